What follows belongs to an exercise in optimizing a design on an open flow for small area; a production flow would make more cautious choices. Where RTL was checked, it was by simulation tests only, not by an equivalence proof against the original. Order is by start time. A run may have started before the one above it ended, and the first run may already hold edits. Not every run is shown, and edits may drop behaviour that the tests do not exercise. Only the layout flow was run in runs 5 to 8, 16 and 17; the RTL was not checked for function there. Power is estimated from default activity; no workload was simulated.

`flow/config.mk`:
```
export PLATFORM = sky130hd
export DESIGN_NAME = UNIT_FINAL
export DESIGN_NICKNAME = UNIT_FINAL
export VERILOG_FILES = /design/flow/design.v
export SDC_FILE = /design/flow/constraint.sdc
export NUM_CORES = 4
export LEC_CHECK = 0
export CAP_MARGIN = 20
export CORE_MARGIN = 2
export CORE_UTILIZATION = 40
export SLEW_MARGIN = 20
```
`flow/constraint.sdc`:
```
create_clock -name core_clock -period 25.0 [get_ports {clk}]
set_input_delay 5.0000 -clock core_clock [delete_from_list [all_inputs] [get_ports {clk}]]
set_output_delay 5.0000 -clock core_clock [all_outputs]
set_load 0.01 [all_outputs]
```
`flow/design.v`:
```
module ad(clk, rst_n, t_data, ad_in, adclk, cs_n, volt);
    input	clk;
    input	rst_n;
    input	[15:0]t_data;  
    input	ad_in;
    output	adclk;
    output	cs_n;
    output	[15:0]volt;
    reg		cs_n;
    reg		adclk;
    reg		[15:0]volt;
    reg		[15:0]rsr;
    reg		[5:0]clk_div;
    reg		[4:0]ad_count;
    always@(posedge clk or negedge rst_n)
    begin
    if(!rst_n)
        cs_n <= 1'b1;
    else if(t_data >= 16'd1 && t_data <= 16'd700)
        cs_n <= 1'b0;
    else
        cs_n <= 1'b1;
    end
    always@(posedge clk or negedge rst_n)
    begin
    if(!rst_n)
        clk_div <= 6'b0;
    else if(cs_n)
        clk_div <= 6'b0;
    else
        begin
        if(clk_div < 6'd39) 
            clk_div <= clk_div + 1'b1;
        else
            clk_div <= 6'b0;
        end
    end
    always@(posedge clk or negedge rst_n) 
    begin
    if(!rst_n)
        adclk <= 1'b1;
    else if(cs_n)
		adclk <= 1'b1;
    else if(clk_div == 6'd19)
        adclk <= 1'b1;
    else if(clk_div == 6'd39)
        begin
        if(ad_count >= 6'd16)
            adclk <= 1'b1;
        else
            adclk <= 1'b0;
        end
    end
    always@(posedge clk or negedge rst_n)
    begin
    if(!rst_n)
        begin
        volt <= 16'b0;
        ad_count <= 5'b0;
        end
    else if(cs_n)
        begin
        volt <= rsr;
        ad_count <= 5'b0;
        end
    else if(clk_div == 6'd39)
        begin
        if(ad_count < 5'd16)
            ad_count <= ad_count + 1'b1;
        else
            ad_count <= 5'd16;
        end
    end
    always@(posedge clk or negedge rst_n)
    begin
    if(!rst_n)
        rsr <= 16'b0;
    else if(clk_div == 6'd19)
        begin
        if(ad_count < 5'd16)
            begin
            rsr[0] <= ad_in;
            rsr[15:1] <= rsr[14:0];
            end
        end
    end
endmodule
module DoublePulse (
  input enable,
  input clk,
  input rst_n,
  input TEM,
  output reg K1,
  output reg K2
);
parameter SHAKE_TIMES=2; 
parameter WORK_DELAY_TIMES=249; 
reg [1:0]sigin_syn;
reg [7:0]cnt_work_delay; 
reg [7:0]cnt_1us;
reg [7:0]cnt_shake; 
reg [7:0]cnt_lowshake; 
always@(posedge clk or negedge rst_n)
begin 
	if(!rst_n)
	sigin_syn<=2'b0;
	else
	sigin_syn<={sigin_syn[0],TEM};
end 
always@(posedge clk or negedge rst_n)
begin
	if(!rst_n)
	cnt_1us<=8'd0;
	else if(sigin_syn[0]!=sigin_syn[1])
	cnt_1us<=8'd0;
	else if(cnt_1us==8'd99)
	cnt_1us<=8'd0;
	else 
	cnt_1us<=cnt_1us+1'b1;
end 
always@(posedge clk or negedge rst_n)   
begin 
	if(!rst_n)
	cnt_shake<=8'd0;
	else if(~sigin_syn[1])
	cnt_shake<=8'd0;
	else if(cnt_shake<8'd250&&cnt_1us==8'd99)
	cnt_shake<=cnt_shake +1'b1;
end
always@(posedge clk or negedge rst_n)   
begin 
	if(!rst_n)
	cnt_lowshake<=8'd0;
	else if(sigin_syn[1])
	cnt_lowshake<=8'd0;
	else if(cnt_lowshake<8'd250&&cnt_1us==8'd99)
	cnt_lowshake<=cnt_lowshake +1'b1;
end
always@(posedge clk or negedge rst_n)
begin 
	if(!rst_n) begin
		K1<=1'b0;
		K2<=1'b0;
	end
	else if((cnt_shake>(SHAKE_TIMES))) begin
		K1<=1'b0;
		K2<=1'b0;	
	end
	else if((cnt_lowshake>(SHAKE_TIMES)))begin
		K1 <= 1'b1;
		K2 <= 1'b1;	
	end
end 
endmodule
 module err_high_detect (
						clk			,
						rst_n		,
						time_1us    ,
						reset_unit	,
						signal_in	,
						signal_out  ,
						delay_tims	
						);
input clk			;
input rst_n			;
input time_1us    	;
input reset_unit	;
input signal_in	;
output reg signal_out	;
input [13:0]delay_tims;
    parameter DEBOUNCE_TIME = 4; 
    reg [8:0] count;  
    reg signal_in_dly;  
    always @(posedge clk or negedge rst_n) begin
        if (!rst_n)
            signal_in_dly <= 0;
        else
            signal_in_dly <= signal_in;
    end
    always @(posedge clk or negedge rst_n) begin
            if (!rst_n) begin
                count <= 0;
                signal_out <= 0;
            end else if (signal_in == signal_in_dly) begin
                if (count < DEBOUNCE_TIME) begin
                    count <= count + 1;
                end else begin
                    signal_out <= signal_in_dly;  
                end
            end else begin
                count <= 0;  
                signal_out <= 0;  
            end
    end
endmodule 
`timescale  1ns/1ns
module  uart_rx
#(
    parameter   UART_BPS    =   'd9600,          
    parameter   CLK_FREQ    =   'd40_000_000     
)
(
    input   wire            sys_clk     ,    
    input   wire            sys_rst_n   ,    
    input   wire            rx          ,    
    output  reg     [7:0]   po_data     ,    
    output  reg             po_flag          
);
localparam  BAUD_CNT_MAX    =   CLK_FREQ/UART_BPS   ;
reg         rx_reg1     ;
reg         rx_reg2     ;
reg         rx_reg3     ;
reg         start_nedge ;
reg         work_en     ;
reg [12:0]  baud_cnt    ;
reg         bit_flag    ;
reg [3:0]   bit_cnt     ;
reg [7:0]   rx_data     ;
reg         rx_flag     ;
always@(posedge sys_clk or negedge sys_rst_n)
    if(sys_rst_n == 1'b0)
        rx_reg1 <= 1'b1;
    else
        rx_reg1 <= rx;
always@(posedge sys_clk or negedge sys_rst_n)
    if(sys_rst_n == 1'b0)
        rx_reg2 <= 1'b1;
    else
        rx_reg2 <= rx_reg1;
always@(posedge sys_clk or negedge sys_rst_n)
    if(sys_rst_n == 1'b0)
        rx_reg3 <= 1'b1;
    else
        rx_reg3 <= rx_reg2;
always@(posedge sys_clk or negedge sys_rst_n)
    if(sys_rst_n == 1'b0)
        start_nedge <= 1'b0;
    else    if((~rx_reg2) && (rx_reg3))
        start_nedge <= 1'b1;
    else
        start_nedge <= 1'b0;
always@(posedge sys_clk or negedge sys_rst_n)
    if(sys_rst_n == 1'b0)
        work_en <= 1'b0;
    else    if(start_nedge == 1'b1)
        work_en <= 1'b1;
    else    if((bit_cnt == 4'd8) && (bit_flag == 1'b1))
        work_en <= 1'b0;
always@(posedge sys_clk or negedge sys_rst_n)
    if(sys_rst_n == 1'b0)
        baud_cnt <= 13'b0;
    else    if((baud_cnt == BAUD_CNT_MAX - 1) || (work_en == 1'b0))
        baud_cnt <= 13'b0;
    else    if(work_en == 1'b1)
        baud_cnt <= baud_cnt + 1'b1;
always@(posedge sys_clk or negedge sys_rst_n)
    if(sys_rst_n == 1'b0)
        bit_flag <= 1'b0;
    else    if(baud_cnt == BAUD_CNT_MAX/2 - 1)
        bit_flag <= 1'b1;
    else
        bit_flag <= 1'b0;
always@(posedge sys_clk or negedge sys_rst_n)
    if(sys_rst_n == 1'b0)
        bit_cnt <= 4'b0;
    else    if((bit_cnt == 4'd8) && (bit_flag == 1'b1))
        bit_cnt <= 4'b0;
     else    if(bit_flag ==1'b1)
         bit_cnt <= bit_cnt + 1'b1;
always@(posedge sys_clk or negedge sys_rst_n)
    if(sys_rst_n == 1'b0)
        rx_data <= 8'b0;
    else    if((bit_cnt >= 4'd1)&&(bit_cnt <= 4'd8)&&(bit_flag == 1'b1))
        rx_data <= {rx_reg3, rx_data[7:1]};
always@(posedge sys_clk or negedge sys_rst_n)
    if(sys_rst_n == 1'b0)
        rx_flag <= 1'b0;
    else    if((bit_cnt == 4'd8) && (bit_flag == 1'b1))
        rx_flag <= 1'b1;
    else
        rx_flag <= 1'b0;
always@(posedge sys_clk or negedge sys_rst_n)
    if(sys_rst_n == 1'b0)
        po_data <= 8'b0;
    else    if(rx_flag == 1'b1)
        po_data <= rx_data;
always@(posedge sys_clk or negedge sys_rst_n)
    if(sys_rst_n == 1'b0)
        po_flag <= 1'b0;
    else
        po_flag <= rx_flag;
endmodule
`timescale  1ns/1ns
module  uart_tx
#(
    parameter   UART_BPS    =   'd9600,          
    parameter   CLK_FREQ    =   'd40_000_000     
)
(
     input   wire            sys_clk     ,    
     input   wire            sys_rst_n   ,    
     input   wire    [7:0]   pi_data     ,    
     input   wire            pi_flag     ,    
     output  reg             tx               
);
localparam  BAUD_CNT_MAX    =   CLK_FREQ/UART_BPS   ;
reg [12:0]  baud_cnt;
reg         bit_flag;
reg [3:0]   bit_cnt ;
reg         work_en ;
always@(posedge sys_clk or negedge sys_rst_n)
        if(sys_rst_n == 1'b0)
            work_en <= 1'b0;
        else    if(pi_flag == 1'b1)
            work_en <= 1'b1;
        else    if((bit_flag == 1'b1) && (bit_cnt == 4'd9))
            work_en <= 1'b0;
always@(posedge sys_clk or negedge sys_rst_n)
        if(sys_rst_n == 1'b0)
            baud_cnt <= 13'b0;
        else    if((baud_cnt == BAUD_CNT_MAX - 1) || (work_en == 1'b0))
            baud_cnt <= 13'b0;
        else    if(work_en == 1'b1)
            baud_cnt <= baud_cnt + 1'b1;
always@(posedge sys_clk or negedge sys_rst_n)
        if(sys_rst_n == 1'b0)
            bit_flag <= 1'b0;
        else    if(baud_cnt == 13'd1)
            bit_flag <= 1'b1;
        else
            bit_flag <= 1'b0;
always@(posedge sys_clk or negedge sys_rst_n)
    if(sys_rst_n == 1'b0)
        bit_cnt <= 4'b0;
    else    if((bit_flag == 1'b1) && (bit_cnt == 4'd9))
        bit_cnt <= 4'b0;
    else    if((bit_flag == 1'b1) && (work_en == 1'b1))
        bit_cnt <= bit_cnt + 1'b1;
always@(posedge sys_clk or negedge sys_rst_n)
        if(sys_rst_n == 1'b0)
            tx <= 1'b1;  
        else    if(bit_flag == 1'b1)
            case(bit_cnt)
                0       : tx <= 1'b0;
                1       : tx <= pi_data[0];
                2       : tx <= pi_data[1];
                3       : tx <= pi_data[2];
                4       : tx <= pi_data[3];
                5       : tx <= pi_data[4];
                6       : tx <= pi_data[5];
                7       : tx <= pi_data[6];
                8       : tx <= pi_data[7];
                9       : tx <= 1'b1;
                default : tx <= 1'b1;
            endcase
endmodule
`timescale  1ns/1ns
module  rs232
(
    input   wire    sys_clk     ,    
    input   wire    sys_rst_n   ,    
    input   wire    rx          ,    
    output  wire    tx               
);
parameter   UART_BPS    =   14'd9600        ,    
            CLK_FREQ    =   26'd40_000_000  ;    
wire    [7:0]   po_data;
wire            po_flag;
uart_rx
#(
    .UART_BPS    (UART_BPS  ),   
    .CLK_FREQ    (CLK_FREQ  )    
)
uart_rx_inst
(
    .sys_clk    (sys_clk    ),   
    .sys_rst_n  (sys_rst_n  ),   
    .rx         (rx         ),   
    .po_data    (po_data    ),   
    .po_flag    (po_flag    )    
);
uart_tx
#(
    .UART_BPS    (UART_BPS  ),   
    .CLK_FREQ    (CLK_FREQ  )    
)
uart_tx_inst
(
    .sys_clk    (sys_clk    ),   
    .sys_rst_n  (sys_rst_n  ),   
    .pi_data    (po_data    ),   
    .pi_flag    (po_flag    ),   
    .tx         (tx         )    
);
endmodule
module UNIT_FINAL(
               input	clk,
					input sys_rst_n,
					input	ad_in,
					output	adclk,
					input   TEM,
					input    rx,
					input [3:0]ERR, 
					output   tx,
					output   cs_n,
					output	K_1 ,
					output	K_2 ,
					output	K_3 ,
					output	K_4 ,
					output	LED1,
					output	LED2,
					output	LED3,
					output	LED4,
					output	LED5, 
					output	LED7, 
					output	LED8, 
					output	LED9, 
					output	LED10 
				);
	reg		LED1_reg,LED2_reg,LED3_reg,LED4_reg,LED5_reg;
	reg		[19:0]t;
	reg		[15:0]tri_200us;
    reg		[15:0]tri_20us;
	reg	 EnableOut;
	wire	[15:0]volt;
    assign LED1 = LED1_reg;
	assign LED2 = LED2_reg;
	assign LED3 = LED3_reg;
	assign LED4 = LED4_reg;
	assign LED5 = LED5_reg;
wire [3:0] igbt_err;
assign LED7=~igbt_err[3]; 
assign LED8=~igbt_err[2];
assign LED9=~igbt_err[1];	
assign LED10=~igbt_err[0];
always@(posedge clk or negedge sys_rst_n)
	begin
	if(!sys_rst_n)
		t <= 20'h0;
	else if(t < 20'hFFFFF)
		t <= t + 1'b1;
	else
		t <= 20'hFFFFF;
	end
always@(posedge clk or negedge sys_rst_n)
	begin
	  if(!sys_rst_n)
		tri_200us <= 16'b0;
	  else if(t < 20'h0FFF)
		tri_200us <= 16'b0;
	  else 
	   begin
	     if(tri_200us < 16'd7999) 
		 tri_200us <= tri_200us + 1'b1;   
	     else
		 begin
		 tri_200us <= 16'b0;
		 end
	   end
	end
	ad ad
	(   .clk      (clk     ),   
		.rst_n    (sys_rst_n),
		.t_data(tri_200us),
		.ad_in    (ad_in   ),
		.adclk    (adclk   ),
		.cs_n     (cs_n    ),
 		.volt     (volt    )
	);
		always@(posedge clk or negedge sys_rst_n)
	 begin
		 if(!sys_rst_n)
		   begin
			  LED1_reg <=1; 
			  LED2_reg <=1; 
			  LED3_reg <=1; 
			  LED4_reg <=1; 
			  LED5_reg <=1; 
			  EnableOut<=0;
		   end
		 else if(t>=20'hFFFF)
		    begin
		       if((volt > 16'h0000)&&(volt <=16'h0860))
			   begin
				  LED4_reg <=0; 
				  EnableOut<=0;
				 end		
			   else if((volt > 16'h800)&&(volt <=16'h8b0)) 
			   begin
			      LED1_reg <=1; 
				  LED2_reg <=1; 
				  LED4_reg <=1; 
				  LED5_reg <=1;
				  LED3_reg <=0; 
				  EnableOut<=0;
				 end
			   else if((volt > 16'h8b0)&&(volt <=16'hc0c)) 
			   begin
			      LED1_reg <=1; 
				  LED3_reg <=1; 
				  LED4_reg <=1; 
				  LED5_reg <=1;
				  LED2_reg <=0; 
				  EnableOut<=1;
				 end				 
			  else if(volt > 16'hc0c) 
			   begin
				  LED2_reg <=1; 
				  LED3_reg <=1; 
				  LED4_reg <=1; 
				  LED5_reg <=1;
				  LED1_reg <=0; 
				  EnableOut<=0;
				 end
			  else 
			   begin
			      LED1_reg <=1; 
				  LED2_reg <=1; 
				  LED3_reg <=1; 
				  LED4_reg <=1; 
				  LED5_reg <=1;  
				  EnableOut<=0;
			end   end
		 else 
		   begin
			  LED1_reg <=1; 
			  LED2_reg <=1; 
			  LED3_reg <=1; 
			  LED4_reg <=1; 
			  LED5_reg <=1; 
			  EnableOut<=0;
		  end
	end
DoublePulse DoublePulse1(
	    .enable ( 1'b1 ),
		.clk ( clk   ),
		.rst_n ( sys_rst_n ),
		.TEM ( TEM   ),
		.K1 ( K_1   ),
		.K2 ( K_2    )
	);
	DoublePulse DoublePulse4(
		.enable ( 1'b1 ),
		.clk ( clk   ),
		.rst_n ( sys_rst_n ),
		.TEM ( TEM   ),
		.K1 ( K_3   ),
		.K2 ( K_4   )
		);
   rs232  rs232
(
   . sys_clk   (clk  ) ,    
   . sys_rst_n (sys_rst_n) ,    
   . rx        (rx       ) ,    
   . tx        (tx       )      
);
wire time_1us;
wire time_1ms;	
wire time_100ns;
parameter COUNT_1US=39;
parameter COUNT_1MS=999;
parameter COUNT_100NS = 3;
reg [5:0]cnt_time;
reg	[10:0]cnt_time1ms;
reg [3:0] cnt_time100ns;
always@(posedge clk or negedge sys_rst_n)
begin 
	if(!sys_rst_n)
	cnt_time<=0;
	else if(cnt_time==COUNT_1US)
	cnt_time<=0;
	else 
	cnt_time<=cnt_time+1'b1;
end 
always@(posedge clk or negedge sys_rst_n)
begin 
	if(!sys_rst_n)
	cnt_time1ms<=0;
	else if(cnt_time1ms==COUNT_1MS)
	cnt_time1ms<=0;
	else if(cnt_time==COUNT_1US) 
	cnt_time1ms<=cnt_time1ms+1'b1;
end 
always @(posedge clk or negedge sys_rst_n)
begin
    if (!sys_rst_n)
        cnt_time100ns <= 0;
    else if (cnt_time100ns == COUNT_100NS)
        cnt_time100ns <= 0;
    else
        cnt_time100ns <= cnt_time100ns + 1'b1;
end
assign time_1us = (cnt_time>6'd19)?1'b1:1'b0;
assign time_1ms = (cnt_time1ms>11'd499)?1'b1:1'b0; 
assign time_100ns = (cnt_time100ns > 4'd3) ? 1'b1 : 1'b0;
err_high_detect err1(
						.clk(clk),
						.rst_n(sys_rst_n),
						.time_1us(time_100ns), 
						.reset_unit(1'b0),
						.signal_in(~ERR[0]),
						.signal_out(igbt_err[0]),
						.delay_tims(14'd1) 
						);
err_high_detect err2(
						.clk(clk),
						.rst_n(sys_rst_n),
						.time_1us(time_100ns), 
						.reset_unit(1'b0),
						.signal_in(~ERR[1]),
						.signal_out(igbt_err[1]),
						.delay_tims(14'd1) 
						);
err_high_detect err3(
						.clk(clk),
						.rst_n(sys_rst_n),
						.time_1us(time_100ns), 
						.reset_unit(1'b0),
						.signal_in(~ERR[2]),
						.signal_out(igbt_err[2]),
						.delay_tims(14'd1) 
						);
err_high_detect err4(
						.clk(clk),
						.rst_n(sys_rst_n),
						.time_1us(time_100ns), 
						.reset_unit(1'b0),
						.signal_in(~ERR[3]),
						.signal_out(igbt_err[3]),
						.delay_tims(14'd1) 
						);	
endmodule	
```
`flow/run.sh`:
```
#!/bin/bash
# synth_recipe.tcl (not shown) runs the flow's synth.tcl, then flattens the netlist and writes it again
# the make line also repeats each setting of config.mk as NAME=value (left out here)
make -C /OpenROAD-flow-scripts/flow DESIGN_CONFIG=/design/flow/config.mk WORK_HOME=/design/flow/orfs CLKGATE_MAP_FILE= SYNTH_SCRIPT=/design/flow/synth_recipe.tcl finish
```
==> results.sh, run 1 <==
export IMPL_synth_fa_ha_area_share_pct=4.20
export IMPL_holdPathStages=0
export IMPL_critPathKind="register to output pin"
export IMPL_post_dp_hpwl_microns=11800
export IMPL_rr_startpoint="DoublePulse1.cnt_1us[0]"
export IMPL_crit_family="flip-flops"
export IMPL_synth_compound_area_share_pct=7.70
export IMPL_final_setup_tns_ns=0
export IMPL_ys_warn_count=6
export IMPL_hp_class="register to register"
export IMPL_postSynthCellCount=1010
export IMPL_synthSimpleGateAreaFrac_pct=18.7
export IMPL_slew_limit_headroom_pct=45.2
export IMPL_cts_resized=0
export IMPL_crit_slowest_cell="dfstp_2"
export IMPL_endpoint_kind="output pin"
export IMPL_maxCapViolCount=0
export IMPL_slew_violations=0
export IMPL_diodes=0
export IMPL_ir_worst_vdd_v=0.0000586
export IMPL_drive_above_1_share_pct=12.0
export IMPL_wl_per_cell_microns=13.3
export IMPL_clkSlewWorstSetupHoldPaths_ns=0.06
export IMPL_fin_crit_sh_pct=28.2
export IMPL_synth_top_family_by_area="simple AND/OR/NAND/NOR gates"
export IMPL_crit_chain="clkdlybuf4s50_1"
export IMPL_design_core_area_sq_mm=0.0270
export IMPL_clockBufferDepth=3
export IMPL_status="complete, no violations"
export IMPL_initial_core_util_pct=40.8
export IMPL_min_to="rs232.uart_rx_inst.rx_reg2"
export IMPL_clock_sinks=242
export IMPL_vias_per_cell=5.22
export IMPL_synthArstFlopShare_pct=100
export IMPL_num_rows=60
export IMPL_boundaryPins=25
export IMPL_grt_usage_pct=13.7
export IMPL_fp_dieW_microns=170
export IMPL_syn_area_sq_mm=0.0110
export IMPL_post_cts_buffers=0
export IMPL_die_h_microns=170
export IMPL_largest_reg_flops=20
export IMPL_gp_congestion=0.765
export IMPL_dieArea_sq_mm=0.0289
export IMPL_hold_slack_ns=0.364
export IMPL_cts_root_buffer="clkbuf_16"
export IMPL_tightest_slew_ns=0.823
export IMPL_fmax_mhz=142
export IMPL_synth_xor_area_share_pct=5.56
export IMPL_power_density_mw_per_mm2=72.5
export IMPL_grt_pass1_vias=7212
export IMPL_grt_overflow=0
export IMPL_largest_register="t"
export IMPL_report_final_setup_viol=0
export IMPL_cp_data_arrival_time_ns=2.05
export IMPL_antenna_found_initial=0
export IMPL_synthFlopType="dfrtp_1"
export IMPL_critPathLaunchType="register"
export IMPL_postSynthAreaPerCell_sq_um=10.9
export IMPL_grt_max_degree=113
export IMPL_yosysSeqAreaShare_pct=55.0
export IMPL_detail_route_antenna_nets=0
export IMPL_drtIter0Drc=480
export IMPL_synth_mux_area_fraction_pct=6.04
export IMPL_h_tree_depth=1
export IMPL_wl_microns=18600
export IMPL_nets=1080
export IMPL_path_buf_inv=1
export IMPL_fin_skew_ns=0.0100
export IMPL_finalCriticalPeriod_ns=7.05
export IMPL_synth_ff_latch_count=242
export IMPL_port_buffer_count=23
export IMPL_synthDistinctLibCells=63
export IMPL_reg2reg_to="DoublePulse1.cnt_lowshake[5]"
export IMPL_grt_pass1_wl_microns=33800
export IMPL_max_stage_delay_ns=0.87
export IMPL_firstDrtPassIters=5
export IMPL_worstHoldStart="rs232.uart_rx_inst.rx_reg1"
export IMPL_leakagePower_nw=5.65
export IMPL_hold_buffers=0
export IMPL_rsz0062_at_grt="false"
export IMPL_vias=7289
export IMPL_hold_violations=0
export IMPL_reg2reg_depth=5
export IMPL_synth_enable_flop_cells=0
export IMPL_path_max_fanout=26
export IMPL_route_detailed_drc=0
export IMPL_cp_required_ns=20.00
export IMPL_syn2layout_area_growth_pct=14.2
export IMPL_numCtsBuffers=27
export IMPL_reg2reg_slack_ns=22.75
export IMPL_worst_skew_pair_late_latency_ns=0.54
export IMPL_tritoncts="built"
-- synth_stat cells (30+ instances only) --
| master | number | area (sq um) |
|---|---|---|
| ha_1 | 37 | 463 |
| a21oi_1 | 34 | 170 |
| inv_1 | 37 | 139 |
| nand3_1 | 44 | 220 |
| clkbuf_1 | 30 | 113 |
| nand2_1 | 70 | 263 |
| xnor2_1 | 37 | 324 |
| nor2_1 | 105 | 394 |
| dfrtp_1 | 232 | 5810 |
| xor2_1 | 33 | 289 |
| mux2_2 | 52 | 586 |
-- how the worst max path moves through the flow --
stage	slack (ns)	depth (start not counted)	end	start
detailed placement	18.43	2	DoublePulse4.K1	sys_rst_n
global route	17.85	1	cs_n	ad.cs_n
CTS	17.90	1	cs_n	ad.cs_n
global placement	18.45	2	DoublePulse4.K1	sys_rst_n
finish	17.95	1	cs_n	ad.cs_n
floorplan	19.12	5	err1.signal_out	ERR[0]
-- per-layer routing --
| layer | share of wire, % | GRT usage, % |
|---|---|---|
| met5 | 0 | 0 |
| met4 | 2.6 | 4.12 |
| met3 | 2.3 | 2.07 |
| met2 | 45 | 21.9 |
| met1 | 50 | 19.2 |
-- per-stage QoR --
step	instance area, sq um	setup WS [ns]	power, mW	instances	util (%)
floorplan	11000	19.12	0.464	1012	-
global placement	11600	18.45	0.485	1346	42.9
detailed placement	11600	18.43	0.486	1346	42.9
CTS	12600	17.90	0.928	1396	46.6
global route	12600	17.85	0.954	1396	46.6
finish	12600	17.95	0.913	1396	46.6
-- power by group --
part / total (mW) / internal [mW] / switching (mW)
Sequential: 0.422 / 0.408 / 0.0144
Combinational: 0.0554 / 0.0231 / 0.0323
Clock: 0.435 / 0.269 / 0.166
-- layout make-up --
cell class | count | area (sq um)
clock buffers | 30 | 707
clock inverters | 20 | 297
fillers | 2489 | 14400
inverters | 37 | 139
multi-input cells | 697 | 4680
flip-flops and latches | 242 | 6070
well taps | 341 | 427
repair buffers | 29 | 280
-- placed cells by master, fill, tap and decap left out, types with 26 or more instances in the layout --
| master | instances |
|---|---|
| nand2_1 | 70 |
| mux2_2 | 52 |
| inv_1 | 37 |
| xnor2_1 | 37 |
| ha_1 | 37 |
| dfrtp_1 | 232 |
| a21oi_1 | 34 |
| nor2_1 | 105 |
| xor2_1 | 33 |
| nor4_1 | 26 |
| o21ai_0 | 28 |
| nor2b_1 | 28 |
| clkbuf_16 | 27 |
| nand3_1 | 44 |
-- cells by family (layout without fill, tap and decap cells) --
kind of cell / after synthesis / after routing
buffers and inverters: 73 / 116
adders and majority gates: 37 / 37
xor gates and xnor gates: 70 / 70
muxes: 60 / 60
AOI/OAI and AO/OA: 129 / 129
other: 2 / 4
DFF: 242 / 242
and+or+nand+nor: 397 / 397
==> run 2: changes to the inputs <==
==> flow/design.v (replaced) <==
module ad (
    input  clk,
    input  rst_n,
    input  ad_in,
    output adclk,
    output cs_n,
    output LED1,
    output LED2,
    output LED3,
    output LED4
);
    reg [5:0] l;    
    reg [7:0] h;    
    reg [3:0] w;    
    wire l_end = (l == 6'd39);
    wire t_ok  = w[3] & w[0];
    always @(posedge clk or negedge rst_n)
        if (!rst_n) begin
            l <= 6'd23;
            h <= 8'd97;
            w <= 4'd0;
        end else begin
            l <= l_end ? 6'd0 : l + 6'd1;
            if (l_end)
                h <= (h == 8'd199) ? 8'd0 : h + 8'd1;
            if (!t_ok && h == 8'd135 && l == 6'd37)
                w <= w + 4'd1;
        end
    wire l_lo = (l < 6'd20);
    assign cs_n  = ~((h < 8'd17) || (h == 8'd17 && l_lo));
    assign adclk = ~((h != 8'd0) && (h <= 8'd16) && l_lo);
    localparam Z = 3'b000, E86 = 3'b001, E8B = 3'b010, EC0 = 3'b011;
    localparam C4 = 3'b100, C1 = 3'b101, C2 = 3'b110, C3 = 3'b111;
    reg  [2:0] s;
    wire       samp = (l == 6'd19) && (h < 8'd16);
    wire [3:0] p    = h[3:0];
    wire [2:0] sp   = (p == 4'd0) ? Z : s;
    wire       b    = ad_in;
    wire [15:0] K860 = 16'h0860, K8B0 = 16'h08B0, KC0C = 16'h0C0C;
    wire c860 = K860[4'd15 - p];
    wire c8B0 = K8B0[4'd15 - p];
    wire cC0C = KC0C[4'd15 - p];
    reg [2:0] sn;
    always @(*) begin
        sn = sp;
        case (sp)
            Z:   if (b) sn = (p < 4'd4) ? C4 : (p == 4'd4) ? E86 : C1;
            E86: if (p <= 4'd8) begin
                     if (p == 4'd5)      sn = b ? EC0 : E86;
                     else if (p == 4'd8) sn = b ? E8B : E86;
                     else if (b)         sn = C3;
                 end else begin
                     if (b & ~c860)      sn = C2;
                     else if (~b & c860) sn = C1;
                 end
            E8B: if (b & ~c8B0)      sn = C3;
                 else if (~b & c8B0) sn = C2;
            EC0: if (b & ~cC0C)      sn = C4;
                 else if (~b & cC0C) sn = C3;
            default: sn = sp;
        endcase
    end
    always @(posedge clk)
        if (samp)
            s <= sn;
    wire win = (h > 8'd17) || (h == 8'd17 && l >= 6'd21);
    reg [4:1] led;
    always @(posedge clk or negedge rst_n)
        if (!rst_n)
            led <= 4'b1111;
        else if (!t_ok)
            led <= 4'b1111;
        else if (win)
            case (s[1:0])
                2'b01: led[4] <= 1'b0;
                2'b10: led <= 4'b1011;
                2'b11: led <= 4'b1101;
                2'b00: led <= s[2] ? 4'b1110 : 4'b1111;
            endcase
    assign LED1 = led[1];
    assign LED2 = led[2];
    assign LED3 = led[3];
    assign LED4 = led[4];
endmodule
module DoublePulse (
    input      clk,
    input      rst_n,
    input      TEM,
    output reg K
);
    reg       s0, s1;
    reg [6:0] cnt;
    reg [1:0] c;
    always @(posedge clk or negedge rst_n)
        if (!rst_n) begin
            s0  <= 1'b0;
            s1  <= 1'b0;
            cnt <= 7'd0;
            c   <= 2'd0;
            K   <= 1'b0;
        end else begin
            s0 <= TEM;
            s1 <= s0;
            if (s0 != s1 || cnt == 7'd99)
                cnt <= 7'd0;
            else
                cnt <= cnt + 7'd1;
            if (c == 2'd3) begin
                c <= 2'd0;
                K <= ~K;
            end else if (s1 != K)
                c <= 2'd0;
            else if (cnt == 7'd99)
                c <= c + 2'd1;
        end
endmodule
module err_high_detect (
    input  clk,
    input  rst_n,
    input  err,
    output led
);
    reg       e;     
    reg [2:0] st;
    always @(posedge clk or negedge rst_n)
        if (!rst_n) begin
            e  <= 1'b1;
            st <= 3'd0;
        end else begin
            e <= err;
            if (err != e)
                st <= 3'd0;
            else if (st != 3'd5)
                st <= st + 3'd1;
        end
    assign led = (st != 3'd5) | e;
endmodule
module uart_rx (
    input            sys_clk,
    input            sys_rst_n,
    input            rx,
    output reg [7:0] rx_data,
    output reg [3:0] bit_cnt,
    output reg       po_flag
);
    localparam IDLE = 4'd15;
    reg        rx_reg1, rx_reg2, rx_reg3;
    reg        start_nedge;
    reg [12:0] baud_cnt;
    wire work_en  = (bit_cnt != IDLE);
    wire bit_flag = (baud_cnt == 13'd2083);
    wire rx_flag  = (baud_cnt == 13'd2084) && (bit_cnt == 4'd0 || bit_cnt == IDLE);
    always @(posedge sys_clk or negedge sys_rst_n)
        if (!sys_rst_n) begin
            rx_reg1     <= 1'b1;
            rx_reg2     <= 1'b1;
            rx_reg3     <= 1'b1;
            start_nedge <= 1'b0;
            baud_cnt    <= 13'd0;
            bit_cnt     <= IDLE;
            po_flag     <= 1'b0;
        end else begin
            rx_reg1     <= rx;
            rx_reg2     <= rx_reg1;
            rx_reg3     <= rx_reg2;
            start_nedge <= ~rx_reg2 & rx_reg3;
            if (baud_cnt == 13'd4165 || !work_en)
                baud_cnt <= 13'd0;
            else
                baud_cnt <= baud_cnt + 13'd1;
            if (bit_flag && bit_cnt == 4'd8)
                bit_cnt <= start_nedge ? 4'd0 : IDLE;
            else if (bit_flag)
                bit_cnt <= bit_cnt + 4'd1;
            else if (start_nedge && !work_en)
                bit_cnt <= 4'd0;
            po_flag <= rx_flag;
        end
    always @(posedge sys_clk)
        if (bit_flag && bit_cnt != 4'd0)
            rx_data <= {rx_reg3, rx_data[7:1]};
endmodule
module uart_tx (
    input        sys_clk,
    input        sys_rst_n,
    input  [7:0] rx_data,
    input  [3:0] rx_cnt,
    input        pi_flag,
    output reg   tx
);
    localparam IDLE = 4'd15;
    reg [12:0] baud_cnt;
    reg [3:0]  bit_cnt;
    wire work_en  = (bit_cnt != IDLE);
    wire bit_flag = (baud_cnt == 13'd2);
    wire [2:0] shifted = (rx_cnt >= 4'd2 && rx_cnt <= 4'd8) ? rx_cnt[2:0] - 3'd1 : 3'd0;
    wire [2:0] idx     = bit_cnt[2:0] - 3'd1 - shifted;
    always @(posedge sys_clk or negedge sys_rst_n)
        if (!sys_rst_n) begin
            baud_cnt <= 13'd0;
            bit_cnt  <= IDLE;
            tx       <= 1'b1;
        end else begin
            if (baud_cnt == 13'd4165 || !work_en)
                baud_cnt <= 13'd0;
            else
                baud_cnt <= baud_cnt + 13'd1;
            if (bit_flag && bit_cnt == 4'd9)
                bit_cnt <= pi_flag ? 4'd0 : IDLE;
            else if (pi_flag && !work_en)
                bit_cnt <= 4'd0;
            else if (bit_flag)
                bit_cnt <= bit_cnt + 4'd1;
            if (bit_flag)
                case (bit_cnt)
                    4'd0:    tx <= 1'b0;
                    4'd9:    tx <= 1'b1;
                    default: tx <= rx_data[idx];
                endcase
        end
endmodule
module rs232 (
    input  sys_clk,
    input  sys_rst_n,
    input  rx,
    output tx
);
    wire [7:0] rx_data;
    wire [3:0] rx_cnt;
    wire       po_flag;
    uart_rx uart_rx_inst (
        .sys_clk   (sys_clk),
        .sys_rst_n (sys_rst_n),
        .rx        (rx),
        .rx_data   (rx_data),
        .bit_cnt   (rx_cnt),
        .po_flag   (po_flag)
    );
    uart_tx uart_tx_inst (
        .sys_clk   (sys_clk),
        .sys_rst_n (sys_rst_n),
        .rx_data   (rx_data),
        .rx_cnt    (rx_cnt),
        .pi_flag   (po_flag),
        .tx        (tx)
    );
endmodule
module UNIT_FINAL(
    input        clk,
    input        sys_rst_n,
    input        ad_in,
    output       adclk,
    input        TEM,
    input        rx,
    input  [3:0] ERR,
    output       tx,
    output       cs_n,
    output       K_1,
    output       K_2,
    output       K_3,
    output       K_4,
    output       LED1,
    output       LED2,
    output       LED3,
    output       LED4,
    output       LED5,
    output       LED7,
    output       LED8,
    output       LED9,
    output       LED10
);
    ad ad (
        .clk   (clk),
        .rst_n (sys_rst_n),
        .ad_in (ad_in),
        .adclk (adclk),
        .cs_n  (cs_n),
        .LED1  (LED1),
        .LED2  (LED2),
        .LED3  (LED3),
        .LED4  (LED4)
    );
    assign LED5 = 1'b1;
    wire k;
    DoublePulse DoublePulse1 (
        .clk   (clk),
        .rst_n (sys_rst_n),
        .TEM   (TEM),
        .K     (k)
    );
    assign K_1 = k;
    assign K_2 = k;
    assign K_3 = k;
    assign K_4 = k;
    err_high_detect err1 (.clk(clk), .rst_n(sys_rst_n), .err(ERR[0]), .led(LED10));
    err_high_detect err2 (.clk(clk), .rst_n(sys_rst_n), .err(ERR[1]), .led(LED9));
    err_high_detect err3 (.clk(clk), .rst_n(sys_rst_n), .err(ERR[2]), .led(LED8));
    err_high_detect err4 (.clk(clk), .rst_n(sys_rst_n), .err(ERR[3]), .led(LED7));
    rs232 rs232 (
        .sys_clk   (clk),
        .sys_rst_n (sys_rst_n),
        .rx        (rx),
        .tx        (tx)
    );
endmodule
==> run 2 against run 1 <==
  * Non-clock buffer count fell by 4
  * Clock power fell by 69%
  * Register-to-register slack got worse by 0.86 ns
  * Highest routed layer unchanged
  * Critical endpoint unchanged
  * Cell count fell by 46%
  * Flip-flop and latch count fell by 141
  * Cell area fell by 50%
==> results.sh, run 2 <==
export IMPL_status="complete, no violations"
export IMPL_grt_max_degree=76
export IMPL_synth_common_cells="70 x nor2_1, 63 x dfrtp_1, 44 x nand2_1"
export IMPL_h_tree_depth=3
export IMPL_worst_skew_pair_late_latency_ns=0.34
export IMPL_hp_class="register to register"
export IMPL_finalPower_mw=0.332
export IMPL_leakagePower_nw=2.55
export IMPL_synthDistinctLibCells=76
export IMPL_rsz0062_at_grt="false"
export IMPL_clkSlewWorstSetupHoldPaths_ns=0.07
export IMPL_postSynthCellCount=555
export IMPL_reg2reg_slack_ns=21.89
export IMPL_syn_area_sq_mm=0.00567
export IMPL_cts_root_buffer="clkbuf_16"
export IMPL_wl_per_cell_microns=13.6
export IMPL_critPathLaunchType="register"
export IMPL_drtIter0Drc=294
export IMPL_hold_buffers=0
export IMPL_synth_top_area_share_pct=27.8
export IMPL_finalCriticalPeriod_ns=7.19
export IMPL_firstDrtPassIters=4
export IMPL_slew_violations=0
export IMPL_clockBufferDepth=2
export IMPL_dieArea_sq_mm=0.0151
export IMPL_grt_overflow=0
export IMPL_port_buffer_count=23
export IMPL_yosysMostFrequentCell="nor2_1"
export IMPL_worstHoldStart="rs232.uart_rx_inst.rx_reg1"
export IMPL_hold_violations=0
export IMPL_maxCapViolCount=0
export IMPL_fin_crit_sh_pct=28.7
export IMPL_grt_pass1_vias=4008
export IMPL_postSynthAreaPerCell_sq_um=10.2
export IMPL_post_dp_hpwl_microns=7210
export IMPL_die_h_microns=123
export IMPL_final_cell_mix="70 x nor2_1, 63 x dfrtp_1, 44 x nand2_1"
export IMPL_drive_above_1_share_pct=12.0
export IMPL_cp_required_ns=20.00
export IMPL_synth_ff_latch_count=101
export IMPL_final_setup_tns_ns=0
export IMPL_numCtsBuffers=9
export IMPL_vias=3997
export IMPL_antenna_found_initial=0
export IMPL_reg2reg_to="rs232.uart_tx_inst.tx"
export IMPL_path_max_fanout=7
export IMPL_num_rows=43
export IMPL_synth_enable_flop_cells=11
export IMPL_post_cts_buffers=0
export IMPL_reg2reg_depth=11
export IMPL_power_density_mw_per_mm2=52.8
export IMPL_vias_per_cell=5.28
export IMPL_slew_limit_headroom_pct=36.0
export IMPL_diodes=0
export IMPL_clock_sinks=101
export IMPL_fmax_mhz=139
export IMPL_endpoint_kind="output pin"
export IMPL_gp_congestion=0.896
export IMPL_synthFlopType="dfrtp_1"
export IMPL_detail_route_antenna_nets=0
export IMPL_n_fill_cell=1315
export IMPL_fp_dieW_microns=123
export IMPL_synth_area_top_cells="dfrtp_1 28%, dfstp_2 13%, ha_1 8.4%"
export IMPL_grt_usage_pct=15.1
export IMPL_ir_worst_vdd_v=0.0000391
export IMPL_cts_resized=0
export IMPL_report_final_setup_viol=0
export IMPL_critPathKind="register to output pin"
export IMPL_min_to="rs232.uart_rx_inst.rx_reg2"
export IMPL_rr_startpoint="rs232.uart_rx_inst.bit_cnt[1]"
export IMPL_tightest_slew_ns=0.959
export IMPL_route_detailed_drc=0
export IMPL_mostFrequentLayoutCell="nor2_1"
export IMPL_wl_microns=10300
export IMPL_boundaryPins=25
export IMPL_initial_core_util_pct=40.8
export IMPL_synthArstFlopShare_pct=89.1
export IMPL_ys_warn_count=5
export IMPL_holdPathStages=0
export IMPL_fin_skew_ns=0.00571
export IMPL_syn2layout_area_growth_pct=11.0
export IMPL_grt_pass1_wl_microns=18500
export IMPL_cp_data_arrival_time_ns=2.19
export IMPL_design_core_area_sq_mm=0.0139
export IMPL_tritoncts="built"
export IMPL_yosysSeqAreaShare_pct=46.1
export IMPL_nets=620
export IMPL_yosysTopAreaCell="dfrtp_1"
==> run 2: cell count changes after synthesis, moves of 23 or more <==
cell / delta
mux2_2: -51
nor4_1: -23
nor2_1: -35
dfrtp_1: -169
clkbuf_1: -27
nor2b_1: -25
nand2_1: -26
==> run 2: kinds of logic (layout without fill, tap and decap cells) <==
kind of cell,count (synthesis),after routing,share of synthesized area [%]
xor gates and xnor gates,47,47,7.26
other,1,1,0.0661
and+or+nand+nor,218,218,20.5
muxes,7,7,1.90
AOI/OAI and AO/OA,90,90,10.8
DFF,101,101,46.1
adders and majority gates,39,39,8.74
buffers and inverters,52,74,4.61
==> run 2: metrics by stage <==
| step | std cells | setup WS (ns) | instance area, sq um | hold slack [ns] | util, % |
|---|---|---|---|---|---|
| after detailed placement | 741 | 18.23 | 6000 | 0.349 | 43.2 |
| after global placement | 741 | 18.26 | 6000 | 0.347 | 43.2 |
| final | 757 | 17.81 | 6290 | 0.357 | 45.3 |
| after floorplan | 555 | 18.74 | 5670 | 0.345 | - |
| after global routing | 757 | 17.66 | 6290 | 0.363 | 45.3 |
| after CTS | 757 | 17.81 | 6290 | 0.359 | 45.3 |
==> run 2: area by class of cell <==
type / instances / area [sq um] / share of cell area [%]
multi-input cells: 402 / 2790 / 44.4
flip-flops and latches: 101 / 2620 / 41.6
repair buffers: 25 / 243 / 3.86
clock buffers: 10 / 229 / 3.64
well taps: 180 / 225 / 3.58
inverters: 33 / 124 / 1.97
clock inverters: 6 / 63.8 / 1.01
==> run 2: where the power goes <==
| part | total (mW) | internal (mW) | switching (mW) |
|---|---|---|---|
| combinational | 0.0186 | 0.00817 | 0.0105 |
| sequential | 0.177 | 0.172 | 0.00469 |
| clock | 0.137 | 0.0774 | 0.0594 |
==> run 2: worst max path at each step <==
stage                 start  endpoint  cells past startpoint
floorplan           ad.h[0]      cs_n                      5
global placement    ad.h[0]      cs_n                      6
detailed placement  ad.h[0]      cs_n                      6
CTS                 ad.h[0]      cs_n                      6
global route        ad.h[1]      cs_n                      6
finish              ad.h[0]      cs_n                      6
==> run 2: layer usage <==
layer  track usage (%)  vias to the layer above  part of all wire (%)
met4              3.91                        0                  0.74
li1                  -                     1974                     -
met3              3.87                        5                   3.0
met5                 0                        -                     0
met2              25.0                       58                    49
met1              19.9                     1960                    47
==> run 2: worst max-delay path, stage by stage (launching register included) <==
cell and delay, ns:
dfstp_2 0.60, inv_1 0.10, ha_1 0.22, inv_1 0.08
o31ai_1 0.08, o21ai_0 0.20, clkdlybuf4s50_1 0.56
==> run 3: changes to the inputs <==
--- a/flow/config.mk
+++ b/flow/config.mk
@@ -6,4 +6,5 @@
 export NUM_CORES = 4
 export LEC_CHECK = 0
+export ABC_AREA = 1
 export CAP_MARGIN = 20
 export CORE_MARGIN = 2
==> run 3 against run 2 <==
  * Still clean on timing, DRC and antenna
  * Die area increased by 1.5%
  * Hold slack gained 0.00067 ns
  * Sequential power hardly changed
  * Non-clock buffer count is the same
  * Critical path type unchanged
  * Critical endpoint is now adclk
==> results.sh, run 3 <==
export IMPL_tightest_slew_ns=0.952
export IMPL_reg2reg_to="rs232.uart_tx_inst.tx"
export IMPL_synth_top_area_share_pct=27.4
export IMPL_syn2layout_area_growth_pct=11.8
export IMPL_post_dp_hpwl_microns=7780
export IMPL_endpoint_kind="output pin"
export IMPL_h_tree_depth=3
export IMPL_worst_skew_pair_late_latency_ns=0.35
export IMPL_vias_per_cell=4.88
export IMPL_postLayoutCoreUtil_pct=46.0
export IMPL_fin_crit_sh_pct=28.7
export IMPL_tritoncts="built"
export IMPL_slew_violations=0
export IMPL_critPathKind="register to output pin"
export IMPL_reg2reg_depth=14
export IMPL_wl_microns=10600
export IMPL_maxCapViolCount=0
export IMPL_post_cts_buffers=0
export IMPL_final_cell_mix="132 x nand2_1, 94 x inv_1, 71 x nor2_1"
export IMPL_wl_per_cell_microns=11.8
export IMPL_path_max_fanout=6
export IMPL_design_core_area_sq_mm=0.0140
export IMPL_startpoint="ad.h[0]"
export IMPL_drtIter0Drc=256
export IMPL_status="complete, no violations"
export IMPL_route_detailed_drc=0
export IMPL_boundaryPins=25
export IMPL_synthArstFlopShare_pct=89.1
export IMPL_grt_pass1_vias=4138
export IMPL_gp_congestion=0.916
export IMPL_worst_slack_ns=17.83
export IMPL_die_h_microns=124
export IMPL_ff_latch_area_sq_mm=0.00262
export IMPL_clkSlewWorstSetupHoldPaths_ns=0.07
export IMPL_antenna_found_initial=0
export IMPL_clock_sinks=101
export IMPL_ys_warn_count=5
export IMPL_postSynthAreaPerCell_sq_um=8.35
export IMPL_synth_enable_flop_cells=11
export IMPL_hold_slack_ns=0.358
export IMPL_post_dp_cell_area_sq_mm=0.00615
export IMPL_cp_required_ns=20.00
export IMPL_syn_area_sq_mm=0.00575
export IMPL_synth_ff_latch_count=101
export IMPL_yosysSeqAreaShare_pct=45.5
export IMPL_slew_limit_headroom_pct=36.2
export IMPL_fp_dieW_microns=124
export IMPL_nets=762
export IMPL_finalCriticalPeriod_ns=7.17
export IMPL_clockBufferDepth=2
export IMPL_hold_violations=0
export IMPL_fin_skew_ns=0.00805
export IMPL_rsz0062_at_grt="false"
export IMPL_port_buffer_count=23
export IMPL_synth_common_cells="132 x nand2_1, 94 x inv_1, 71 x nor2_1"
export IMPL_ir_worst_vdd_v=0.0000392
export IMPL_report_final_setup_viol=0
export IMPL_synthFlopType="dfrtp_1"
export IMPL_hp_class="register to register"
export IMPL_vias=4389
export IMPL_grt_overflow=0
export IMPL_fmax_mhz=139
export IMPL_yosysMostFrequentCell="nand2_1"
export IMPL_dieArea_sq_mm=0.0154
export IMPL_post_place_ws_ns=18.23
export IMPL_finish_instance_area_sq_mm=0.00643
export IMPL_grt_usage_pct=15.0
export IMPL_rr_startpoint="rs232.uart_rx_inst.bit_cnt[1]"
export IMPL_power_density_mw_per_mm2=52.2
export IMPL_grt_pass1_wl_microns=18300
export IMPL_final_setup_tns_ns=0
export IMPL_n_fill_cell=1390
export IMPL_grt_max_degree=76
export IMPL_numCtsBuffers=9
export IMPL_synth_area_top_cells="dfrtp_1 27%, dfstp_2 12%, nand2_1 8.6%"
export IMPL_mostFrequentLayoutCell="nand2_1"
export IMPL_crit_end="adclk"
export IMPL_yosysTopAreaCell="dfrtp_1"
export IMPL_hold_buffers=0
export IMPL_synthDistinctLibCells=39
export IMPL_critPathLaunchType="register"
export IMPL_firstDrtPassIters=4
export IMPL_leakagePower_nw=2.88
export IMPL_num_rows=43
export IMPL_drive_above_1_share_pct=9.60
export IMPL_diodes=0
export IMPL_postSynthCellCount=689
export IMPL_cts_resized=0
export IMPL_cts_root_buffer="clkbuf_16"
export IMPL_initial_core_util_pct=41.1
export IMPL_reg2reg_slack_ns=22.53
export IMPL_detail_route_antenna_nets=0
export IMPL_multi_input_comb_area_sq_mm=0.00270
export IMPL_cp_data_arrival_time_ns=2.17
run 3: cell count changes in the layout (fill, tap and decap cells not counted), sizes merged, moves of 8 or more:
cell,change
nand2,+88
a21oi,+11
nor3,+17
nand3,+35
nand4,+8
inv,+67
xnor2,-14
run 3: logic make-up after synthesis:
family | after synthesis | synth area share (%)
and+or+nand+nor | 344 | 27.1
buffers and inverters | 108 | 7.59
DFF | 101 | 45.5
AOI/OAI and AO/OA | 66 | 6.59
adders and majority gates | 39 | 8.61
xor gates and xnor gates | 30 | 4.57
other | 1 | 0.0652
run 3: area by class of cell:
cell class	count	area share [%]
clock buffer	9	3.50
clock inverter	7	0.895
inverter	97	5.66
multi-input combinational	480	42.0
sequential	101	40.7
tap	180	3.50
timing repair buffer	25	3.77
run 3: metal layers:
layer | vias to the layer above | GRT usage [%] | routed length (microns)
li1 | 2288 | - | -
met2 | 37 | 25.0 | 5120
met3 | 7 | 4.21 | 266
met4 | 0 | 4.21 | 96
met1 | 2057 | 19.0 | 5140
met5 | - | 0 | 0
run 3: how the worst min path moves through the flow:
stage	from	end	slack [ns]	cells past startpoint
2_1_floorplan	rs232.uart_rx_inst.rx_reg1	rs232.uart_rx_inst.rx_reg2	0.35	0
3_3_place_gp	rs232.uart_rx_inst.rx_reg1	rs232.uart_rx_inst.rx_reg2	0.35	0
3_5_place_dp	rs232.uart_rx_inst.rx_reg1	rs232.uart_rx_inst.rx_reg2	0.35	0
4_1_cts	rs232.uart_rx_inst.rx_reg1	rs232.uart_rx_inst.rx_reg2	0.36	0
5_1_grt	rs232.uart_rx_inst.rx_reg1	rs232.uart_rx_inst.rx_reg2	0.37	0
6_report	rs232.uart_rx_inst.rx_reg1	rs232.uart_rx_inst.rx_reg2	0.36	0
run 3: worst max-delay path: stages (launching register included):
cell and delay, ns:
dfstp_2 0.56, inv_1 0.11, ha_1 0.25, nand2_1 0.17
nand2_1 0.08, nand2_1 0.09, nand3b_1 0.08, clkdlybuf4s50_1 0.49
run 3: where the power goes:
group,switching [mW],internal [mW],leakage (nW)
Combinational,0.0127,0.0105,1.54
Clock,0.0658,0.0691,0.135
Sequential,0.00507,0.173,1.21
run 3: metrics by stage:
stage | instances | total power [mW]
final | 899 | 0.336
after CTS | 899 | 0.342
after global placement | 883 | 0.203
after floorplan | 689 | 0.196
after global routing | 899 | 0.354
after detailed placement | 883 | 0.205
==> run 4: changes to the inputs <==
--- a/flow/design.v
+++ b/flow/design.v
@@ -140,6 +140,5 @@
     input            sys_rst_n,
     input            rx,
-    output reg [7:0] rx_data,
-    output reg [3:0] bit_cnt,
+    output reg [7:0] po_data,
     output reg       po_flag
 );
@@ -148,4 +147,6 @@
     reg        start_nedge;
     reg [12:0] baud_cnt;
+    reg [3:0]  bit_cnt;
+    reg [7:0]  rx_data;
     wire work_en  = (bit_cnt != IDLE);
     wire bit_flag = (baud_cnt == 13'd2083);
@@ -180,10 +181,12 @@
         if (bit_flag && bit_cnt != 4'd0)
             rx_data <= {rx_reg3, rx_data[7:1]};
+    always @(posedge sys_clk)
+        if (rx_flag)
+            po_data <= rx_data;
 endmodule
 module uart_tx (
     input        sys_clk,
     input        sys_rst_n,
-    input  [7:0] rx_data,
-    input  [3:0] rx_cnt,
+    input  [7:0] pi_data,
     input        pi_flag,
     output reg   tx
@@ -194,6 +197,4 @@
     wire work_en  = (bit_cnt != IDLE);
     wire bit_flag = (baud_cnt == 13'd2);
-    wire [2:0] shifted = (rx_cnt >= 4'd2 && rx_cnt <= 4'd8) ? rx_cnt[2:0] - 3'd1 : 3'd0;
-    wire [2:0] idx     = bit_cnt[2:0] - 3'd1 - shifted;
     always @(posedge sys_clk or negedge sys_rst_n)
         if (!sys_rst_n) begin
@@ -216,5 +217,5 @@
                     4'd0:    tx <= 1'b0;
                     4'd9:    tx <= 1'b1;
-                    default: tx <= rx_data[idx];
+                    default: tx <= pi_data[bit_cnt[2:0] - 3'd1];
                 endcase
         end
@@ -226,6 +227,5 @@
     output tx
 );
-    wire [7:0] rx_data;
-    wire [3:0] rx_cnt;
+    wire [7:0] po_data;
     wire       po_flag;
     uart_rx uart_rx_inst (
@@ -233,6 +233,5 @@
         .sys_rst_n (sys_rst_n),
         .rx        (rx),
-        .rx_data   (rx_data),
-        .bit_cnt   (rx_cnt),
+        .po_data   (po_data),
         .po_flag   (po_flag)
     );
@@ -240,6 +239,5 @@
         .sys_clk   (sys_clk),
         .sys_rst_n (sys_rst_n),
-        .rx_data   (rx_data),
-        .rx_cnt    (rx_cnt),
+        .pi_data   (po_data),
         .pi_flag   (po_flag),
         .tx        (tx)
--- a/flow/config.mk
+++ b/flow/config.mk
@@ -6,5 +6,4 @@
 export NUM_CORES = 4
 export LEC_CHECK = 0
-export ABC_AREA = 1
 export CAP_MARGIN = 20
 export CORE_MARGIN = 2
==> run 4 against run 3 <==
  * Still clean
  * Clock skew shrank 0.0016 ns
  * Highest routed layer unchanged
  * Global-route usage decreased by 0.63 points
  * Critical path depth fell by 2
==> results.sh, run 4 <==
export IMPL_cts_resized=0
export IMPL_reg2reg_depth=7
export IMPL_critPathKind="register to output pin"
export IMPL_synth_enable_flop_cells=19
export IMPL_ys_warn_count=5
export IMPL_h_tree_depth=3
export IMPL_yosysSeqAreaShare_pct=50.5
export IMPL_antenna_found_initial=0
export IMPL_cts_root_buffer="clkbuf_16"
export IMPL_hp_class="register to register"
export IMPL_die_h_microns=123
export IMPL_n_fill_cell=1269
export IMPL_grt_usage_pct=14.3
export IMPL_hold_violations=0
export IMPL_grt_pass1_vias=3825
export IMPL_gp_congestion=0.829
export IMPL_synth_area_top_cells="dfrtp_1 28%, dfstp_2 13%, edfxtp_1 10%"
export IMPL_hold_buffers=0
export IMPL_synthDistinctLibCells=65
export IMPL_initial_core_util_pct=40.9
export IMPL_critPathLaunchType="register"
export IMPL_synthArstFlopShare_pct=82.6
export IMPL_power_density_mw_per_mm2=55.1
export IMPL_min_to="rs232.uart_rx_inst.rx_reg2"
export IMPL_endpoint_kind="output pin"
export IMPL_top_layer="met4"
export IMPL_dieArea_sq_mm=0.0151
export IMPL_final_cell_mix="67 x nor2_1, 63 x dfrtp_1, 42 x nand2_1"
export IMPL_final_setup_tns_ns=0
export IMPL_crit_slowest_cell="clkdlybuf4s50_1"
export IMPL_fmax_mhz=136
export IMPL_crit_chain="or3_4, or2_2, a21oi_1, a41oi_1, clkdlybuf4s50_1"
export IMPL_worst_skew_pair_late_latency_ns=0.34
export IMPL_report_final_setup_viol=0
export IMPL_vias=3886
export IMPL_post_cts_buffers=0
export IMPL_cp_required_ns=20.00
export IMPL_post_dp_hpwl_microns=6930
export IMPL_boundaryPins=25
export IMPL_tritoncts="built"
export IMPL_route_detailed_drc=0
export IMPL_synthFlopType="dfrtp_1"
export IMPL_wl_microns=9970
export IMPL_vias_per_cell=5.24
export IMPL_clkSlewWorstSetupHoldPaths_ns=0.07
export IMPL_synth_ff_latch_count=109
export IMPL_yosysTopAreaCell="dfrtp_1"
export IMPL_detail_route_antenna_nets=0
export IMPL_dr_wl_met2_microns=4650
export IMPL_reg2reg_to="rs232.uart_tx_inst.tx"
export IMPL_slew_limit_headroom_pct=43.0
export IMPL_reg2reg_slack_ns=22.71
export IMPL_postSynthCellCount=538
export IMPL_wl_per_cell_microns=13.4
export IMPL_cp_data_arrival_time_ns=2.34
export IMPL_leakagePower_nw=2.63
export IMPL_wl_met1_microns=4840
export IMPL_grt_max_degree=52
export IMPL_worstHoldStart="rs232.uart_rx_inst.rx_reg1"
export IMPL_finalPower_mw=0.349
export IMPL_drive_above_1_share_pct=11.0
export IMPL_num_rows=43
export IMPL_ir_worst_vdd_v=0.0000421
export IMPL_numCtsBuffers=9
export IMPL_design_core_area_sq_mm=0.0138
export IMPL_firstDrtPassIters=4
export IMPL_nets=602
export IMPL_fin_skew_ns=0.00643
export IMPL_hold_slack_ns=0.364
export IMPL_syn2layout_area_growth_pct=11.8
export IMPL_dr_wl_met3_microns=291
export IMPL_rr_startpoint="rs232.uart_tx_inst.bit_cnt[0]"
export IMPL_maxCapViolCount=0
export IMPL_synth_common_cells="67 x nor2_1, 63 x dfrtp_1, 42 x nand2_1"
export IMPL_path_max_fanout=5
export IMPL_syn_area_sq_mm=0.00566
export IMPL_port_buffer_count=23
export IMPL_clockBufferDepth=2
export IMPL_fp_dieW_microns=123
export IMPL_holdPathStages=0
export IMPL_diodes=0
export IMPL_yosysMostFrequentCell="nor2_1"
export IMPL_grt_overflow=0
export IMPL_fin_crit_sh_pct=29.4
export IMPL_max_stage_delay_ns=0.52
export IMPL_postSynthAreaPerCell_sq_um=10.5
export IMPL_mostFrequentLayoutCell="nor2_1"
export IMPL_tightest_slew_ns=0.855
export IMPL_drtIter0Drc=205
export IMPL_slew_violations=0
export IMPL_status="complete, no violations"
export IMPL_grt_pass1_wl_microns=17500
export IMPL_synth_top_area_share_pct=27.8
export IMPL_finalCriticalPeriod_ns=7.34
export IMPL_clock_sinks=109
export IMPL_rsz0062_at_grt="false"
run 4: cell count changes in the layout (fill, tap and decap cells not counted), sizes merged, moves of 13 or more:
cell / previous run / this run
xnor2: 11 / 24
inv: 100 / 26
a21oi: 29 / 14
and3: 1 / 20
nand3: 65 / 23
nor3: 34 / 10
nand2: 132 / 42
run 4: metal layers:
layer / GRT usage (%) / vias to the layer above
met2: 23.2 / 63
met1: 19.0 / 1882
li1: - / 1927
met4: 5.97 / 0
met3: 2.44 / 14
met5: 0 / -
run 4: worst max path at each step:
stage / start / to / slack [ns] / cells after the start
after global placement: ad.h[5] / cs_n / 18.06 / 5
after global routing: ad.h[1] / cs_n / 17.57 / 6
final: ad.h[5] / cs_n / 17.66 / 5
after floorplan: ad.h[5] / cs_n / 18.60 / 4
after detailed placement: ad.h[5] / cs_n / 18.05 / 5
after CTS: ad.h[5] / cs_n / 17.66 / 5
run 4: stage by stage:
step	std cells	worst slack (ns)	util, %	instance area, sq um
after global placement	726	18.06	43.7	6040
after CTS	742	17.66	45.8	6330
final	742	17.66	45.8	6330
after global routing	742	17.57	45.8	6330
after floorplan	538	18.60	-	5660
after detailed placement	726	18.05	43.7	6040
run 4: cell families (layout without fill, tap and decap cells):
| kind of cell | count (synthesis) | after routing | synth area share [%] |
|---|---|---|---|
| XOR/XNOR | 48 | 48 | 7.43 |
| multiplexers | 8 | 8 | 1.48 |
| AO/OA/AOI/OAI | 79 | 79 | 9.92 |
| adder cells (fa/ha/maj) | 36 | 36 | 7.96 |
| AND/OR/NAND/NOR | 215 | 215 | 19.4 |
| flip-flops | 109 | 109 | 50.5 |
| other | 1 | 1 | 0.0662 |
| buffers and inverters | 42 | 66 | 3.29 |
run 4: final cells by class:
type,instances,area [sq um],share of cell area (%)
clock buffer,12,236,3.74
clock inverter,4,50.0,0.791
inverter,26,97.6,1.54
multi-input combinational,387,2630,41.5
sequential,109,2860,45.1
tap,180,225,3.56
timing repair buffer,24,235,3.72
run 4: worst max-delay path, delay by kind of cell (launching register included):
family	cells	cell delay, ns
and+or+nand+nor	2	0.72
buffers and inverters	1	0.52
DFF	1	0.40
AOI/OAI and AO/OA	2	0.35
run 4: power breakdown:
part           leakage (nW)  switching, mW  internal, mW  total [mW]
Combinational          1.21         0.0103       0.00808      0.0183
Sequential             1.28        0.00457         0.186       0.191
Clock                 0.134         0.0616        0.0777       0.139
Total                  2.63         0.0764         0.272       0.349
==> run 5: changes to the inputs <==
--- a/flow/design.v
+++ b/flow/design.v
@@ -30,38 +30,20 @@
     assign cs_n  = ~((h < 8'd17) || (h == 8'd17 && l_lo));
     assign adclk = ~((h != 8'd0) && (h <= 8'd16) && l_lo);
-    localparam Z = 3'b000, E86 = 3'b001, E8B = 3'b010, EC0 = 3'b011;
-    localparam C4 = 3'b100, C1 = 3'b101, C2 = 3'b110, C3 = 3'b111;
-    reg  [2:0] s;
     wire       samp = (l == 6'd19) && (h < 8'd16);
     wire [3:0] p    = h[3:0];
-    wire [2:0] sp   = (p == 4'd0) ? Z : s;
     wire       b    = ad_in;
-    wire [15:0] K860 = 16'h0860, K8B0 = 16'h08B0, KC0C = 16'h0C0C;
-    wire c860 = K860[4'd15 - p];
-    wire c8B0 = K8B0[4'd15 - p];
-    wire cC0C = KC0C[4'd15 - p];
-    reg [2:0] sn;
-    always @(*) begin
-        sn = sp;
-        case (sp)
-            Z:   if (b) sn = (p < 4'd4) ? C4 : (p == 4'd4) ? E86 : C1;
-            E86: if (p <= 4'd8) begin
-                     if (p == 4'd5)      sn = b ? EC0 : E86;
-                     else if (p == 4'd8) sn = b ? E8B : E86;
-                     else if (b)         sn = C3;
-                 end else begin
-                     if (b & ~c860)      sn = C2;
-                     else if (~b & c860) sn = C1;
-                 end
-            E8B: if (b & ~c8B0)      sn = C3;
-                 else if (~b & c8B0) sn = C2;
-            EC0: if (b & ~cC0C)      sn = C4;
-                 else if (~b & cC0C) sn = C3;
-            default: sn = sp;
-        endcase
-    end
+    wire       first = (p == 4'd0);
+    wire [15:0] K1 = 16'h0860, K2 = 16'h08B0, K3 = 16'h0C0C;
+    wire [2:0] c = {K3[4'd15 - p], K2[4'd15 - p], K1[4'd15 - p]};
+    reg  [2:0] gt, eq;
+    reg        nz;
+    wire [2:0] eq_i = eq | {3{first}};
+    wire [2:0] gt_i = gt & ~{3{first}};
     always @(posedge clk)
-        if (samp)
-            s <= sn;
+        if (samp) begin
+            eq <= eq_i & ~({3{b}} ^ c);
+            gt <= gt_i | (eq_i & {3{b}} & ~c);
+            nz <= (nz & ~first) | b;
+        end
     wire win = (h > 8'd17) || (h == 8'd17 && l >= 6'd21);
     reg [4:1] led;
@@ -71,11 +53,16 @@
         else if (!t_ok)
             led <= 4'b1111;
-        else if (win)
-            case (s[1:0])
-                2'b01: led[4] <= 1'b0;
-                2'b10: led <= 4'b1011;
-                2'b11: led <= 4'b1101;
-                2'b00: led <= s[2] ? 4'b1110 : 4'b1111;
-            endcase
+        else if (win) begin
+            if (!nz)
+                led <= 4'b1111;            
+            else if (!gt[0])
+                led[4] <= 1'b0;            
+            else if (!gt[1])
+                led <= 4'b1011;            
+            else if (!gt[2])
+                led <= 4'b1101;            
+            else
+                led <= 4'b1110;            
+        end
     assign LED1 = led[1];
     assign LED2 = led[2];
@@ -92,4 +79,6 @@
     reg [6:0] cnt;
     reg [1:0] c;
+    localparam [6:0] C_99 = 7'd75;
+    wire tick = (cnt == C_99);
     always @(posedge clk or negedge rst_n)
         if (!rst_n) begin
@@ -102,8 +91,8 @@
             s0 <= TEM;
             s1 <= s0;
-            if (s0 != s1 || cnt == 7'd99)
+            if (s0 != s1 || tick)
                 cnt <= 7'd0;
             else
-                cnt <= cnt + 7'd1;
+                cnt <= {cnt[5:0], ~(cnt[6] ^ cnt[5])};
             if (c == 2'd3) begin
                 c <= 2'd0;
@@ -111,5 +100,5 @@
             end else if (s1 != K)
                 c <= 2'd0;
-            else if (cnt == 7'd99)
+            else if (tick)
                 c <= c + 2'd1;
         end
@@ -144,12 +133,19 @@
 );
     localparam IDLE = 4'd15;
+    localparam [12:0] MASK = 13'b1010101010101;
+    localparam [12:0] Q_2083 = 13'd1989, Q_4165 = 13'd6425;
     reg        rx_reg1, rx_reg2, rx_reg3;
     reg        start_nedge;
-    reg [12:0] baud_cnt;
+    reg [12:0] baud_reg;
     reg [3:0]  bit_cnt;
     reg [7:0]  rx_data;
-    wire work_en  = (bit_cnt != IDLE);
-    wire bit_flag = (baud_cnt == 13'd2083);
-    wire rx_flag  = (baud_cnt == 13'd2084) && (bit_cnt == 4'd0 || bit_cnt == IDLE);
+    reg        rx_flag;
+    wire [12:0] q        = baud_reg ^ MASK;
+    wire        work_en  = (bit_cnt != IDLE);
+    wire        bit_flag = work_en && (q == Q_2083);
+    wire        load     = !work_en || (q == Q_4165);
+    wire [12:0] q_next   = load ? 13'd0 : {q[11:0], ~(q[12] ^ q[11])};
+    always @(posedge sys_clk)
+        baud_reg <= q_next ^ MASK;
     always @(posedge sys_clk or negedge sys_rst_n)
         if (!sys_rst_n) begin
@@ -158,6 +154,6 @@
             rx_reg3     <= 1'b1;
             start_nedge <= 1'b0;
-            baud_cnt    <= 13'd0;
             bit_cnt     <= IDLE;
+            rx_flag     <= 1'b0;
             po_flag     <= 1'b0;
         end else begin
@@ -166,8 +162,4 @@
             rx_reg3     <= rx_reg2;
             start_nedge <= ~rx_reg2 & rx_reg3;
-            if (baud_cnt == 13'd4165 || !work_en)
-                baud_cnt <= 13'd0;
-            else
-                baud_cnt <= baud_cnt + 13'd1;
             if (bit_flag && bit_cnt == 4'd8)
                 bit_cnt <= start_nedge ? 4'd0 : IDLE;
@@ -176,4 +168,5 @@
             else if (start_nedge && !work_en)
                 bit_cnt <= 4'd0;
+            rx_flag <= bit_flag && bit_cnt == 4'd8;
             po_flag <= rx_flag;
         end
@@ -193,18 +186,20 @@
 );
     localparam IDLE = 4'd15;
-    reg [12:0] baud_cnt;
+    localparam [12:0] MASK = 13'b1010101010101;
+    localparam [12:0] Q_2 = 13'd3, Q_4165 = 13'd6425;
+    reg [12:0] baud_reg;
     reg [3:0]  bit_cnt;
-    wire work_en  = (bit_cnt != IDLE);
-    wire bit_flag = (baud_cnt == 13'd2);
+    wire [12:0] q        = baud_reg ^ MASK;
+    wire        work_en  = (bit_cnt != IDLE);
+    wire        bit_flag = work_en && (q == Q_2);
+    wire        load     = !work_en || (q == Q_4165);
+    wire [12:0] q_next   = load ? 13'd0 : {q[11:0], ~(q[12] ^ q[11])};
+    always @(posedge sys_clk)
+        baud_reg <= q_next ^ MASK;
     always @(posedge sys_clk or negedge sys_rst_n)
         if (!sys_rst_n) begin
-            baud_cnt <= 13'd0;
-            bit_cnt  <= IDLE;
-            tx       <= 1'b1;
+            bit_cnt <= IDLE;
+            tx      <= 1'b1;
         end else begin
-            if (baud_cnt == 13'd4165 || !work_en)
-                baud_cnt <= 13'd0;
-            else
-                baud_cnt <= baud_cnt + 13'd1;
             if (bit_flag && bit_cnt == 4'd9)
                 bit_cnt <= pi_flag ? 4'd0 : IDLE;
==> run 5 against run 4 <==
  * Routed wire length is 11% lower
  * Non-clock buffer count stayed put
  * Flip-flop and latch count up 5
  * Register-to-register slack worse by 0.21 ns
  * Sequential share of layout area is 1.9 points higher
  * Cell count shrank 7.1%
  * Combinational power fell by 6%
  * Global-route usage grew 0.072 points
==> results.sh, run 5 <==
export IMPL_grt_usage_pct=14.4
export IMPL_fin_skew_ns=0.00677
export IMPL_holdPathStages=0
export IMPL_hp_class="register to register"
export IMPL_synth_common_cells="57 x nor2_1, 56 x nand2_1, 38 x dfrtp_1"
export IMPL_diodes=0
export IMPL_pwr_share_seq_pct=41.5
export IMPL_clkPwrFrac_pct=54.9
export IMPL_comb_power_share_pct=3.6
export IMPL_slew_violations=0
export IMPL_crit_slowest_cell="dfstp_2"
export IMPL_power_density_mw_per_mm2=78.7
export IMPL_clock_sinks=114
export IMPL_numCtsBuffers=17
export IMPL_tightest_slew_ns=1.01
export IMPL_firstDrtPassIters=5
export IMPL_initial_core_util_pct=40.6
export IMPL_gp_congestion=0.813
export IMPL_reg2reg_to="ad.eq[2]"
export IMPL_swShare_pct=19.9
export IMPL_reg2reg_slack_ns=22.50
export IMPL_synth_enable_flop_cells=23
export IMPL_vias_per_cell=4.96
export IMPL_worst_slack_ns=17.70
export IMPL_grt_max_degree=66
export IMPL_layout_cells_non_filler=689
export IMPL_max_stage_delay_ns=0.55
export IMPL_yosysTopAreaCell="dfrtp_1"
export IMPL_synthDistinctLibCells=56
export IMPL_vias=3419
export IMPL_synth_ff_latch_count=114
export IMPL_cp_data_arrival_time_ns=2.30
export IMPL_finalPower_mw=0.481
export IMPL_status="complete, no violations"
export IMPL_slew_limit_headroom_pct=31.9
export IMPL_boundaryPins=25
export IMPL_critPathLaunchType="register"
export IMPL_reg2reg_depth=4
export IMPL_dieArea_sq_mm=0.0136
export IMPL_wl_per_cell_microns=12.8
export IMPL_detail_route_antenna_nets=0
export IMPL_fin_crit_sh_pct=29.2
export IMPL_fmax_mhz=137
export IMPL_route_detailed_drc=0
export IMPL_syn_area_sq_mm=0.00509
export IMPL_critPathKind="register to output pin"
export IMPL_dp_cells=657
export IMPL_grt_pass1_vias=3335
export IMPL_hold_violations=0
export IMPL_synthArstFlopShare_pct=57.0
export IMPL_post_place_ws_ns=18.11
export IMPL_yosysSeqAreaShare_pct=56.5
export IMPL_nets=536
export IMPL_final_setup_tns_ns=0
export IMPL_p_int_mw=0.385
export IMPL_startpoint="ad.h[0]"
export IMPL_yosysMostFrequentCell="nor2_1"
export IMPL_power_switching_mw=0.0956
export IMPL_port_buffer_count=23
export IMPL_drtIter0Drc=175
export IMPL_synth_top_area_share_pct=18.7
export IMPL_hold_buffers=0
export IMPL_ys_warn_count=5
export IMPL_worstHoldStart="rs232.uart_rx_inst.rx_reg1"
export IMPL_min_to="rs232.uart_rx_inst.rx_reg2"
export IMPL_h_tree_depth=4
export IMPL_ir_worst_vdd_v=0.0000473
export IMPL_cp_required_ns=20.00
export IMPL_synth_area_top_cells="dfrtp_1 19%, dfstp_2 14%, edfxtp_1 14%"
export IMPL_leakagePower_nw=2.56
export IMPL_num_rows=41
export IMPL_postLayoutCoreUtil_pct=48.8
export IMPL_endpoint_kind="output pin"
export IMPL_hold_slack_ns=0.354
export IMPL_post_dp_hpwl_microns=5860
export IMPL_crit_family="buffers and inverters"
export IMPL_clockBufferDepth=2
export IMPL_worst_skew_pair_late_latency_ns=0.41
export IMPL_grt_overflow=0
export IMPL_clkSlewWorstSetupHoldPaths_ns=0.05
export IMPL_finish_instance_area_sq_mm=0.00611
export IMPL_postSynthCellCount=478
export IMPL_final_cell_mix="57 x nor2_1, 56 x nand2_1, 38 x dfrtp_1"
export IMPL_cts_root_buffer="clkbuf_16"
export IMPL_grt_pass1_wl_microns=15200
export IMPL_cpMostUsedCell="nand2_1"
export IMPL_maxCapViolCount=0
export IMPL_mostFrequentLayoutCell="nor2_1"
export IMPL_crit_chain="inv_1, ha_1, nand2_1, xnor2_1, nor3_1, nand2_1, clkdlybuf4s50_1"
export IMPL_drive_above_1_share_pct=14.1
export IMPL_die_h_microns=117
export IMPL_path_max_fanout=7
export IMPL_fp_dieW_microns=117
export IMPL_post_dp_cell_area_sq_mm=0.00545
export IMPL_antenna_found_initial=0
export IMPL_synthFlopType="dfrtp_1"
export IMPL_rr_startpoint="ad.l[0]"
export IMPL_wl_microns=8840
export IMPL_postSynthAreaPerCell_sq_um=10.6
export IMPL_syn2layout_area_growth_pct=20.1
export IMPL_rsz0062_at_grt="false"
export IMPL_post_cts_buffers=0
export IMPL_tritoncts="built"
export IMPL_finalCriticalPeriod_ns=7.30
export IMPL_report_final_setup_viol=0
export IMPL_design_core_area_sq_mm=0.0125
export IMPL_cts_resized=0
export IMPL_path_buf_inv=2
-- run 5: cell count changes after synthesis, sizes merged, moves of 9 or more --
cell   before  now
nand3      23   14
xor2       24   12
dfxtp       0   26
inv        26   17
dfrtp      63   38
ha         36   23
and3       20    5
nor2       67   57
nand2      42   56
-- run 5: how the worst max path moves through the flow --
stage | to | slack [ns] | cells after the start
2_1_floorplan | adclk | 18.69 | 6
3_3_place_gp | adclk | 18.13 | 7
3_5_place_dp | adclk | 18.11 | 7
4_1_cts | adclk | 17.67 | 7
5_1_grt | adclk | 17.54 | 7
6_report | adclk | 17.70 | 7
-- run 5: cells by family (layout without fill, tap and decap cells) --
group	Yosys count	count (layout)	share of synthesized area, %
AOI/OAI and AO/OA	71	71	8.78
xor gates and xnor gates	28	28	4.82
adders and majority gates	23	23	5.66
buffers and inverters	34	73	2.85
DFF	114	114	56.5
muxes	11	11	2.26
other	1	1	0.0737
and+or+nand+nor	196	196	19.1
-- run 5: power by group through the flow --
stage               Sequential, mW  Clock (mW)  Combinational, mW
global placement             0.202           0             0.0162
global route                 0.200       0.277             0.0199
detailed placement           0.203           0             0.0172
CTS                          0.200       0.269             0.0177
floorplan                    0.202           0             0.0112
finish                       0.200       0.264             0.0172
-- run 5: final cells by class --
cell class	instances	area, sq um
fill	1152	6410
inverter	17	63.8
timing repair buffer	24	233
tap	172	215
sequential	114	2870
multi-input combinational	330	2070
clock inverter	9	148
clock buffer	23	509
-- run 5: metal layers --
| layer | vias to the layer above | GRT usage, % | routed length, microns |
|---|---|---|---|
| met4 | 0 | 7.61 | 192 |
| met3 | 15 | 3.74 | 249 |
| li1 | 1715 | - | - |
| met1 | 1642 | 18.0 | 4190 |
| met5 | - | 0 | 0 |
| met2 | 47 | 22.9 | 4210 |
==> run 6: changes to the inputs <==
--- a/flow/config.mk
+++ b/flow/config.mk
@@ -9,3 +9,6 @@
 export CORE_MARGIN = 2
 export CORE_UTILIZATION = 40
+export CTS_BUF_LIST = sky130_fd_sc_hd__clkbuf_4
+export CTS_CLUSTER_DIAMETER = 100
+export CTS_CLUSTER_SIZE = 50
 export SLEW_MARGIN = 20
==> run 6 against run 5 <==
  * Still clean
  * Routed wire length fell by 2.7%
  * Cell count did not move
  * Critical path type unchanged
  * Flip-flop and latch count unchanged
  * Global-route usage fell by 0.34 points
  * First-iteration DRC count rose by 19%
  * Clock-buffer cell count shrank 5
  * Non-clock buffer count is the same
  * Worst setup slack worse by 0.099 ns
  * Cell area is 5.4% lower
  * Maximum frequency down 1.3%
==> results.sh, run 6 <==
export IMPL_synthFlopType="dfrtp_1"
export IMPL_finish_instance_area_sq_mm=0.00578
export IMPL_syn_area_sq_mm=0.00509
export IMPL_yosysTopAreaCell="dfrtp_1"
export IMPL_rr_startpoint="ad.l[0]"
export IMPL_clkPwrFrac_pct=41.9
export IMPL_multi_input_comb_area_sq_mm=0.00207
export IMPL_vias_per_cell=4.92
export IMPL_vias=3392
export IMPL_hold_violations=0
export IMPL_boundaryPins=25
export IMPL_synth_ff_latch_count=114
export IMPL_tritoncts="built"
export IMPL_firstDrtPassIters=4
export IMPL_grt_overflow=0
export IMPL_layout_cells_non_filler=689
export IMPL_power_density_mw_per_mm2=64.2
export IMPL_grt_max_degree=66
export IMPL_post_cts_buffers=0
export IMPL_hold_buffers=0
export IMPL_startpoint="ad.h[0]"
export IMPL_path_max_fanout=7
export IMPL_synth_top_area_share_pct=18.7
export IMPL_fmax_mhz=135
export IMPL_postSynthCellCount=478
export IMPL_status="complete, no violations"
export IMPL_num_rows=41
export IMPL_leakagePower_nw=2.41
export IMPL_synth_common_cells="57 x nor2_1, 56 x nand2_1, 38 x dfrtp_1"
export IMPL_slew_violations=0
export IMPL_pwr_share_seq_pct=53.6
export IMPL_crit_chain="inv_1, ha_1, nand2_1, xnor2_1, nor3_1, nand2_1, clkdlybuf4s50_1"
export IMPL_h_tree_depth=4
export IMPL_postSynthAreaPerCell_sq_um=10.6
export IMPL_max_stage_delay_ns=0.57
export IMPL_yosysMostFrequentCell="nor2_1"
export IMPL_finalCriticalPeriod_ns=7.40
export IMPL_cp_required_ns=20.00
export IMPL_design_core_area_sq_mm=0.0125
export IMPL_critPathLaunchType="register"
export IMPL_fin_skew_ns=0.0162
export IMPL_worstHoldStart="rs232.uart_rx_inst.rx_reg1"
export IMPL_synthDistinctLibCells=56
export IMPL_drtIter0Drc=209
export IMPL_post_dp_cell_area_sq_mm=0.00545
export IMPL_endpoint_kind="output pin"
export IMPL_gp_congestion=0.813
export IMPL_final_setup_tns_ns=0
export IMPL_final_cell_mix="57 x nor2_1, 56 x nand2_1, 38 x dfrtp_1"
export IMPL_n_fill_cell=1195
export IMPL_dp_cells=657
export IMPL_ff_latch_area_sq_mm=0.00287
export IMPL_cp_data_arrival_time_ns=2.40
export IMPL_slew_limit_headroom_pct=32.5
export IMPL_drive_above_1_share_pct=13.5
export IMPL_rsz0062_at_grt="false"
export IMPL_nets=536
export IMPL_post_dp_hpwl_microns=5860
export IMPL_fin_crit_sh_pct=29.6
export IMPL_mostFrequentLayoutCell="nor2_1"
export IMPL_comb_power_share_pct=4.5
export IMPL_postLayoutCoreUtil_pct=46.2
export IMPL_cts_resized=0
export IMPL_diodes=0
export IMPL_initial_core_util_pct=40.6
export IMPL_grt_pass1_vias=3318
export IMPL_ys_warn_count=5
export IMPL_hp_class="register to register"
export IMPL_die_h_microns=117
export IMPL_dieArea_sq_mm=0.0136
export IMPL_grt_usage_pct=14.1
export IMPL_route_detailed_drc=0
export IMPL_worst_skew_pair_late_latency_ns=0.50
export IMPL_clock_sinks=114
export IMPL_power_switching_mw=0.0806
export IMPL_swShare_pct=21.7
export IMPL_cpMostUsedCell="nand2_1"
export IMPL_fp_dieW_microns=117
export IMPL_critPathKind="register to output pin"
export IMPL_p_int_mw=0.291
export IMPL_synth_area_top_cells="dfrtp_1 19%, dfstp_2 14%, edfxtp_1 14%"
export IMPL_antenna_found_initial=0
export IMPL_maxCapViolCount=0
export IMPL_detail_route_antenna_nets=0
export IMPL_clockBufferDepth=2
export IMPL_wl_per_cell_microns=12.5
export IMPL_numCtsBuffers=17
export IMPL_crit_slowest_cell="dfstp_2"
export IMPL_clkSlewWorstSetupHoldPaths_ns=0.09
export IMPL_yosysSeqAreaShare_pct=56.5
export IMPL_grt_pass1_wl_microns=15000
export IMPL_port_buffer_count=23
export IMPL_synthArstFlopShare_pct=57.0
export IMPL_report_final_setup_viol=0
export IMPL_synth_enable_flop_cells=23
export IMPL_cts_root_buffer="clkbuf_4"
export IMPL_tightest_slew_ns=1.00
export IMPL_syn2layout_area_growth_pct=13.7
export IMPL_wl_microns=8600
export IMPL_ir_worst_vdd_v=0.0000292
[run 6: per-stage QoR]
stage,hold WS (ns),setup WS (ns),total power [mW]
2_1_floorplan,0.345,18.69,0.213
3_3_place_gp,0.347,18.13,0.218
3_5_place_dp,0.348,18.11,0.220
4_1_cts,0.361,17.54,0.377
5_1_grt,0.365,17.39,0.389
6_report,0.359,17.60,0.371
[run 6: worst paths after layout]
kind                       slack (ns)  cells after the start                              to
hold reg to reg                  0.36                      0      rs232.uart_rx_inst.rx_reg2
min in group asynchronous        4.67                      2                      err2.st[2]
setup reg to reg                22.49                      4                        ad.eq[2]
setup / recovery                17.60                      7                           adclk
hold / removal                   0.36                      0      rs232.uart_rx_inst.rx_reg2
max in group asynchronous       19.77                      2  rs232.uart_rx_inst.start_nedge
[run 6: per-layer routing]
metal | wire [microns] | share of wire, % | vias to the layer above | global-route usage [%]
met2 | 4050 | 47 | 39 | 22.5
li1 | - | - | 1713 | -
met5 | 0 | 0 | - | 0
met1 | 4150 | 48 | 1629 | 17.8
met3 | 281 | 3.3 | 11 | 4.83
met4 | 114 | 1.3 | 0 | 4.78
[run 6: final cells by class]
cell class,instances,area share [%]
tap,172,3.72
clock buffer,18,2.34
inverter,17,1.10
clock inverter,14,3.33
sequential,114,49.7
timing repair buffer,24,4.03
multi-input combinational,330,35.8
[run 6: kinds of logic after synthesis]
| group | count (synthesis) | share of synthesized area, % |
|---|---|---|
| AND/OR/NAND/NOR | 196 | 19.1 |
| flip-flops | 114 | 56.5 |
| AO/OA/AOI/OAI | 71 | 8.78 |
| buffers and inverters | 34 | 2.85 |
| XOR/XNOR | 28 | 4.82 |
| adder cells (fa/ha/maj) | 23 | 5.66 |
| multiplexers | 11 | 2.26 |
| other | 1 | 0.0737 |
[run 6: power groups by stage]
| stage | sequential (mW) | combinational [mW] | clock, mW |
|---|---|---|---|
| 2_1_floorplan | 0.202 | 0.0112 | 0 |
| 3_3_place_gp | 0.202 | 0.0162 | 0 |
| 3_5_place_dp | 0.203 | 0.0172 | 0 |
| 4_1_cts | 0.199 | 0.0174 | 0.160 |
| 5_1_grt | 0.200 | 0.0200 | 0.169 |
| 6_report | 0.199 | 0.0168 | 0.156 |
[run 6: worst max-delay path: cells and delay by family, from the launching register on]
kind | cells | cell delay, ns
flip-flops | 1 | 0.57
XOR/XNOR | 1 | 0.14
adder cells (fa/ha/maj) | 1 | 0.26
buffers and inverters | 2 | 0.61
AND/OR/NAND/NOR | 3 | 0.33
==> run 7: changes to the inputs <==
--- a/flow/config.mk
+++ b/flow/config.mk
@@ -10,5 +10,5 @@
 export CORE_UTILIZATION = 40
 export CTS_BUF_LIST = sky130_fd_sc_hd__clkbuf_4
-export CTS_CLUSTER_DIAMETER = 100
-export CTS_CLUSTER_SIZE = 50
+export CTS_CLUSTER_DIAMETER = 500
+export CTS_CLUSTER_SIZE = 100
 export SLEW_MARGIN = 20
==> run 7 against run 6 <==
  * Total power is the same
  * Core utilization is the same
  * Hold slack is the same
  * Routed wire length is the same
  * Synthesized area is the same
  * Clock power is essentially flat
  * Global-route usage is the same
  * Sequential share of layout area is the same
  * First-iteration DRC count is the same
  * Highest routed layer unchanged
==> results.sh, run 7 <==
export IMPL_slew_limit_headroom_pct=32.5
export IMPL_clockBufferDepth=2
export IMPL_grt_pass1_vias=3318
export IMPL_vias_per_cell=4.92
export IMPL_design_core_area_sq_mm=0.0125
export IMPL_mostFrequentLayoutCell="nor2_1"
export IMPL_ys_warn_count=5
export IMPL_fin_skew_ns=0.0162
export IMPL_postSynthAreaPerCell_sq_um=10.6
export IMPL_numCtsBuffers=17
export IMPL_boundaryPins=25
export IMPL_synth_top_area_share_pct=18.7
export IMPL_hold_buffers=0
export IMPL_cp_required_ns=20.00
export IMPL_grt_max_degree=66
export IMPL_hold_violations=0
export IMPL_ir_worst_vdd_v=0.0000292
export IMPL_clock_sinks=114
export IMPL_firstDrtPassIters=4
export IMPL_cts_root_buffer="clkbuf_4"
export IMPL_synth_enable_flop_cells=23
export IMPL_path_max_fanout=7
export IMPL_synth_ff_latch_count=114
export IMPL_final_setup_tns_ns=0
export IMPL_tritoncts="built"
export IMPL_grt_pass1_wl_microns=15000
export IMPL_dieArea_sq_mm=0.0136
export IMPL_port_buffer_count=23
export IMPL_status="complete, no violations"
export IMPL_route_detailed_drc=0
export IMPL_wl_microns=8600
export IMPL_slew_violations=0
export IMPL_yosysMostFrequentCell="nor2_1"
export IMPL_synth_area_top_cells="dfrtp_1 19%, dfstp_2 14%, edfxtp_1 14%"
export IMPL_postSynthCellCount=478
export IMPL_cts_resized=0
export IMPL_critPathKind="register to output pin"
export IMPL_syn_area_sq_mm=0.00509
export IMPL_yosysTopAreaCell="dfrtp_1"
export IMPL_grt_overflow=0
export IMPL_synthArstFlopShare_pct=57.0
export IMPL_clkSlewWorstSetupHoldPaths_ns=0.09
export IMPL_synth_common_cells="57 x nor2_1, 56 x nand2_1, 38 x dfrtp_1"
export IMPL_h_tree_depth=4
export IMPL_hp_class="register to register"
export IMPL_final_cell_mix="57 x nor2_1, 56 x nand2_1, 38 x dfrtp_1"
export IMPL_leakagePower_nw=2.41
export IMPL_grt_usage_pct=14.1
export IMPL_worst_skew_pair_late_latency_ns=0.50
export IMPL_power_density_mw_per_mm2=64.2
export IMPL_synthFlopType="dfrtp_1"
export IMPL_die_h_microns=117
export IMPL_report_final_setup_viol=0
export IMPL_diodes=0
export IMPL_gp_congestion=0.813
export IMPL_wl_per_cell_microns=12.5
export IMPL_drtIter0Drc=209
export IMPL_finalCriticalPeriod_ns=7.40
export IMPL_post_place_ws_ns=18.11
export IMPL_fmax_mhz=135
export IMPL_detail_route_antenna_nets=0
export IMPL_vias=3392
export IMPL_num_rows=41
export IMPL_syn2layout_area_growth_pct=13.7
export IMPL_worst_slack_ns=17.60
export IMPL_maxCapViolCount=0
export IMPL_fin_crit_sh_pct=29.6
export IMPL_nets=536
export IMPL_post_cts_buffers=0
export IMPL_endpoint_kind="output pin"
export IMPL_cp_data_arrival_time_ns=2.40
export IMPL_rsz0062_at_grt="false"
export IMPL_yosysSeqAreaShare_pct=56.5
export IMPL_antenna_found_initial=0
export IMPL_tightest_slew_ns=1.00
export IMPL_drive_above_1_share_pct=13.5
export IMPL_fp_dieW_microns=117
export IMPL_critPathLaunchType="register"
export IMPL_post_dp_hpwl_microns=5860
export IMPL_initial_core_util_pct=40.6
export IMPL_synthDistinctLibCells=56
export IMPL_n_fill_cell=1195
[run 7: cell counts after synthesis]
Identical to the previous run, type by type.
[run 7: final timing paths]
path	endpoint	start	cells past startpoint	slack (ns)
max reg2reg	ad.eq[2]	ad.l[0]	4	22.49
max in group asynchronous	rs232.uart_rx_inst.start_nedge	sys_rst_n	2	19.77
min reg2reg	rs232.uart_rx_inst.rx_reg2	rs232.uart_rx_inst.rx_reg1	0	0.36
min	rs232.uart_rx_inst.rx_reg2	rs232.uart_rx_inst.rx_reg1	0	0.36
max	adclk	ad.h[0]	7	17.60
min in group asynchronous	err2.st[2]	sys_rst_n	2	4.67
[run 7: final cells by class]
cell class | count | area (sq um) | area share [%]
timing repair buffer | 24 | 233 | 4.03
inverter | 17 | 63.8 | 1.10
clock buffer | 18 | 135 | 2.34
clock inverter | 14 | 193 | 3.33
tap | 172 | 215 | 3.72
multi-input combinational | 330 | 2070 | 35.8
sequential | 114 | 2870 | 49.7
[run 7: routing by layer]
metal	vias to the layer above	track usage, %	wire (microns)
li1	1713	-	-
met1	1629	17.8	4150
met2	39	22.5	4050
met3	11	4.83	281
met4	0	4.78	114
met5	-	0	0
[run 7: kinds of logic (layout without fill, tap and decap cells)]
group	Yosys count	count (layout)	synth area share, %
simple gates	196	196	19.1
flops	114	114	56.5
compound gates	71	71	8.78
buf+inv	34	73	2.85
xor+xnor	28	28	4.82
fa+ha+maj	23	23	5.66
mux	11	11	2.26
other cells	1	1	0.0737
[run 7: through the flow]
| step | hold WS, ns | util (%) | area, sq um | cells | power (mW) |
|---|---|---|---|---|---|
| 2_1_floorplan | 0.345 | - | 5090 | 478 | 0.213 |
| 3_3_place_gp | 0.347 | 43.6 | 5450 | 657 | 0.218 |
| 3_5_place_dp | 0.348 | 43.6 | 5450 | 657 | 0.220 |
| 4_1_cts | 0.361 | 46.2 | 5780 | 689 | 0.377 |
| 5_1_grt | 0.365 | 46.2 | 5780 | 689 | 0.389 |
| 6_report | 0.359 | 46.2 | 5780 | 689 | 0.371 |
[run 7: power by group]
| part | total, mW | leakage [nW] | switching, mW | internal (mW) |
|---|---|---|---|---|
| Combinational | 0.0168 | 1.02 | 0.00902 | 0.00782 |
| Clock | 0.156 | 0.176 | 0.0669 | 0.0886 |
| Sequential | 0.199 | 1.21 | 0.00465 | 0.194 |
[run 7: critical path: stages (launching register included)]
cell and delay (ns):
dfstp_2 0.57, inv_1 0.08, ha_1 0.26, nand2_1 0.20, xnor2_1 0.14, nor3_1 0.06, nand2_1 0.07, clkdlybuf4s50_1 0.53
==> run 8: changes to the inputs <==
--- a/flow/config.mk
+++ b/flow/config.mk
@@ -9,5 +9,5 @@
 export CORE_MARGIN = 2
 export CORE_UTILIZATION = 40
-export CTS_BUF_LIST = sky130_fd_sc_hd__clkbuf_4
+export CTS_BUF_LIST = sky130_fd_sc_hd__clkbuf_8
 export CTS_CLUSTER_DIAMETER = 500
 export CTS_CLUSTER_SIZE = 100
==> run 8 against run 7 <==
  * Highest routed layer unchanged
  * Critical path depth is the same
  * Synthesized cell count is the same
  * Still clean on timing, DRC and antenna
  * Cell count is the same
==> results.sh, run 8 <==
export IMPL_ir_worst_vdd_v=0.0000359
export IMPL_cp_data_arrival_time_ns=2.32
export IMPL_antenna_found_initial=0
export IMPL_path_max_fanout=7
export IMPL_leakagePower_nw=2.47
export IMPL_finish_instance_area_sq_mm=0.00592
export IMPL_gp_congestion=0.813
export IMPL_yosysSeqAreaShare_pct=56.5
export IMPL_diodes=0
export IMPL_tritoncts="built"
export IMPL_grt_usage_pct=14.1
export IMPL_drtIter0Drc=166
export IMPL_final_setup_tns_ns=0
export IMPL_synth_common_cells="57 x nor2_1, 56 x nand2_1, 38 x dfrtp_1"
export IMPL_synth_enable_flop_cells=23
export IMPL_postSynthAreaPerCell_sq_um=10.6
export IMPL_post_dp_cell_area_sq_mm=0.00545
export IMPL_cts_root_buffer="clkbuf_8"
export IMPL_cts_resized=0
export IMPL_h_tree_depth=4
export IMPL_wl_per_cell_microns=12.5
export IMPL_n_fill_cell=1171
export IMPL_yosysMostFrequentCell="nor2_1"
export IMPL_critPathLaunchType="register"
export IMPL_nets=536
export IMPL_ys_warn_count=5
export IMPL_slew_violations=0
export IMPL_num_rows=41
export IMPL_wl_microns=8600
export IMPL_synth_area_top_cells="dfrtp_1 19%, dfstp_2 14%, edfxtp_1 14%"
export IMPL_fin_skew_ns=0.00933
export IMPL_synthArstFlopShare_pct=57.0
export IMPL_syn2layout_area_growth_pct=16.5
export IMPL_post_dp_hpwl_microns=5860
export IMPL_drive_above_1_share_pct=14.1
export IMPL_grt_overflow=0
export IMPL_hp_class="register to register"
export IMPL_synthDistinctLibCells=56
export IMPL_firstDrtPassIters=5
export IMPL_initial_core_util_pct=40.6
export IMPL_layout_cells_non_filler=689
export IMPL_synth_top_area_share_pct=18.7
export IMPL_fin_crit_sh_pct=29.3
export IMPL_grt_max_degree=66
export IMPL_port_buffer_count=23
export IMPL_yosysTopAreaCell="dfrtp_1"
export IMPL_final_cell_mix="57 x nor2_1, 56 x nand2_1, 38 x dfrtp_1"
export IMPL_tightest_slew_ns=1.01
export IMPL_slew_limit_headroom_pct=31.8
export IMPL_report_final_setup_viol=0
export IMPL_route_detailed_drc=0
export IMPL_dieArea_sq_mm=0.0136
export IMPL_worst_skew_pair_late_latency_ns=0.42
export IMPL_hold_slack_ns=0.356
export IMPL_synth_ff_latch_count=114
export IMPL_maxCapViolCount=0
export IMPL_die_h_microns=117
export IMPL_status="complete, no violations"
export IMPL_clkSlewWorstSetupHoldPaths_ns=0.06
export IMPL_vias_per_cell=4.91
export IMPL_postSynthCellCount=478
export IMPL_vias=3384
export IMPL_fmax_mhz=137
export IMPL_cp_required_ns=20.00
export IMPL_syn_area_sq_mm=0.00509
export IMPL_clock_sinks=114
export IMPL_detail_route_antenna_nets=0
export IMPL_boundaryPins=25
export IMPL_synthFlopType="dfrtp_1"
export IMPL_fp_dieW_microns=117
export IMPL_numCtsBuffers=17
export IMPL_grt_pass1_wl_microns=15000
export IMPL_design_core_area_sq_mm=0.0125
export IMPL_mostFrequentLayoutCell="nor2_1"
export IMPL_grt_pass1_vias=3311
export IMPL_power_density_mw_per_mm2=70.4
export IMPL_clockBufferDepth=2
export IMPL_rsz0062_at_grt="false"
export IMPL_finalCriticalPeriod_ns=7.32
export IMPL_critPathKind="register to output pin"
export IMPL_post_cts_buffers=0
export IMPL_dp_cells=657
export IMPL_endpoint_kind="output pin"
export IMPL_hold_buffers=0
export IMPL_hold_violations=0
-- run 8: cell types whose count changed in the layout (fill, tap and decap cells not counted) --
cell | previous run | this run
clkbuf_8 | 0 | 21
clkbuf_4 | 18 | 0
clkinv_1 | 4 | 0
inv_1 | 17 | 18
-- run 8: metal layers --
layer / share of wire [%] / global-route usage (%)
met1: 48 / 17.9
met2: 48 / 22.6
met3: 2.8 / 4.20
met4: 1.6 / 5.88
met5: 0 / 0
-- run 8: cells by family after synthesis --
family	after synthesis	share of synthesized area (%)
AND/OR/NAND/NOR	196	19.1
flip-flops	114	56.5
AO/OA/AOI/OAI	71	8.78
buffers and inverters	34	2.85
XOR/XNOR	28	4.82
adder cells (fa/ha/maj)	23	5.66
multiplexers	11	2.26
other	1	0.0737
-- run 8: worst max-delay path, stage by stage, from the launching register on --
cell             delay, ns
dfstp_2               0.56
inv_1                 0.08
ha_1                  0.26
nand2_1               0.20
xnor2_1               0.14
nor3_1                0.06
nand2_1               0.07
clkdlybuf4s50_1       0.53
-- run 8: path summary, 6_finish.rpt --
kind | startpoint | to | slack, ns | depth (start not counted)
worst max-delay path | ad.h[0] | adclk | 17.68 | 7
worst min-delay path | rs232.uart_rx_inst.rx_reg1 | rs232.uart_rx_inst.rx_reg2 | 0.36 | 0
worst max register to register | ad.l[0] | ad.eq[2] | 22.50 | 4
worst min register to register | rs232.uart_rx_inst.rx_reg1 | rs232.uart_rx_inst.rx_reg2 | 0.36 | 0
max in group asynchronous | sys_rst_n | DoublePulse1.c[0] | 19.70 | 2
min in group asynchronous | sys_rst_n | err2.st[2] | 4.75 | 2
-- run 8: where the power goes --
| part | leakage (nW) | internal [mW] | switching (mW) |
|---|---|---|---|
| Clock | 0.243 | 0.128 | 0.0722 |
| Combinational | 1.02 | 0.00782 | 0.00902 |
| Sequential | 1.21 | 0.195 | 0.00467 |
| Total | 2.47 | 0.331 | 0.0859 |
-- run 8: metrics by stage --
step	util (%)	power [mW]	setup WS (ns)
floorplan	-	0.213	18.69
global placement	43.6	0.218	18.13
detailed placement	43.6	0.220	18.11
CTS	47.3	0.422	17.64
global route	47.3	0.434	17.50
finish	47.3	0.417	17.68
-- run 8: area by class of cell --
type	instances	area (sq um)	area share, %
clock buffers	21	289	4.88
clock inverters	11	181	3.06
inverters	17	63.8	1.08
multi-input cells	330	2070	34.9
flip-flops and latches	114	2870	48.5
well taps	172	215	3.63
repair buffers	24	233	3.93
==> run 9: changes to the inputs <==
--- a/flow/design.v
+++ b/flow/design.v
@@ -112,16 +112,17 @@
     reg       e;     
     reg [2:0] st;
+    wire chg  = err ^ e;
+    wire full = st[2] & ~st[1];
     always @(posedge clk or negedge rst_n)
         if (!rst_n) begin
             e  <= 1'b1;
-            st <= 3'd0;
-        end else begin
-            e <= err;
-            if (err != e)
-                st <= 3'd0;
-            else if (st != 3'd5)
-                st <= st + 3'd1;
-        end
-    assign led = (st != 3'd5) | e;
+            st <= 3'b000;
+        end else begin
+            e     <= err;
+            st[2] <= ~chg & (st[2] | st[1]);
+            st[1] <= ~chg & st[0];
+            st[0] <= ~chg & ~st[2];
+        end
+    assign led = ~full | e;
 endmodule
 module uart_rx (
==> flow/flow/run.sh (new file) <==
#!/bin/bash
# The standard layout, with the clock tree built without dummy loads and
# with larger sink clusters. Each tool's output goes to a log in this folder.
set -euo pipefail
export CTS_ARGS="-sink_clustering_enable -repair_clock_nets -dont_use_dummy_load -buf_list sky130_fd_sc_hd__clkbuf_8 -sink_clustering_size 50 -sink_clustering_max_diameter 150"
bash standard.sh > make_flow.log 2>&1
==> flow/standard.sh (new file) <==
#!/bin/bash
# synth_recipe.tcl (not shown) runs the flow's synth.tcl, then flattens the netlist and writes it again
# the make line also repeats each setting of config.mk as NAME=value (left out here)
make -C /OpenROAD-flow-scripts/flow DESIGN_CONFIG=/design/flow/config.mk WORK_HOME=/design/flow/orfs CLKGATE_MAP_FILE= SYNTH_SCRIPT=/design/flow/synth_recipe.tcl "${@:-finish}"
--- a/flow/config.mk
+++ b/flow/config.mk
@@ -9,6 +9,3 @@
 export CORE_MARGIN = 2
 export CORE_UTILIZATION = 40
-export CTS_BUF_LIST = sky130_fd_sc_hd__clkbuf_8
-export CTS_CLUSTER_DIAMETER = 500
-export CTS_CLUSTER_SIZE = 100
 export SLEW_MARGIN = 20
removed: flow/run.sh
==> run 9 against run 8 <==
  * Highest routed layer unchanged
  * Global-route usage is 0.55 points lower
  * Register-to-register slack improved by 0.27 ns
  * Cell area down 6.7%
  * Worst setup slack better by 0.0091 ns
  * Critical endpoint unchanged
  * Sequential share of layout area grew 3.5 points
  * Non-clock buffer count stayed put
  * Largest cell class unchanged
==> results.sh, run 9 <==
export IMPL_status="complete, no violations"
export IMPL_crit_chain="inv_1, ha_1, nand2_1, xor2_1, nand3_1, clkdlybuf4s50_1"
export IMPL_cp_data_arrival_time_ns=2.31
export IMPL_cts_root_buffer="clkbuf_8"
export IMPL_pwr_share_seq_pct=60.6
export IMPL_grt_pass1_wl_microns=14000
export IMPL_final_cell_mix="56 x nor2_1, 44 x nand2_1, 38 x dfrtp_1"
export IMPL_post_cts_buffers=0
export IMPL_dr_wl_met2_microns=3590
export IMPL_fmax_mhz=137
export IMPL_synth_enable_flop_cells=23
export IMPL_grt_pass1_vias=3129
export IMPL_rsz0062_at_grt="false"
export IMPL_swShare_pct=20.4
export IMPL_wl_microns=8000
export IMPL_postSynthAreaPerCell_sq_um=11.0
export IMPL_cp_required_ns=20.00
export IMPL_wl_met1_microns=4020
export IMPL_path_max_fanout=7
export IMPL_critPathLaunchType="register"
export IMPL_worst_skew_pair_late_latency_ns=0.42
export IMPL_synthFlopType="dfrtp_1"
export IMPL_finalCriticalPeriod_ns=7.31
export IMPL_drtIter0Drc=254
export IMPL_synthArstFlopShare_pct=57.0
export IMPL_numCtsBuffers=17
export IMPL_yosysTopAreaCell="dfrtp_1"
export IMPL_port_buffer_count=23
export IMPL_post_dp_hpwl_microns=5520
export IMPL_ys_warn_count=5
export IMPL_vias=3182
export IMPL_nets=495
export IMPL_synth_top_area_share_pct=19.2
export IMPL_crit_family="buffers and inverters"
export IMPL_postLayoutCoreUtil_pct=45.8
export IMPL_critPathKind="register to output pin"
export IMPL_hold_buffers=0
export IMPL_report_final_setup_viol=0
export IMPL_clock_sinks=114
export IMPL_yosysSeqAreaShare_pct=58.1
export IMPL_synthDistinctLibCells=62
export IMPL_max_stage_delay_ns=0.57
export IMPL_h_tree_depth=4
export IMPL_tritoncts="built"
export IMPL_p_int_mw=0.257
export IMPL_design_core_area_sq_mm=0.0121
export IMPL_endpoint_kind="output pin"
export IMPL_syn_area_sq_mm=0.00495
export IMPL_synth_common_cells="56 x nor2_1, 44 x nand2_1, 38 x dfrtp_1"
export IMPL_grt_overflow=0
export IMPL_antenna_found_initial=0
export IMPL_slew_limit_headroom_pct=43.8
export IMPL_fin_crit_sh_pct=29.2
export IMPL_vias_per_cell=4.99
export IMPL_power_switching_mw=0.0659
export IMPL_grt_usage_pct=13.6
export IMPL_final_setup_tns_ns=0
export IMPL_fin_skew_ns=0.0231
export IMPL_cts_resized=0
export IMPL_hp_class="register to register"
export IMPL_leakagePower_nw=2.29
export IMPL_clockBufferDepth=2
export IMPL_power_density_mw_per_mm2=58.4
export IMPL_route_detailed_drc=0
export IMPL_wl_per_cell_microns=12.5
export IMPL_ir_worst_vdd_v=0.0000283
export IMPL_hold_violations=0
export IMPL_drive_above_1_share_pct=13.0
export IMPL_clkPwrFrac_pct=36.3
export IMPL_boundaryPins=25
export IMPL_tightest_slew_ns=0.843
export IMPL_diodes=0
export IMPL_dieArea_sq_mm=0.0133
export IMPL_num_rows=40
export IMPL_mostFrequentLayoutCell="nor2_1"
export IMPL_finalPower_mw=0.323
export IMPL_detail_route_antenna_nets=0
export IMPL_dr_wl_met3_microns=271
export IMPL_post_place_ws_ns=18.12
export IMPL_reg2reg_slack_ns=22.77
export IMPL_firstDrtPassIters=4
export IMPL_path_buf_inv=2
export IMPL_synth_area_top_cells="dfrtp_1 19%, dfstp_2 14%, edfxtp_1 14%"
export IMPL_postSynthCellCount=448
export IMPL_comb_power_share_pct=3.1
export IMPL_synth_ff_latch_count=114
export IMPL_worst_slack_ns=17.69
export IMPL_crit_slowest_cell="dfstp_2"
export IMPL_yosysMostFrequentCell="nor2_1"
export IMPL_clkSlewWorstSetupHoldPaths_ns=0.06
export IMPL_top_layer="met4"
export IMPL_slew_violations=0
export IMPL_die_h_microns=115
export IMPL_maxCapViolCount=0
export IMPL_grt_max_degree=66
export IMPL_gp_congestion=0.765
export IMPL_fp_dieW_microns=115
export IMPL_syn2layout_area_growth_pct=11.8
export IMPL_initial_core_util_pct=41.0
## run 9: final timing paths
kind,from,depth (start not counted),end
max,ad.h[0],6,adclk
min,rs232.uart_rx_inst.rx_reg1,0,rs232.uart_rx_inst.rx_reg2
max reg2reg,rs232.uart_tx_inst.bit_cnt[0],7,rs232.uart_tx_inst.tx
min reg2reg,rs232.uart_rx_inst.rx_reg1,0,rs232.uart_rx_inst.rx_reg2
max in group asynchronous,sys_rst_n,2,err2.st[0]
min in group asynchronous,sys_rst_n,2,DoublePulse1.K
## run 9: routing by layer
layer | track usage, % | vias to the layer above
li1 | - | 1589
met1 | 17.6 | 1543
met5 | 0 | -
met3 | 4.90 | 9
met4 | 6.27 | 0
met2 | 20.4 | 41
## run 9: logic make-up (layout without fill, tap and decap cells)
kind of cell / after synthesis / in the layout / share of synthesized area, %
flops: 114 / 114 / 58.1
buf+inv: 38 / 60 / 3.44
mux: 9 / 9 / 2.61
fa+ha+maj: 14 / 14 / 3.54
xor+xnor: 23 / 23 / 4.07
other cells: 1 / 1 / 0.0758
simple gates: 183 / 183 / 19.4
compound gates: 66 / 66 / 8.85
## run 9: area by class of cell
cell class	instances	area [sq um]
flip-flops and latches	114	2870
clock buffers	17	234
fillers	1144	6530
inverters	19	71.3
multi-input cells	296	1910
well taps	168	210
repair buffers	24	233
## run 9: power groups by stage
stage	registers (mW)	logic (mW)	clock network [mW]
floorplan	0.198	0.00522	0
global placement	0.199	0.0101	0
detailed placement	0.199	0.0104	0
CTS	0.196	0.0104	0.124
global route	0.196	0.0117	0.131
finish	0.196	0.0101	0.117
## run 9: stage by stage
stage | std cells | cell area, sq um | hold slack [ns]
after global routing | 638 | 5530 | 0.361
after global placement | 621 | 5290 | 0.346
final | 638 | 5530 | 0.354
after CTS | 638 | 5520 | 0.355
after detailed placement | 621 | 5290 | 0.347
after floorplan | 448 | 4950 | 0.345
==> run 10: changes to the inputs <==
==> flow/flow/run.sh (replaced) <==
#!/bin/bash
# The standard layout, with the clock tree built without dummy loads and
# with larger sink clusters. Each tool's output goes to a log in this folder.
set -euo pipefail
export CTS_ARGS="-sink_clustering_enable -repair_clock_nets -dont_use_dummy_load -buf_list sky130_fd_sc_hd__clkbuf_4 -sink_clustering_size 30 -sink_clustering_max_diameter 100"
bash standard.sh > make_flow.log 2>&1
==> run 10 against run 9 <==
  * Core utilization fell by 0.86 points
  * Maximum frequency fell by 1.1%
  * Combinational power is essentially flat
  * Cell area down 1.9%
  * Routed wire length fell by 0.20%
  * Critical path depth is the same
  * Critical path type unchanged
  * Largest power group unchanged
==> results.sh, run 10 <==
export IMPL_status="complete, no violations"
export IMPL_fin_crit_sh_pct=29.6
export IMPL_cp_data_arrival_time_ns=2.39
export IMPL_firstDrtPassIters=4
export IMPL_path_max_fanout=7
export IMPL_worst_skew_pair_late_latency_ns=0.50
export IMPL_numCtsBuffers=17
export IMPL_slew_limit_headroom_pct=44.2
export IMPL_num_rows=40
export IMPL_post_cts_buffers=0
export IMPL_boundaryPins=25
export IMPL_ff_latch_area_sq_mm=0.00287
export IMPL_synth_common_cells="56 x nor2_1, 44 x nand2_1, 38 x dfrtp_1"
export IMPL_tightest_slew_ns=0.837
export IMPL_reg2reg_slack_ns=22.76
export IMPL_route_detailed_drc=0
export IMPL_final_setup_tns_ns=0
export IMPL_hold_violations=0
export IMPL_cts_root_buffer="clkbuf_4"
export IMPL_ys_warn_count=5
export IMPL_post_dp_cell_area_sq_mm=0.00529
export IMPL_synthDistinctLibCells=62
export IMPL_clkSlewWorstSetupHoldPaths_ns=0.08
export IMPL_cts_resized=0
export IMPL_critPathKind="register to output pin"
export IMPL_detail_route_antenna_nets=0
export IMPL_h_tree_depth=4
export IMPL_die_h_microns=115
export IMPL_hold_buffers=0
export IMPL_synth_area_top_cells="dfrtp_1 19%, dfstp_2 14%, edfxtp_1 14%"
export IMPL_power_density_mw_per_mm2=53.5
export IMPL_ir_worst_vdd_v=0.0000268
export IMPL_clock_sinks=114
export IMPL_grt_pass1_wl_microns=14000
export IMPL_mostFrequentLayoutCell="nor2_1"
export IMPL_post_dp_hpwl_microns=5520
export IMPL_max_stage_delay_ns=0.58
export IMPL_syn2layout_area_growth_pct=9.69
export IMPL_design_core_area_sq_mm=0.0121
export IMPL_critPathLaunchType="register"
export IMPL_slew_violations=0
export IMPL_postSynthAreaPerCell_sq_um=11.0
export IMPL_yosysMostFrequentCell="nor2_1"
export IMPL_synthArstFlopShare_pct=57.0
export IMPL_yosysSeqAreaShare_pct=58.1
export IMPL_wl_per_cell_microns=12.5
export IMPL_dieArea_sq_mm=0.0133
export IMPL_fin_skew_ns=0.0346
export IMPL_vias=3181
export IMPL_finalCriticalPeriod_ns=7.39
export IMPL_synth_top_area_share_pct=19.2
export IMPL_synth_ff_latch_count=114
export IMPL_wl_microns=7980
export IMPL_leakagePower_nw=2.24
export IMPL_tritoncts="built"
export IMPL_report_final_setup_viol=0
export IMPL_synth_enable_flop_cells=23
export IMPL_cp_required_ns=20.00
export IMPL_grt_max_degree=66
export IMPL_rsz0062_at_grt="false"
export IMPL_endpoint_kind="output pin"
export IMPL_n_fill_cell=1160
export IMPL_fmax_mhz=135
export IMPL_finish_instance_area_sq_mm=0.00543
export IMPL_initial_core_util_pct=41.0
export IMPL_port_buffer_count=23
export IMPL_postSynthCellCount=448
export IMPL_drtIter0Drc=221
export IMPL_multi_input_comb_area_sq_mm=0.00191
export IMPL_vias_per_cell=4.98
export IMPL_crit_chain="inv_1, ha_1, nand2_1, xor2_1, nand3_1, clkdlybuf4s50_1"
export IMPL_grt_usage_pct=13.6
export IMPL_fp_dieW_microns=115
export IMPL_hold_slack_ns=0.357
export IMPL_synthFlopType="dfrtp_1"
export IMPL_syn_area_sq_mm=0.00495
export IMPL_maxCapViolCount=0
export IMPL_hp_class="register to register"
export IMPL_clockBufferDepth=2
export IMPL_nets=495
export IMPL_crit_slowest_cell="dfstp_2"
export IMPL_yosysTopAreaCell="dfrtp_1"
export IMPL_antenna_found_initial=1
export IMPL_drive_above_1_share_pct=13.0
export IMPL_gp_congestion=0.765
export IMPL_grt_overflow=0
export IMPL_grt_pass1_vias=3108
export IMPL_final_cell_mix="56 x nor2_1, 44 x nand2_1, 38 x dfrtp_1"
==> run 10: path summary, 6_finish.rpt <==
| path | start | cells after the start | endpoint |
|---|---|---|---|
| max | ad.h[0] | 6 | adclk |
| min | rs232.uart_rx_inst.rx_reg1 | 0 | rs232.uart_rx_inst.rx_reg2 |
| max reg2reg | rs232.uart_tx_inst.bit_cnt[0] | 7 | rs232.uart_tx_inst.tx |
| min reg2reg | rs232.uart_rx_inst.rx_reg1 | 0 | rs232.uart_rx_inst.rx_reg2 |
| max in group asynchronous | sys_rst_n | 2 | ad.l[5] |
| min in group asynchronous | sys_rst_n | 2 | DoublePulse1.cnt[2] |
==> run 10: metrics by stage <==
stage / total power [mW] / std cells / setup slack (ns) / utilization [%]
floorplan: 0.204 / 448 / 18.71 / -
global route: 0.306 / 639 / 17.43 / 45.0
global placement: 0.209 / 621 / 18.14 / 43.9
finish: 0.290 / 639 / 17.61 / 45.0
CTS: 0.297 / 638 / 17.54 / 44.9
detailed placement: 0.209 / 621 / 18.12 / 43.9
==> run 10: cells by family (layout without fill, tap and decap cells) <==
group           count (synthesis)  after routing  share of synthesized area, %
simple gates                  183            183                          19.4
flops                         114            114                          58.1
compound gates                 66             66                          8.85
buf+inv                        38             60                          3.44
xor+xnor                       23             23                          4.07
fa+ha+maj                      14             14                          3.54
mux                             9              9                          2.61
other cells                     1              2                        0.0758
==> run 10: cell type report <==
cell class	count	share of cell area (%)
repair buffers	24	4.29
flip-flops and latches	114	52.9
well taps	168	3.87
clock buffers	17	2.35
multi-input cells	296	35.2
diodes	1	0.0461
inverters	19	1.31
==> run 10: critical path: cells and delay by family, from the launching register on <==
family	cells	cell delay, ns
simple gates	2	0.33
buf+inv	2	0.57
flops	1	0.58
xor+xnor	1	0.17
fa+ha+maj	1	0.26
==> run 10: per-layer routing <==
metal	track usage, %	vias to the layer above	wire length (microns)
met4	6.02	0	79
li1	-	1595	-
met1	17.7	1533	4030
met3	5.38	4	288
met5	0	-	0
met2	20.2	49	3580
==> run 10: power breakdown <==
group          internal [mW]  switching [mW]
sequential             0.193         0.00231
combinational        0.00434         0.00570
clock                 0.0310          0.0538
total                  0.228          0.0618
==> run 11: changes to the inputs <==
==> flow/run.sh (new file) <==
#!/bin/bash
# synth_recipe.tcl (not shown) runs the flow's synth.tcl, then flattens the netlist and writes it again
# the make line also repeats each setting of config.mk as NAME=value (left out here)
make -C /OpenROAD-flow-scripts/flow DESIGN_CONFIG=/design/flow/config.mk WORK_HOME=/design/flow/orfs CLKGATE_MAP_FILE= SYNTH_SCRIPT=/design/flow/synth_recipe.tcl finish
--- a/flow/config.mk
+++ b/flow/config.mk
@@ -9,3 +9,6 @@
 export CORE_MARGIN = 2
 export CORE_UTILIZATION = 40
+export CTS_BUF_LIST = sky130_fd_sc_hd__clkbuf_4
+export CTS_CLUSTER_DIAMETER = 100
+export CTS_CLUSTER_SIZE = 50
 export SLEW_MARGIN = 20
removed: flow/flow/run.sh
removed: flow/standard.sh
==> run 11 against run 10 <==
  * Hold slack better by 0.0022 ns
  * Total power is 7.2% higher
  * Cell count is 2.3% higher
  * Synthesized cell count stayed put
  * Clock-buffer cell count is 2 higher
  * Combinational power hardly changed
  * Synthesized area stayed put
==> results.sh, run 11 <==
export IMPL_status="complete, no violations"
export IMPL_dieArea_sq_mm=0.0133
export IMPL_endpoint_kind="output pin"
export IMPL_syn2layout_area_growth_pct=11.4
export IMPL_detail_route_antenna_nets=0
export IMPL_crit_family="flip-flops"
export IMPL_final_setup_tns_ns=0
export IMPL_p_int_mw=0.237
export IMPL_grt_pass1_vias=3137
export IMPL_hold_buffers=0
export IMPL_reg2reg_slack_ns=22.78
export IMPL_design_core_area_sq_mm=0.0121
export IMPL_synth_common_cells="56 x nor2_1, 44 x nand2_1, 38 x dfrtp_1"
export IMPL_wl_microns=8010
export IMPL_synth_compound_area_share_pct=8.85
export IMPL_worstHoldStart="rs232.uart_rx_inst.rx_reg1"
export IMPL_comb_power_share_pct=3.2
export IMPL_pwr_share_seq_pct=62.8
export IMPL_grt_max_degree=66
export IMPL_reg2reg_depth=7
export IMPL_crit_end="adclk"
export IMPL_fin_crit_sh_pct=29.6
export IMPL_fin_skew_ns=0.0198
export IMPL_tritoncts="built"
export IMPL_startpoint="ad.h[0]"
export IMPL_grt_overflow=0
export IMPL_numCtsBuffers=17
export IMPL_synthDistinctLibCells=62
export IMPL_post_place_ws_ns=18.12
export IMPL_fmax_mhz=135
export IMPL_postSynthCellCount=448
export IMPL_synth_top_area_share_pct=19.2
export IMPL_vias=3205
export IMPL_final_cell_mix="56 x nor2_1, 44 x nand2_1, 38 x dfrtp_1"
export IMPL_nets=495
export IMPL_yosysTopAreaCell="dfrtp_1"
export IMPL_route_detailed_drc=0
export IMPL_clkPwrFrac_pct=34.0
export IMPL_finalCriticalPeriod_ns=7.41
export IMPL_synth_mux_area_fraction_pct=2.61
export IMPL_slew_violations=0
export IMPL_worst_slack_ns=17.59
export IMPL_synth_fa_ha_area_share_pct=3.54
export IMPL_clockBufferDepth=2
export IMPL_post_dp_cell_area_sq_mm=0.00529
export IMPL_cp_data_arrival_time_ns=2.41
export IMPL_rr_startpoint="rs232.uart_tx_inst.bit_cnt[0]"
export IMPL_postSynthAreaPerCell_sq_um=11.0
export IMPL_tightest_slew_ns=0.837
export IMPL_drive_above_1_share_pct=15.3
export IMPL_rsz0062_at_grt="false"
export IMPL_cp_required_ns=20.00
export IMPL_post_dp_hpwl_microns=5520
export IMPL_report_final_setup_viol=0
export IMPL_num_rows=40
export IMPL_mostFrequentLayoutCell="nor2_1"
export IMPL_syn_area_sq_mm=0.00495
export IMPL_antenna_found_initial=1
export IMPL_wl_per_cell_microns=12.2
export IMPL_clock_sinks=114
export IMPL_cts_root_buffer="clkbuf_4"
export IMPL_cp_num_cells=6
export IMPL_port_buffer_count=23
export IMPL_synth_area_top_cells="dfrtp_1 19%, dfstp_2 14%, edfxtp_1 14%"
export IMPL_hp_class="register to register"
export IMPL_grt_usage_pct=13.6
export IMPL_slew_limit_headroom_pct=44.2
export IMPL_maxCapViolCount=0
export IMPL_leakagePower_nw=2.29
export IMPL_power_switching_mw=0.0743
export IMPL_crit_chain="inv_1, ha_1, nand2_1, xor2_1, nand3_1, clkdlybuf4s50_1"
export IMPL_n_fill_cell=1159
export IMPL_post_cts_buffers=0
export IMPL_hold_violations=0
export IMPL_synth_top_family_by_area="simple AND/OR/NAND/NOR gates"
export IMPL_ir_worst_vdd_v=0.0000327
export IMPL_worst_skew_pair_late_latency_ns=0.52
export IMPL_critPathLaunchType="register"
export IMPL_synth_ff_latch_count=114
export IMPL_synthArstFlopShare_pct=57.0
export IMPL_yosysSeqAreaShare_pct=58.1
export IMPL_critPathKind="register to output pin"
export IMPL_die_h_microns=115
export IMPL_h_tree_depth=4
export IMPL_swShare_pct=23.9
export IMPL_grt_pass1_wl_microns=14100
export IMPL_synth_xor_area_share_pct=4.07
export IMPL_cts_resized=0
export IMPL_synthFlopType="dfrtp_1"
export IMPL_synth_enable_flop_cells=23
export IMPL_boundaryPins=25
export IMPL_max_stage_delay_ns=0.58
export IMPL_power_density_mw_per_mm2=56.4
export IMPL_fp_dieW_microns=115
export IMPL_drtIter0Drc=241
export IMPL_firstDrtPassIters=4
export IMPL_vias_per_cell=4.90
export IMPL_path_max_fanout=7
export IMPL_initial_core_util_pct=41.0
export IMPL_gp_congestion=0.765
export IMPL_clkSlewWorstSetupHoldPaths_ns=0.09
export IMPL_ys_warn_count=5
export IMPL_finish_instance_area_sq_mm=0.00551
export IMPL_crit_slowest_cell="dfstp_2"
export IMPL_yosysMostFrequentCell="nor2_1"
export IMPL_synthSimpleGateAreaFrac_pct=19.4
export IMPL_path_buf_inv=2
export IMPL_reg2reg_to="rs232.uart_tx_inst.tx"
[run 11: metrics by stage]
step	power, mW	utilization (%)	cells	hold slack, ns
final	0.311	45.7	654	0.359
after global placement	0.209	43.9	621	0.346
after floorplan	0.204	-	448	0.345
after detailed placement	0.209	43.9	621	0.347
after CTS	0.317	45.6	653	0.361
after global routing	0.327	45.7	654	0.367
[run 11: worst min-delay path by stage]
stage | endpoint | slack [ns] | depth (start not counted)
after global placement | rs232.uart_rx_inst.rx_reg2 | 0.35 | 0
after CTS | rs232.uart_rx_inst.rx_reg2 | 0.36 | 0
final | rs232.uart_rx_inst.rx_reg2 | 0.36 | 0
after global routing | rs232.uart_rx_inst.rx_reg2 | 0.37 | 0
after floorplan | rs232.uart_rx_inst.rx_reg2 | 0.35 | 0
after detailed placement | rs232.uart_rx_inst.rx_reg2 | 0.35 | 0
[run 11: routing by layer]
layer,vias up,GRT usage [%],routed length [microns]
li1,1609,-,-
met1,1541,17.7,4030
met2,46,20.4,3580
met3,9,4.90,287
met4,0,6.51,107
met5,-,0,0
[run 11: kinds of logic after synthesis]
kind of cell,Yosys count
flops,114
mux,9
compound gates,66
xor+xnor,23
simple gates,183
other cells,1
buf+inv,38
fa+ha+maj,14
[run 11: area by class of cell]
type	instances	area, sq um	area share, %
Sequential cell	114	2870	52.1
Inverter	19	71.3	1.29
Timing Repair Buffer	24	233	4.22
Clock inverter	13	71.3	1.29
Multi-Input combinational cell	296	1910	34.6
Tap cell	168	210	3.81
Antenna cell	1	2.50	0.0454
Clock buffer	19	143	2.59
[run 11: power by group through the flow]
stage               Clock [mW]  Combinational, mW  Sequential, mW
finish                   0.106             0.0101           0.195
floorplan                    0            0.00522           0.198
CTS                      0.111             0.0104           0.195
global route             0.119             0.0117           0.196
detailed placement           0             0.0104           0.199
global placement             0             0.0101           0.199
==> run 12: changes to the inputs <==
--- a/flow/design.v
+++ b/flow/design.v
@@ -47,26 +47,28 @@
         end
     wire win = (h > 8'd17) || (h == 8'd17 && l >= 6'd21);
-    reg [4:1] led;
+    reg       led4;
+    reg [1:0] k;
     always @(posedge clk or negedge rst_n)
-        if (!rst_n)
-            led <= 4'b1111;
-        else if (!t_ok)
-            led <= 4'b1111;
-        else if (win) begin
-            if (!nz)
-                led <= 4'b1111;            
-            else if (!gt[0])
-                led[4] <= 1'b0;            
-            else if (!gt[1])
-                led <= 4'b1011;            
-            else if (!gt[2])
-                led <= 4'b1101;            
-            else
-                led <= 4'b1110;            
-        end
-    assign LED1 = led[1];
-    assign LED2 = led[2];
-    assign LED3 = led[3];
-    assign LED4 = led[4];
+        if (!rst_n) begin
+            led4 <= 1'b1;
+            k    <= 2'b00;
+        end else if (!t_ok) begin
+            led4 <= 1'b1;
+            k    <= 2'b00;
+        end else if (win) begin
+            if (!nz) begin                    
+                led4 <= 1'b1;
+                k    <= 2'b00;
+            end else if (!gt[0])              
+                led4 <= 1'b0;
+            else begin
+                led4 <= 1'b1;
+                k    <= {~gt[2], ~gt[1] | gt[2]};
+            end
+        end
+    assign LED1 = (k != 2'b01);
+    assign LED2 = (k != 2'b10);
+    assign LED3 = (k != 2'b11);
+    assign LED4 = led4;
 endmodule
 module DoublePulse (
@@ -131,5 +133,5 @@
     input            rx,
     output reg [7:0] po_data,
-    output reg       po_flag
+    output reg       rx_flag
 );
     localparam IDLE = 4'd15;
@@ -141,5 +143,4 @@
     reg [3:0]  bit_cnt;
     reg [7:0]  rx_data;
-    reg        rx_flag;
     wire [12:0] q        = baud_reg ^ MASK;
     wire        work_en  = (bit_cnt != IDLE);
@@ -157,5 +158,4 @@
             bit_cnt     <= IDLE;
             rx_flag     <= 1'b0;
-            po_flag     <= 1'b0;
         end else begin
             rx_reg1     <= rx;
@@ -170,5 +170,4 @@
                 bit_cnt <= 4'd0;
             rx_flag <= bit_flag && bit_cnt == 4'd8;
-            po_flag <= rx_flag;
         end
     always @(posedge sys_clk)
@@ -183,17 +182,22 @@
     input        sys_rst_n,
     input  [7:0] pi_data,
-    input        pi_flag,
+    input        rx_flag,
     output reg   tx
 );
-    localparam IDLE = 4'd15;
+    localparam IDLE = 4'd15, CHAIN = 4'd10;
     localparam [12:0] MASK = 13'b1010101010101;
-    localparam [12:0] Q_2 = 13'd3, Q_4165 = 13'd6425;
+    localparam [12:0] Q_M1 = 13'h1000, Q_4165 = 13'd6425;
     reg [12:0] baud_reg;
     reg [3:0]  bit_cnt;
     wire [12:0] q        = baud_reg ^ MASK;
     wire        work_en  = (bit_cnt != IDLE);
-    wire        bit_flag = work_en && (q == Q_2);
+    wire        q_lo     = (q[12:2] == 11'd0);
+    wire        q_1      = q_lo & ~q[1] & q[0];           
+    wire        bit_flag = work_en & q_lo & q[1] & q[0];  
+    wire        stop     = bit_flag && bit_cnt == 4'd9;
+    wire        start    = rx_flag && (!work_en || stop);
     wire        load     = !work_en || (q == Q_4165);
-    wire [12:0] q_next   = load ? 13'd0 : {q[11:0], ~(q[12] ^ q[11])};
+    wire [12:0] q_next   = start ? Q_M1 :
+                           load  ? 13'd0 : {q[11:0], ~(q[12] ^ q[11])};
     always @(posedge sys_clk)
         baud_reg <= q_next ^ MASK;
@@ -203,7 +207,11 @@
             tx      <= 1'b1;
         end else begin
-            if (bit_flag && bit_cnt == 4'd9)
-                bit_cnt <= pi_flag ? 4'd0 : IDLE;
-            else if (pi_flag && !work_en)
+            if (start)
+                bit_cnt <= 4'd0;
+            else if (rx_flag && bit_cnt == 4'd9 && q_1)
+                bit_cnt <= CHAIN;
+            else if (stop)
+                bit_cnt <= IDLE;
+            else if (bit_flag && bit_cnt == CHAIN)
                 bit_cnt <= 4'd0;
             else if (bit_flag)
@@ -211,7 +219,7 @@
             if (bit_flag)
                 case (bit_cnt)
-                    4'd0:    tx <= 1'b0;
-                    4'd9:    tx <= 1'b1;
-                    default: tx <= pi_data[bit_cnt[2:0] - 3'd1];
+                    4'd0:            tx <= 1'b0;
+                    4'd9, CHAIN:     tx <= 1'b1;
+                    default:         tx <= pi_data[bit_cnt[2:0] - 3'd1];
                 endcase
         end
@@ -224,5 +232,5 @@
 );
     wire [7:0] po_data;
-    wire       po_flag;
+    wire       rx_flag;
     uart_rx uart_rx_inst (
         .sys_clk   (sys_clk),
@@ -230,5 +238,5 @@
         .rx        (rx),
         .po_data   (po_data),
-        .po_flag   (po_flag)
+        .rx_flag   (rx_flag)
     );
     uart_tx uart_tx_inst (
@@ -236,5 +244,5 @@
         .sys_rst_n (sys_rst_n),
         .pi_data   (po_data),
-        .pi_flag   (po_flag),
+        .rx_flag   (rx_flag),
         .tx        (tx)
     );
==> flow/flow/run.sh (new file) <==
#!/bin/bash
# Layout flow: the standard synthesis; then ABC maps the combinational
# logic again for area, keeping every register cell as the synthesis made it;
# then the standard layout, with a clock tree built without dummy loads.
# Each tool writes its full output to a log file in this folder.
set -euo pipefail
W=$(pwd)
RES=$W/orfs/results/$FLOW_PLATFORM/UNIT_FINAL/base
LIB=$FLOW_HOME/platforms/$FLOW_PLATFORM/lib/sky130_fd_sc_hd__tt_025C_1v80.lib
YOSYS=$FLOW_HOME/../tools/install/yosys/bin/yosys
[[ -x $YOSYS ]] || YOSYS=yosys

# 1. standard synthesis
bash standard.sh "$RES/1_2_yosys.v" > synth.log 2>&1
cp "$RES/1_2_yosys.v" "$W/synth_standard.v"

# 2. area re-mapping of the logic between the registers
cat > "$W/remap.ys" <<EOS
read_liberty -ignore_miss_func $LIB
read_verilog $W/synth_standard.v
hierarchy -top $FLOW_TOP
setattr -mod -set keep_hierarchy 1 sky130_fd_sc_hd__df* sky130_fd_sc_hd__edf* sky130_fd_sc_hd__sdf* sky130_fd_sc_hd__sedf* sky130_fd_sc_hd__dl* sky130_fd_sc_hd__conb*
flatten
opt_clean -purge
abc -liberty $LIB -dont_use sky130_fd_sc_hd__probe_p_8 -dont_use sky130_fd_sc_hd__probec_p_8 -dont_use sky130_fd_sc_hd__lpflow_bleeder_1 -dont_use sky130_fd_sc_hd__lpflow_clkbufkapwr_1 -dont_use sky130_fd_sc_hd__lpflow_clkbufkapwr_16 -dont_use sky130_fd_sc_hd__lpflow_clkbufkapwr_2 -dont_use sky130_fd_sc_hd__lpflow_clkbufkapwr_4 -dont_use sky130_fd_sc_hd__lpflow_clkbufkapwr_8 -dont_use sky130_fd_sc_hd__lpflow_clkinvkapwr_1 -dont_use sky130_fd_sc_hd__lpflow_clkinvkapwr_16 -dont_use sky130_fd_sc_hd__lpflow_clkinvkapwr_2 -dont_use sky130_fd_sc_hd__lpflow_clkinvkapwr_4 -dont_use sky130_fd_sc_hd__lpflow_clkinvkapwr_8 -dont_use sky130_fd_sc_hd__lpflow_decapkapwr_12 -dont_use sky130_fd_sc_hd__lpflow_decapkapwr_3 -dont_use sky130_fd_sc_hd__lpflow_decapkapwr_4 -dont_use sky130_fd_sc_hd__lpflow_decapkapwr_6 -dont_use sky130_fd_sc_hd__lpflow_decapkapwr_8 -dont_use sky130_fd_sc_hd__lpflow_inputiso0n_1 -dont_use sky130_fd_sc_hd__lpflow_inputiso0p_1 -dont_use sky130_fd_sc_hd__lpflow_inputiso1n_1 -dont_use sky130_fd_sc_hd__lpflow_inputiso1p_1 -dont_use sky130_fd_sc_hd__lpflow_inputisolatch_1 -dont_use sky130_fd_sc_hd__lpflow_isobufsrc_1 -dont_use sky130_fd_sc_hd__lpflow_isobufsrc_16 -dont_use sky130_fd_sc_hd__lpflow_isobufsrc_2 -dont_use sky130_fd_sc_hd__lpflow_isobufsrc_4 -dont_use sky130_fd_sc_hd__lpflow_isobufsrc_8 -dont_use sky130_fd_sc_hd__lpflow_isobufsrckapwr_16 -dont_use sky130_fd_sc_hd__lpflow_lsbuf_lh_hl_isowell_tap_1 -dont_use sky130_fd_sc_hd__lpflow_lsbuf_lh_hl_isowell_tap_2 -dont_use sky130_fd_sc_hd__lpflow_lsbuf_lh_hl_isowell_tap_4 -dont_use sky130_fd_sc_hd__lpflow_lsbuf_lh_isowell_4 -dont_use sky130_fd_sc_hd__lpflow_lsbuf_lh_isowell_tap_1 -dont_use sky130_fd_sc_hd__lpflow_lsbuf_lh_isowell_tap_2 -dont_use sky130_fd_sc_hd__lpflow_lsbuf_lh_isowell_tap_4 -dont_use sky130_fd_sc_hd__fill_1 -dont_use sky130_fd_sc_hd__fill_2 -dont_use sky130_fd_sc_hd__fill_4 -dont_use sky130_fd_sc_hd__fill_8  -script +strash;ifraig;dc2;dch,-f;amap;topo;dnsize;strash;dch,-f;amap;topo;dnsize
opt_clean -purge
stat -liberty $LIB
select $FLOW_TOP
write_verilog -selected -noattr -nohex -nodec $W/synth_remapped.v
EOS
$YOSYS -s "$W/remap.ys" > remap.log 2>&1
cp "$W/synth_remapped.v" "$RES/1_2_yosys.v"
touch "$RES/1_2_yosys.v"

# 3. standard layout, clock tree without dummy loads
export CTS_ARGS="-sink_clustering_enable -repair_clock_nets -dont_use_dummy_load -buf_list sky130_fd_sc_hd__clkbuf_8"
bash standard.sh > layout.log 2>&1
==> flow/standard.sh (new file) <==
#!/bin/bash
# synth_recipe.tcl (not shown) runs the flow's synth.tcl, then flattens the netlist and writes it again
# the make line also repeats each setting of config.mk as NAME=value (left out here)
make -C /OpenROAD-flow-scripts/flow DESIGN_CONFIG=/design/flow/config.mk WORK_HOME=/design/flow/orfs CLKGATE_MAP_FILE= SYNTH_SCRIPT=/design/flow/synth_recipe.tcl "${@:-finish}"
--- a/flow/config.mk
+++ b/flow/config.mk
@@ -9,6 +9,3 @@
 export CORE_MARGIN = 2
 export CORE_UTILIZATION = 40
-export CTS_BUF_LIST = sky130_fd_sc_hd__clkbuf_4
-export CTS_CLUSTER_DIAMETER = 100
-export CTS_CLUSTER_SIZE = 50
 export SLEW_MARGIN = 20
removed: flow/run.sh
==> run 12 against run 11 <==
  * Global-route usage decreased by 0.31 points
  * Sequential share of layout area increased by 5.3 points
  * Clock skew decreased by 0.0036 ns
  * Via count decreased by 5.9%
  * Clock power decreased by 22%
  * Hold slack improved by 0.00056 ns
  * Non-clock buffer count unchanged
  * Register-to-register slack got worse by 0.64 ns
  * Critical path depth increased by 2
  * Critical path type unchanged
  * Largest cell class unchanged
  * Highest routed layer unchanged
==> results.sh, run 12 <==
export IMPL_finalCriticalPeriod_ns=7.48
export IMPL_fin_crit_sh_pct=29.9
export IMPL_dieArea_sq_mm=0.0118
export IMPL_slew_limit_headroom_pct=28.6
export IMPL_rr_startpoint="ad.l[1]"
export IMPL_report_final_setup_viol=0
export IMPL_clockBufferDepth=2
export IMPL_cpMostUsedCell="clkinv_1"
export IMPL_reg2reg_depth=15
export IMPL_route_detailed_drc=0
export IMPL_power_switching_mw=0.0567
export IMPL_cp_data_arrival_time_ns=2.48
export IMPL_crit_chain="clkinv_1, nand2_1, nor2_1, clkinv_1, nor2_1, clkinv_1, o211ai_1, clkdlybuf4s50_1"
export IMPL_clkPwrFrac_pct=29.5
export IMPL_maxCapViolCount=0
export IMPL_finalPower_mw=0.281
export IMPL_postSynthCellCount=439
export IMPL_finish_instance_area_sq_mm=0.00491
export IMPL_path_buf_inv=4
export IMPL_grt_pass1_wl_microns=12500
export IMPL_critPathLaunchType="register"
export IMPL_ys_warn_count=5
export IMPL_post_place_ws_ns=17.89
export IMPL_clkSlewWorstSetupHoldPaths_ns=0.08
export IMPL_dp_cells=603
export IMPL_grt_pass1_vias=2916
export IMPL_gp_congestion=0.846
export IMPL_ir_worst_vdd_v=0.0000226
export IMPL_syn_area_sq_mm=0.00438
export IMPL_clock_sinks=112
export IMPL_postSynthAreaPerCell_sq_um=9.97
export IMPL_grt_max_degree=64
export IMPL_tightest_slew_ns=1.07
export IMPL_wl_microns=7110
export IMPL_die_h_microns=109
export IMPL_rsz0062_at_grt="false"
export IMPL_boundaryPins=25
export IMPL_wl_per_cell_microns=11.6
export IMPL_p_int_mw=0.224
export IMPL_cts_root_buffer="clkbuf_8"
export IMPL_post_dp_hpwl_microns=5140
export IMPL_status="complete, no violations"
export IMPL_drive_above_1_share_pct=7.42
export IMPL_hold_violations=0
export IMPL_n_fill_cell=1047
export IMPL_path_max_fanout=6
export IMPL_initial_core_util_pct=40.7
export IMPL_fin_skew_ns=0.0163
export IMPL_syn2layout_area_growth_pct=12.2
export IMPL_vias_per_cell=4.93
export IMPL_worst_slack_ns=17.52
export IMPL_port_buffer_count=23
export IMPL_postLayoutCoreUtil_pct=45.7
export IMPL_grt_overflow=0
export IMPL_tritoncts="built"
export IMPL_swShare_pct=20.2
export IMPL_vias=3016
export IMPL_cts_resized=0
export IMPL_critPathKind="register to output pin"
export IMPL_final_cell_mix="95 x nor2_1, 60 x clkinv_1, 40 x nand2_1"
export IMPL_numCtsBuffers=9
export IMPL_mostFrequentLayoutCell="nor2_1"
export IMPL_comb_power_share_pct=2.9
export IMPL_holdPathStages=0
export IMPL_fmax_mhz=134
export IMPL_pwr_share_seq_pct=67.6
export IMPL_detail_route_antenna_nets=0
export IMPL_reg2reg_to="ad.h[7]"
export IMPL_firstDrtPassIters=4
export IMPL_leakagePower_nw=1.90
export IMPL_grt_usage_pct=13.3
export IMPL_nets=483
export IMPL_h_tree_depth=3
export IMPL_layout_cells_non_filler=612
export IMPL_design_core_area_sq_mm=0.0107
export IMPL_final_setup_tns_ns=0
export IMPL_cp_required_ns=20.00
export IMPL_max_stage_delay_ns=0.57
export IMPL_endpoint_kind="output pin"
export IMPL_min_to="rs232.uart_rx_inst.rx_reg2"
export IMPL_diodes=0
export IMPL_slew_violations=0
export IMPL_power_density_mw_per_mm2=57.2
export IMPL_drtIter0Drc=183
export IMPL_hold_buffers=0
export IMPL_hp_class="register to register"
export IMPL_post_cts_buffers=0
export IMPL_fp_dieW_microns=109
export IMPL_post_dp_cell_area_sq_mm=0.00478
export IMPL_crit_family="buffers and inverters"
export IMPL_worst_skew_pair_late_latency_ns=0.36
export IMPL_antenna_found_initial=0
export IMPL_num_rows=38
export IMPL_hold_slack_ns=0.360
export IMPL_worstHoldStart="rs232.uart_rx_inst.rx_reg1"
export IMPL_crit_slowest_cell="clkdlybuf4s50_1"
export IMPL_reg2reg_slack_ns=22.14
run 12: final cells by class:
| class | instances | area, sq um | share of cell area, % |
|---|---|---|---|
| clock buffer | 9 | 124 | 2.52 |
| inverter | 60 | 225 | 4.59 |
| multi-input combinational | 267 | 1330 | 27.2 |
| sequential | 112 | 2820 | 57.4 |
| tap | 140 | 175 | 3.57 |
| timing repair buffer | 24 | 233 | 4.74 |
run 12: worst max path at each step:
stage / start / endpoint / slack, ns / depth (start not counted)
after floorplan: ad.h[1] / adclk / 18.58 / 7
after global placement: ad.h[1] / adclk / 17.99 / 8
after detailed placement: ad.h[1] / adclk / 17.89 / 8
after CTS: ad.h[1] / adclk / 17.50 / 8
after global routing: ad.h[1] / adclk / 17.32 / 8
final: ad.h[1] / adclk / 17.52 / 8
run 12: power by group through the flow:
stage          Sequential [mW]  Clock (mW)  Combinational, mW
2_1_floorplan            0.193           0            0.00352
3_3_place_gp             0.194           0            0.00814
3_5_place_dp             0.194           0            0.00838
4_1_cts                  0.190      0.0884            0.00838
5_1_grt                  0.190      0.0937            0.00935
6_report                 0.190      0.0829            0.00805
run 12: per-layer routing:
metal  routed length (microns)  vias to the layer above  GRT usage [%]  share of wire, %
met1                      3440                     1426           16.8                48
met3                       172                       11           3.07               2.4
li1                          -                     1545              -                 -
met2                      3390                       34           21.6                48
met5                         0                        -              0                 0
met4                       115                        0           6.32               1.6
run 12: worst reg2reg max path: cells and delay by family (launching register included):
family	cells	cell delay, ns
flip-flops	1	0.54
AO/OA/AOI/OAI	2	0.27
AND/OR/NAND/NOR	7	1.24
buffers and inverters	6	0.70
==> run 13: changes to the inputs <==
--- a/flow/flow/run.sh
+++ b/flow/flow/run.sh
@@ -34,4 +34,4 @@
 
 # 3. standard layout, clock tree without dummy loads
-export CTS_ARGS="-sink_clustering_enable -repair_clock_nets -dont_use_dummy_load -buf_list sky130_fd_sc_hd__clkbuf_8"
+export CTS_ARGS="-sink_clustering_enable -repair_clock_nets -dont_use_dummy_load -root_buf sky130_fd_sc_hd__clkbuf_16 -buf_list sky130_fd_sc_hd__clkbuf_8"
 bash standard.sh > layout.log 2>&1
==> run 13 against run 12 <==
  * Combinational power is essentially flat
  * Clock skew shrank 0.0069 ns
  * Core utilization grew 0.94 points
  * Largest power group unchanged
  * Still clean
  * Maximum frequency increased by 0.32%
==> results.sh, run 13 <==
export IMPL_grt_usage_pct=13.5
export IMPL_clkSlewWorstSetupHoldPaths_ns=0.06
export IMPL_dp_cells=603
export IMPL_finish_instance_area_sq_mm=0.00501
export IMPL_rsz0062_at_grt="false"
export IMPL_syn2layout_area_growth_pct=14.5
export IMPL_leakagePower_nw=1.94
export IMPL_drtIter0Drc=206
export IMPL_grt_overflow=0
export IMPL_finalCriticalPeriod_ns=7.46
export IMPL_layout_cells_non_filler=612
export IMPL_post_dp_cell_area_sq_mm=0.00478
export IMPL_finalPower_mw=0.316
export IMPL_drive_above_1_share_pct=7.42
export IMPL_post_dp_hpwl_microns=5140
export IMPL_status="complete, no violations"
export IMPL_slew_violations=0
export IMPL_num_rows=38
export IMPL_worst_skew_pair_late_latency_ns=0.34
export IMPL_vias_per_cell=4.92
export IMPL_fin_skew_ns=0.00941
export IMPL_firstDrtPassIters=5
export IMPL_cpMostUsedCell="clkinv_1"
export IMPL_crit_family="buffers and inverters"
export IMPL_fmax_mhz=134
export IMPL_critPathKind="register to output pin"
export IMPL_gp_congestion=0.846
export IMPL_cts_resized=0
export IMPL_hold_slack_ns=0.357
export IMPL_clock_sinks=112
export IMPL_mostFrequentLayoutCell="nor2_1"
export IMPL_postSynthCellCount=439
export IMPL_diodes=0
export IMPL_crit_slowest_cell="clkdlybuf4s50_1"
export IMPL_vias=3014
export IMPL_cp_data_arrival_time_ns=2.46
export IMPL_design_core_area_sq_mm=0.0107
export IMPL_slew_limit_headroom_pct=28.5
export IMPL_cp_required_ns=20.00
export IMPL_numCtsBuffers=9
export IMPL_final_setup_tns_ns=0
export IMPL_nets=483
export IMPL_endpoint_kind="output pin"
export IMPL_max_stage_delay_ns=0.57
export IMPL_wl_microns=7150
export IMPL_hold_violations=0
export IMPL_ys_warn_count=5
export IMPL_fp_dieW_microns=109
export IMPL_dieArea_sq_mm=0.0118
export IMPL_power_density_mw_per_mm2=63.1
export IMPL_initial_core_util_pct=40.7
export IMPL_route_detailed_drc=0
export IMPL_port_buffer_count=23
export IMPL_crit_chain="clkinv_1, nand2_1, nor2_1, clkinv_1, nor2_1, clkinv_1, o211ai_1, clkdlybuf4s50_1"
export IMPL_hold_buffers=0
export IMPL_cts_root_buffer="clkbuf_16"
export IMPL_postSynthAreaPerCell_sq_um=9.97
export IMPL_final_cell_mix="95 x nor2_1, 60 x clkinv_1, 40 x nand2_1"
export IMPL_hp_class="register to register"
export IMPL_path_buf_inv=4
export IMPL_maxCapViolCount=0
export IMPL_clockBufferDepth=2
export IMPL_tritoncts="built"
export IMPL_h_tree_depth=3
export IMPL_tightest_slew_ns=1.07
export IMPL_syn_area_sq_mm=0.00438
export IMPL_post_cts_buffers=0
export IMPL_detail_route_antenna_nets=0
export IMPL_path_max_fanout=6
export IMPL_antenna_found_initial=0
export IMPL_boundaryPins=25
export IMPL_die_h_microns=109
export IMPL_fin_crit_sh_pct=29.8
export IMPL_critPathLaunchType="register"
export IMPL_wl_per_cell_microns=11.7
export IMPL_grt_pass1_wl_microns=12600
export IMPL_grt_max_degree=64
export IMPL_report_final_setup_viol=0
export IMPL_ir_worst_vdd_v=0.0000397
export IMPL_grt_pass1_vias=2927
## run 13: stage by stage
stage          util [%]  setup slack (ns)
6_report           46.6             17.54
5_1_grt            46.6             17.35
4_1_cts            46.6             17.53
3_5_place_dp       44.5             17.89
3_3_place_gp       44.5             17.99
2_1_floorplan         -             18.58
## run 13: layout make-up
| type | instances | area, sq um |
|---|---|---|
| clock buffers | 9 | 225 |
| fillers | 1030 | 5740 |
| inverters | 60 | 225 |
| multi-input cells | 267 | 1330 |
| flip-flops and latches | 112 | 2820 |
| well taps | 140 | 175 |
| repair buffers | 24 | 233 |
## run 13: power breakdown
part	total (mW)	internal, mW	switching, mW
registers	0.190	0.189	0.00146
clock network	0.118	0.0636	0.0542
logic	0.00807	0.00323	0.00484
## run 13: path summary, 6_finish.rpt
| check | start | to | slack, ns | cells past startpoint |
|---|---|---|---|---|
| max | ad.h[1] | adclk | 17.54 | 8 |
| min | rs232.uart_rx_inst.rx_reg1 | rs232.uart_rx_inst.rx_reg2 | 0.36 | 0 |
| max reg2reg | ad.l[1] | ad.h[7] | 22.14 | 15 |
| min reg2reg | rs232.uart_rx_inst.rx_reg1 | rs232.uart_rx_inst.rx_reg2 | 0.36 | 0 |
| max in group asynchronous | sys_rst_n | ad.w[1] | 19.65 | 2 |
| min in group asynchronous | sys_rst_n | err3.st[0] | 4.82 | 2 |
## run 13: per-layer routing
layer	vias up	wire length [microns]	track usage, %
met5	-	0	0
met4	0	161	6.14
met3	14	196	3.44
met2	33	3340	22.1
met1	1415	3450	16.7
li1	1552	-	-
## run 13: worst reg2reg max path: cells and delay by family (launching register included)
family | cells | cell delay (ns)
AND/OR/NAND/NOR | 7 | 1.24
buffers and inverters | 6 | 0.69
flip-flops | 1 | 0.53
AO/OA/AOI/OAI | 2 | 0.27
==> run 14: changes to the inputs <==
--- a/flow/flow/run.sh
+++ b/flow/flow/run.sh
@@ -34,4 +34,5 @@
 
 # 3. standard layout, clock tree without dummy loads
-export CTS_ARGS="-sink_clustering_enable -repair_clock_nets -dont_use_dummy_load -root_buf sky130_fd_sc_hd__clkbuf_16 -buf_list sky130_fd_sc_hd__clkbuf_8"
+export BUFFER_PORTS_ARGS="-buffer_cell sky130_fd_sc_hd__buf_1"
+export CTS_ARGS="-sink_clustering_enable -repair_clock_nets -dont_use_dummy_load -buf_list sky130_fd_sc_hd__clkbuf_8"
 bash standard.sh > layout.log 2>&1
==> run 14 against run 13 <==
  * Still clean on timing, DRC and antenna
  * Critical path depth unchanged
  * Hold slack improved by 0.0074 ns
  * Maximum frequency increased by 5.2%
  * Largest cell class unchanged
  * Highest routed layer unchanged
==> results.sh, run 14 <==
export IMPL_finalCriticalPeriod_ns=7.09
export IMPL_rsz0062_at_grt="false"
export IMPL_initial_core_util_pct=40.7
export IMPL_n_fill_cell=1060
export IMPL_design_core_area_sq_mm=0.0107
export IMPL_report_final_setup_viol=0
export IMPL_nets=483
export IMPL_ir_worst_vdd_v=0.0000229
export IMPL_grt_pass1_vias=2922
export IMPL_detail_route_antenna_nets=0
export IMPL_dieArea_sq_mm=0.0118
export IMPL_slew_violations=0
export IMPL_maxCapViolCount=0
export IMPL_cts_resized=0
export IMPL_num_rows=38
export IMPL_h_tree_depth=3
export IMPL_power_density_mw_per_mm2=58.6
export IMPL_tritoncts="built"
export IMPL_crit_chain="clkinv_1, nand2_1, nor2_1, clkinv_1, nor2_1, clkinv_1, o211ai_1, buf_1"
export IMPL_fin_crit_sh_pct=28.4
export IMPL_drtIter0Drc=183
export IMPL_grt_pass1_wl_microns=12600
export IMPL_mostFrequentLayoutCell="nor2_1"
export IMPL_critPathKind="register to output pin"
export IMPL_cp_data_arrival_time_ns=2.09
export IMPL_grt_max_degree=64
export IMPL_fin_skew_ns=0.0335
export IMPL_final_cell_mix="95 x nor2_1, 60 x clkinv_1, 40 x nand2_1"
export IMPL_postSynthAreaPerCell_sq_um=9.97
export IMPL_postLayoutCoreUtil_pct=44.4
export IMPL_wl_microns=7000
export IMPL_leakagePower_nw=1.84
export IMPL_crit_slowest_cell="dfrtp_1"
export IMPL_firstDrtPassIters=5
export IMPL_vias_per_cell=4.90
export IMPL_multi_input_comb_area_sq_mm=0.00133
export IMPL_die_h_microns=109
export IMPL_cp_required_ns=20.00
export IMPL_status="complete, no violations"
export IMPL_numCtsBuffers=9
export IMPL_port_buffer_count=23
export IMPL_tightest_slew_ns=1.01
export IMPL_clkSlewWorstSetupHoldPaths_ns=0.09
export IMPL_post_dp_hpwl_microns=5150
export IMPL_fp_dieW_microns=109
export IMPL_cts_root_buffer="clkbuf_8"
export IMPL_route_detailed_drc=0
export IMPL_antenna_found_initial=0
export IMPL_endpoint_kind="output pin"
export IMPL_grt_overflow=0
export IMPL_hold_violations=0
export IMPL_drive_above_1_share_pct=7.42
export IMPL_gp_congestion=0.825
export IMPL_hold_buffers=0
export IMPL_wl_per_cell_microns=11.4
export IMPL_ys_warn_count=5
export IMPL_finish_instance_area_sq_mm=0.00477
export IMPL_syn_area_sq_mm=0.00438
export IMPL_postSynthCellCount=439
export IMPL_max_stage_delay_ns=0.42
export IMPL_clockBufferDepth=2
export IMPL_boundaryPins=25
export IMPL_final_setup_tns_ns=0
export IMPL_post_cts_buffers=0
export IMPL_finalPower_mw=0.280
export IMPL_clock_sinks=112
export IMPL_fmax_mhz=141
export IMPL_post_dp_cell_area_sq_mm=0.00465
export IMPL_hp_class="register to register"
export IMPL_grt_usage_pct=13.5
export IMPL_slew_limit_headroom_pct=32.2
export IMPL_worst_skew_pair_late_latency_ns=0.36
export IMPL_path_max_fanout=6
export IMPL_cpMostUsedCell="clkinv_1"
export IMPL_critPathLaunchType="register"
export IMPL_diodes=0
export IMPL_syn2layout_area_growth_pct=9.01
export IMPL_ff_latch_area_sq_mm=0.00282
export IMPL_vias=2998
==> run 14: path summary, 6_finish.rpt <==
kind                                             from                         end  slack [ns]  depth (start not counted)
max reg2reg                                   ad.l[0]                     ad.h[7]       22.10                         15
max in group asynchronous                   sys_rst_n                     ad.h[7]       19.65                          2
min                        rs232.uart_rx_inst.rx_reg1  rs232.uart_rx_inst.rx_reg2        0.36                          0
min in group asynchronous                   sys_rst_n                  err3.st[0]        4.80                          2
min reg2reg                rs232.uart_rx_inst.rx_reg1  rs232.uart_rx_inst.rx_reg2        0.36                          0
max                                           ad.h[1]                       adclk       17.91                          8
==> run 14: power breakdown <==
group	leakage (nW)	total (mW)	internal, mW	switching, mW
registers	1.19	0.190	0.188	0.00140
clock network	0.0647	0.0830	0.0325	0.0505
logic	0.582	0.00692	0.00218	0.00474
==> run 14: stage by stage <==
step | instances | worst slack, ns | hold slack, ns
final | 612 | 17.91 | 0.365
after global routing | 612 | 17.68 | 0.369
after CTS | 612 | 17.90 | 0.365
after detailed placement | 603 | 18.28 | 0.352
after global placement | 603 | 18.39 | 0.347
after floorplan | 439 | 18.58 | 0.345
==> run 14: routing by layer <==
metal / global-route usage [%] / wire [microns] / vias to the layer above
met5: 0 / 0 / -
met4: 6.50 / 117 / 0
met3: 2.11 / 139 / 10
met2: 21.8 / 3310 / 35
met1: 17.7 / 3430 / 1400
li1: - / - / 1553
==> run 14: worst max-delay path, delay by kind of cell (launching register included) <==
family	cells	cell delay [ns]
AOI/OAI and AO/OA	1	0.21
buffers and inverters	4	0.62
and+or+nand+nor	3	0.53
DFF	1	0.42
==> run 14: layout make-up <==
| cell class | instances | area share, % |
|---|---|---|
| Tap cell | 140 | 3.67 |
| Clock buffer | 9 | 2.60 |
| Timing Repair Buffer | 24 | 1.99 |
| Sequential cell | 112 | 59.1 |
| Multi-Input combinational cell | 267 | 27.9 |
| Inverter | 60 | 4.72 |
==> run 15: changes to the inputs <==
--- a/flow/flow/run.sh
+++ b/flow/flow/run.sh
@@ -34,5 +34,4 @@
 
 # 3. standard layout, clock tree without dummy loads
-export BUFFER_PORTS_ARGS="-buffer_cell sky130_fd_sc_hd__buf_1"
-export CTS_ARGS="-sink_clustering_enable -repair_clock_nets -dont_use_dummy_load -buf_list sky130_fd_sc_hd__clkbuf_8"
+export CTS_ARGS="-sink_clustering_enable -repair_clock_nets -dont_use_dummy_load -root_buf sky130_fd_sc_hd__clkbuf_8 -buf_list sky130_fd_sc_hd__clkbuf_4"
 bash standard.sh > layout.log 2>&1
==> run 15 against run 14 <==
  * Clock power hardly changed
  * Synthesized cell count stayed put
  * Combinational power is 16% higher
  * Critical path depth stayed put
  * Sequential power hardly changed
  * Synthesized area stayed put
  * Clock skew is 0.017 ns lower
  * First-iteration DRC count stayed put
  * Non-clock buffer count stayed put
  * Register-to-register slack better by 0.04 ns
==> results.sh, run 15 <==
export IMPL_port_buffer_count=23
export IMPL_clock_sinks=112
export IMPL_slew_limit_headroom_pct=28.6
export IMPL_cp_required_ns=20.00
export IMPL_wl_microns=7110
export IMPL_max_stage_delay_ns=0.57
export IMPL_critPathKind="register to output pin"
export IMPL_post_cts_buffers=0
export IMPL_drive_above_1_share_pct=7.42
export IMPL_reg2reg_depth=15
export IMPL_fmax_mhz=134
export IMPL_syn2layout_area_growth_pct=12.2
export IMPL_grt_pass1_vias=2916
export IMPL_finalCriticalPeriod_ns=7.48
export IMPL_dieArea_sq_mm=0.0118
export IMPL_wl_per_cell_microns=11.6
export IMPL_die_h_microns=109
export IMPL_drtIter0Drc=183
export IMPL_ir_worst_vdd_v=0.0000226
export IMPL_cts_root_buffer="clkbuf_8"
export IMPL_mostFrequentLayoutCell="nor2_1"
export IMPL_crit_slowest_cell="clkdlybuf4s50_1"
export IMPL_worst_slack_ns=17.52
export IMPL_fin_crit_sh_pct=29.9
export IMPL_final_setup_tns_ns=0
export IMPL_crit_chain="clkinv_1, nand2_1, nor2_1, clkinv_1, nor2_1, clkinv_1, o211ai_1, clkdlybuf4s50_1"
export IMPL_endpoint_kind="output pin"
export IMPL_postSynthCellCount=439
export IMPL_route_detailed_drc=0
export IMPL_num_rows=38
export IMPL_clkSlewWorstSetupHoldPaths_ns=0.08
export IMPL_numCtsBuffers=9
export IMPL_path_buf_inv=4
export IMPL_tightest_slew_ns=1.07
export IMPL_slew_violations=0
export IMPL_status="complete, no violations"
export IMPL_crit_family="buffers and inverters"
export IMPL_maxCapViolCount=0
export IMPL_design_core_area_sq_mm=0.0107
export IMPL_holdPathStages=0
export IMPL_hp_class="register to register"
export IMPL_vias_per_cell=4.93
export IMPL_firstDrtPassIters=4
export IMPL_clockBufferDepth=2
export IMPL_h_tree_depth=3
export IMPL_path_max_fanout=6
export IMPL_worst_skew_pair_late_latency_ns=0.36
export IMPL_ys_warn_count=5
export IMPL_post_place_ws_ns=17.89
export IMPL_cpMostUsedCell="clkinv_1"
export IMPL_leakagePower_nw=1.90
export IMPL_fin_skew_ns=0.0163
export IMPL_vias=3016
export IMPL_post_dp_hpwl_microns=5140
export IMPL_detail_route_antenna_nets=0
export IMPL_critPathLaunchType="register"
export IMPL_postSynthAreaPerCell_sq_um=9.97
export IMPL_grt_pass1_wl_microns=12500
export IMPL_initial_core_util_pct=40.7
export IMPL_grt_max_degree=64
export IMPL_cp_num_cells=8
export IMPL_grt_usage_pct=13.3
export IMPL_gp_congestion=0.846
export IMPL_hold_violations=0
export IMPL_diodes=0
export IMPL_final_cell_mix="95 x nor2_1, 60 x clkinv_1, 40 x nand2_1"
export IMPL_rsz0062_at_grt="false"
export IMPL_tritoncts="built"
export IMPL_report_final_setup_viol=0
export IMPL_power_density_mw_per_mm2=57.2
export IMPL_boundaryPins=25
export IMPL_antenna_found_initial=0
export IMPL_nets=483
export IMPL_fp_dieW_microns=109
export IMPL_hold_buffers=0
export IMPL_grt_overflow=0
export IMPL_syn_area_sq_mm=0.00438
export IMPL_cts_resized=0
export IMPL_cp_data_arrival_time_ns=2.48
run 15: per-layer routing:
metal  routed length [microns]  track usage (%)  part of all wire (%)  vias up
li1                          -                -                     -     1545
met3                       172             3.07                   2.4       11
met4                       115             6.32                   1.6        0
met5                         0                0                     0        -
met2                      3390             21.6                    48       34
met1                      3440             16.8                    48     1426
run 15: final timing paths:
kind	from	end	slack, ns
max in group asynchronous	sys_rst_n	ad.w[1]	19.67
min reg2reg	rs232.uart_rx_inst.rx_reg1	rs232.uart_rx_inst.rx_reg2	0.36
min	rs232.uart_rx_inst.rx_reg1	rs232.uart_rx_inst.rx_reg2	0.36
min in group asynchronous	sys_rst_n	err3.st[0]	4.79
max reg2reg	ad.l[1]	ad.h[7]	22.14
max	ad.h[1]	adclk	17.52
run 15: metrics by stage:
stage          power [mW]  utilization (%)  instances  hold slack [ns]  area, sq um
5_1_grt             0.293             45.7        612            0.367         4910
4_1_cts             0.287             45.7        612            0.361         4910
3_5_place_dp        0.202             44.5        603            0.349         4780
2_1_floorplan       0.197                -        439            0.345         4380
6_report            0.281             45.7        612            0.360         4910
3_3_place_gp        0.202             44.5        603            0.347         4780
run 15: final cells by class:
type	count	area [sq um]
fillers	1047	5840
flip-flops and latches	112	2820
multi-input cells	267	1330
repair buffers	24	233
inverters	60	225
well taps	140	175
clock buffers	9	124
run 15: power breakdown:
part / internal, mW / switching (mW) / total [mW]
Clock: 0.0325 / 0.0504 / 0.0829
Combinational: 0.00323 / 0.00482 / 0.00805
Sequential: 0.188 / 0.00146 / 0.190
==> run 16: changes to the inputs <==
--- a/flow/design.v
+++ b/flow/design.v
@@ -30,20 +30,38 @@
     assign cs_n  = ~((h < 8'd17) || (h == 8'd17 && l_lo));
     assign adclk = ~((h != 8'd0) && (h <= 8'd16) && l_lo);
+    localparam Z = 3'b000, E86 = 3'b001, E8B = 3'b010, EC0 = 3'b011;
+    localparam C4 = 3'b100, C1 = 3'b101, C2 = 3'b110, C3 = 3'b111;
+    reg  [2:0] s;
     wire       samp = (l == 6'd19) && (h < 8'd16);
     wire [3:0] p    = h[3:0];
+    wire [2:0] sp   = (p == 4'd0) ? Z : s;
     wire       b    = ad_in;
-    wire       first = (p == 4'd0);
-    wire [15:0] K1 = 16'h0860, K2 = 16'h08B0, K3 = 16'h0C0C;
-    wire [2:0] c = {K3[4'd15 - p], K2[4'd15 - p], K1[4'd15 - p]};
-    reg  [2:0] gt, eq;
-    reg        nz;
-    wire [2:0] eq_i = eq | {3{first}};
-    wire [2:0] gt_i = gt & ~{3{first}};
+    wire [15:0] K860 = 16'h0860, K8B0 = 16'h08B0, KC0C = 16'h0C0C;
+    wire c860 = K860[4'd15 - p];
+    wire c8B0 = K8B0[4'd15 - p];
+    wire cC0C = KC0C[4'd15 - p];
+    reg [2:0] sn;
+    always @(*) begin
+        sn = sp;
+        case (sp)
+            Z:   if (b) sn = (p < 4'd4) ? C4 : (p == 4'd4) ? E86 : C1;
+            E86: if (p <= 4'd8) begin
+                     if (p == 4'd5)      sn = b ? EC0 : E86;
+                     else if (p == 4'd8) sn = b ? E8B : E86;
+                     else if (b)         sn = C3;
+                 end else begin
+                     if (b & ~c860)      sn = C2;
+                     else if (~b & c860) sn = C1;
+                 end
+            E8B: if (b & ~c8B0)      sn = C3;
+                 else if (~b & c8B0) sn = C2;
+            EC0: if (b & ~cC0C)      sn = C4;
+                 else if (~b & cC0C) sn = C3;
+            default: sn = sp;
+        endcase
+    end
     always @(posedge clk)
-        if (samp) begin
-            eq <= eq_i & ~({3{b}} ^ c);
-            gt <= gt_i | (eq_i & {3{b}} & ~c);
-            nz <= (nz & ~first) | b;
-        end
+        if (samp)
+            s <= sn;
     wire win = (h > 8'd17) || (h == 8'd17 && l >= 6'd21);
     reg       led4;
@@ -57,13 +75,15 @@
             k    <= 2'b00;
         end else if (win) begin
-            if (!nz) begin                    
-                led4 <= 1'b1;
-                k    <= 2'b00;
-            end else if (!gt[0])              
-                led4 <= 1'b0;
-            else begin
-                led4 <= 1'b1;
-                k    <= {~gt[2], ~gt[1] | gt[2]};
-            end
+            case (s[1:0])
+                2'b00: begin                  
+                    led4 <= 1'b1;
+                    k    <= {1'b0, s[2]};
+                end
+                2'b01: led4 <= 1'b0;           
+                default: begin                
+                    led4 <= 1'b1;
+                    k    <= {1'b1, ~s[0]};
+                end
+            endcase
         end
     assign LED1 = (k != 2'b01);
==> flow/flow/run.sh (replaced) <==
#!/bin/bash
# Layout flow: the standard synthesis; then ABC maps the combinational
# logic again for area (several scripts, the smallest result is kept), with
# every register cell kept as the synthesis made it; then the standard
# layout, with single-drive port buffers and a clock tree built without dummy
# loads. Each tool writes its full output to a log file in this folder.
set -euo pipefail
W=$(pwd)
RES=$W/orfs/results/$FLOW_PLATFORM/UNIT_FINAL/base
LIB=$FLOW_HOME/platforms/$FLOW_PLATFORM/lib/sky130_fd_sc_hd__tt_025C_1v80.lib
YOSYS=$FLOW_HOME/../tools/install/yosys/bin/yosys
[[ -x $YOSYS ]] || YOSYS=yosys

# 1. standard synthesis
bash standard.sh "$RES/1_2_yosys.v" > synth.log 2>&1
cp "$RES/1_2_yosys.v" "$W/synth_standard.v"

# 2. area re-mapping of the logic between the registers
SCRIPTS=(
  "+&get,-n;&st;&dc2;&dch,-f;&nf,-R,1000;&put;strash;&get,-n;&dch,-f;&nf,-R,1000;&put;topo;dnsize"
  "+&get,-n;&st;&dch,-f;&nf,-R,1000;&put;topo;dnsize"
  "+&get,-n;&st;&dc2;&dch,-f;&nf,-R,1000;&put;strash;&get,-n;&dc2;&dch,-f;&nf,-R,1000;&put;strash;&get,-n;&dch,-f;&nf,-R,1000;&put;topo;dnsize"
  "+strash;ifraig;dc2;dch,-f;amap;topo;dnsize;strash;dch,-f;amap;topo;dnsize"
)
best=""; best_area=""
for i in "${!SCRIPTS[@]}"; do
  cat > "$W/remap$i.ys" <<EOS
read_liberty -ignore_miss_func $LIB
read_verilog $W/synth_standard.v
hierarchy -top $FLOW_TOP
setattr -mod -set keep_hierarchy 1 sky130_fd_sc_hd__df* sky130_fd_sc_hd__edf* sky130_fd_sc_hd__sdf* sky130_fd_sc_hd__sedf* sky130_fd_sc_hd__dl* sky130_fd_sc_hd__conb*
flatten
opt_clean -purge
abc -liberty $LIB -dont_use sky130_fd_sc_hd__probe_p_8 -dont_use sky130_fd_sc_hd__probec_p_8 -dont_use sky130_fd_sc_hd__lpflow_bleeder_1 -dont_use sky130_fd_sc_hd__lpflow_clkbufkapwr_1 -dont_use sky130_fd_sc_hd__lpflow_clkbufkapwr_16 -dont_use sky130_fd_sc_hd__lpflow_clkbufkapwr_2 -dont_use sky130_fd_sc_hd__lpflow_clkbufkapwr_4 -dont_use sky130_fd_sc_hd__lpflow_clkbufkapwr_8 -dont_use sky130_fd_sc_hd__lpflow_clkinvkapwr_1 -dont_use sky130_fd_sc_hd__lpflow_clkinvkapwr_16 -dont_use sky130_fd_sc_hd__lpflow_clkinvkapwr_2 -dont_use sky130_fd_sc_hd__lpflow_clkinvkapwr_4 -dont_use sky130_fd_sc_hd__lpflow_clkinvkapwr_8 -dont_use sky130_fd_sc_hd__lpflow_decapkapwr_12 -dont_use sky130_fd_sc_hd__lpflow_decapkapwr_3 -dont_use sky130_fd_sc_hd__lpflow_decapkapwr_4 -dont_use sky130_fd_sc_hd__lpflow_decapkapwr_6 -dont_use sky130_fd_sc_hd__lpflow_decapkapwr_8 -dont_use sky130_fd_sc_hd__lpflow_inputiso0n_1 -dont_use sky130_fd_sc_hd__lpflow_inputiso0p_1 -dont_use sky130_fd_sc_hd__lpflow_inputiso1n_1 -dont_use sky130_fd_sc_hd__lpflow_inputiso1p_1 -dont_use sky130_fd_sc_hd__lpflow_inputisolatch_1 -dont_use sky130_fd_sc_hd__lpflow_isobufsrc_1 -dont_use sky130_fd_sc_hd__lpflow_isobufsrc_16 -dont_use sky130_fd_sc_hd__lpflow_isobufsrc_2 -dont_use sky130_fd_sc_hd__lpflow_isobufsrc_4 -dont_use sky130_fd_sc_hd__lpflow_isobufsrc_8 -dont_use sky130_fd_sc_hd__lpflow_isobufsrckapwr_16 -dont_use sky130_fd_sc_hd__lpflow_lsbuf_lh_hl_isowell_tap_1 -dont_use sky130_fd_sc_hd__lpflow_lsbuf_lh_hl_isowell_tap_2 -dont_use sky130_fd_sc_hd__lpflow_lsbuf_lh_hl_isowell_tap_4 -dont_use sky130_fd_sc_hd__lpflow_lsbuf_lh_isowell_4 -dont_use sky130_fd_sc_hd__lpflow_lsbuf_lh_isowell_tap_1 -dont_use sky130_fd_sc_hd__lpflow_lsbuf_lh_isowell_tap_2 -dont_use sky130_fd_sc_hd__lpflow_lsbuf_lh_isowell_tap_4 -dont_use sky130_fd_sc_hd__fill_1 -dont_use sky130_fd_sc_hd__fill_2 -dont_use sky130_fd_sc_hd__fill_4 -dont_use sky130_fd_sc_hd__fill_8  -script ${SCRIPTS[$i]}
opt_clean -purge
tee -o $W/remap$i.stat stat -liberty $LIB
select $FLOW_TOP
write_verilog -selected -noattr -nohex -nodec $W/synth_remap$i.v
EOS
  if $YOSYS -s "$W/remap$i.ys" > "remap$i.log" 2>&1; then
    a=$(grep -m1 "Chip area for module '.$FLOW_TOP'" "$W/remap$i.stat" | awk '{print $NF}')
    echo "script $i: area $a" >> remap_choice.log
    if [[ -n "$a" ]] && { [[ -z "$best_area" ]] || awk -v a="$a" -v b="$best_area" 'BEGIN{exit !(a < b)}'; }; then
      best=$i; best_area=$a
    fi
  fi
done
echo "chosen: script $best, area $best_area" >> remap_choice.log
cp "$W/synth_remap$best.v" "$RES/1_2_yosys.v"
touch "$RES/1_2_yosys.v"

# 3. standard layout
export BUFFER_PORTS_ARGS="-buffer_cell sky130_fd_sc_hd__buf_1"
export CTS_ARGS="-sink_clustering_enable -repair_clock_nets -dont_use_dummy_load -buf_list sky130_fd_sc_hd__clkbuf_8"
bash standard.sh > layout.log 2>&1
==> run 16 against run 15 <==
  * First-iteration DRC count decreased by 44%
  * Die area decreased by 3.5%
  * Routed wire length decreased by 3.4%
  * Total power fell by 3.9%
  * Sequential share of layout area rose by 1.1 points
  * Critical endpoint is now cs_n
  * Critical path depth fell by 1
  * Core utilization decreased by 0.84 points
  * Clock power down 2.5%
  * Sequential power decreased by 4%
  * Cell area fell by 6.1%
  * Synthesized area down 3.6%
  * Worst setup slack improved by 0.29 ns
==> results.sh, run 16 <==
export IMPL_post_cts_buffers=0
export IMPL_post_dp_hpwl_microns=5000
export IMPL_slew_violations=0
export IMPL_num_rows=37
export IMPL_dieArea_sq_mm=0.0114
export IMPL_cp_required_ns=20.00
export IMPL_syn_area_sq_mm=0.00422
export IMPL_gp_congestion=0.857
export IMPL_critPathLaunchType="register"
export IMPL_fin_skew_ns=0.0230
export IMPL_finalCriticalPeriod_ns=7.20
export IMPL_firstDrtPassIters=5
export IMPL_status="complete, no violations"
export IMPL_endpoint_kind="output pin"
export IMPL_clockBufferDepth=2
export IMPL_report_final_setup_viol=0
export IMPL_drtIter0Drc=103
export IMPL_postSynthCellCount=421
export IMPL_ir_worst_vdd_v=0.0000421
export IMPL_h_tree_depth=3
export IMPL_finalPower_mw=0.270
export IMPL_cts_root_buffer="clkbuf_8"
export IMPL_design_core_area_sq_mm=0.0103
export IMPL_vias=2952
export IMPL_route_detailed_drc=0
export IMPL_cp_data_arrival_time_ns=2.20
export IMPL_cts_resized=0
export IMPL_postSynthAreaPerCell_sq_um=10.0
export IMPL_path_max_fanout=6
export IMPL_hold_violations=0
export IMPL_antenna_found_initial=0
export IMPL_diodes=0
export IMPL_wl_per_cell_microns=11.7
export IMPL_die_h_microns=107
export IMPL_power_density_mw_per_mm2=58.6
export IMPL_detail_route_antenna_nets=0
export IMPL_rsz0062_at_grt="false"
export IMPL_ys_warn_count=5
export IMPL_tightest_slew_ns=0.811
export IMPL_worst_skew_pair_late_latency_ns=0.36
export IMPL_grt_overflow=0
export IMPL_grt_pass1_wl_microns=12400
export IMPL_fmax_mhz=139
export IMPL_numCtsBuffers=9
export IMPL_grt_usage_pct=13.5
export IMPL_final_cell_mix="92 x nor2_1, 46 x clkinv_1, 43 x nand2_1"
export IMPL_wl_microns=6880
export IMPL_mostFrequentLayoutCell="nor2_1"
export IMPL_port_buffer_count=23
export IMPL_drive_above_1_share_pct=7.71
export IMPL_hold_buffers=0
export IMPL_final_setup_tns_ns=0
export IMPL_grt_pass1_vias=2893
export IMPL_nets=465
export IMPL_critPathKind="register to output pin"
export IMPL_fin_crit_sh_pct=28.8
export IMPL_tritoncts="built"
export IMPL_boundaryPins=25
export IMPL_clock_sinks=108
export IMPL_leakagePower_nw=1.74
export IMPL_maxCapViolCount=0
export IMPL_clkSlewWorstSetupHoldPaths_ns=0.09
export IMPL_hp_class="register to register"
export IMPL_slew_limit_headroom_pct=45.7
export IMPL_grt_max_degree=64
export IMPL_fp_dieW_microns=107
export IMPL_vias_per_cell=5.00
export IMPL_syn2layout_area_growth_pct=9.23
export IMPL_initial_core_util_pct=41.0
-- run 16: path summary, 6_finish.rpt --
kind	from	end	slack (ns)	cells after the start
setup / recovery	ad.h[1]	cs_n	17.80	7
hold / removal	rs232.uart_rx_inst.rx_reg1	rs232.uart_rx_inst.rx_reg2	0.34	0
setup reg to reg	ad.l[1]	ad.h[7]	22.07	12
hold reg to reg	rs232.uart_rx_inst.rx_reg1	rs232.uart_rx_inst.rx_reg2	0.34	0
max in group asynchronous	sys_rst_n	ad.l[3]	19.69	2
min in group asynchronous	sys_rst_n	ad.w[0]	4.81	2
-- run 16: cell type report --
cell class | count | area (sq um)
flip-flops and latches | 108 | 2700
clock buffers | 9 | 124
multi-input cells | 267 | 1350
repair buffers | 24 | 95.1
well taps | 136 | 170
fillers | 979 | 5670
inverters | 46 | 173
-- run 16: routing by layer --
layer  vias to the layer above  share of wire (%)  track usage [%]
met5                         -                  0                0
met4                         0                1.5             4.73
met3                        10                3.6             4.01
met2                        46                 46             22.4
met1                      1392                 48             16.9
li1                       1504                  -                -
-- run 16: worst max-delay path: stages, from the launching register on --
cell	delay [ns]
dfrtp_1	0.43
clkinv_1	0.13
nand2_1	0.08
nor2_1	0.14
nand2_1	0.15
a2111oi_0	0.64
a31oi_1	0.10
buf_1	0.16
-- run 16: where the power goes --
part / switching, mW / total, mW / leakage (nW) / internal, mW
logic: 0.00443 / 0.00651 / 0.511 / 0.00208
registers: 0.00137 / 0.182 / 1.16 / 0.181
clock network: 0.0484 / 0.0808 / 0.0647 / 0.0324
-- run 16: metrics by stage --
step / area [sq um] / worst slack, ns / std cells / utilization [%] / hold WS, ns
after global routing: 4610 / 17.53 / 590 / 44.8 / 0.343
after CTS: 4610 / 17.82 / 590 / 44.8 / 0.340
after detailed placement: 4480 / 18.24 / 581 / 43.6 / 0.347
after global placement: 4480 / 18.35 / 581 / 43.6 / 0.347
after floorplan: 4220 / 18.59 / 421 / - / 0.345
final: 4610 / 17.80 / 590 / 44.8 / 0.340
==> run 17: changes to the inputs <==
--- a/flow/design.v
+++ b/flow/design.v
@@ -152,5 +152,7 @@
     input            sys_rst_n,
     input            rx,
-    output reg [7:0] po_data,
+    output reg [7:0] rx_data,
+    output reg       drop,
+    output     [3:0] shifted,
     output reg       rx_flag
 );
@@ -162,5 +164,4 @@
     reg [12:0] baud_reg;
     reg [3:0]  bit_cnt;
-    reg [7:0]  rx_data;
     wire [12:0] q        = baud_reg ^ MASK;
     wire        work_en  = (bit_cnt != IDLE);
@@ -193,13 +194,14 @@
     always @(posedge sys_clk)
         if (bit_flag && bit_cnt != 4'd0)
-            rx_data <= {rx_reg3, rx_data[7:1]};
-    always @(posedge sys_clk)
-        if (rx_flag)
-            po_data <= rx_data;
+            {rx_data, drop} <= {rx_reg3, rx_data};
+    assign shifted = rx_flag ? 4'd8 :
+                     (bit_cnt >= 4'd2 && bit_cnt <= 4'd8) ? bit_cnt - 4'd1 : 4'd0;
 endmodule
 module uart_tx (
     input        sys_clk,
     input        sys_rst_n,
-    input  [7:0] pi_data,
+    input  [7:0] rx_data,
+    input        drop,
+    input  [3:0] shifted,
     input        rx_flag,
     output reg   tx
@@ -210,4 +212,6 @@
     reg [12:0] baud_reg;
     reg [3:0]  bit_cnt;
+    wire [8:0]  bits     = {rx_data, drop};
+    wire [3:0]  sel      = bit_cnt - shifted;
     wire [12:0] q        = baud_reg ^ MASK;
     wire        work_en  = (bit_cnt != IDLE);
@@ -241,5 +245,5 @@
                     4'd0:            tx <= 1'b0;
                     4'd9, CHAIN:     tx <= 1'b1;
-                    default:         tx <= pi_data[bit_cnt[2:0] - 3'd1];
+                    default:         tx <= bits[sel];
                 endcase
         end
@@ -251,5 +255,7 @@
     output tx
 );
-    wire [7:0] po_data;
+    wire [7:0] rx_data;
+    wire       drop;
+    wire [3:0] shifted;
     wire       rx_flag;
     uart_rx uart_rx_inst (
@@ -257,5 +263,7 @@
         .sys_rst_n (sys_rst_n),
         .rx        (rx),
-        .po_data   (po_data),
+        .rx_data   (rx_data),
+        .drop      (drop),
+        .shifted   (shifted),
         .rx_flag   (rx_flag)
     );
@@ -263,5 +271,7 @@
         .sys_clk   (sys_clk),
         .sys_rst_n (sys_rst_n),
-        .pi_data   (po_data),
+        .rx_data   (rx_data),
+        .drop      (drop),
+        .shifted   (shifted),
         .rx_flag   (rx_flag),
         .tx        (tx)
==> run 17 against run 16 <==
  * Total power shrank 5.1%
  * Synthesized cell count grew 7.1%
  * Die area shrank 1.3%
  * Largest power group unchanged
==> results.sh, run 17 <==
export IMPL_status="complete, no violations"
export IMPL_post_place_ws_ns=18.58
export IMPL_cp_num_cells=6
export IMPL_wl_per_cell_microns=11.6
export IMPL_grt_overflow=0
export IMPL_clock_sinks=101
export IMPL_num_rows=37
export IMPL_diodes=0
export IMPL_cts_root_buffer="clkbuf_8"
export IMPL_tightest_slew_ns=0.925
export IMPL_path_max_fanout=5
export IMPL_path_buf_inv=2
export IMPL_top_layer="met4"
export IMPL_postSynthAreaPerCell_sq_um=9.23
export IMPL_final_cell_mix="108 x nor2_1, 53 x clkinv_1, 40 x nand2_1"
export IMPL_endpoint_kind="output pin"
export IMPL_leakagePower_nw=1.81
export IMPL_antenna_found_initial=0
export IMPL_detail_route_antenna_nets=0
export IMPL_route_detailed_drc=0
export IMPL_postSynthCellCount=451
export IMPL_firstDrtPassIters=4
export IMPL_nets=495
export IMPL_critPathKind="register to output pin"
export IMPL_slew_violations=0
export IMPL_clockBufferDepth=2
export IMPL_rsz0062_at_grt="false"
export IMPL_mostFrequentLayoutCell="nor2_1"
export IMPL_syn_area_sq_mm=0.00416
export IMPL_cpMostUsedCell="nor2_1"
export IMPL_wl_microns=7220
export IMPL_wl_met1_microns=3520
export IMPL_grt_max_degree=64
export IMPL_worst_slack_ns=18.19
export IMPL_die_h_microns=106
export IMPL_grt_pass1_wl_microns=13100
export IMPL_dr_wl_met2_microns=3410
export IMPL_tritoncts="built"
export IMPL_boundaryPins=25
export IMPL_max_stage_delay_ns=0.43
export IMPL_grt_usage_pct=14.3
export IMPL_dr_wl_met3_microns=200
export IMPL_reg2reg_depth=12
export IMPL_design_core_area_sq_mm=0.0102
export IMPL_fp_dieW_microns=106
export IMPL_maxCapViolCount=0
export IMPL_grt_pass1_vias=3020
export IMPL_port_buffer_count=23
export IMPL_report_final_setup_viol=0
export IMPL_vias=3121
export IMPL_slew_limit_headroom_pct=38.1
export IMPL_cp_required_ns=20.00
export IMPL_cts_resized=0
export IMPL_critPathLaunchType="register"
export IMPL_post_cts_buffers=0
export IMPL_vias_per_cell=5.03
export IMPL_post_dp_hpwl_microns=5320
export IMPL_gp_congestion=0.907
export IMPL_dieArea_sq_mm=0.0112
export IMPL_drtIter0Drc=145
export IMPL_fin_crit_sh_pct=27.2
export IMPL_clkSlewWorstSetupHoldPaths_ns=0.11
export IMPL_fin_skew_ns=0.0444
export IMPL_crit_family="simple AND/OR/NAND/NOR gates"
export IMPL_holdPathStages=0
export IMPL_final_setup_tns_ns=0
export IMPL_numCtsBuffers=9
export IMPL_hp_class="register to register"
export IMPL_n_fill_cell=986
export IMPL_initial_core_util_pct=40.7
export IMPL_ff_latch_area_sq_mm=0.00249
export IMPL_finalCriticalPeriod_ns=6.81
export IMPL_hold_violations=0
export IMPL_fmax_mhz=147
export IMPL_multi_input_comb_area_sq_mm=0.00148
export IMPL_hold_buffers=0
export IMPL_crit_chain="nor2_1, clkinv_1, nor2_1, nand2_1, o2111ai_1, buf_1"
export IMPL_power_density_mw_per_mm2=56.3
export IMPL_crit_slowest_cell="dfrtp_1"
export IMPL_drive_above_1_share_pct=7.23
export IMPL_syn2layout_area_growth_pct=9.35
export IMPL_finalPower_mw=0.256
export IMPL_h_tree_depth=3
export IMPL_cp_data_arrival_time_ns=1.81
export IMPL_ir_worst_vdd_v=0.0000255
export IMPL_worst_skew_pair_late_latency_ns=0.37
export IMPL_ys_warn_count=5
## run 17: worst paths after layout
kind / start / endpoint / slack (ns)
setup / recovery: ad.h[1] / adclk / 18.19
hold / removal: rs232.uart_rx_inst.rx_reg1 / rs232.uart_rx_inst.rx_reg2 / 0.36
setup reg to reg: rs232.uart_rx_inst.bit_cnt[2] / rs232.uart_tx_inst.tx / 22.24
hold reg to reg: rs232.uart_rx_inst.rx_reg1 / rs232.uart_rx_inst.rx_reg2 / 0.36
max in group asynchronous: sys_rst_n / rs232.uart_rx_inst.rx_flag / 19.65
min in group asynchronous: sys_rst_n / err2.st[2] / 4.78
## run 17: routing by layer
metal  global-route usage, %  vias to the layer above
li1                        -                     1611
met3                    4.48                        7
met2                    22.9                       36
met5                       0                        -
met1                    18.9                     1467
met4                    3.76                        0
## run 17: through the flow
step	hold slack [ns]	cells	instance area [sq um]	util, %
4_1_cts	0.367	620	4550	44.5
3_3_place_gp	0.349	611	4430	43.3
2_1_floorplan	0.345	451	4160	-
6_report	0.364	620	4550	44.5
5_1_grt	0.371	620	4550	44.5
3_5_place_dp	0.350	611	4430	43.3
## run 17: area by class of cell
class / count / share of cell area, %
inverter: 53 / 4.37
sequential: 101 / 54.7
multi-input combinational: 297 / 32.4
timing repair buffer: 24 / 2.09
clock buffer: 9 / 2.72
tap: 136 / 3.74
## run 17: power by group
group,internal (mW),switching (mW)
Clock,0.0324,0.0469
Sequential,0.168,0.00154
Combinational,0.00217,0.00458
Total,0.203,0.0530
==> run 18: changes to the inputs <==
--- a/flow/design.v
+++ b/flow/design.v
@@ -157,5 +157,5 @@
     output reg       rx_flag
 );
-    localparam IDLE = 4'd15;
+    localparam IDLE = 4'd8, START = 4'd9;
     localparam [12:0] MASK = 13'b1010101010101;
     localparam [12:0] Q_2083 = 13'd1989, Q_4165 = 13'd6425;
@@ -163,7 +163,7 @@
     reg        start_nedge;
     reg [12:0] baud_reg;
-    reg [3:0]  bit_cnt;
+    reg [3:0]  state;
     wire [12:0] q        = baud_reg ^ MASK;
-    wire        work_en  = (bit_cnt != IDLE);
+    wire        work_en  = (state != IDLE);
     wire        bit_flag = work_en && (q == Q_2083);
     wire        load     = !work_en || (q == Q_4165);
@@ -177,5 +177,5 @@
             rx_reg3     <= 1'b1;
             start_nedge <= 1'b0;
-            bit_cnt     <= IDLE;
+            state       <= IDLE;
             rx_flag     <= 1'b0;
         end else begin
@@ -184,17 +184,18 @@
             rx_reg3     <= rx_reg2;
             start_nedge <= ~rx_reg2 & rx_reg3;
-            if (bit_flag && bit_cnt == 4'd8)
-                bit_cnt <= start_nedge ? 4'd0 : IDLE;
+            if (bit_flag && state == 4'd7)
+                state <= start_nedge ? START : IDLE;
+            else if (bit_flag && state == START)
+                state <= 4'd0;
             else if (bit_flag)
-                bit_cnt <= bit_cnt + 4'd1;
+                state <= state + 4'd1;
             else if (start_nedge && !work_en)
-                bit_cnt <= 4'd0;
-            rx_flag <= bit_flag && bit_cnt == 4'd8;
+                state <= START;
+            rx_flag <= bit_flag && state == 4'd7;
         end
     always @(posedge sys_clk)
-        if (bit_flag && bit_cnt != 4'd0)
+        if (bit_flag && !state[3])
             {rx_data, drop} <= {rx_reg3, rx_data};
-    assign shifted = rx_flag ? 4'd8 :
-                     (bit_cnt >= 4'd2 && bit_cnt <= 4'd8) ? bit_cnt - 4'd1 : 4'd0;
+    assign shifted = {rx_flag, state[2:0] & {3{~state[3]}}};
 endmodule
 module uart_tx (
@@ -207,17 +208,17 @@
     output reg   tx
 );
-    localparam IDLE = 4'd15, CHAIN = 4'd10;
+    localparam STOP = 4'd8, IDLE = 4'd9, CHAIN = 4'd10, START = 4'd11;
     localparam [12:0] MASK = 13'b1010101010101;
     localparam [12:0] Q_M1 = 13'h1000, Q_4165 = 13'd6425;
     reg [12:0] baud_reg;
-    reg [3:0]  bit_cnt;
+    reg [3:0]  state;
     wire [8:0]  bits     = {rx_data, drop};
-    wire [3:0]  sel      = bit_cnt - shifted;
+    wire [3:0]  sel      = {1'b0, state[2:0]} + 4'd1 - shifted;
     wire [12:0] q        = baud_reg ^ MASK;
-    wire        work_en  = (bit_cnt != IDLE);
+    wire        work_en  = (state != IDLE);
     wire        q_lo     = (q[12:2] == 11'd0);
     wire        q_1      = q_lo & ~q[1] & q[0];           
     wire        bit_flag = work_en & q_lo & q[1] & q[0];  
-    wire        stop     = bit_flag && bit_cnt == 4'd9;
+    wire        stop     = bit_flag && state == STOP;
     wire        start    = rx_flag && (!work_en || stop);
     wire        load     = !work_en || (q == Q_4165);
@@ -228,21 +229,23 @@
     always @(posedge sys_clk or negedge sys_rst_n)
         if (!sys_rst_n) begin
-            bit_cnt <= IDLE;
-            tx      <= 1'b1;
+            state <= IDLE;
+            tx    <= 1'b1;
         end else begin
             if (start)
-                bit_cnt <= 4'd0;
-            else if (rx_flag && bit_cnt == 4'd9 && q_1)
-                bit_cnt <= CHAIN;
+                state <= START;
+            else if (rx_flag && state == STOP && q_1)
+                state <= CHAIN;
             else if (stop)
-                bit_cnt <= IDLE;
-            else if (bit_flag && bit_cnt == CHAIN)
-                bit_cnt <= 4'd0;
+                state <= IDLE;
+            else if (bit_flag && state == CHAIN)
+                state <= START;
+            else if (bit_flag && state == START)
+                state <= 4'd0;
             else if (bit_flag)
-                bit_cnt <= bit_cnt + 4'd1;
+                state <= state + 4'd1;          
             if (bit_flag)
-                case (bit_cnt)
-                    4'd0:            tx <= 1'b0;
-                    4'd9, CHAIN:     tx <= 1'b1;
+                case (state)
+                    START:           tx <= 1'b0;
+                    STOP, CHAIN:     tx <= 1'b1;
                     default:         tx <= bits[sel];
                 endcase
==> run 18 against run 17 <==
  * Critical path type unchanged
  * Global-route usage is 0.68 points lower
  * Largest power group unchanged
  * Synthesized cell count is 3.3% lower
  * Routed wire length is 5.5% lower
  * Still clean
  * Sequential share of layout area is 1.3 points higher
  * Flip-flop and latch count stayed put
  * Die area is 2.8% lower
  * First-iteration DRC count is 37% lower
  * Combinational power is 0.7% lower
  * Maximum frequency is 0.25% higher
==> results.sh, run 18 <==
export IMPL_reg2reg_depth=15
export IMPL_final_setup_tns_ns=0
export IMPL_tightest_slew_ns=0.770
export IMPL_diodes=0
export IMPL_grtUsageMet2_pct=21.8
export IMPL_critPathLaunchType="register"
export IMPL_fin_crit_sh_pct=27.2
export IMPL_clockBufferDepth=2
export IMPL_status="complete, no violations"
export IMPL_vias=2923
export IMPL_grt_pass1_wl_microns=12300
export IMPL_fp_dieW_microns=105
export IMPL_fmax_mhz=147
export IMPL_slew_violations=0
export IMPL_rsz0062_at_grt="false"
export IMPL_gp_congestion=0.869
export IMPL_worst_skew_pair_late_latency_ns=0.35
export IMPL_detail_route_antenna_nets=0
export IMPL_postSynthAreaPerCell_sq_um=9.27
export IMPL_finalCriticalPeriod_ns=6.79
export IMPL_startpoint="ad.h[0]"
export IMPL_cp_data_arrival_time_ns=1.79
export IMPL_n_fill_cell=967
export IMPL_grt_pass1_vias=2823
export IMPL_cts_root_buffer="clkbuf_8"
export IMPL_vias_per_cell=4.85
export IMPL_post_dp_hpwl_microns=5020
export IMPL_ir_worst_vdd_v=0.0000276
export IMPL_nets=481
export IMPL_syn2layout_area_growth_pct=9.72
export IMPL_worstHoldStart="rs232.uart_rx_inst.rx_reg1"
export IMPL_hold_slack_ns=0.365
export IMPL_hp_class="register to register"
export IMPL_grt_max_degree=64
export IMPL_postSynthCellCount=436
export IMPL_numCtsBuffers=9
export IMPL_cp_required_ns=20.00
export IMPL_die_h_microns=105
export IMPL_cts_resized=0
export IMPL_fin_skew_ns=0.0225
export IMPL_path_max_fanout=4
export IMPL_port_buffer_count=23
export IMPL_dieArea_sq_mm=0.0109
export IMPL_tritoncts="built"
export IMPL_worst_slack_ns=18.21
export IMPL_hold_violations=0
export IMPL_power_density_mw_per_mm2=57.6
export IMPL_holdPathStages=0
export IMPL_mostFrequentLayoutCell="nor2_1"
export IMPL_num_rows=36
export IMPL_wl_microns=6820
export IMPL_grt_usage_pct=13.6
export IMPL_rr_startpoint="ad.l[0]"
export IMPL_maxCapViolCount=0
export IMPL_syn_area_sq_mm=0.00404
export IMPL_finalPower_mw=0.255
export IMPL_post_place_ws_ns=18.58
export IMPL_design_core_area_sq_mm=0.00977
export IMPL_grt_overflow=0
export IMPL_report_final_setup_viol=0
export IMPL_h_tree_depth=3
export IMPL_route_detailed_drc=0
export IMPL_final_cell_mix="109 x nor2_1, 50 x clkinv_1, 44 x dfrtp_1"
export IMPL_met3_usage_pct=3.45
export IMPL_hold_buffers=0
export IMPL_ys_warn_count=5
export IMPL_leakagePower_nw=1.77
export IMPL_drtIter0Drc=91
export IMPL_slew_limit_headroom_pct=48.7
export IMPL_critPathKind="register to output pin"
export IMPL_finish_instance_area_sq_mm=0.00443
export IMPL_drive_above_1_share_pct=6.60
export IMPL_busiest_layer="met2"
export IMPL_wl_per_cell_microns=11.3
export IMPL_clkSlewWorstSetupHoldPaths_ns=0.08
export IMPL_initial_core_util_pct=41.3
export IMPL_firstDrtPassIters=4
export IMPL_reg2reg_slack_ns=22.08
export IMPL_endpoint_kind="output pin"
export IMPL_grt_util_met1_pct=18.2
export IMPL_clock_sinks=101
export IMPL_post_dp_cell_area_sq_mm=0.00431
export IMPL_antenna_found_initial=0
export IMPL_boundaryPins=25
export IMPL_post_cts_buffers=0
[run 18: layout make-up]
type	count	area [sq um]	area share [%]
Inverter	50	188	4.23
Sequential cell	101	2480	56.0
Clock buffer	9	124	2.79
Multi-Input combinational cell	285	1370	30.9
Tap cell	133	166	3.75
Timing Repair Buffer	25	103	2.31
[run 18: metrics by stage]
step	util [%]	instances
2_1_floorplan	-	436
3_3_place_gp	44.1	594
3_5_place_dp	44.1	594
4_1_cts	45.4	603
5_1_grt	45.4	603
6_report	45.4	603
[run 18: power by group]
group	total [mW]	internal, mW	switching (mW)
registers	0.170	0.168	0.00142
clock network	0.0786	0.0324	0.0462
logic	0.00670	0.00217	0.00453
[run 18: routing by layer]
layer,up-vias,wire (microns)
met5,-,0
met4,0,70
met3,7,186
met2,38,3160
met1,1352,3410
li1,1526,-
[run 18: worst paths after layout]
path / endpoint
worst max-delay path: cs_n
worst min-delay path: rs232.uart_rx_inst.rx_reg2
worst max register to register: ad.h[7]
worst min register to register: rs232.uart_rx_inst.rx_reg2
max in group asynchronous: rs232.uart_rx_inst.state[2]
min in group asynchronous: err2.st[0]
[run 18: critical path, cell delays in order, from the launching register on]
cell and delay (ns):
dfstp_2 0.55, clkinv_1 0.11, nor3_1 0.29, nand4_1 0.16, nor2_1 0.11, a21oi_1 0.07
buf_1 0.16
==> run 19: changes to the inputs <==
--- a/flow/design.v
+++ b/flow/design.v
@@ -10,22 +10,28 @@
     output LED4
 );
-    reg [5:0] l;    
+    reg       a;    
+    reg [4:0] m;    
     reg [7:0] h;    
     reg [3:0] w;    
-    wire l_end = (l == 6'd39);
+    localparam [4:0] M_0 = 5'd0, M_3 = 5'd7, M_17 = 5'd15, M_19 = 5'd29;
+    wire m_end = (m == M_19);
+    wire l_end = a & m_end;
     wire t_ok  = w[3] & w[0];
     always @(posedge clk or negedge rst_n)
         if (!rst_n) begin
-            l <= 6'd23;
+            a <= 1'b1;
+            m <= M_3;
             h <= 8'd97;
             w <= 4'd0;
         end else begin
-            l <= l_end ? 6'd0 : l + 6'd1;
+            m <= m_end ? M_0 : {m[3:0], ~(m[4] ^ m[2])};
+            if (m_end)
+                a <= ~a;
             if (l_end)
                 h <= (h == 8'd199) ? 8'd0 : h + 8'd1;
-            if (!t_ok && h == 8'd135 && l == 6'd37)
+            if (!t_ok && h == 8'd135 && a && m == M_17)
                 w <= w + 4'd1;
         end
-    wire l_lo = (l < 6'd20);
+    wire l_lo = ~a;
     assign cs_n  = ~((h < 8'd17) || (h == 8'd17 && l_lo));
     assign adclk = ~((h != 8'd0) && (h <= 8'd16) && l_lo);
@@ -33,5 +39,5 @@
     localparam C4 = 3'b100, C1 = 3'b101, C2 = 3'b110, C3 = 3'b111;
     reg  [2:0] s;
-    wire       samp = (l == 6'd19) && (h < 8'd16);
+    wire       samp = ~a && m_end && (h < 8'd16);
     wire [3:0] p    = h[3:0];
     wire [2:0] sp   = (p == 4'd0) ? Z : s;
@@ -64,5 +70,5 @@
         if (samp)
             s <= sn;
-    wire win = (h > 8'd17) || (h == 8'd17 && l >= 6'd21);
+    wire win = (h > 8'd17) || (h == 8'd17 && a && m != M_0);
     reg       led4;
     reg [1:0] k;
@@ -132,19 +138,19 @@
     output led
 );
-    reg       e;     
+    reg       en;    
     reg [2:0] st;
-    wire chg  = err ^ e;
+    wire chg  = ~(err ^ en);
     wire full = st[2] & ~st[1];
     always @(posedge clk or negedge rst_n)
         if (!rst_n) begin
-            e  <= 1'b1;
+            en <= 1'b0;
             st <= 3'b000;
         end else begin
-            e     <= err;
+            en    <= ~err;
             st[2] <= ~chg & (st[2] | st[1]);
             st[1] <= ~chg & st[0];
             st[0] <= ~chg & ~st[2];
         end
-    assign led = ~full | e;
+    assign led = ~(full & en);
 endmodule
 module uart_rx (
@@ -213,6 +219,7 @@
     reg [12:0] baud_reg;
     reg [3:0]  state;
-    wire [8:0]  bits     = {rx_data, drop};
-    wire [3:0]  sel      = {1'b0, state[2:0]} + 4'd1 - shifted;
+    wire [2:0]  t        = shifted[2:0];
+    wire [2:0]  sel      = state[2:0] - t;
+    wire        use_drop = shifted[3] || ({1'b0, t} == {1'b0, state[2:0]} + 4'd1);
     wire [12:0] q        = baud_reg ^ MASK;
     wire        work_en  = (state != IDLE);
@@ -248,5 +255,5 @@
                     START:           tx <= 1'b0;
                     STOP, CHAIN:     tx <= 1'b1;
-                    default:         tx <= bits[sel];
+                    default:         tx <= use_drop ? drop : rx_data[sel];
                 endcase
         end
==> run 19 against run 18 <==
  * Largest power group unchanged
  * Flip-flop and latch count is the same
  * Critical endpoint is now adclk
  * Global-route usage shrank 0.13 points
  * Largest cell class unchanged
  * Maximum frequency shrank 3.0%
  * Routed wire length shrank 1.9%
  * First-iteration DRC count shrank 14%
  * Synthesized cell count shrank 12%
  * Critical path type unchanged
  * Combinational power grew 24%
  * Non-clock buffer count is the same
==> results.sh, run 19 <==
export IMPL_status="complete, no violations"
export IMPL_reg2reg_slack_ns=22.63
export IMPL_slew_violations=0
export IMPL_leakagePower_nw=1.82
export IMPL_crit_slowest_cell="dfrtp_1"
export IMPL_ir_worst_vdd_v=0.0000277
export IMPL_power_density_mw_per_mm2=58.6
export IMPL_h_tree_depth=3
export IMPL_cp_required_ns=20.00
export IMPL_grt_pass1_vias=2653
export IMPL_firstDrtPassIters=4
export IMPL_hold_buffers=0
export IMPL_reg2reg_depth=7
export IMPL_hp_class="register to register"
export IMPL_crit_chain="nor3_1, nand2b_1, a211oi_1, o21ai_0, buf_1"
export IMPL_grt_pass1_wl_microns=12100
export IMPL_post_dp_hpwl_microns=4760
export IMPL_final_setup_tns_ns=0
export IMPL_max_stage_delay_ns=0.45
export IMPL_postLayoutCoreUtil_pct=45.2
export IMPL_boundaryPins=25
export IMPL_antenna_found_initial=0
export IMPL_met3_usage_pct=3.26
export IMPL_grt_max_degree=64
export IMPL_cp_data_arrival_time_ns=2.00
export IMPL_worst_skew_pair_late_latency_ns=0.36
export IMPL_die_h_microns=104
export IMPL_fmax_mhz=143
export IMPL_clkSlewWorstSetupHoldPaths_ns=0.08
export IMPL_finalPower_mw=0.259
export IMPL_holdPathStages=0
export IMPL_numCtsBuffers=9
export IMPL_rsz0062_at_grt="false"
export IMPL_fp_dieW_microns=104
export IMPL_critPathLaunchType="register"
export IMPL_wl_per_cell_microns=12.2
export IMPL_maxCapViolCount=0
export IMPL_reg2reg_to="rs232.uart_rx_inst.state[0]"
export IMPL_drtIter0Drc=78
export IMPL_cts_root_buffer="clkbuf_8"
export IMPL_min_to="rs232.uart_rx_inst.rx_reg2"
export IMPL_slew_limit_headroom_pct=48.9
export IMPL_gp_congestion=0.859
export IMPL_grt_usage_pct=13.5
export IMPL_worst_slack_ns=18.00
export IMPL_postSynthCellCount=382
export IMPL_fin_crit_sh_pct=28.0
export IMPL_syn2layout_area_growth_pct=9.89
export IMPL_fin_skew_ns=0.0313
export IMPL_path_max_fanout=8
export IMPL_mostFrequentLayoutCell="nor2_1"
export IMPL_drive_above_1_share_pct=6.73
export IMPL_clock_sinks=101
export IMPL_report_final_setup_viol=0
export IMPL_nets=427
export IMPL_tritoncts="built"
export IMPL_endpoint_kind="output pin"
export IMPL_finalCriticalPeriod_ns=7.00
export IMPL_post_cts_buffers=0
export IMPL_diodes=0
export IMPL_route_detailed_drc=0
export IMPL_initial_core_util_pct=41.2
export IMPL_grtUsageMet2_pct=21.3
export IMPL_clockBufferDepth=2
export IMPL_wl_microns=6690
export IMPL_vias=2698
export IMPL_tightest_slew_ns=0.756
export IMPL_final_cell_mix="53 x nor2_1, 48 x dfrtp_1, 43 x nand2_1"
export IMPL_post_place_ws_ns=18.40
export IMPL_ys_warn_count=5
export IMPL_syn_area_sq_mm=0.00402
export IMPL_vias_per_cell=4.91
export IMPL_grt_overflow=0
export IMPL_detail_route_antenna_nets=0
export IMPL_num_rows=36
export IMPL_dieArea_sq_mm=0.0109
export IMPL_busiest_layer="met2"
export IMPL_postSynthAreaPerCell_sq_um=10.5
export IMPL_hold_violations=0
export IMPL_design_core_area_sq_mm=0.00977
export IMPL_port_buffer_count=23
export IMPL_cts_resized=0
export IMPL_grt_util_met1_pct=18.2
export IMPL_critPathKind="register to output pin"
export IMPL_rr_startpoint="rs232.uart_rx_inst.baud_reg[0]"
export IMPL_worstHoldStart="rs232.uart_rx_inst.rx_reg1"
==> run 19: per-layer routing <==
metal  part of all wire [%]  up-vias  wire length [microns]
met4                    1.6        0                    108
met2                     46       40                   3090
met1                     49     1257                   3300
li1                       -     1390                      -
met5                      0        -                      0
met3                    2.8       11                    189
==> run 19: cell type report <==
class	instances	area, sq um
Fill cell	941	5350
Timing Repair Buffer	25	103
Multi-Input combinational cell	270	1510
Inverter	11	41.3
Tap cell	133	166
Sequential cell	101	2480
Clock buffer	9	124
==> run 19: how the worst max path moves through the flow <==
stage | startpoint | end | depth (start not counted)
2_1_floorplan | ad.h[1] | adclk | 4
3_3_place_gp | ad.h[1] | adclk | 5
3_5_place_dp | ad.h[1] | adclk | 5
4_1_cts | ad.h[1] | adclk | 5
5_1_grt | ad.h[1] | adclk | 5
6_report | ad.h[1] | adclk | 5
==> run 19: report_power, final <==
group          total (mW)  leakage [nW]  switching [mW]  internal [mW]
clock network      0.0794        0.0647          0.0470         0.0324
registers           0.172          1.11         0.00219          0.169
logic             0.00831         0.644         0.00505        0.00325
==> run 19: through the flow <==
stage | std cells | hold slack [ns] | area, sq um
final | 549 | 0.361 | 4420
after global routing | 549 | 0.366 | 4420
after CTS | 549 | 0.363 | 4420
after detailed placement | 540 | 0.350 | 4300
after global placement | 540 | 0.351 | 4290
after floorplan | 382 | 0.345 | 4020
==> run 19: critical path: cells and delay by family, from the launching register on <==
family | cells | cell delay, ns
simple gates | 2 | 0.67
flops | 1 | 0.45
compound gates | 2 | 0.39
buf+inv | 1 | 0.15
==> run 20: changes to the inputs <==
--- a/flow/flow/run.sh
+++ b/flow/flow/run.sh
@@ -52,4 +52,4 @@
 # 3. standard layout
 export BUFFER_PORTS_ARGS="-buffer_cell sky130_fd_sc_hd__buf_1"
-export CTS_ARGS="-sink_clustering_enable -repair_clock_nets -dont_use_dummy_load -buf_list sky130_fd_sc_hd__clkbuf_8"
+export CTS_ARGS="-sink_clustering_enable -repair_clock_nets -dont_use_dummy_load -buf_list sky130_fd_sc_hd__buf_6"
 bash standard.sh > layout.log 2>&1
==> run 20 against run 19 <==
  * Synthesized cell count unchanged
  * Critical path depth is the same
  * Clock-buffer cell count unchanged
  * Die area did not move
  * Largest cell class unchanged
  * Sequential share of layout area rose by 0.29 points
  * Cell area decreased by 0.51%
  * Non-clock buffer count unchanged
  * Critical endpoint unchanged
==> results.sh, run 20 <==
export IMPL_power_switching_mw=0.0546
export IMPL_grt_pass1_wl_microns=12100
export IMPL_post_cts_buffers=0
export IMPL_vias_per_cell=4.91
export IMPL_ir_worst_vdd_v=0.0000277
export IMPL_hold_slack_ns=0.362
export IMPL_dp_cells=540
export IMPL_dieArea_sq_mm=0.0109
export IMPL_postSynthAreaPerCell_sq_um=10.5
export IMPL_grt_max_degree=64
export IMPL_diodes=0
export IMPL_slew_limit_headroom_pct=48.5
export IMPL_fin_skew_ns=0.0352
export IMPL_firstDrtPassIters=4
export IMPL_grt_overflow=0
export IMPL_die_h_microns=104
export IMPL_numCtsBuffers=9
export IMPL_syn2layout_area_growth_pct=9.33
export IMPL_grtUsageMet2_pct=21.4
export IMPL_critPathKind="register to output pin"
export IMPL_route_detailed_drc=0
export IMPL_hold_violations=0
export IMPL_fin_crit_sh_pct=27.9
export IMPL_drtIter0Drc=81
export IMPL_pwr_share_seq_pct=67.3
export IMPL_final_cell_mix="53 x nor2_1, 48 x dfrtp_1, 43 x nand2_1"
export IMPL_n_fill_cell=946
export IMPL_nets=427
export IMPL_tritoncts="built"
export IMPL_wl_microns=6670
export IMPL_ys_warn_count=5
export IMPL_maxCapViolCount=0
export IMPL_endpoint_kind="output pin"
export IMPL_initial_core_util_pct=41.2
export IMPL_detail_route_antenna_nets=0
export IMPL_crit_chain="nor3_1, nand2b_1, a211oi_1, o21ai_0, buf_1"
export IMPL_status="complete, no violations"
export IMPL_postSynthCellCount=382
export IMPL_power_density_mw_per_mm2=58.0
export IMPL_rsz0062_at_grt="false"
export IMPL_hp_class="register to register"
export IMPL_port_buffer_count=23
export IMPL_grt_usage_pct=13.5
export IMPL_fmax_mhz=144
export IMPL_antenna_found_initial=0
export IMPL_layout_cells_non_filler=549
export IMPL_finalCriticalPeriod_ns=6.96
export IMPL_drive_above_1_share_pct=6.73
export IMPL_fp_dieW_microns=104
export IMPL_crit_slowest_cell="dfrtp_1"
export IMPL_post_dp_hpwl_microns=4760
export IMPL_cp_required_ns=20.00
export IMPL_hold_buffers=0
export IMPL_cp_data_arrival_time_ns=1.96
export IMPL_p_int_mw=0.201
export IMPL_design_core_area_sq_mm=0.00977
export IMPL_wl_per_cell_microns=12.2
export IMPL_clkSlewWorstSetupHoldPaths_ns=0.09
export IMPL_final_setup_tns_ns=0
export IMPL_mostFrequentLayoutCell="nor2_1"
export IMPL_tightest_slew_ns=0.773
export IMPL_clockBufferDepth=2
export IMPL_syn_area_sq_mm=0.00402
export IMPL_path_max_fanout=8
export IMPL_cts_root_buffer="buf_6"
export IMPL_slew_violations=0
export IMPL_cts_resized=0
export IMPL_boundaryPins=25
export IMPL_comb_power_share_pct=3.3
export IMPL_critPathLaunchType="register"
export IMPL_swShare_pct=21.4
export IMPL_met3_usage_pct=3.45
export IMPL_leakagePower_nw=1.81
export IMPL_num_rows=36
export IMPL_grt_util_met1_pct=18.1
export IMPL_max_stage_delay_ns=0.45
export IMPL_worst_skew_pair_late_latency_ns=0.32
export IMPL_h_tree_depth=3
export IMPL_clock_sinks=101
export IMPL_gp_congestion=0.859
export IMPL_grt_pass1_vias=2652
export IMPL_clkPwrFrac_pct=29.5
export IMPL_report_final_setup_viol=0
export IMPL_busiest_layer="met2"
export IMPL_vias=2698
==> run 20: final timing paths <==
path | startpoint | slack, ns | end | cells after the start
setup / recovery | ad.h[1] | 18.04 | adclk | 5
hold / removal | rs232.uart_rx_inst.rx_reg1 | 0.36 | rs232.uart_rx_inst.rx_reg2 | 0
hold reg to reg | rs232.uart_rx_inst.rx_reg1 | 0.36 | rs232.uart_rx_inst.rx_reg2 | 0
min in group asynchronous | sys_rst_n | 4.82 | err3.st[0] | 2
max in group asynchronous | sys_rst_n | 19.63 | rs232.uart_rx_inst.state[2] | 2
setup reg to reg | rs232.uart_rx_inst.baud_reg[0] | 22.63 | rs232.uart_rx_inst.state[0] | 7
==> run 20: worst max-delay path, delay by kind of cell, from the launching register on <==
family | cells | cell delay, ns
and+or+nand+nor | 2 | 0.67
DFF | 1 | 0.45
AOI/OAI and AO/OA | 2 | 0.39
buffers and inverters | 1 | 0.15
==> run 20: routing by layer <==
metal  vias up  share of wire, %
met1      1261                50
li1       1391                 -
met2        38                46
met4         0               1.4
met5         -                 0
met3         8               2.6
==> run 20: layout make-up <==
cell class | instances | area, sq um | share of cell area [%]
clock buffers | 9 | 101 | 2.30
flip-flops and latches | 101 | 2480 | 56.3
inverters | 11 | 41.3 | 0.939
well taps | 133 | 166 | 3.78
multi-input cells | 270 | 1510 | 34.4
repair buffers | 25 | 103 | 2.33
==> run 20: stage by stage <==
stage	setup slack (ns)	total power, mW	cell area, sq um	utilization, %
floorplan	18.68	0.179	4020	-
global placement	18.47	0.183	4290	43.9
detailed placement	18.40	0.184	4300	44.0
CTS	18.03	0.259	4400	45.0
global route	17.86	0.267	4400	45.0
finish	18.04	0.255	4400	45.0
==> run 20: power by group through the flow <==
| stage | clock [mW] | sequential [mW] | combinational, mW |
|---|---|---|---|
| after floorplan | 0 | 0.174 | 0.00474 |
| after global placement | 0 | 0.175 | 0.00839 |
| after detailed placement | 0 | 0.175 | 0.00864 |
| after CTS | 0.0782 | 0.172 | 0.00867 |
| after global routing | 0.0846 | 0.172 | 0.00985 |
| final | 0.0753 | 0.172 | 0.00831 |
==> run 21: changes to the inputs <==
--- a/flow/flow/run.sh
+++ b/flow/flow/run.sh
@@ -52,4 +52,4 @@
 # 3. standard layout
 export BUFFER_PORTS_ARGS="-buffer_cell sky130_fd_sc_hd__buf_1"
-export CTS_ARGS="-sink_clustering_enable -repair_clock_nets -dont_use_dummy_load -buf_list sky130_fd_sc_hd__buf_6"
+export CTS_ARGS="-sink_clustering_enable -repair_clock_nets -dont_use_dummy_load -root_buf sky130_fd_sc_hd__buf_6 -buf_list sky130_fd_sc_hd__buf_4"
 bash standard.sh > layout.log 2>&1
==> run 21 against run 20 <==
  * Clock-buffer cell count did not move
  * Worst setup slack stayed put
  * Die area did not move
  * Largest power group unchanged
  * Clock power hardly changed
  * Combinational power barely moved
  * Still clean
  * Sequential power about the same
==> results.sh, run 21 <==
export IMPL_status="complete, no violations"
export IMPL_detail_route_antenna_nets=0
export IMPL_route_detailed_drc=0
export IMPL_slew_limit_headroom_pct=48.5
export IMPL_antenna_found_initial=0
export IMPL_wl_microns=6670
export IMPL_grt_usage_pct=13.5
export IMPL_grt_max_degree=64
export IMPL_fp_dieW_microns=104
export IMPL_cp_data_arrival_time_ns=1.96
export IMPL_critPathLaunchType="register"
export IMPL_postSynthCellCount=382
export IMPL_vias_per_cell=4.91
export IMPL_dieArea_sq_mm=0.0109
export IMPL_cp_required_ns=20.00
export IMPL_clkSlewWorstSetupHoldPaths_ns=0.09
export IMPL_post_dp_hpwl_microns=4760
export IMPL_port_buffer_count=23
export IMPL_report_final_setup_viol=0
export IMPL_drive_above_1_share_pct=6.73
export IMPL_hold_buffers=0
export IMPL_grt_pass1_vias=2652
export IMPL_diodes=0
export IMPL_worst_skew_pair_late_latency_ns=0.32
export IMPL_leakagePower_nw=1.81
export IMPL_cts_resized=0
export IMPL_fin_skew_ns=0.0352
export IMPL_syn2layout_area_growth_pct=9.33
export IMPL_grt_overflow=0
export IMPL_initial_core_util_pct=41.2
export IMPL_rr_startpoint="rs232.uart_rx_inst.baud_reg[0]"
export IMPL_crit_family="simple AND/OR/NAND/NOR gates"
export IMPL_slew_violations=0
export IMPL_ir_worst_vdd_v=0.0000277
export IMPL_max_stage_delay_ns=0.45
export IMPL_postSynthAreaPerCell_sq_um=10.5
export IMPL_ys_warn_count=5
export IMPL_die_h_microns=104
export IMPL_power_density_mw_per_mm2=58.0
export IMPL_tightest_slew_ns=0.773
export IMPL_tritoncts="built"
export IMPL_nets=427
export IMPL_hold_violations=0
export IMPL_drtIter0Drc=81
export IMPL_cts_root_buffer="buf_6"
export IMPL_path_buf_inv=1
export IMPL_rsz0062_at_grt="false"
export IMPL_maxCapViolCount=0
export IMPL_grt_pass1_wl_microns=12100
export IMPL_reg2reg_slack_ns=22.63
export IMPL_numCtsBuffers=9
export IMPL_gp_congestion=0.859
export IMPL_syn_area_sq_mm=0.00402
export IMPL_reg2reg_to="rs232.uart_rx_inst.state[0]"
export IMPL_wl_per_cell_microns=12.2
export IMPL_holdPathStages=0
export IMPL_final_setup_tns_ns=0
export IMPL_num_rows=36
export IMPL_crit_chain="nor3_1, nand2b_1, a211oi_1, o21ai_0, buf_1"
export IMPL_hold_slack_ns=0.362
export IMPL_min_to="rs232.uart_rx_inst.rx_reg2"
export IMPL_hp_class="register to register"
export IMPL_mostFrequentLayoutCell="nor2_1"
export IMPL_path_max_fanout=8
export IMPL_fmax_mhz=144
export IMPL_boundaryPins=25
export IMPL_critPathKind="register to output pin"
export IMPL_crit_slowest_cell="dfrtp_1"
export IMPL_finalCriticalPeriod_ns=6.96
export IMPL_endpoint_kind="output pin"
export IMPL_h_tree_depth=3
export IMPL_clock_sinks=101
export IMPL_vias=2698
export IMPL_reg2reg_depth=7
export IMPL_worstHoldStart="rs232.uart_rx_inst.rx_reg1"
export IMPL_fin_crit_sh_pct=27.9
export IMPL_final_cell_mix="53 x nor2_1, 48 x dfrtp_1, 43 x nand2_1"
export IMPL_clockBufferDepth=2
export IMPL_design_core_area_sq_mm=0.00977
export IMPL_post_cts_buffers=0
export IMPL_firstDrtPassIters=4
run 21: power breakdown:
group	switching, mW	internal [mW]
combinational	0.00506	0.00325
sequential	0.00219	0.170
clock	0.0474	0.0279
total	0.0546	0.201
run 21: cell type report:
class                      instances  area (sq um)
fill                             946          5380
sequential                       101          2480
multi-input combinational        270          1510
tap                              133           166
timing repair buffer              25           103
clock buffer                       9           101
inverter                          11          41.3
run 21: worst max-delay path by stage:
stage               startpoint  endpoint  slack, ns  cells after the start
finish                 ad.h[1]     adclk      18.04                      5
global route           ad.h[1]     adclk      17.86                      5
CTS                    ad.h[1]     adclk      18.03                      5
detailed placement     ad.h[1]     adclk      18.40                      5
global placement       ad.h[1]     adclk      18.47                      5
floorplan              ad.h[1]     adclk      18.68                      4
run 21: routing by layer:
| layer | track usage [%] | routed length, microns | vias up |
|---|---|---|---|
| met5 | 0 | 0 | - |
| met3 | 3.45 | 173 | 8 |
| met2 | 21.4 | 3100 | 38 |
| met4 | 4.15 | 94 | 0 |
| li1 | - | - | 1391 |
| met1 | 18.1 | 3310 | 1261 |
run 21: per-stage QoR:
| stage | setup slack, ns | cell area (sq um) | instances | total power, mW | utilization [%] |
|---|---|---|---|---|---|
| after global placement | 18.47 | 4290 | 540 | 0.183 | 43.9 |
| final | 18.04 | 4400 | 549 | 0.255 | 45.0 |
| after global routing | 17.86 | 4400 | 549 | 0.267 | 45.0 |
| after floorplan | 18.68 | 4020 | 382 | 0.179 | - |
| after CTS | 18.03 | 4400 | 549 | 0.259 | 45.0 |
| after detailed placement | 18.40 | 4300 | 540 | 0.184 | 44.0 |
==> run 22: changes to the inputs <==
--- a/flow/flow/run.sh
+++ b/flow/flow/run.sh
@@ -52,4 +52,4 @@
 # 3. standard layout
 export BUFFER_PORTS_ARGS="-buffer_cell sky130_fd_sc_hd__buf_1"
-export CTS_ARGS="-sink_clustering_enable -repair_clock_nets -dont_use_dummy_load -root_buf sky130_fd_sc_hd__buf_6 -buf_list sky130_fd_sc_hd__buf_4"
+export CTS_ARGS="-sink_clustering_enable -repair_clock_nets -dont_use_dummy_load -buf_list sky130_fd_sc_hd__buf_4 sky130_fd_sc_hd__buf_6"
 bash standard.sh > layout.log 2>&1
==> run 22 against run 21 <==
  * The run now fails in clock tree synthesis (4_1_cts)
  * Synthesized area did not move
  * Synthesized cell count unchanged
==> results.sh, run 22 <==
export IMPL_fp_dieW_microns=104
export IMPL_num_rows=36
export IMPL_stop_stage="clock tree synthesis (4_1_cts)"
export IMPL_post_dp_hpwl_microns=4760
export IMPL_status="did not finish"
export IMPL_ys_warn_count=5
export IMPL_postSynthCellCount=382
export IMPL_postSynthAreaPerCell_sq_um=10.5
export IMPL_boundaryPins=25
export IMPL_gp_congestion=0.859
export IMPL_initial_core_util_pct=41.2
export IMPL_port_buffer_count=23
export IMPL_syn_area_sq_mm=0.00402
export IMPL_stop_error="[ERROR STA-0564] clock_tree_synthesis positional arguments not supported."
export IMPL_die_h_microns=104
export IMPL_dp_cells=540
==> run 22: metrics by stage <==
stage,worst slack (ns),util [%],instance area [sq um]
detailed placement,18.40,44.0,4300
global placement,18.47,43.9,4290
floorplan,18.68,-,4020
==> run 22: worst min-delay path by stage <==
stage                               startpoint                          to  slack [ns]
floorplan           rs232.uart_rx_inst.rx_reg1  rs232.uart_rx_inst.rx_reg2        0.35
global placement    rs232.uart_rx_inst.rx_reg1  rs232.uart_rx_inst.rx_reg2        0.35
detailed placement  rs232.uart_rx_inst.rx_reg1  rs232.uart_rx_inst.rx_reg2        0.35
==> run 22: power groups by stage <==
| stage | clock (mW) | combinational (mW) | sequential (mW) |
|---|---|---|---|
| after global placement | 0 | 0.00839 | 0.175 |
| after detailed placement | 0 | 0.00864 | 0.175 |
| after floorplan | 0 | 0.00474 | 0.174 |
==> run 23: changes to the inputs <==
--- a/flow/design.v
+++ b/flow/design.v
@@ -161,7 +161,7 @@
     output reg       drop,
     output     [3:0] shifted,
-    output reg       rx_flag
+    output           rx_flag
 );
-    localparam IDLE = 4'd8, START = 4'd9;
+    localparam IDLE = 4'd8, START = 4'd9, IDLE_F = 4'd10, START_F = 4'd11;
     localparam [12:0] MASK = 13'b1010101010101;
     localparam [12:0] Q_2083 = 13'd1989, Q_4165 = 13'd6425;
@@ -171,5 +171,5 @@
     reg [3:0]  state;
     wire [12:0] q        = baud_reg ^ MASK;
-    wire        work_en  = (state != IDLE);
+    wire        work_en  = !(state == IDLE || state == IDLE_F);
     wire        bit_flag = work_en && (q == Q_2083);
     wire        load     = !work_en || (q == Q_4165);
@@ -184,5 +184,4 @@
             start_nedge <= 1'b0;
             state       <= IDLE;
-            rx_flag     <= 1'b0;
         end else begin
             rx_reg1     <= rx;
@@ -191,5 +190,5 @@
             start_nedge <= ~rx_reg2 & rx_reg3;
             if (bit_flag && state == 4'd7)
-                state <= start_nedge ? START : IDLE;
+                state <= start_nedge ? START_F : IDLE_F;
             else if (bit_flag && state == START)
                 state <= 4'd0;
@@ -198,9 +197,13 @@
             else if (start_nedge && !work_en)
                 state <= START;
-            rx_flag <= bit_flag && state == 4'd7;
+            else if (state == START_F)
+                state <= START;
+            else if (state == IDLE_F)
+                state <= IDLE;
         end
     always @(posedge sys_clk)
         if (bit_flag && !state[3])
             {rx_data, drop} <= {rx_reg3, rx_data};
+    assign rx_flag = (state == IDLE_F || state == START_F);
     assign shifted = {rx_flag, state[2:0] & {3{~state[3]}}};
 endmodule
--- a/flow/flow/run.sh
+++ b/flow/flow/run.sh
@@ -3,5 +3,6 @@
 # logic again for area (several scripts, the smallest result is kept), with
 # every register cell kept as the synthesis made it; then the standard
-# layout, with single-drive port buffers and a clock tree built without dummy
+# layout, with single-drive port buffers and a clock tree of buf_6 cells built
+# without dummy
 # loads. Each tool writes its full output to a log file in this folder.
 set -euo pipefail
@@ -52,4 +53,4 @@
 # 3. standard layout
 export BUFFER_PORTS_ARGS="-buffer_cell sky130_fd_sc_hd__buf_1"
-export CTS_ARGS="-sink_clustering_enable -repair_clock_nets -dont_use_dummy_load -buf_list sky130_fd_sc_hd__buf_4 sky130_fd_sc_hd__buf_6"
+export CTS_ARGS="-sink_clustering_enable -repair_clock_nets -dont_use_dummy_load -buf_list sky130_fd_sc_hd__buf_6"
 bash standard.sh > layout.log 2>&1
==> run 23 against run 22 <==
  * Now clean on timing, DRC and antenna
  * Synthesized cell count rose by 2.6%
  * Synthesized area grew 0.68%
==> results.sh, run 23 <==
export IMPL_startpoint="ad.h[3]"
export IMPL_cts_root_buffer="buf_6"
export IMPL_max_stage_delay_ns=0.56
export IMPL_clock_sinks=100
export IMPL_crit_slowest_cell="dfrtp_1"
export IMPL_postSynthCellCount=392
export IMPL_diodes=0
export IMPL_dieArea_sq_mm=0.0109
export IMPL_endpoint_kind="output pin"
export IMPL_reg2reg_depth=7
export IMPL_drive_above_1_share_pct=6.34
export IMPL_path_max_fanout=17
export IMPL_numCtsBuffers=9
export IMPL_status="complete, no violations"
export IMPL_clkSlewWorstSetupHoldPaths_ns=0.09
export IMPL_cp_data_arrival_time_ns=1.75
export IMPL_grt_pass1_wl_microns=12200
export IMPL_route_detailed_drc=0
export IMPL_final_cell_mix="53 x nor2_1, 52 x nand2_1, 47 x dfrtp_1"
export IMPL_multi_input_comb_area_sq_mm=0.00156
export IMPL_reg2reg_slack_ns=22.72
export IMPL_crit_end="adclk"
export IMPL_slew_violations=0
export IMPL_initial_core_util_pct=41.3
export IMPL_fp_dieW_microns=105
export IMPL_grt_pass1_vias=2686
export IMPL_fin_crit_sh_pct=27.0
export IMPL_cts_resized=0
export IMPL_grt_max_degree=63
export IMPL_postSynthAreaPerCell_sq_um=10.3
export IMPL_vias=2860
export IMPL_detail_route_antenna_nets=0
export IMPL_nets=437
export IMPL_firstDrtPassIters=6
export IMPL_critPathLaunchType="register"
export IMPL_worst_skew_pair_late_latency_ns=0.33
export IMPL_maxCapViolCount=0
export IMPL_syn_area_sq_mm=0.00405
export IMPL_tritoncts="built"
export IMPL_crit_chain="nor4_1, o21ai_0, nand2_1, buf_1"
export IMPL_reg2reg_to="rs232.uart_tx_inst.tx"
export IMPL_critPathKind="register to output pin"
export IMPL_finalCriticalPeriod_ns=6.75
export IMPL_cp_required_ns=20.00
export IMPL_ir_worst_vdd_v=0.0000260
export IMPL_ys_warn_count=5
export IMPL_wl_per_cell_microns=12.7
export IMPL_ff_latch_area_sq_mm=0.00245
export IMPL_postLayoutCoreUtil_pct=45.0
export IMPL_design_core_area_sq_mm=0.00982
export IMPL_grt_usage_pct=13.7
export IMPL_tightest_slew_ns=0.785
export IMPL_hold_buffers=0
export IMPL_final_setup_tns_ns=0
export IMPL_report_final_setup_viol=0
export IMPL_power_density_mw_per_mm2=57.7
export IMPL_fin_skew_ns=0.0199
export IMPL_num_rows=36
export IMPL_hold_violations=0
export IMPL_vias_per_cell=5.12
export IMPL_clockBufferDepth=2
export IMPL_rsz0062_at_grt="false"
export IMPL_port_buffer_count=23
export IMPL_n_fill_cell=968
export IMPL_slew_limit_headroom_pct=47.7
export IMPL_gp_congestion=0.893
export IMPL_drtIter0Drc=127
export IMPL_leakagePower_nw=1.77
export IMPL_fmax_mhz=148
export IMPL_grt_overflow=0
export IMPL_rr_startpoint="rs232.uart_rx_inst.state[0]"
export IMPL_syn2layout_area_growth_pct=9.14
export IMPL_hp_class="register to register"
export IMPL_boundaryPins=25
export IMPL_antenna_found_initial=0
export IMPL_wl_microns=7100
export IMPL_post_dp_hpwl_microns=4940
export IMPL_die_h_microns=105
export IMPL_h_tree_depth=3
export IMPL_mostFrequentLayoutCell="nor2_1"
export IMPL_post_cts_buffers=0
[run 23: cell type report]
| type | count | area share [%] |
|---|---|---|
| multi-input combinational | 281 | 35.3 |
| tap | 133 | 3.76 |
| clock buffer | 9 | 2.29 |
| inverter | 11 | 0.934 |
| sequential | 100 | 55.4 |
| timing repair buffer | 25 | 2.32 |
[run 23: worst min path at each step]
stage,from,end,slack (ns),cells after the start
global placement,rs232.uart_rx_inst.rx_reg1,rs232.uart_rx_inst.rx_reg2,0.35,0
CTS,rs232.uart_rx_inst.rx_reg1,rs232.uart_rx_inst.rx_reg2,0.36,0
finish,rs232.uart_rx_inst.rx_reg1,rs232.uart_rx_inst.rx_reg2,0.36,0
global route,rs232.uart_rx_inst.rx_reg2,rs232.uart_rx_inst.rx_reg3,0.37,0
floorplan,rs232.uart_rx_inst.rx_reg1,rs232.uart_rx_inst.rx_reg2,0.35,0
detailed placement,rs232.uart_rx_inst.rx_reg1,rs232.uart_rx_inst.rx_reg2,0.35,0
[run 23: critical path, delay by kind of cell (launching register included)]
family,cells,cell delay [ns]
buf+inv,1,0.15
flops,1,0.56
simple gates,2,0.58
compound gates,1,0.15
[run 23: power by group]
group          total, mW  internal (mW)  switching (mW)  leakage, nW
clock network     0.0764         0.0279          0.0485       0.0545
logic            0.00848        0.00336         0.00512        0.630
registers          0.170          0.168         0.00213         1.09
[run 23: per-layer routing]
layer	up-vias	GRT usage [%]	share of wire, %
li1	1437	-	-
met1	1359	17.2	47
met2	55	22.5	47
met3	9	4.87	4.3
met4	0	3.81	1.5
met5	-	0	0
[run 23: metrics by stage]
stage / cell area [sq um] / setup WS [ns] / total power, mW / std cells / hold slack, ns
detailed placement: 4320 / 18.59 / 0.182 / 550 / 0.347
floorplan: 4050 / 18.88 / 0.178 / 392 / 0.345
CTS: 4420 / 18.23 / 0.260 / 559 / 0.361
global route: 4420 / 18.03 / 0.266 / 559 / 0.367
finish: 4420 / 18.25 / 0.255 / 559 / 0.359
global placement: 4320 / 18.58 / 0.182 / 550 / 0.347
==> run 24: changes to the inputs <==
==> flow/flow/run.sh (replaced) <==
#!/bin/bash
# Layout flow:
#  1. the standard synthesis;
#  2. ABC maps the logic between the registers again for area: three rounds,
#     each trying several scripts on the best netlist so far, keeping the
#     smallest; every register cell stays as the synthesis made it;
#  3. the standard layout, with single-drive port buffers and a clock tree
#     of buf_6 cells built without dummy loads.
# Each tool writes its full output to a log file in this folder.
set -euo pipefail
W=$(pwd)
RES=$W/orfs/results/$FLOW_PLATFORM/UNIT_FINAL/base
LIB=$FLOW_HOME/platforms/$FLOW_PLATFORM/lib/sky130_fd_sc_hd__tt_025C_1v80.lib
YOSYS=$FLOW_HOME/../tools/install/yosys/bin/yosys
[[ -x $YOSYS ]] || YOSYS=yosys

# 1. standard synthesis
bash standard.sh "$RES/1_2_yosys.v" > synth.log 2>&1
cp "$RES/1_2_yosys.v" "$W/synth_standard.v"

# 2. area re-mapping
SCRIPTS=(
  "+&get,-n;&st;&dc2;&dch,-f;&nf,-R,1000;&put;strash;&get,-n;&dch,-f;&nf,-R,1000;&put;topo;dnsize"
  "+&get,-n;&st;&dch,-f;&nf,-R,1000;&put;topo;dnsize"
  "+&get,-n;&st;&dc2;&dch,-f;&nf,-R,1000;&put;strash;&get,-n;&dc2;&dch,-f;&nf,-R,1000;&put;strash;&get,-n;&dch,-f;&nf,-R,1000;&put;topo;dnsize"
  "+strash;ifraig;dc2;dch,-f;amap;topo;dnsize;strash;dch,-f;amap;topo;dnsize"
  "+&get,-n;&st;&if,-K,4,-a;&mfs;&st;&dc2;&dch,-f;&nf,-R,1000;&put;topo;dnsize"
  "+strash;dc2;resub,-K,8;dc2;&get,-n;&st;&dch,-f;&nf,-R,1000;&put;topo;dnsize"
  "+&get,-n;&st;&if,-K,6,-a;&mfs;&st;&dch,-f;&nf,-R,1000;&put;topo;dnsize"
  "+&get,-n;&st;&synch2;&dch,-f;&nf,-R,1000;&put;topo;dnsize"
)
best="$W/synth_standard.v"; best_area=""
for r in 1 2 3; do
  src=$best
  for i in "${!SCRIPTS[@]}"; do
    n=remap_r${r}_$i
    cat > "$W/$n.ys" <<EOS
read_liberty -ignore_miss_func $LIB
read_verilog $src
hierarchy -top $FLOW_TOP
setattr -mod -set keep_hierarchy 1 sky130_fd_sc_hd__df* sky130_fd_sc_hd__edf* sky130_fd_sc_hd__sdf* sky130_fd_sc_hd__sedf* sky130_fd_sc_hd__dl* sky130_fd_sc_hd__conb*
flatten
opt_clean -purge
abc -liberty $LIB -dont_use sky130_fd_sc_hd__probe_p_8 -dont_use sky130_fd_sc_hd__probec_p_8 -dont_use sky130_fd_sc_hd__lpflow_bleeder_1 -dont_use sky130_fd_sc_hd__lpflow_clkbufkapwr_1 -dont_use sky130_fd_sc_hd__lpflow_clkbufkapwr_16 -dont_use sky130_fd_sc_hd__lpflow_clkbufkapwr_2 -dont_use sky130_fd_sc_hd__lpflow_clkbufkapwr_4 -dont_use sky130_fd_sc_hd__lpflow_clkbufkapwr_8 -dont_use sky130_fd_sc_hd__lpflow_clkinvkapwr_1 -dont_use sky130_fd_sc_hd__lpflow_clkinvkapwr_16 -dont_use sky130_fd_sc_hd__lpflow_clkinvkapwr_2 -dont_use sky130_fd_sc_hd__lpflow_clkinvkapwr_4 -dont_use sky130_fd_sc_hd__lpflow_clkinvkapwr_8 -dont_use sky130_fd_sc_hd__lpflow_decapkapwr_12 -dont_use sky130_fd_sc_hd__lpflow_decapkapwr_3 -dont_use sky130_fd_sc_hd__lpflow_decapkapwr_4 -dont_use sky130_fd_sc_hd__lpflow_decapkapwr_6 -dont_use sky130_fd_sc_hd__lpflow_decapkapwr_8 -dont_use sky130_fd_sc_hd__lpflow_inputiso0n_1 -dont_use sky130_fd_sc_hd__lpflow_inputiso0p_1 -dont_use sky130_fd_sc_hd__lpflow_inputiso1n_1 -dont_use sky130_fd_sc_hd__lpflow_inputiso1p_1 -dont_use sky130_fd_sc_hd__lpflow_inputisolatch_1 -dont_use sky130_fd_sc_hd__lpflow_isobufsrc_1 -dont_use sky130_fd_sc_hd__lpflow_isobufsrc_16 -dont_use sky130_fd_sc_hd__lpflow_isobufsrc_2 -dont_use sky130_fd_sc_hd__lpflow_isobufsrc_4 -dont_use sky130_fd_sc_hd__lpflow_isobufsrc_8 -dont_use sky130_fd_sc_hd__lpflow_isobufsrckapwr_16 -dont_use sky130_fd_sc_hd__lpflow_lsbuf_lh_hl_isowell_tap_1 -dont_use sky130_fd_sc_hd__lpflow_lsbuf_lh_hl_isowell_tap_2 -dont_use sky130_fd_sc_hd__lpflow_lsbuf_lh_hl_isowell_tap_4 -dont_use sky130_fd_sc_hd__lpflow_lsbuf_lh_isowell_4 -dont_use sky130_fd_sc_hd__lpflow_lsbuf_lh_isowell_tap_1 -dont_use sky130_fd_sc_hd__lpflow_lsbuf_lh_isowell_tap_2 -dont_use sky130_fd_sc_hd__lpflow_lsbuf_lh_isowell_tap_4 -dont_use sky130_fd_sc_hd__fill_1 -dont_use sky130_fd_sc_hd__fill_2 -dont_use sky130_fd_sc_hd__fill_4 -dont_use sky130_fd_sc_hd__fill_8  -script ${SCRIPTS[$i]}
opt_clean -purge
tee -o $W/$n.stat stat -liberty $LIB
select $FLOW_TOP
write_verilog -selected -noattr -nohex -nodec $W/$n.v
EOS
    if $YOSYS -s "$W/$n.ys" > "$n.log" 2>&1; then
      a=$(grep -m1 "Chip area for module '.$FLOW_TOP'" "$W/$n.stat" | awk '{print $NF}')
      echo "round $r script $i: area $a" >> remap_choice.log
      if [[ -n "$a" ]] && { [[ -z "$best_area" ]] || awk -v a="$a" -v b="$best_area" 'BEGIN{exit !(a < b)}'; }; then
        best="$W/$n.v"; best_area=$a
      fi
    fi
  done
done
echo "chosen: $best, area $best_area" >> remap_choice.log
cp "$best" "$RES/1_2_yosys.v"
touch "$RES/1_2_yosys.v"

# 3. standard layout
export BUFFER_PORTS_ARGS="-buffer_cell sky130_fd_sc_hd__buf_1"
export CTS_ARGS="-sink_clustering_enable -repair_clock_nets -dont_use_dummy_load -buf_list sky130_fd_sc_hd__buf_6"
bash standard.sh > layout.log 2>&1
==> run 24 against run 23 <==
  * Still clean on timing, DRC and antenna
  * Via count decreased by 5.9%
  * Synthesized cell count decreased by 5.4%
  * Global-route usage decreased by 0.57 points
  * Clock skew increased by 0.00056 ns
  * Non-clock buffer count decreased by 1
  * Flip-flop and latch count unchanged
  * Worst setup slack got worse by 0.36 ns
  * Clock power decreased by 1%
  * Critical path type unchanged
  * Largest cell class unchanged
==> results.sh, run 24 <==
export IMPL_slew_violations=0
export IMPL_grtUsageMet2_pct=20.2
export IMPL_post_cts_buffers=0
export IMPL_maxCapViolCount=0
export IMPL_report_final_setup_viol=0
export IMPL_rsz0062_at_grt="false"
export IMPL_min_to="rs232.uart_rx_inst.rx_reg3"
export IMPL_reg2reg_to="rs232.uart_tx_inst.tx"
export IMPL_detail_route_antenna_nets=0
export IMPL_worstHoldStart="rs232.uart_rx_inst.rx_reg2"
export IMPL_route_detailed_drc=0
export IMPL_design_core_area_sq_mm=0.00968
export IMPL_numCtsBuffers=9
export IMPL_drtIter0Drc=122
export IMPL_grt_pass1_wl_microns=11500
export IMPL_rr_startpoint="rs232.uart_tx_inst.state[0]"
export IMPL_mostFrequentLayoutCell="nor2_1"
export IMPL_path_max_fanout=13
export IMPL_leakagePower_nw=1.75
export IMPL_reg2reg_depth=7
export IMPL_h_tree_depth=3
export IMPL_wl_per_cell_microns=12.2
export IMPL_vias=2692
export IMPL_clkSlewWorstSetupHoldPaths_ns=0.09
export IMPL_initial_core_util_pct=40.9
export IMPL_grt_util_met1_pct=17.6
export IMPL_postSynthAreaPerCell_sq_um=10.7
export IMPL_syn2layout_area_growth_pct=9.29
export IMPL_ir_worst_vdd_v=0.0000352
export IMPL_slew_limit_headroom_pct=49.0
export IMPL_cp_data_arrival_time_ns=2.11
export IMPL_clock_sinks=100
export IMPL_grt_pass1_vias=2562
export IMPL_busiest_layer="met2"
export IMPL_nets=415
export IMPL_port_buffer_count=23
export IMPL_cts_root_buffer="buf_6"
export IMPL_cts_resized=0
export IMPL_reg2reg_slack_ns=22.66
export IMPL_clockBufferDepth=2
export IMPL_gp_congestion=0.841
export IMPL_grt_overflow=0
export IMPL_boundaryPins=25
export IMPL_critPathLaunchType="register"
export IMPL_dieArea_sq_mm=0.0107
export IMPL_crit_chain="nor4_1, xor2_1, or3_1, buf_1"
export IMPL_fin_skew_ns=0.0205
export IMPL_grt_max_degree=63
export IMPL_firstDrtPassIters=4
export IMPL_grt_usage_pct=13.1
export IMPL_met3_usage_pct=4.09
export IMPL_crit_slowest_cell="nor4_1"
export IMPL_status="complete, no violations"
export IMPL_post_dp_hpwl_microns=4650
export IMPL_drive_above_1_share_pct=6.93
export IMPL_power_density_mw_per_mm2=58.7
export IMPL_final_cell_mix="54 x nor2_1, 47 x dfrtp_1, 35 x nand2_1"
export IMPL_final_setup_tns_ns=0
export IMPL_fin_crit_sh_pct=28.4
export IMPL_finalPower_mw=0.254
export IMPL_fmax_mhz=141
export IMPL_vias_per_cell=5.01
export IMPL_cp_required_ns=20.00
export IMPL_hold_slack_ns=0.368
export IMPL_postSynthCellCount=371
export IMPL_n_fill_cell=944
export IMPL_finalCriticalPeriod_ns=7.11
export IMPL_hold_buffers=0
export IMPL_max_stage_delay_ns=0.67
export IMPL_ys_warn_count=5
export IMPL_worst_skew_pair_late_latency_ns=0.31
export IMPL_wl_microns=6550
export IMPL_diodes=0
export IMPL_fp_dieW_microns=104
export IMPL_tightest_slew_ns=0.759
export IMPL_holdPathStages=0
export IMPL_endpoint_kind="output pin"
export IMPL_syn_area_sq_mm=0.00396
export IMPL_die_h_microns=104
export IMPL_hp_class="register to register"
export IMPL_tritoncts="built"
export IMPL_hold_violations=0
export IMPL_critPathKind="register to output pin"
export IMPL_antenna_found_initial=0
export IMPL_num_rows=36
-- run 24: cell count changes in the layout (fill, tap and decap cells not counted), moves of 3 or more --
cell      before  now
nor2b_1       15   10
o31ai_1        3    0
o21a_1         2    6
a211oi_1       1    5
nor3b_1        3    0
nand2_1       52   35
or3_1          0    3
-- run 24: power breakdown --
part	internal [mW]	leakage [nW]	switching [mW]	total, mW
sequential	0.168	1.10	0.00229	0.170
combinational	0.00328	0.596	0.00503	0.00831
clock	0.0279	0.0545	0.0475	0.0754
total	0.199	1.75	0.0548	0.254
-- run 24: per-stage QoR --
step / setup WS [ns] / utilization, % / instances / instance area, sq um
2_1_floorplan: 18.53 / - / 371 / 3960
4_1_cts: 17.87 / 44.6 / 537 / 4320
5_1_grt: 17.69 / 44.7 / 537 / 4330
3_3_place_gp: 18.23 / 43.6 / 528 / 4220
6_report: 17.89 / 44.7 / 537 / 4330
3_5_place_dp: 18.25 / 43.6 / 528 / 4220
-- run 24: layout make-up --
| cell class | instances | area [sq um] | share of cell area, % |
|---|---|---|---|
| flip-flops and latches | 100 | 2450 | 56.6 |
| multi-input cells | 259 | 1470 | 33.9 |
| well taps | 133 | 166 | 3.85 |
| clock buffers | 9 | 101 | 2.34 |
| repair buffers | 24 | 95.1 | 2.20 |
| inverters | 12 | 45.0 | 1.04 |
-- run 24: critical path: cells and delay by family, from the launching register on --
| kind | cells | cell delay [ns] |
|---|---|---|
| xor gates and xnor gates | 1 | 0.12 |
| buffers and inverters | 1 | 0.14 |
| DFF | 1 | 0.52 |
| and+or+nand+nor | 2 | 1.02 |
-- run 24: how the worst max path moves through the flow --
stage,start,end,slack [ns],cells past startpoint
after global routing,ad.h[3],adclk,17.69,4
after detailed placement,ad.h[3],adclk,18.25,4
final,ad.h[3],adclk,17.89,4
after global placement,ad.h[3],adclk,18.23,4
after floorplan,ad.h[3],adclk,18.53,3
after CTS,ad.h[3],adclk,17.87,4
-- run 24: metal layers --
metal  part of all wire, %  wire [microns]
met4                   1.3              88
met5                     0               0
met1                    51            3310
met3                   3.5             230
met2                    45            2920
==> run 25: changes to the inputs <==
--- a/flow/design.v
+++ b/flow/design.v
@@ -165,5 +165,5 @@
     localparam IDLE = 4'd8, START = 4'd9, IDLE_F = 4'd10, START_F = 4'd11;
     localparam [12:0] MASK = 13'b1010101010101;
-    localparam [12:0] Q_2083 = 13'd1989, Q_4165 = 13'd6425;
+    localparam [12:0] Q_2083 = 13'd1989, Q_5823 = 13'd5830;
     reg        rx_reg1, rx_reg2, rx_reg3;
     reg        start_nedge;
@@ -173,6 +173,6 @@
     wire        work_en  = !(state == IDLE || state == IDLE_F);
     wire        bit_flag = work_en && (q == Q_2083);
-    wire        load     = !work_en || (q == Q_4165);
-    wire [12:0] q_next   = load ? 13'd0 : {q[11:0], ~(q[12] ^ q[11])};
+    wire [12:0] q_next   = !work_en ? 13'd0 :
+                           bit_flag ? Q_5823 : {q[11:0], ~(q[12] ^ q[11])};
     always @(posedge sys_clk)
         baud_reg <= q_next ^ MASK;
@@ -219,5 +219,5 @@
     localparam STOP = 4'd8, IDLE = 4'd9, CHAIN = 4'd10, START = 4'd11;
     localparam [12:0] MASK = 13'b1010101010101;
-    localparam [12:0] Q_M1 = 13'h1000, Q_4165 = 13'd6425;
+    localparam [12:0] Q_M1 = 13'h1000, Q_3742 = 13'd5161;
     reg [12:0] baud_reg;
     reg [3:0]  state;
@@ -232,7 +232,7 @@
     wire        stop     = bit_flag && state == STOP;
     wire        start    = rx_flag && (!work_en || stop);
-    wire        load     = !work_en || (q == Q_4165);
-    wire [12:0] q_next   = start ? Q_M1 :
-                           load  ? 13'd0 : {q[11:0], ~(q[12] ^ q[11])};
+    wire [12:0] q_next   = start    ? Q_M1 :
+                           !work_en ? 13'd0 :
+                           bit_flag ? Q_3742 : {q[11:0], ~(q[12] ^ q[11])};
     always @(posedge sys_clk)
         baud_reg <= q_next ^ MASK;
==> run 25 against run 24 <==
  * Routed wire length is 0.32% higher
  * Synthesized cell count increased by 12%
  * Critical path type unchanged
  * Clock-buffer cell count unchanged
  * Sequential power about the same
  * Still clean
  * Largest power group unchanged
  * Combinational power is 3.1% lower
  * Hold slack got worse by 0.0011 ns
==> results.sh, run 25 <==
export IMPL_grt_overflow=0
export IMPL_post_dp_cell_area_sq_mm=0.00422
export IMPL_slew_violations=0
export IMPL_cts_root_buffer="buf_6"
export IMPL_post_cts_buffers=0
export IMPL_status="complete, no violations"
export IMPL_ys_warn_count=5
export IMPL_rsz0062_at_grt="false"
export IMPL_hold_buffers=0
export IMPL_syn2layout_area_growth_pct=9.17
export IMPL_firstDrtPassIters=4
export IMPL_die_h_microns=103
export IMPL_postLayoutCoreUtil_pct=44.6
export IMPL_vias=2896
export IMPL_leakagePower_nw=1.70
export IMPL_grt_max_degree=63
export IMPL_fin_crit_sh_pct=27.8
export IMPL_mostFrequentLayoutCell="nor2_1"
export IMPL_report_final_setup_viol=0
export IMPL_tritoncts="built"
export IMPL_finish_instance_area_sq_mm=0.00432
export IMPL_diodes=0
export IMPL_finalPower_mw=0.252
export IMPL_hold_violations=0
export IMPL_post_dp_hpwl_microns=4820
export IMPL_route_detailed_drc=0
export IMPL_dieArea_sq_mm=0.0107
export IMPL_grt_usage_pct=13.4
export IMPL_drive_above_1_share_pct=5.78
export IMPL_antenna_found_initial=0
export IMPL_numCtsBuffers=9
export IMPL_critPathKind="register to output pin"
export IMPL_endpoint_kind="output pin"
export IMPL_finalCriticalPeriod_ns=6.95
export IMPL_critPathLaunchType="register"
export IMPL_postSynthCellCount=417
export IMPL_num_rows=36
export IMPL_cp_required_ns=20.00
export IMPL_nets=461
export IMPL_tightest_slew_ns=0.741
export IMPL_fmax_mhz=144
export IMPL_fin_skew_ns=0.0396
export IMPL_worst_slack_ns=18.05
export IMPL_final_cell_mix="88 x nor2_1, 61 x clkinv_1, 47 x dfrtp_1"
export IMPL_port_buffer_count=23
export IMPL_initial_core_util_pct=40.9
export IMPL_ir_worst_vdd_v=0.0000262
export IMPL_dp_cells=574
export IMPL_vias_per_cell=4.97
export IMPL_power_density_mw_per_mm2=58.3
export IMPL_detail_route_antenna_nets=0
export IMPL_design_core_area_sq_mm=0.00968
export IMPL_drtIter0Drc=101
export IMPL_gp_congestion=0.885
export IMPL_boundaryPins=25
export IMPL_n_fill_cell=954
export IMPL_layout_cells_non_filler=583
export IMPL_final_setup_tns_ns=0
export IMPL_clkSlewWorstSetupHoldPaths_ns=0.08
export IMPL_post_place_ws_ns=18.42
export IMPL_wl_microns=6570
export IMPL_clock_sinks=100
export IMPL_hp_class="register to register"
export IMPL_clockBufferDepth=2
export IMPL_cp_data_arrival_time_ns=1.95
export IMPL_wl_per_cell_microns=11.3
export IMPL_postSynthAreaPerCell_sq_um=9.49
export IMPL_hold_slack_ns=0.367
export IMPL_maxCapViolCount=0
export IMPL_slew_limit_headroom_pct=50.6
export IMPL_cts_resized=0
export IMPL_path_max_fanout=8
export IMPL_grt_pass1_wl_microns=11300
export IMPL_fp_dieW_microns=103
export IMPL_worst_skew_pair_late_latency_ns=0.32
export IMPL_syn_area_sq_mm=0.00396
export IMPL_grt_pass1_vias=2639
export IMPL_h_tree_depth=3
==> run 25: path summary, 6_finish.rpt <==
check                           cells past startpoint  slack [ns]                           to                       start
worst max-delay path                                7       18.05                         cs_n                     ad.h[3]
worst min-delay path                                0        0.37   rs232.uart_rx_inst.rx_reg3  rs232.uart_rx_inst.rx_reg2
worst max register to register                     15       21.91                      ad.h[6]                     ad.m[0]
worst min register to register                      0        0.37   rs232.uart_rx_inst.rx_reg3  rs232.uart_rx_inst.rx_reg2
max in group asynchronous                           2       19.68  rs232.uart_rx_inst.state[0]                   sys_rst_n
min in group asynchronous                           2        4.82                      ad.w[1]                   sys_rst_n
==> run 25: critical path, stage by stage (launching register included) <==
cell and delay, ns:
dfrtp_1 0.44, clkinv_1 0.16, nand3_1 0.15, nor2_1 0.30
o21ai_0 0.16, o21ai_0 0.17, clkinv_1 0.13, buf_1 0.14
==> run 25: metal layers <==
| layer | global-route usage, % | up-vias | share of wire [%] |
|---|---|---|---|
| li1 | - | 1497 | - |
| met1 | 17.0 | 1343 | 48 |
| met2 | 21.8 | 47 | 48 |
| met3 | 3.83 | 9 | 3.2 |
| met4 | 4.76 | 0 | 1.2 |
| met5 | 0 | - | 0 |
==> run 25: cell type report <==
class	count	area [sq um]	share of cell area [%]
sequential	100	2450	56.7
multi-input combinational	256	1280	29.5
inverter	61	229	5.30
tap	133	166	3.85
clock buffer	9	101	2.35
timing repair buffer	24	95.1	2.20
==> run 25: where the power goes <==
| part | internal, mW | switching, mW | leakage (nW) |
|---|---|---|---|
| clock | 0.0279 | 0.0466 | 0.0545 |
| sequential | 0.168 | 0.00193 | 1.10 |
| combinational | 0.00276 | 0.00529 | 0.546 |
==> run 26: changes to the inputs <==
--- a/flow/flow/run.sh
+++ b/flow/flow/run.sh
@@ -63,4 +63,4 @@
 # 3. standard layout
 export BUFFER_PORTS_ARGS="-buffer_cell sky130_fd_sc_hd__buf_1"
-export CTS_ARGS="-sink_clustering_enable -repair_clock_nets -dont_use_dummy_load -buf_list sky130_fd_sc_hd__buf_6"
+export CTS_ARGS="-sink_clustering_enable -repair_clock_nets -dont_use_dummy_load -root_buf sky130_fd_sc_hd__buf_6 -tree_buf sky130_fd_sc_hd__buf_4 -buf_list sky130_fd_sc_hd__buf_4"
 bash standard.sh > layout.log 2>&1
==> run 26 against run 25 <==
  * Still clean on timing, DRC and antenna
  * Hold slack is the same
  * Non-clock buffer count is the same
  * Clock-buffer cell count unchanged
  * Critical path type unchanged
==> results.sh, run 26 <==
export IMPL_path_max_fanout=8
export IMPL_fin_skew_ns=0.0396
export IMPL_hold_buffers=0
export IMPL_swShare_pct=21.4
export IMPL_clkSlewWorstSetupHoldPaths_ns=0.08
export IMPL_clockBufferDepth=2
export IMPL_num_rows=36
export IMPL_startpoint="ad.h[3]"
export IMPL_report_final_setup_viol=0
export IMPL_design_core_area_sq_mm=0.00968
export IMPL_leakagePower_nw=1.70
export IMPL_reg2reg_depth=15
export IMPL_cts_resized=0
export IMPL_fmax_mhz=144
export IMPL_port_buffer_count=23
export IMPL_status="complete, no violations"
export IMPL_power_switching_mw=0.0539
export IMPL_final_setup_tns_ns=0
export IMPL_finalCriticalPeriod_ns=6.95
export IMPL_post_dp_hpwl_microns=4820
export IMPL_multi_input_comb_area_sq_mm=0.00128
export IMPL_postSynthCellCount=417
export IMPL_tightest_slew_ns=0.741
export IMPL_wl_microns=6570
export IMPL_worstHoldStart="rs232.uart_rx_inst.rx_reg2"
export IMPL_final_cell_mix="88 x nor2_1, 61 x clkinv_1, 47 x dfrtp_1"
export IMPL_tritoncts="built"
export IMPL_cts_root_buffer="buf_6"
export IMPL_layout_cells_non_filler=583
export IMPL_p_int_mw=0.198
export IMPL_finalPower_mw=0.252
export IMPL_cp_data_arrival_time_ns=1.95
export IMPL_critPathLaunchType="register"
export IMPL_clkPwrFrac_pct=29.6
export IMPL_dieArea_sq_mm=0.0107
export IMPL_hp_class="register to register"
export IMPL_maxCapViolCount=0
export IMPL_fin_crit_sh_pct=27.8
export IMPL_grt_pass1_vias=2639
export IMPL_numCtsBuffers=9
export IMPL_ir_worst_vdd_v=0.0000262
export IMPL_grt_max_degree=63
export IMPL_route_detailed_drc=0
export IMPL_syn_area_sq_mm=0.00396
export IMPL_mostFrequentLayoutCell="nor2_1"
export IMPL_die_h_microns=103
export IMPL_boundaryPins=25
export IMPL_vias_per_cell=4.97
export IMPL_detail_route_antenna_nets=0
export IMPL_worst_skew_pair_late_latency_ns=0.32
export IMPL_nets=461
export IMPL_endpoint_kind="output pin"
export IMPL_drive_above_1_share_pct=5.78
export IMPL_slew_violations=0
export IMPL_rsz0062_at_grt="false"
export IMPL_fp_dieW_microns=103
export IMPL_pwr_share_seq_pct=67.2
export IMPL_initial_core_util_pct=40.9
export IMPL_n_fill_cell=954
export IMPL_syn2layout_area_growth_pct=9.17
export IMPL_hold_slack_ns=0.367
export IMPL_antenna_found_initial=0
export IMPL_comb_power_share_pct=3.2
export IMPL_drtIter0Drc=101
export IMPL_h_tree_depth=3
export IMPL_cp_required_ns=20.00
export IMPL_gp_congestion=0.885
export IMPL_dp_cells=574
export IMPL_ys_warn_count=5
export IMPL_grt_usage_pct=13.4
export IMPL_grt_overflow=0
export IMPL_post_cts_buffers=0
export IMPL_ff_latch_area_sq_mm=0.00245
export IMPL_diodes=0
export IMPL_critPathKind="register to output pin"
export IMPL_power_density_mw_per_mm2=58.3
export IMPL_vias=2896
export IMPL_rr_startpoint="ad.m[0]"
export IMPL_holdPathStages=0
export IMPL_grt_pass1_wl_microns=11300
export IMPL_clock_sinks=100
export IMPL_slew_limit_headroom_pct=50.6
export IMPL_postSynthAreaPerCell_sq_um=9.49
export IMPL_hold_violations=0
export IMPL_firstDrtPassIters=4
export IMPL_wl_per_cell_microns=11.3
run 26: cell counts in the layout (fill, tap and decap cells not counted):
Identical to the previous run, type by type.
run 26: layout make-up:
class                      instances  area share (%)
inverter                          61            5.30
timing repair buffer              24            2.20
multi-input combinational        256            29.5
sequential                       100            56.7
tap                              133            3.85
clock buffer                       9            2.35
run 26: final timing paths:
path                                                     to  slack [ns]
worst max register to register                      ad.h[6]       21.91
worst min-delay path             rs232.uart_rx_inst.rx_reg3        0.37
min in group asynchronous                           ad.w[1]        4.82
worst min register to register   rs232.uart_rx_inst.rx_reg3        0.37
worst max-delay path                                   cs_n       18.05
max in group asynchronous       rs232.uart_rx_inst.state[0]       19.68
run 26: metal layers:
metal | share of wire, % | GRT usage [%]
met2 | 48 | 21.8
met4 | 1.2 | 4.76
met1 | 48 | 17.0
met5 | 0 | 0
met3 | 3.2 | 3.83
run 26: metrics by stage:
| stage | util, % | setup slack (ns) | area [sq um] |
|---|---|---|---|
| final | 44.6 | 18.05 | 4320 |
| after global routing | 44.6 | 17.87 | 4320 |
| after CTS | 44.6 | 18.06 | 4320 |
| after detailed placement | 43.6 | 18.42 | 4220 |
| after global placement | 43.6 | 18.54 | 4220 |
| after floorplan | - | 18.76 | 3960 |
run 26: power by group through the flow:
stage | Sequential [mW] | Clock (mW) | Combinational (mW)
finish | 0.169 | 0.0745 | 0.00805
global route | 0.170 | 0.0847 | 0.00952
CTS | 0.169 | 0.0782 | 0.00840
detailed placement | 0.173 | 0 | 0.00841
global placement | 0.172 | 0 | 0.00812
floorplan | 0.172 | 0 | 0.00459
run 26: worst max-delay path, stage by stage (launching register included):
cell and delay [ns]:
dfrtp_1 0.44, clkinv_1 0.16, nand3_1 0.15, nor2_1 0.30, o21ai_0 0.16, o21ai_0 0.17, clkinv_1 0.13, buf_1 0.14
==> run 27: changes to the inputs <==
--- a/flow/design.v
+++ b/flow/design.v
@@ -10,9 +10,10 @@
     output LED4
 );
-    reg       a;    
+    reg       an;   
     reg [4:0] m;    
     reg [7:0] h;    
     reg [3:0] w;    
-    localparam [4:0] M_0 = 5'd0, M_3 = 5'd7, M_17 = 5'd15, M_19 = 5'd29;
+    localparam [4:0] M_0 = 5'd12, M_3 = 5'd0, M_17 = 5'd21, M_19 = 5'd23;
+    wire a = ~an;
     wire m_end = (m == M_19);
     wire l_end = a & m_end;
@@ -20,5 +21,5 @@
     always @(posedge clk or negedge rst_n)
         if (!rst_n) begin
-            a <= 1'b1;
+            an <= 1'b0;
             m <= M_3;
             h <= 8'd97;
@@ -27,5 +28,5 @@
             m <= m_end ? M_0 : {m[3:0], ~(m[4] ^ m[2])};
             if (m_end)
-                a <= ~a;
+                an <= ~an;
             if (l_end)
                 h <= (h == 8'd199) ? 8'd0 : h + 8'd1;
@@ -163,5 +164,5 @@
     output           rx_flag
 );
-    localparam IDLE = 4'd8, START = 4'd9, IDLE_F = 4'd10, START_F = 4'd11;
+    localparam IDLE = 4'd0, START = 4'd1, IDLE_F = 4'd2, START_F = 4'd3, D0 = 4'd8, D7 = 4'd15;
     localparam [12:0] MASK = 13'b1010101010101;
     localparam [12:0] Q_2083 = 13'd1989, Q_5823 = 13'd5830;
@@ -189,8 +190,8 @@
             rx_reg3     <= rx_reg2;
             start_nedge <= ~rx_reg2 & rx_reg3;
-            if (bit_flag && state == 4'd7)
+            if (bit_flag && state == D7)
                 state <= start_nedge ? START_F : IDLE_F;
             else if (bit_flag && state == START)
-                state <= 4'd0;
+                state <= D0;
             else if (bit_flag)
                 state <= state + 4'd1;
@@ -203,8 +204,8 @@
         end
     always @(posedge sys_clk)
-        if (bit_flag && !state[3])
+        if (bit_flag && state[3])
             {rx_data, drop} <= {rx_reg3, rx_data};
     assign rx_flag = (state == IDLE_F || state == START_F);
-    assign shifted = {rx_flag, state[2:0] & {3{~state[3]}}};
+    assign shifted = {rx_flag, state[2:0] & {3{state[3]}}};
 endmodule
 module uart_tx (
@@ -217,5 +218,5 @@
     output reg   tx
 );
-    localparam STOP = 4'd8, IDLE = 4'd9, CHAIN = 4'd10, START = 4'd11;
+    localparam IDLE = 4'd0, START = 4'd1, STOP = 4'd2, CHAIN = 4'd3, D0 = 4'd8, D7 = 4'd15;
     localparam [12:0] MASK = 13'b1010101010101;
     localparam [12:0] Q_M1 = 13'h1000, Q_3742 = 13'd5161;
@@ -251,7 +252,9 @@
                 state <= START;
             else if (bit_flag && state == START)
-                state <= 4'd0;
+                state <= D0;
+            else if (bit_flag && state == D7)
+                state <= STOP;
             else if (bit_flag)
-                state <= state + 4'd1;          
+                state <= state + 4'd1;
             if (bit_flag)
                 case (state)
--- a/flow/flow/run.sh
+++ b/flow/flow/run.sh
@@ -63,4 +63,4 @@
 # 3. standard layout
 export BUFFER_PORTS_ARGS="-buffer_cell sky130_fd_sc_hd__buf_1"
-export CTS_ARGS="-sink_clustering_enable -repair_clock_nets -dont_use_dummy_load -root_buf sky130_fd_sc_hd__buf_6 -tree_buf sky130_fd_sc_hd__buf_4 -buf_list sky130_fd_sc_hd__buf_4"
+export CTS_ARGS="-sink_clustering_enable -repair_clock_nets -dont_use_dummy_load -buf_list sky130_fd_sc_hd__buf_6"
 bash standard.sh > layout.log 2>&1
==> run 27 against run 26 <==
  * Critical path depth shrank 2
  * Register-to-register slack gained 0.57 ns
  * Still clean
  * Sequential share of layout area shrank 0.10 points
  * Total power grew 11%
  * Sequential power grew 11%
  * Critical endpoint is now adclk
  * Largest power group unchanged
  * Largest cell class unchanged
  * Global-route usage grew 0.25 points
  * Highest routed layer unchanged
  * Routed wire length grew 0.15%
  * First-iteration DRC count shrank 24%
  * Flip-flop and latch count is the same
  * Clock power grew 1%
  * Synthesized area shrank 0.38%
==> results.sh, run 27 <==
export IMPL_clkSlewWorstSetupHoldPaths_ns=0.08
export IMPL_design_core_area_sq_mm=0.00968
export IMPL_ys_warn_count=5
export IMPL_wl_per_cell_microns=12.1
export IMPL_finalCriticalPeriod_ns=6.97
export IMPL_cp_required_ns=20.00
export IMPL_boundaryPins=25
export IMPL_power_density_mw_per_mm2=65.0
export IMPL_gp_congestion=0.852
export IMPL_reg2reg_depth=13
export IMPL_dieArea_sq_mm=0.0107
export IMPL_clockBufferDepth=2
export IMPL_initial_core_util_pct=40.7
export IMPL_h_tree_depth=3
export IMPL_endpoint_kind="output pin"
export IMPL_fin_crit_sh_pct=27.9
export IMPL_syn_area_sq_mm=0.00394
export IMPL_reg2reg_to="rs232.uart_tx_inst.tx"
export IMPL_worstHoldStart="rs232.uart_rx_inst.rx_reg1"
export IMPL_finalPower_mw=0.280
export IMPL_hp_class="register to register"
export IMPL_tightest_slew_ns=0.789
export IMPL_rsz0062_at_grt="false"
export IMPL_vias_per_cell=5.02
export IMPL_syn2layout_area_growth_pct=9.40
export IMPL_worst_skew_pair_late_latency_ns=0.34
export IMPL_ir_worst_vdd_v=0.0000438
export IMPL_post_dp_hpwl_microns=4500
export IMPL_slew_violations=0
export IMPL_grt_pass1_wl_microns=11200
export IMPL_antenna_found_initial=0
export IMPL_hold_violations=0
export IMPL_path_max_fanout=10
export IMPL_reg2reg_slack_ns=22.48
export IMPL_drive_above_1_share_pct=5.11
export IMPL_hold_buffers=0
export IMPL_fin_skew_ns=0.0361
export IMPL_critPathLaunchType="register"
export IMPL_fmax_mhz=143
export IMPL_grt_usage_pct=13.6
export IMPL_slew_limit_headroom_pct=46.9
export IMPL_vias=2730
export IMPL_maxCapViolCount=0
export IMPL_grt_pass1_vias=2482
export IMPL_startpoint="ad.h[3]"
export IMPL_final_setup_tns_ns=0
export IMPL_drtIter0Drc=77
export IMPL_cts_resized=0
export IMPL_grt_overflow=0
export IMPL_num_rows=36
export IMPL_tritoncts="built"
export IMPL_crit_slowest_cell="dfrtp_1"
export IMPL_diodes=0
export IMPL_clock_sinks=100
export IMPL_leakagePower_nw=1.76
export IMPL_post_cts_buffers=0
export IMPL_wl_microns=6580
export IMPL_mostFrequentLayoutCell="nor2_1"
export IMPL_fp_dieW_microns=103
export IMPL_cp_data_arrival_time_ns=1.97
export IMPL_critPathKind="register to output pin"
export IMPL_rr_startpoint="rs232.uart_rx_inst.state[3]"
export IMPL_numCtsBuffers=9
export IMPL_max_stage_delay_ns=0.49
export IMPL_crit_chain="nor3_1, nand2_1, a21oi_1, o211ai_1, buf_1"
export IMPL_route_detailed_drc=0
export IMPL_postSynthAreaPerCell_sq_um=10.5
export IMPL_crit_end="adclk"
export IMPL_report_final_setup_viol=0
export IMPL_grt_max_degree=63
export IMPL_final_cell_mix="55 x nor2_1, 54 x dfrtp_1, 48 x nand2_1"
export IMPL_firstDrtPassIters=5
export IMPL_die_h_microns=103
export IMPL_status="complete, no violations"
export IMPL_nets=422
export IMPL_cts_root_buffer="buf_6"
export IMPL_postSynthCellCount=377
export IMPL_detail_route_antenna_nets=0
export IMPL_port_buffer_count=23
## run 27: cell type report
cell class | count | area [sq um]
Timing Repair Buffer | 25 | 103
Multi-Input combinational cell | 264 | 1450
Clock buffer | 9 | 101
Tap cell | 133 | 166
Sequential cell | 100 | 2440
Fill cell | 925 | 5370
Inverter | 13 | 48.8
## run 27: metrics by stage
stage	worst slack, ns	hold WS, ns	cells	area, sq um	util [%]
floorplan	18.68	0.345	377	3940	-
global placement	18.46	0.347	535	4210	43.5
detailed placement	18.40	0.349	535	4210	43.5
CTS	18.02	0.359	544	4310	44.5
global route	17.87	0.360	544	4310	44.5
finish	18.03	0.357	544	4310	44.5
## run 27: power breakdown
part / leakage [nW] / internal, mW / switching (mW)
Combinational: 0.583 / 0.00780 / 0.00970
Clock: 0.0545 / 0.0279 / 0.0474
Sequential: 1.12 / 0.179 / 0.00826
## run 27: critical path, delay by kind of cell (launching register included)
| kind | cells | cell delay, ns |
|---|---|---|
| AND/OR/NAND/NOR | 2 | 0.67 |
| flip-flops | 1 | 0.49 |
| AO/OA/AOI/OAI | 2 | 0.35 |
| buffers and inverters | 1 | 0.14 |
## run 27: worst min-delay path by stage
stage                                             to  cells after the start
after floorplan           rs232.uart_rx_inst.rx_reg2                      0
after global placement    rs232.uart_rx_inst.rx_reg2                      0
after detailed placement  rs232.uart_rx_inst.rx_reg2                      0
after CTS                 rs232.uart_rx_inst.rx_reg2                      0
after global routing      rs232.uart_rx_inst.rx_reg2                      0
final                     rs232.uart_rx_inst.rx_reg2                      0
## run 27: metal layers
metal | track usage (%) | routed length [microns]
met1 | 17.3 | 3100
met2 | 21.8 | 3170
met3 | 4.23 | 204
met4 | 5.36 | 112
met5 | 0 | 0

[what the ideal ports hide]
No port has a modelled driver above. Below, the same layouts with a new extraction and two added sets of constraints.
Step 1 (the two cells are an assumption about what drives the block):
set clk [get_ports {clk}]
set_driving_cell -lib_cell sky130_fd_sc_hd__clkbuf_16 $clk
set_driving_cell -lib_cell sky130_fd_sc_hd__buf_2 [delete_from_list [all_inputs] $clk]
Step 2 times the ports against the registers' clock, not the clock port: input delays grow and output delays shrink by t, the midpoint of the rising clock arrivals with the driver on.
Slacks: ideal ports / drivers / drivers and shift; pairs: ideal ports / drivers.
run | t (ns) | setup WS [ns] | worst register clock-pin slew, ns
run 1 | 0.584 | 17.948 / 17.901 / 18.485 | 0.06 / 0.06
run 2 | 0.379 | 17.814 / 17.774 / 18.152 | 0.07 / 0.07
run 3 | 0.388 | 17.831 / 17.791 / 18.179 | 0.08 / 0.08
run 4 | 0.381 | 17.662 / 17.621 / 18.002 | 0.07 / 0.07
run 5 | 0.447 | 17.701 / 17.660 / 18.107 | 0.05 / 0.05
run 6 | 0.524 | 17.603 / 17.571 / 18.095 | 0.11 / 0.11
run 7 | 0.524 | 17.603 / 17.571 / 18.095 | 0.11 / 0.11
run 8 | 0.450 | 17.682 / 17.650 / 18.100 | 0.07 / 0.07
run 9 | 0.438 | 17.692 / 17.662 / 18.099 | 0.07 / 0.07
run 10 | 0.514 | 17.608 / 17.578 / 18.092 | 0.10 / 0.10
run 11 | 0.538 | 17.588 / 17.558 / 18.097 | 0.11 / 0.11
run 12 | 0.378 | 17.517 / 17.489 / 17.867 | 0.09 / 0.09
run 13 | 0.365 | 17.541 / 17.507 / 17.872 | 0.07 / 0.07
run 14 | 0.376 | 17.908 / 17.879 / 18.255 | 0.11 / 0.11
run 15 | 0.378 | 17.517 / 17.489 / 17.867 | 0.09 / 0.09
run 16 | 0.381 | 17.804 / 17.770 / 18.150 | 0.09 / 0.09
run 17 | 0.378 | 18.190 / 18.158 / 18.536 | 0.11 / 0.11
run 18 | 0.369 | 18.207 / 18.178 / 18.547 | 0.10 / 0.10
run 19 | 0.378 | 17.998 / 17.967 / 18.345 | 0.10 / 0.10
run 20 | 0.340 | 18.035 / 18.003 / 18.343 | 0.11 / 0.11
run 21 | 0.340 | 18.035 / 18.003 / 18.343 | 0.11 / 0.11
run 23 | 0.350 | 18.251 / 18.219 / 18.569 | 0.10 / 0.10
run 24 | 0.338 | 17.890 / 17.859 / 18.197 | 0.10 / 0.10
run 25 | 0.339 | 18.050 / 18.017 / 18.355 | 0.11 / 0.11
run 26 | 0.339 | 18.050 / 18.017 / 18.355 | 0.11 / 0.11
run 27 | 0.351 | 18.028 / 17.996 / 18.347 | 0.11 / 0.11
After both steps setup and hold are still met in every run listed.
